Background: an optimization exercise with open tools, aiming at small area and a short achievable clock period. Do not read the settings as production practice. RTL that was checked went through simulation tests only; none was proved equivalent to the original. Runs are listed by start time; runs that overlapped did not see each other's results, and the first one shown may already differ from the original design. Some runs may be left out. An edit can pass the tests and still lose a function that they never use. The RTL of runs 2 to 9, 13, 23 to 25, 27, 28 and 31 was laid out without a check of its function. The flow treats the clock pin as an ideal source. Dropping or thinning the clock tree relies on that and would not hold on a real chip. Power and IR drop assume default switching activity.

==> flow/design.v <==
module alu(
             clk_p_i,
             reset_n_i,
             data_a_i,
             data_b_i,
             inst_i,
             data_o
             );
      input           clk_p_i;
      input           reset_n_i;
      input   [7:0]   data_a_i;
      input   [7:0]   data_b_i;
      input   [2:0]   inst_i;
      output reg  [15:0]  data_o;
      reg     [15:0]   ALU_d2_w;
      reg     [7:0]    data_a_d1_r;
      reg     [7:0]    data_b_d1_r;
      reg     [2:0]    inst_d1_r;
      always@ (*)
      begin
          case(inst_d1_r)
            3'b000:    ALU_d2_w = {data_a_d1_r[7] ? 8'b11111111 : 8'b0, data_a_d1_r} + {data_b_d1_r[7] ? 8'b11111111 : 8'b0, data_b_d1_r};
            3'b001:    ALU_d2_w = {data_b_d1_r[7] ? 8'b11111111 : 8'b0, data_b_d1_r} - {data_a_d1_r[7] ? 8'b11111111 : 8'b0, data_a_d1_r};
            3'b010:    ALU_d2_w = {data_a_d1_r[7] ? 8'b11111111 : 8'b0, data_a_d1_r} * {data_b_d1_r[7] ? 8'b11111111 : 8'b0, data_b_d1_r};
            3'b011:    ALU_d2_w = {8'b0, data_a_d1_r & data_b_d1_r};
            3'b100:    ALU_d2_w = {8'b0, data_a_d1_r ^ data_b_d1_r};
            3'b101:    ALU_d2_w = {8'b0, data_a_d1_r[7] ? ~data_a_d1_r + 1'b1 : data_a_d1_r};
            3'b110:    ALU_d2_w = ({8'b0, data_a_d1_r} + {8'b0, data_b_d1_r}) >> 1;
            3'b111:    ALU_d2_w = (data_a_d1_r == 8'b0) ? {8'b0, data_b_d1_r} : {8'b0, data_b_d1_r} % {8'b0, data_a_d1_r};
            default:   ALU_d2_w = 0;
          endcase
      end
      always@(posedge clk_p_i or negedge reset_n_i)
      begin
          if (reset_n_i == 1'b0)
          begin
            data_a_d1_r <= 0;
            data_b_d1_r <= 0;
            inst_d1_r   <= 0;
            data_o <= 0;
          end
          else
          begin
            data_a_d1_r <= data_a_i;
            data_b_d1_r <= data_b_i;
            inst_d1_r   <= inst_i;
            data_o <= ALU_d2_w;
          end
      end
endmodule
==> flow/run.sh <==
#!/bin/bash
# synth_recipe.tcl (not shown) runs the flow's synth.tcl, then flattens the netlist and writes it again
# the make line also repeats each setting of config.mk as NAME=value (left out here)
make -C /OpenROAD-flow-scripts/flow DESIGN_CONFIG=/design/flow/config.mk WORK_HOME=/design/flow/orfs CLKGATE_MAP_FILE= SYNTH_SCRIPT=/design/flow/synth_recipe.tcl finish
==> flow/config.mk <==
export PLATFORM = sky130hd
export DESIGN_NAME = alu
export DESIGN_NICKNAME = alu
export VERILOG_FILES = /design/flow/design.v
export SDC_FILE = /design/flow/constraint.sdc
export NUM_CORES = 4
export LEC_CHECK = 0
export CAP_MARGIN = 20
export CORE_MARGIN = 2
export CORE_UTILIZATION = 40
export SLEW_MARGIN = 20
==> flow/constraint.sdc <==
create_clock -name core_clock -period 30.0 [get_ports {clk_p_i}]
set_input_delay 6.0000 -clock core_clock [delete_from_list [all_inputs] [get_ports {clk_p_i}]]
set_output_delay 6.0000 -clock core_clock [all_outputs]
set_load 0.01 [all_outputs]
==> results_dict.tcl, run 1 <==
set metrics [dict create \
    status "no timing/DRC/antenna violations" \
    portBuffers 36 \
    post-place-ws_ns -1.027 \
    slew_violations 0 \
    nets 1883 \
    max_freq_mhz 34.72 \
    final-hold-violation-count 0 \
    maxSlewHeadroom_pct 35.87 \
    synth_xor_area_share_pct 7.347 \
    overflow 0 \
    gp_congestion 0.9122 \
    cts_hold_buf 0 \
    dieHeight_um 176.5 \
    rows 63 \
    synth_top_family_by_area "adder cells" \
    fin_ws_ns 1.197 \
    synthDistinctLibCells 97 \
    path_max_fanout 11 \
    core_um2 29480 \
    fp.dieW_um 176.5 \
    drt-total-wl_mm 36.59 \
    cp.arrival_ns 29.00 \
    area_delta_synth_final_pct 18.31 \
    yosys_warnings 1 \
    drive_above_1_share_pct 16.06 \
    cts_max_path_buffers 2 \
    grt_pass1_vias 11200 \
    grt_max_degree 36 \
    clk_pin_slew_ns 0.06 \
    cts_tree "built" \
    ys.flop_type "dfrtp_1" \
    grt.total_usage_pct 23.43 \
    cts_made_buffers 5 \
    synth_cells 1495 \
    ios 37 \
    n_antenna_cell 0 \
    drt_iter0_drc 866 \
    final_min_period_over_clock_period_pct 96.01 \
    synth_compound_area_share_pct 25.86 \
    synth_area_per_cell_um2 7.962 \
    clock_sinks 35 \
    routed_via_density 5.758 \
    vias 11530 \
    die-area_um2 31160 \
    grt_pass1_wl_mm 58.80 \
    drcViolationCount 0 \
    crit_type "register to register" \
    min_period_ns 28.80 \
    skew_ns 0.008515 \
    critPathCaptureType "register" \
    synth-seq-area-share_pct 7.358 \
    ys_seq_elements 35 \
    h-tree-depth 2 \
    asyncSetResetFlopFracSynth_pct 100.0 \
    worstSetupStartpointType "register" \
    clk_latency_ns 0.30 \
    whs_ns 0.7546 \
    max_stage_delay_ns 0.61 \
    dr.pass1.iters 6 \
    hp-start "data_b_d1_r[0]" \
    synth_mux_area_share_pct 4.036 \
    required_ns 30.20 \
    synth-simple-area-share_pct 18.40 \
    setup_violations 0 \
    wl_per_cell_um 18.27 \
    crit-reg2reg-launch "data_b_d1_r[3]" \
    startpoint "data_b_d1_r[3]" \
    postRouteAntennaNets 0 \
    worstMarginPinSlew_ns 0.9609 \
    synthAdderAreaFrac_pct 31.01 \
    syn_area_um2 11900 \
    root_buffer "clkbuf_16" \
    dp_hpwl_mm 28.49 \
    hold_class "register to register" \
    drv_cap 0 \
    synth_edf_count 0 \
    fillers 2911 \
    cp_slowest_cell "or4_4" \
    initial_core_util_pct 40.38 \
    antenna_found_initial 0 \
    finish.utilization_pct 47.77 \
    path_common_cell "o21a_1" \
]
-- final timing paths --
path	end	slack (ns)	depth (start not counted)
hold reg to reg	data_o[0]	0.75	3
max in group asynchronous	data_a_d1_r[0]	23.52	1
min in group asynchronous	data_o[2]	5.84	1
setup / recovery	data_o[6]	1.20	137
setup reg to reg	data_o[6]	1.20	137
hold / removal	data_o[0]	0.75	3
-- cells by family after synthesis --
kind of cell               Yosys count
AOI/OAI and AO/OA                  445
and+or+nand+nor                    439
adders and majority gates          250
buffers and inverters              182
xor gates and xnor gates            99
muxes                               44
DFF                                 35
other                                1
-- final cells by class --
cell class,instances,area [um^2],area share (%)
inverters,142,539.3,3.829
multi-input cells,1285,10800,76.68
well taps,390,488.0,3.465
clock inverters,3,67.56,0.4797
flip-flops and latches,35,878.3,6.237
repair buffers,143,1186,8.422
clock buffers,5,125.1,0.8884
-- Yosys cell counts, types with 8 or more instances --
library cell	n	area, um^2
inv_1	135	506.7
xor2_1	40	350.3
ha_1	175	2190
mux2i_1	16	160.2
a22oi_1	8	60.06
mux2_2	25	281.5
a21o_1	46	345.3
o31ai_1	26	195.2
nand2b_1	17	106.4
and2_1	18	112.6
nor2b_1	12	75.07
a31oi_1	14	87.58
o21a_1	43	322.8
o21bai_1	12	90.09
dfrtp_1	35	875.8
xnor2_1	58	508.0
fa_1	75	1501
nand2_1	121	454.2
o221ai_1	8	70.07
nand3_1	17	85.08
nor3_1	47	235.2
clkbuf_1	31	116.4
o21ai_0	72	360.4
and3_1	10	62.56
o22ai_1	14	87.58
a21oi_1	94	470.5
o211ai_1	22	165.2
nor2_1	117	439.2
or3_1	23	143.9
-- registers in the layout, summed over array words and instances, names as in the netlist --
register,cells
data_a_d1_r,8
data_b_d1_r,8
data_o,16
inst_d1_r,3
-- cells in the final DEF (no fill, tap or decap), types with 33 or more instances in the layout --
cell type / n
dfrtp_1: 33
nor2_1: 109
o21ai_0: 67
clkdlybuf4s50_1: 35
ha_1: 167
buf_4: 103
nand2_1: 118
a21o_1: 46
o21a_1: 43
xor2_1: 40
nor3_1: 46
inv_1: 134
xnor2_1: 58
fa_1: 75
a21oi_1: 83
-- per-layer routing --
layer	routed length (um)	up-vias	GRT usage, %	share of wire (%)
li1	-	5636	-	-
met1	17090	5509	32.75	47
met2	16800	315	38.66	46
met3	1782	73	2.433	4.9
met4	923	0	5.785	2.5
met5	0	-	0	0
-- through the flow --
| step | setup TNS (ns) | cell area (um^2) | std cells |
|---|---|---|---|
| 2_1_floorplan | 0 | 11950 | 1502 |
| 3_3_place_gp | -3.486 | 12940 | 1931 |
| 3_5_place_dp | -12.65 | 12940 | 1931 |
| 4_1_cts | 0 | 13290 | 1946 |
| 5_1_grt | -4.436 | 14080 | 2003 |
| 6_report | 0 | 14080 | 2003 |
-- what timing repair did --
action / CTS / global route
cloned: 0 / 0
pin swaps: 3 / 37
buffers inserted: 7 / 57
endpoints found under the setup margin: 16 / 16
resized for setup: 22 / 75
-- worst max-delay path: cells and delay by family (launching register included) --
kind | cells | cell delay (ns)
adders and majority gates | 15 | 4.32
muxes | 6 | 1.98
and+or+nand+nor | 38 | 7.45
DFF | 1 | 0.38
AOI/OAI and AO/OA | 69 | 13.29
buffers and inverters | 9 | 1.26
Power of run 1 is left out: the tool's default activity adds up to more than one toggle a clock period on the data nets, which glitch-free logic cannot reach.
==> run 2, diff against run 1 <==
==> flow/design.v (replaced) <==
module alu(
             clk_p_i,
             reset_n_i,
             data_a_i,
             data_b_i,
             inst_i,
             data_o
             );
      input           clk_p_i;
      input           reset_n_i;
      input   [7:0]   data_a_i;
      input   [7:0]   data_b_i;
      input   [2:0]   inst_i;
      output reg  [15:0]  data_o;
      reg     [7:0]    data_a_d1_r;
      reg     [7:0]    data_b_d1_r;
      reg     [2:0]    inst_d1_r;
      wire    [7:0]    a = data_a_d1_r;
      wire    [7:0]    b = data_b_d1_r;
      wire             op_sub = (inst_d1_r == 3'b001);
      wire             op_abs = (inst_d1_r == 3'b101);
      wire             inv    = op_sub | (op_abs & a[7]);
      wire    [7:0]    x      = op_abs ? 8'b0 : b;
      wire    [7:0]    y      = a ^ {8{inv}};
      wire    [8:0]    s      = {1'b0, x} + {1'b0, y} + {8'b0, inv};
      wire             s8     = x[7] ^ y[7] ^ s[8];
      wire    [15:0]   prod;
      wire pp_0_0 = a[0] & b[0];
      wire pp_0_1 = a[0] & b[1];
      wire pp_0_2 = a[0] & b[2];
      wire pp_0_3 = a[0] & b[3];
      wire pp_0_4 = a[0] & b[4];
      wire pp_0_5 = a[0] & b[5];
      wire pp_0_6 = a[0] & b[6];
      wire pp_0_7 = ~(a[0] & b[7]);
      wire pp_1_0 = a[1] & b[0];
      wire pp_1_1 = a[1] & b[1];
      wire pp_1_2 = a[1] & b[2];
      wire pp_1_3 = a[1] & b[3];
      wire pp_1_4 = a[1] & b[4];
      wire pp_1_5 = a[1] & b[5];
      wire pp_1_6 = a[1] & b[6];
      wire pp_1_7 = ~(a[1] & b[7]);
      wire pp_2_0 = a[2] & b[0];
      wire pp_2_1 = a[2] & b[1];
      wire pp_2_2 = a[2] & b[2];
      wire pp_2_3 = a[2] & b[3];
      wire pp_2_4 = a[2] & b[4];
      wire pp_2_5 = a[2] & b[5];
      wire pp_2_6 = a[2] & b[6];
      wire pp_2_7 = ~(a[2] & b[7]);
      wire pp_3_0 = a[3] & b[0];
      wire pp_3_1 = a[3] & b[1];
      wire pp_3_2 = a[3] & b[2];
      wire pp_3_3 = a[3] & b[3];
      wire pp_3_4 = a[3] & b[4];
      wire pp_3_5 = a[3] & b[5];
      wire pp_3_6 = a[3] & b[6];
      wire pp_3_7 = ~(a[3] & b[7]);
      wire pp_4_0 = a[4] & b[0];
      wire pp_4_1 = a[4] & b[1];
      wire pp_4_2 = a[4] & b[2];
      wire pp_4_3 = a[4] & b[3];
      wire pp_4_4 = a[4] & b[4];
      wire pp_4_5 = a[4] & b[5];
      wire pp_4_6 = a[4] & b[6];
      wire pp_4_7 = ~(a[4] & b[7]);
      wire pp_5_0 = a[5] & b[0];
      wire pp_5_1 = a[5] & b[1];
      wire pp_5_2 = a[5] & b[2];
      wire pp_5_3 = a[5] & b[3];
      wire pp_5_4 = a[5] & b[4];
      wire pp_5_5 = a[5] & b[5];
      wire pp_5_6 = a[5] & b[6];
      wire pp_5_7 = ~(a[5] & b[7]);
      wire pp_6_0 = a[6] & b[0];
      wire pp_6_1 = a[6] & b[1];
      wire pp_6_2 = a[6] & b[2];
      wire pp_6_3 = a[6] & b[3];
      wire pp_6_4 = a[6] & b[4];
      wire pp_6_5 = a[6] & b[5];
      wire pp_6_6 = a[6] & b[6];
      wire pp_6_7 = ~(a[6] & b[7]);
      wire pp_7_0 = ~(a[7] & b[0]);
      wire pp_7_1 = ~(a[7] & b[1]);
      wire pp_7_2 = ~(a[7] & b[2]);
      wire pp_7_3 = ~(a[7] & b[3]);
      wire pp_7_4 = ~(a[7] & b[4]);
      wire pp_7_5 = ~(a[7] & b[5]);
      wire pp_7_6 = ~(a[7] & b[6]);
      wire pp_7_7 = a[7] & b[7];
      wire m_1, m_2; assign {m_2,m_1} = pp_0_6 + pp_1_5;
      wire m_3, m_4; assign {m_4,m_3} = pp_0_7 + pp_1_6 + pp_2_5;
      wire m_5, m_6; assign {m_6,m_5} = pp_3_4 + pp_4_3;
      wire m_7, m_8; assign {m_8,m_7} = pp_1_7 + pp_2_6 + pp_3_5;
      wire m_9, m_10; assign {m_10,m_9} = pp_4_4 + pp_5_3 + pp_6_2;
      wire m_11, m_12; assign {m_12,m_11} = pp_2_7 + pp_3_6 + pp_4_5;
      wire m_13, m_14; assign {m_14,m_13} = pp_0_4 + pp_1_3;
      wire m_15, m_16; assign {m_16,m_15} = pp_0_5 + pp_1_4 + pp_2_3;
      wire m_17, m_18; assign {m_18,m_17} = pp_3_2 + pp_4_1;
      wire m_19, m_20; assign {m_20,m_19} = m_1 + pp_2_4 + pp_3_3;
      wire m_21, m_22; assign {m_22,m_21} = pp_4_2 + pp_5_1 + pp_6_0;
      wire m_23, m_24; assign {m_24,m_23} = m_2 + m_3 + m_5;
      wire m_25, m_26; assign {m_26,m_25} = pp_5_2 + pp_6_1 + pp_7_0;
      wire m_27, m_28; assign {m_28,m_27} = m_4 + m_6 + m_7;
      wire m_29, m_30; assign {m_30,m_29} = m_9 + pp_7_1 + 1'b1;
      wire m_31, m_32; assign {m_32,m_31} = m_8 + m_10 + m_11;
      wire m_33, m_34; assign {m_34,m_33} = pp_5_4 + pp_6_3 + pp_7_2;
      wire m_35, m_36; assign {m_36,m_35} = m_12 + pp_3_7 + pp_4_6;
      wire m_37, m_38; assign {m_38,m_37} = pp_5_5 + pp_6_4 + pp_7_3;
      wire m_39, m_40; assign {m_40,m_39} = pp_4_7 + pp_5_6 + pp_6_5;
      wire m_41, m_42; assign {m_42,m_41} = pp_0_3 + pp_1_2;
      wire m_43, m_44; assign {m_44,m_43} = m_13 + pp_2_2 + pp_3_1;
      wire m_45, m_46; assign {m_46,m_45} = m_14 + m_15 + m_17;
      wire m_47, m_48; assign {m_48,m_47} = m_16 + m_18 + m_19;
      wire m_49, m_50; assign {m_50,m_49} = m_20 + m_22 + m_23;
      wire m_51, m_52; assign {m_52,m_51} = m_24 + m_26 + m_27;
      wire m_53, m_54; assign {m_54,m_53} = m_28 + m_30 + m_31;
      wire m_55, m_56; assign {m_56,m_55} = m_32 + m_34 + m_35;
      wire m_57, m_58; assign {m_58,m_57} = m_36 + m_38 + m_39;
      wire m_59, m_60; assign {m_60,m_59} = m_40 + pp_5_7 + pp_6_6;
      wire m_61, m_62; assign {m_62,m_61} = pp_0_2 + pp_1_1;
      wire m_63, m_64; assign {m_64,m_63} = m_41 + pp_2_1 + pp_3_0;
      wire m_65, m_66; assign {m_66,m_65} = m_42 + m_43 + pp_4_0;
      wire m_67, m_68; assign {m_68,m_67} = m_44 + m_45 + pp_5_0;
      wire m_69, m_70; assign {m_70,m_69} = m_46 + m_47 + m_21;
      wire m_71, m_72; assign {m_72,m_71} = m_48 + m_49 + m_25;
      wire m_73, m_74; assign {m_74,m_73} = m_50 + m_51 + m_29;
      wire m_75, m_76; assign {m_76,m_75} = m_52 + m_53 + m_33;
      wire m_77, m_78; assign {m_78,m_77} = m_54 + m_55 + m_37;
      wire m_79, m_80; assign {m_80,m_79} = m_56 + m_57 + pp_7_4;
      wire m_81, m_82; assign {m_82,m_81} = m_58 + m_59 + pp_7_5;
      wire m_83, m_84; assign {m_84,m_83} = m_60 + pp_6_7 + pp_7_6;
      wire [15:0] mra = {1'b1,m_84,m_82,m_80,m_78,m_76,m_74,m_72,m_70,m_68,m_66,m_64,m_62,m_61,pp_0_1,pp_0_0};
      wire [15:0] mrb = {1'b0,pp_7_7,m_83,m_81,m_79,m_77,m_75,m_73,m_71,m_69,m_67,m_65,m_63,pp_2_0,pp_1_0,1'b0};
      assign prod = mra + mrb;
      wire    [7:0]    rem;
      genvar k;
      generate
        for (k = 1; k <= 8; k = k + 1) begin : g_div
          wire [k-1:0] t;
          wire [k-1:0] r;
          wire [k:0]   d;
          wire         hi_zero;
          if (k == 1) begin : g_first
            assign t = b[7];
          end else begin : g_next
            assign t = {g_div[k-1].r, b[8-k]};
          end
          if (k == 8) begin : g_hz8
            assign hi_zero = 1'b1;
          end else begin : g_hz
            assign hi_zero = ~|a[7:k];
          end
          assign d = {1'b0, t} - {1'b0, a[k-1:0]};
          assign r = (hi_zero & ~d[k]) ? d[k-1:0] : t;
        end
      endgenerate
      assign rem = g_div[8].r;
      reg     [15:0]   ALU_d2_w;
      always@ (*)
      begin
          case(inst_d1_r)
            3'b000:    ALU_d2_w = {{7{s8}}, s8, s[7:0]};
            3'b001:    ALU_d2_w = {{7{s8}}, s8, s[7:0]};
            3'b010:    ALU_d2_w = prod;
            3'b011:    ALU_d2_w = {8'b0, a & b};
            3'b100:    ALU_d2_w = {8'b0, a ^ b};
            3'b101:    ALU_d2_w = {8'b0, s[7:0]};
            3'b110:    ALU_d2_w = {8'b0, s[8:1]};
            default:   ALU_d2_w = {8'b0, rem};
          endcase
      end
      always@(posedge clk_p_i)
          data_b_d1_r <= data_b_i;
      always@(posedge clk_p_i or negedge reset_n_i)
      begin
          if (reset_n_i == 1'b0)
          begin
            data_a_d1_r <= 0;
            inst_d1_r   <= 3'b011;
            data_o <= 0;
          end
          else
          begin
            data_a_d1_r <= data_a_i;
            inst_d1_r   <= inst_i;
            data_o <= ALU_d2_w;
          end
      end
endmodule
--- a/flow/config.mk
+++ b/flow/config.mk
@@ -5,6 +5,7 @@
 export SDC_FILE = /design/flow/constraint.sdc
 export NUM_CORES = 4
 export LEC_CHECK = 0
+export ABC_AREA = 1
 export CAP_MARGIN = 20
 export CORE_MARGIN = 2
 export CORE_UTILIZATION = 40
==> results_dict.tcl, run 2 <==
set metrics [dict create \
    dieHeight_um 123.3 \
    cp.arrival_ns 10.05 \
    initial_core_util_pct 41.02 \
    vias 4773 \
    cts_hold_buf 0 \
    crit-reg2reg-launch "data_a_d1_r[7]" \
    nets 941 \
    reg2reg_to "data_o[2]" \
    hold_class "register to register" \
    maxSlewHeadroom_pct 40.37 \
    largest_reg_flops 16 \
    r2r_slack_ns 20.11 \
    die-area_um2 15210 \
    crit_type "register to register" \
    dp_hpwl_mm 11.29 \
    p_comb_share_pct 61.7 \
    gp_congestion 0.8943 \
    powerDensity_nw_per_um2 51.15 \
    synth-seq-area-share_pct 14.72 \
    drv_cap 0 \
    synth_mux_area_share_pct 0 \
    overflow 0 \
    cp_slowest_cell "dfrtp_1" \
    synth.top_cell.area_share_pct 17.14 \
    rows 43 \
    drive_above_1_share_pct 7.009 \
    synth_top_family_by_area "adder cells" \
    finalPower_uw 326.8 \
    final-hold-violation-count 0 \
    setup_tns_ns 0 \
    antenna_found_initial 0 \
    portBuffers 36 \
    ios 37 \
    top_regs "data_o (16), data_a_d1_r (8), data_b_d1_r (8)" \
    critPathCaptureType "register" \
    max_freq_mhz 101.1 \
    syn_area_um2 5694 \
    clk_latency_ns 0.30 \
    grt_pass1_wl_mm 23.76 \
    fin_ws_ns 20.11 \
    drt_iter0_drc 333 \
    post-place-ws_ns 20.14 \
    synth.most_common_cell "nand2_1" \
    drcViolationCount 0 \
    final_min_period_over_clock_period_pct 32.96 \
    status "no timing/DRC/antenna violations" \
    ys_seq_elements 35 \
    dp_cells 971 \
    grt_max_degree 28 \
    synth_cells 769 \
    drt-total-wl_mm 14.24 \
    required_ns 30.16 \
    max_stage_delay_ns 0.63 \
    power.share.clock_pct 19.9 \
    layout_commonest_cell "nand2_1" \
    clock_sinks 35 \
    synth_common_cells "nand2_1, inv_1, ha_1" \
    synth_area_leaders "ha_1, fa_1, nand2_1" \
    top_register "data_o" \
    clk_pin_slew_ns 0.06 \
    n_antenna_cell 0 \
    crit_end "data_o[2]" \
    post_cts_buffers 0 \
    fillers 1437 \
    synth_area_per_cell_um2 7.405 \
    synthDistinctLibCells 55 \
    synth_xor_area_share_pct 4.614 \
    root_buffer "clkbuf_16" \
    dr.pass1.iters 4 \
    layout_common_cells "nand2_1, inv_1, ha_1" \
    worstMarginPinSlew_ns 0.8877 \
    switching_share_pct 44.87 \
    path_max_fanout 12 \
    core_um2 13880 \
    multi_input_area_um2 4174 \
    cts_tree "built" \
    reg2regPathDepth 61 \
    power.switching_uw 146.6 \
    ys.flop_type "dfrtp_1" \
    fin_cells 979 \
    grt.total_usage_pct 20.44 \
    p_seq_share_pct 18.4 \
    postRouteAntennaNets 0 \
    setup_violations 0 \
    synthAdderAreaFrac_pct 32.61 \
    slew_violations 0 \
    path_common_cell "nand2_1" \
    cts_resized 0 \
    worstSetupStartpointType "register" \
    intPower_uw 180.2 \
    startpoint "data_a_d1_r[7]" \
    routed_via_density 4.875 \
    cts_max_path_buffers 2 \
    rsz0062_at_grt "no" \
    wl_per_cell_um 14.54 \
    cts_made_buffers 5 \
    p_leak_nw 3.501 \
    synth-simple-area-share_pct 23.93 \
    seqCellArea_um2 838.3 \
    synth_top_area_cell "ha_1" \
    grt_pass1_vias 4884 \
    area_delta_synth_final_pct 12.22 \
    asyncSetResetFlopFracSynth_pct 77.14 \
    skew_ns 0.01436 \
    h-tree-depth 2 \
    vdd_ir_drop_max_uv 24.35 \
    fp.dieW_um 123.3 \
    synth_compound_area_share_pct 12.15 \
    yosys_warnings 1 \
    synth_edf_count 0 \
    min_period_ns 9.888 \
]
run 2: power by group through the flow:
stage                     Combinational (mW)  Sequential (mW)  Clock, mW
after floorplan                        0.149           0.0605          0
after global routing                   0.231           0.0610     0.0683
final                                  0.202           0.0600     0.0652
after CTS                              0.203           0.0602     0.0675
after detailed placement               0.201           0.0609          0
after global placement                 0.202           0.0610          0
run 2: stage by stage:
step	hold WS (ns)	utilization, %	cell area [um^2]
6_report	0.7492	46.03	6390
2_1_floorplan	0.6390	-	5694
3_3_place_gp	0.7315	44.78	6216
4_1_cts	0.7587	46.03	6390
3_5_place_dp	0.7559	44.78	6216
5_1_grt	0.8055	46.03	6390
run 2: worst min-delay path by stage:
stage                    from         to  slack, ns  depth (start not counted)
3_3_place_gp     inst_d1_r[1]  data_o[6]       0.73                          4
3_5_place_dp     inst_d1_r[1]  data_o[6]       0.76                          4
6_report         inst_d1_r[1]  data_o[6]       0.75                          4
4_1_cts          inst_d1_r[1]  data_o[6]       0.76                          4
2_1_floorplan  data_b_d1_r[1]  data_o[1]       0.64                          3
5_1_grt          inst_d1_r[1]  data_o[5]       0.81                          4
run 2: final cells by class:
| class | instances | area share (%) |
|---|---|---|
| inverters | 157 | 9.321 |
| clock buffers | 6 | 2.173 |
| clock inverters | 2 | 0.5483 |
| flip-flops and latches | 35 | 13.12 |
| multi-input cells | 560 | 65.32 |
| well taps | 180 | 3.525 |
| repair buffers | 39 | 5.992 |
run 2: kinds of logic (layout without fill, tap and decap cells):
logic type      after synthesis  after routing
fa+ha+maj                   122            122
simple gates                298            298
buf+inv                     174            204
flops                        35             35
xor+xnor                     30             30
compound gates              110            110
run 2: layer usage:
layer	share of wire (%)	vias to the layer above	GRT usage, %	wire [um]
met5	0	-	0	0
met4	1.9	0	6.605	275
met3	3.8	24	3.367	534
met2	47	68	34.92	6723
met1	47	2190	26.25	6705
li1	-	2491	-	-
run 2: worst max-delay path, delay by kind of cell, from the launching register on:
| kind | cells | cell delay [ns] |
|---|---|---|
| buf+inv | 7 | 0.74 |
| simple gates | 31 | 3.32 |
| fa+ha+maj | 7 | 2.55 |
| flops | 1 | 0.63 |
| compound gates | 16 | 2.50 |
==> run 3, diff against run 2 <==
==> flow/flow/run.sh (new file) <==
#!/bin/bash
# Standard layout, but synthesis without the full/half-adder cell map so that
# ABC maps the adder logic itself (smaller and faster here).
set -o pipefail
cp standard.sh standard.sh.log.txt 2>/dev/null
export ADDER_MAP_FILE=
bash standard.sh finish > flow_standard.log 2>&1
==> flow/standard.sh (new file) <==
#!/bin/bash
# synth_recipe.tcl (not shown) runs the flow's synth.tcl, then flattens the netlist and writes it again
# the make line also repeats each setting of config.mk as NAME=value (left out here)
make -C /OpenROAD-flow-scripts/flow DESIGN_CONFIG=/design/flow/config.mk WORK_HOME=/design/flow/orfs CLKGATE_MAP_FILE= SYNTH_SCRIPT=/design/flow/synth_recipe.tcl "${@:-finish}"
removed: flow/run.sh
==> results_dict.tcl, run 3 <==
set metrics [dict create \
    top_register "data_o" \
    setup_tns_ns 0 \
    p_seq_share_pct 20.8 \
    r2r_slack_ns 23.18 \
    synth_top_family_by_area "simple AND/OR/NAND/NOR gates" \
    layout_commonest_cell "nand2_1" \
    intPower_uw 149.7 \
    worstSetupStartpointType "register" \
    final-hold-violation-count 0 \
    synth_top_area_cell "nand2_1" \
    vias 6266 \
    finish.utilization_pct 44.74 \
    antenna_found_initial 0 \
    path_max_fanout 1 \
    die-area_um2 16020 \
    drive_above_1_share_pct 13.50 \
    drt_iter0_drc 477 \
    dieHeight_um 126.6 \
    clk_latency_ns 0.30 \
    max_stage_delay_ns 0.53 \
    skew_ns 0.007821 \
    hold_class "register to register" \
    drcViolationCount 0 \
    wl_met2_mm 7.527 \
    routed_via_density 5.132 \
    synth.most_common_cell "nand2_1" \
    fillers 1569 \
    finalPower_uw 282.3 \
    reg2regPathDepth 53 \
    cts_max_path_buffers 2 \
    synth.top_cell.area_share_pct 19.37 \
    worstPathCellList "clkdlybuf4s50_1" \
    post_cts_buffers 0 \
    synth_compound_area_share_pct 11.27 \
    portBuffers 36 \
    drv_cap 0 \
    fp.dieW_um 126.6 \
    m1WireLength_mm 8.452 \
    worstMarginPinSlew_ns 0.9983 \
    asyncSetResetFlopFracSynth_pct 77.14 \
    status "no timing/DRC/antenna violations" \
    dr.pass1.iters 5 \
    synth_cells 1013 \
    cts_hold_buf 0 \
    postRouteAntennaNets 0 \
    syn_area_um2 6008 \
    synthAdderAreaFrac_pct 0.4998 \
    layout_common_cells "nand2_1, nand3_1, inv_1" \
    whs_ns 0.7595 \
    nets 1057 \
    p_comb_share_pct 59.3 \
    synth-simple-area-share_pct 53.60 \
    grt.total_usage_pct 22.47 \
    core_um2 14590 \
    place_area_um2 6380 \
    power.share.clock_pct 19.8 \
    crit_family "buffers and inverters" \
    n_antenna_cell 0 \
    synth_edf_count 0 \
    cts_tree "built" \
    ios 37 \
    grt_pass1_vias 5748 \
    overflow 0 \
    postLayoutCellArea_um2 6528 \
    area_delta_synth_final_pct 8.642 \
    grt_max_degree 28 \
    min_delay_path_depth 4 \
    synth-seq-area-share_pct 13.95 \
    ys_seq_elements 35 \
    initial_core_util_pct 41.18 \
    hp-start "inst_d1_r[0]" \
    clk_pin_slew_ns 0.06 \
    synth_xor_area_share_pct 8.892 \
    gp_congestion 0.9035 \
    wl_met3_mm 1.162 \
    cts_resized 0 \
    top_regs "data_o (16), data_a_d1_r (8), data_b_d1_r (8)" \
    synth_area_leaders "nand2_1, nand3_1, dfrtp_1" \
    rsz0062_at_grt "no" \
    critPathBufInv 1 \
    synth_mux_area_share_pct 0 \
    wl_per_cell_um 14.18 \
    cts_made_buffers 5 \
    yosys_warnings 1 \
    rows 44 \
    topRoutingLayerUsed "met4" \
    slew_violations 0 \
    synthDistinctLibCells 51 \
    clock_sinks 35 \
    p_leak_nw 3.455 \
    vdd_ir_drop_max_uv 24.37 \
    drt-total-wl_mm 17.32 \
    setup_violations 0 \
    reg2reg_to "data_o[5]" \
    power.switching_uw 132.5 \
    required_ns 24.00 \
    largest_reg_flops 16 \
    synth_common_cells "nand2_1, nand3_1, inv_1" \
    max_freq_mhz 139.7 \
    root_buffer "clkbuf_16" \
    grt_pass1_wl_mm 29.26 \
    min_to "data_o[2]" \
    crit-reg2reg-launch "data_a_d1_r[1]" \
    final_min_period_over_clock_period_pct 23.86 \
    min_period_ns 7.157 \
    cp.arrival_ns 1.16 \
    dp_hpwl_mm 13.26 \
    critPathCaptureType "output pin" \
    ys.flop_type "dfrtp_1" \
    cp_slowest_cell "clkdlybuf4s50_1" \
    switching_share_pct 46.96 \
    crit_type "register to output pin" \
    synth_area_per_cell_um2 5.931 \
    h-tree-depth 2 \
    maxSlewHeadroom_pct 33.45 \
    powerDensity_nw_per_um2 43.24 \
]
-- run 3: cell count changes after synthesis, sizes merged, moves of 12 or more --
| cell | before | now |
|---|---|---|
| fa | 44 | 0 |
| nor2 | 30 | 107 |
| inv | 155 | 115 |
| clkbuf | 10 | 22 |
| nand2 | 193 | 373 |
| xor2 | 17 | 46 |
| a21oi | 45 | 25 |
| ha | 78 | 0 |
| nand3 | 44 | 148 |
-- run 3: kinds of logic after synthesis --
logic type      Yosys count
compound gates          104
buf+inv                 144
fa+ha+maj                 3
flops                    35
xor+xnor                 61
simple gates            666
-- run 3: routing by layer --
metal / up-vias / track usage (%)
met5: - / 0
met2: 189 / 35.61
li1: 3286 / -
met1: 2774 / 32.79
met3: 17 / 2.952
met4: 0 / 4.331
-- run 3: worst reg2reg max path: cells and delay by family (launching register included) --
| family | cells | cell delay, ns |
|---|---|---|
| buffers and inverters | 3 | 0.65 |
| AOI/OAI and AO/OA | 2 | 0.29 |
| DFF | 1 | 0.74 |
| and+or+nand+nor | 48 | 5.03 |
-- run 3: worst max-delay path by stage --
stage | from | end | cells after the start
finish | data_o[4] | data_o[4] | 1
global route | data_a_d1_r[1] | data_o[6] | 53
CTS | data_o[4] | data_o[4] | 1
detailed placement | data_o[4] | data_o[4] | 1
global placement | data_o[11] | data_o[11] | 1
floorplan | data_o[0] | data_o[0] | 0
-- run 3: power by group through the flow --
stage,logic (mW),registers (mW),clock network [mW]
6_report,0.168,0.0588,0.0560
5_1_grt,0.191,0.0593,0.0601
4_1_cts,0.167,0.0588,0.0583
3_5_place_dp,0.166,0.0597,0
3_3_place_gp,0.165,0.0596,0
2_1_floorplan,0.130,0.0585,0
-- run 3: stage by stage --
step | cells | worst slack, ns
finish | 1221 | 22.84
global route | 1221 | 22.40
floorplan | 1013 | 23.62
detailed placement | 1213 | 23.15
global placement | 1213 | 23.17
CTS | 1221 | 22.82
-- run 3: final cells by class --
cell class              count  area, um^2  share of cell area, %
inverters                 119       451.7                  6.920
clock buffers               7       142.6                  2.185
clock inverters             1       5.005                0.07667
well taps                 184       230.2                  3.527
flip-flops and latches     35       838.3                  12.84
multi-input cells         834        4462                  68.35
repair buffers             41       397.9                  6.095
==> run 4, diff against run 3 <==
==> flow/flow/run.sh (replaced) <==
#!/bin/bash
# Layout flow: the standard ORFS flow with three changes.
#  1. Synthesis runs ORFS's own synthesis script unchanged, but without the
#     full/half-adder cell map (ADDER_MAP_FILE empty), so that ABC maps the
#     adder logic together with the rest.
#  2. ABC uses flow/abc_area.script (a delay-targeted map with area recovery)
#     in place of ORFS's area script: a copy of ORFS's scripts folder with
#     only that file replaced is used for the synthesis step.
#  3. The port buffers that global placement inserts are buf_2 cells.
# Each step's full output goes to a log file in this folder.
set -e
HERE=$(pwd)
rm -rf "$HERE/scripts"
cp -r "$FLOW_HOME/scripts" "$HERE/scripts"
cp "$HERE/flow/abc_area.script" "$HERE/scripts/abc_area.script"
export ADDER_MAP_FILE=
bash standard.sh SCRIPTS_DIR="$HERE/scripts" synth > "$HERE/log_synth.txt" 2>&1
export BUFFER_PORTS_ARGS="-buffer_cell sky130_fd_sc_hd__buf_2"
bash standard.sh finish > "$HERE/log_finish.txt" 2>&1
==> flow/flow/abc_area.script (new file) <==
strash
dch
map -D 6000
topo
stime -c
buffer -c
upsize -c
dnsize -c
==> results_dict.tcl, run 4 <==
set metrics [dict create \
    fp.dieW_um 116.5 \
    p_leak_nw 2.738 \
    finalPower_uw 262.9 \
    min_period_ns 8.205 \
    drt-total-wl_mm 15.01 \
    synth_top_area_cell "nand2_1" \
    area_delta_synth_final_pct 9.441 \
    dr.pass1.iters 5 \
    cts_max_path_buffers 2 \
    gp_congestion 0.9147 \
    overflow 0 \
    max_freq_mhz 121.9 \
    clk_latency_ns 0.30 \
    maxSlewHeadroom_pct 44.14 \
    ys_seq_elements 35 \
    critPathCaptureType "register" \
    grt_pass1_vias 5049 \
    rows 41 \
    path_common_cell "nand2_1" \
    postRouteAntennaNets 0 \
    post_cts_buffers 0 \
    finish.utilization_pct 44.44 \
    core_um2 12470 \
    worstMarginPinSlew_ns 0.8315 \
    skew_ns 0.004610 \
    cp_slowest_cell "dfrtp_1" \
    synth-seq-area-share_pct 16.56 \
    asyncSetResetFlopFracSynth_pct 77.14 \
    drcViolationCount 0 \
    fin_ws_ns 21.80 \
    layout_commonest_cell "nand2_1" \
    hold_class "register to register" \
    h-tree-depth 2 \
    dp_cells 1049 \
    slew_violations 0 \
    status "no timing/DRC/antenna violations" \
    cp.arrival_ns 8.37 \
    fillers 1345 \
    vdd_ir_drop_max_uv 25.51 \
    synth_cells 860 \
    cts_tree "built" \
    drv_cap 0 \
    die-area_um2 13570 \
    worstSetupStartpointType "register" \
    largest_reg_flops 16 \
    grt_max_degree 28 \
    dp_hpwl_mm 11.63 \
    min_delay_path_depth 2 \
    final_min_period_over_clock_period_pct 27.35 \
    nets 905 \
    cts_made_buffers 5 \
    grt_pass1_wl_mm 24.56 \
    synth_area_per_cell_um2 5.886 \
    synth.top_cell.area_share_pct 14.24 \
    synth.most_common_cell "nand2_1" \
    ios 37 \
    crit_type "register to register" \
    portBuffers 36 \
    n_antenna_cell 0 \
    initial_core_util_pct 40.61 \
    root_buffer "clkbuf_16" \
    top_register "data_o" \
    ys.flop_type "dfrtp_1" \
    setup_violations 0 \
    final-hold-violation-count 0 \
    top_regs "data_o (16), data_a_d1_r (8), data_b_d1_r (8)" \
    grt.total_usage_pct 23.17 \
    required_ns 30.16 \
    drt_iter0_drc 389 \
    routed_via_density 5.213 \
    cts_hold_buf 0 \
    post-place-ws_ns 21.90 \
    wl_per_cell_um 14.20 \
    synthDistinctLibCells 62 \
    reg2regPathDepth 55 \
    dieHeight_um 116.5 \
    path_max_fanout 16 \
    clock_sinks 35 \
    clk_pin_slew_ns 0.06 \
    cts_resized 0 \
    layout_common_cells "nand2_1, nor2_1, inv_1" \
    synth_area_leaders "nand2_1, dfrtp_1, nor2_1" \
    powerDensity_nw_per_um2 47.44 \
    fin_cells 1057 \
    synth_common_cells "nand2_1, nor2_1, inv_1" \
    rsz0062_at_grt "no" \
    antenna_found_initial 0 \
    yosys_warnings 1 \
    drive_above_1_share_pct 11.98 \
    setup_tns_ns 0 \
    vias 5510 \
    synth_edf_count 0 \
    max_stage_delay_ns 0.80 \
    syn_area_um2 5062 \
]
==> run 4: layout make-up <==
class,instances,area [um^2],area share (%)
clock buffer,5,125.1,2.258
clock inverter,3,43.79,0.7904
inverter,112,425.4,7.678
multi-input combinational,693,3705,66.87
sequential,35,838.3,15.13
tap,172,215.2,3.884
timing repair buffer,37,187.7,3.388
==> run 4: power breakdown <==
| part | internal, mW | total [mW] | switching (mW) |
|---|---|---|---|
| clock | 0.0392 | 0.0614 | 0.0222 |
| sequential | 0.0530 | 0.0589 | 0.00586 |
| combinational | 0.0525 | 0.143 | 0.0901 |
| total | 0.145 | 0.263 | 0.118 |
==> run 4: critical path, delay by kind of cell (launching register included) <==
family / cells / cell delay [ns]
XOR/XNOR: 3 / 0.58
buffers and inverters: 6 / 0.83
flip-flops: 1 / 0.80
AO/OA/AOI/OAI: 16 / 2.55
adder cells (fa/ha/maj): 1 / 0.35
AND/OR/NAND/NOR: 29 / 2.93
==> run 4: routing by layer <==
layer	vias up	track usage (%)	wire [um]
li1	2843	-	-
met1	2487	30.49	6962
met2	148	37.09	6817
met3	32	4.982	870
met4	0	9.127	359
met5	-	0	0
==> run 4: path summary, 6_finish.rpt <==
check,start,endpoint,slack (ns)
max in group asynchronous,reset_n_i,data_o[1],23.82
worst max-delay path,data_a_d1_r[2],data_o[5],21.80
min in group asynchronous,reset_n_i,data_o[9],5.74
worst min-delay path,inst_d1_r[1],data_o[0],0.76
worst max register to register,data_a_d1_r[2],data_o[5],21.80
worst min register to register,inst_d1_r[1],data_o[0],0.76
==> run 4: through the flow <==
stage / hold WS, ns / cell area, um^2
2_1_floorplan: 0.6906 / 5062
3_3_place_gp: 0.7680 / 5371
3_5_place_dp: 0.7506 / 5371
4_1_cts: 0.7605 / 5540
5_1_grt: 0.8312 / 5540
6_report: 0.7584 / 5540
==> run 4: cell families after synthesis <==
logic type | share of synthesized area, %
compound gates | 20.66
xor+xnor | 13.79
fa+ha+maj | 1.409
buf+inv | 10.26
flops | 16.56
mux | 0.2224
simple gates | 37.10
==> run 5, diff against run 4 <==
==> flow/flow/abc_area.script (replaced) <==
strash
dch
map -B 0.9
topo
stime -c
buffer -c
upsize -c
dnsize -c
==> results_dict.tcl, run 5 <==
set metrics [dict create \
    min_period_ns 6.782 \
    cts_resized 0 \
    syn_area_um2 6008 \
    synth_area_per_cell_um2 5.931 \
    grt.total_usage_pct 22.44 \
    portBuffers 36 \
    critPathBufInv 1 \
    cts_made_buffers 5 \
    n_antenna_cell 0 \
    status "no timing/DRC/antenna violations" \
    drt-total-wl_mm 17.40 \
    antenna_found_initial 0 \
    layout_commonest_cell "nand2_1" \
    vias 6292 \
    ys.flop_type "dfrtp_1" \
    setup_violations 0 \
    slew_violations 0 \
    critPathCaptureType "output pin" \
    cp.arrival_ns 0.78 \
    hold_class "register to register" \
    crit_type "register to output pin" \
    dieHeight_um 126.6 \
    worstSetupStartpointType "register" \
    setup_tns_ns 0 \
    clock_sinks 35 \
    root_buffer "clkbuf_16" \
    largest_reg_flops 16 \
    ys_seq_elements 35 \
    initial_core_util_pct 41.18 \
    routed_via_density 5.157 \
    post_cts_buffers 0 \
    grt_max_degree 28 \
    max_freq_mhz 147.4 \
    drcViolationCount 0 \
    crit_family "flip-flops" \
    gp_congestion 0.9160 \
    powerDensity_nw_per_um2 43.43 \
    vdd_ir_drop_max_uv 20.43 \
    yosys_warnings 1 \
    place_area_um2 6192 \
    cts_hold_buf 0 \
    grt_pass1_wl_mm 28.87 \
    p_leak_nw 3.465 \
    synth_top_area_cell "nand2_1" \
    core_um2 14590 \
    finish.utilization_pct 43.46 \
    ios 37 \
    maxSlewHeadroom_pct 33.42 \
    fillers 1605 \
    fin_ws_ns 23.22 \
    synth.most_common_cell "nand2_1" \
    drv_cap 0 \
    dr.pass1.iters 5 \
    clk_latency_ns 0.30 \
    rsz0062_at_grt "no" \
    grt_pass1_vias 5733 \
    cts_tree "built" \
    required_ns 24.00 \
    seqCellArea_um2 838.3 \
    nets 1056 \
    dp_hpwl_mm 13.53 \
    final_min_period_over_clock_period_pct 22.61 \
    fp.dieW_um 126.6 \
    synthDistinctLibCells 51 \
    synth_common_cells "nand2_1, nand3_1, inv_1" \
    area_delta_synth_final_pct 5.519 \
    layout_common_cells "nand2_1, nand3_1, inv_1" \
    wl_per_cell_um 14.26 \
    synth_edf_count 0 \
    synth_area_leaders "nand2_1, nand3_1, dfrtp_1" \
    max_stage_delay_ns 0.36 \
    h-tree-depth 2 \
    path_max_fanout 1 \
    final-hold-violation-count 0 \
    cp_slowest_cell "dfrtp_1" \
    postRouteAntennaNets 0 \
    multi_input_area_um2 4462 \
    drive_above_1_share_pct 16.89 \
    drt_iter0_drc 543 \
    clk_pin_slew_ns 0.05 \
    synth_cells 1013 \
    post-place-ws_ns 23.45 \
    overflow 0 \
    top_register "data_o" \
    top_regs "data_o (16), data_a_d1_r (8), data_b_d1_r (8)" \
    synth-seq-area-share_pct 13.95 \
    asyncSetResetFlopFracSynth_pct 77.14 \
    synth.top_cell.area_share_pct 19.37 \
    die-area_um2 16020 \
    worstMarginPinSlew_ns 0.9987 \
    skew_ns 0.008170 \
    cts_max_path_buffers 2 \
    rows 44 \
    worstPathCellList "buf_2" \
    postLayoutCellArea_um2 6340 \
]
-- run 5: cell types whose count changed in the layout (fill, tap and decap cells not counted), sizes merged, moves of 6 or more --
cell / change
o21ai: -33
xor2: -9
nor3: -11
o211ai: -6
nand3b: +7
xnor2: -8
inv: +9
nor2: -49
nand3: +104
a21oi: -10
nand2: +173
-- run 5: cell families after synthesis --
family | synth area share (%)
AND/OR/NAND/NOR | 53.60
buffers and inverters | 11.79
AO/OA/AOI/OAI | 11.27
XOR/XNOR | 8.892
flip-flops | 13.95
adder cells (fa/ha/maj) | 0.4998
-- run 5: power by group --
part	total [mW]	internal [mW]	leakage, nW	switching, mW
combinational	0.162	0.0580	3.00	0.104
clock	0.0543	0.0330	0.0739	0.0213
sequential	0.0587	0.0529	0.395	0.00581
-- run 5: layout make-up --
type                       instances  share of cell area (%)
multi-input combinational        834                   70.38
sequential                        35                   13.22
inverter                         119                   7.125
tap                              184                   3.631
timing repair buffer              40                   3.316
clock buffer                       7                   2.250
clock inverter                     1                 0.07894
-- run 5: metal layers --
metal | GRT usage, % | wire [um]
met1 | 32.39 | 8563
met2 | 35.61 | 7592
met4 | 5.236 | 260
met5 | 0 | 0
met3 | 2.868 | 980
-- run 5: path summary, 6_finish.rpt --
path | depth (start not counted) | start | slack (ns) | endpoint
min in group asynchronous | 1 | reset_n_i | 5.75 | data_o[6]
max reg2reg | 49 | data_a_d1_r[1] | 23.34 | data_o[5]
min reg2reg | 4 | inst_d1_r[0] | 0.75 | data_o[2]
max in group asynchronous | 1 | reset_n_i | 23.82 | data_o[4]
max | 1 | data_o[5] | 23.22 | data_o[5]
min | 4 | inst_d1_r[0] | 0.75 | data_o[2]
-- run 5: through the flow --
| step | hold slack, ns | power (mW) | cells |
|---|---|---|---|
| 2_1_floorplan | 0.6735 | 0.1889 | 1013 |
| 3_3_place_gp | 0.7430 | 0.2195 | 1212 |
| 3_5_place_dp | 0.7408 | 0.2207 | 1212 |
| 4_1_cts | 0.7548 | 0.2767 | 1220 |
| 5_1_grt | 0.7849 | 0.3022 | 1220 |
| 6_report | 0.7516 | 0.2754 | 1220 |
==> run 6, diff against run 5 <==
--- a/flow/flow/run.sh
+++ b/flow/flow/run.sh
@@ -6,7 +6,9 @@
 #  2. ABC uses flow/abc_area.script (a delay-targeted map with area recovery)
 #     in place of ORFS's area script: a copy of ORFS's scripts folder with
 #     only that file replaced is used for the synthesis step.
-#  3. The port buffers that global placement inserts are buf_2 cells.
+#  3. Timing repair aims for 23.3 ns of setup slack (a 6.7 ns period) so
+#     that the resizer works on the critical paths even though the clock is slow.
+#  4. The port buffers that global placement inserts are buf_2 cells.
 # Each step's full output goes to a log file in this folder.
 set -e
 HERE=$(pwd)
@@ -16,4 +18,5 @@
 export ADDER_MAP_FILE=
 bash standard.sh SCRIPTS_DIR="$HERE/scripts" synth > "$HERE/log_synth.txt" 2>&1
 export BUFFER_PORTS_ARGS="-buffer_cell sky130_fd_sc_hd__buf_2"
+export SETUP_SLACK_MARGIN=${SETUP_MARGIN_OVERRIDE:-23.3}
 bash standard.sh finish > "$HERE/log_finish.txt" 2>&1
==> flow/flow/abc_area.script (replaced) <==
strash
dch
map -D 7000
topo
stime -c
buffer -c
upsize -c
dnsize -c
==> results_dict.tcl, run 6 <==
set metrics [dict create \
    top_regs "data_o (16), data_a_d1_r (8), data_b_d1_r (8)" \
    required_ns 30.17 \
    overflow 0 \
    nets 962 \
    cts_made_buffers 5 \
    asyncSetResetFlopFracSynth_pct 77.14 \
    setup_violations 0 \
    routed_via_density 5.186 \
    final-hold-violation-count 0 \
    p_comb_share_pct 61.0 \
    p_leak_nw 3.055 \
    layout_common_cells "nand2_1, nor2_1, inv_1" \
    worstMarginPinSlew_ns 0.9932 \
    skew_ns 0.009230 \
    reg2regPathDepth 58 \
    max_stage_delay_ns 0.50 \
    wl_per_cell_um 14.89 \
    setup_tns_ns 0 \
    met3_usage_pct 3.086 \
    portBuffers 36 \
    synth_top_area_cell "nand2_1" \
    grt_max_degree 28 \
    critPathCaptureType "register" \
    layout_commonest_cell "nand2_1" \
    ys.flop_type "dfrtp_1" \
    root_buffer "clkbuf_16" \
    grt_pass1_wl_mm 25.41 \
    area_delta_synth_final_pct 28.51 \
    fin_cells 1110 \
    r2r_slack_ns 22.43 \
    reg2reg_to "data_o[3]" \
    busiest_layer "met2" \
    synth_common_cells "nand2_1, nor2_1, inv_1" \
    grt.total_usage_pct 24.44 \
    drt_iter0_drc 388 \
    finalPower_uw 279.5 \
    dr.pass1.iters 5 \
    maxSlewHeadroom_pct 33.28 \
    largest_reg_flops 16 \
    min_delay_path_depth 2 \
    grt_use_met2_pct 40.16 \
    initial_core_util_pct 41.20 \
    drive_above_1_share_pct 28.03 \
    h-tree-depth 2 \
    p_seq_share_pct 20.8 \
    cts_hold_buf 0 \
    dieHeight_um 115.7 \
    crit_type "register to register" \
    cts_max_path_buffers 2 \
    synth_area_leaders "nand2_1, dfrtp_1, nor2_1" \
    synth_area_per_cell_um2 5.884 \
    cts_tree "built" \
    synth_edf_count 0 \
    intPower_uw 152.0 \
    gp_congestion 0.9493 \
    antenna_found_initial 0 \
    switching_share_pct 45.62 \
    top_register "data_o" \
    post-place-ws_ns 21.68 \
    synth_cells 848 \
    dp_hpwl_mm 11.39 \
    powerDensity_nw_per_um2 43.58 \
    power.share.clock_pct 18.3 \
    slew_violations 0 \
    grt_pass1_vias 5171 \
    clk_pin_slew_ns 0.06 \
    final_min_period_over_clock_period_pct 25.23 \
    syn_area_um2 4990 \
    path_max_fanout 8 \
    vias 5757 \
    dp_cells 1034 \
    drcViolationCount 0 \
    fin_ws_ns 22.43 \
    max_freq_mhz 132.1 \
    min_to "data_o[0]" \
    drv_cap 0 \
    fp.dieW_um 115.7 \
    power.switching_uw 127.5 \
    drt-total-wl_mm 16.53 \
    ios 37 \
    vdd_ir_drop_max_uv 29.50 \
    hp-start "inst_d1_r[1]" \
    core_um2 12110 \
    postRouteAntennaNets 0 \
    grtUsageMet1_pct 34.22 \
    clk_latency_ns 0.29 \
    cp_slowest_cell "dfrtp_4" \
    synth-seq-area-share_pct 16.80 \
    rsz0062_at_grt "yes" \
    min_period_ns 7.568 \
    rows 40 \
    n_antenna_cell 0 \
    die-area_um2 13380 \
    ys_seq_elements 35 \
    cp.arrival_ns 7.74 \
    worstSetupStartpointType "register" \
    crit-reg2reg-launch "data_a_d1_r[2]" \
    yosys_warnings 1 \
    clock_sinks 35 \
    hold_class "register to register" \
    status "no timing/DRC/antenna violations" \
    synthDistinctLibCells 60 \
    synth.top_cell.area_share_pct 13.31 \
    synth.most_common_cell "nand2_1" \
]
-- run 6: layout make-up --
type | instances | area (um^2)
repair buffers | 103 | 693.2
fillers | 1241 | 5699
repair inverters | 1 | 6.256
flip-flops and latches | 35 | 854.6
well taps | 168 | 210.2
multi-input cells | 682 | 4056
clock buffers | 7 | 132.6
inverters | 113 | 454.2
clock inverters | 1 | 5.005
-- run 6: worst max-delay path by stage --
| stage | from | endpoint | slack [ns] | cells after the start |
|---|---|---|---|---|
| finish | data_a_d1_r[2] | data_o[3] | 22.43 | 58 |
| floorplan | data_a_d1_r[3] | data_o[3] | 23.26 | 63 |
| global placement | data_a_d1_r[1] | data_o[3] | 21.92 | 54 |
| detailed placement | data_a_d1_r[1] | data_o[3] | 21.68 | 57 |
| CTS | data_a_d1_r[2] | data_o[3] | 22.57 | 59 |
| global route | data_a_d1_r[2] | data_o[3] | 21.93 | 60 |
-- run 6: timing repair --
action                                  CTS  global route
buffers inserted                         49            18
endpoints found under the setup margin   24            24
cloned                                    1             0
pin swaps                                36            53
gates resized for setup                  55            79
-- run 6: routing by layer --
metal,part of all wire (%),up-vias
met5,0,-
met4,1.8,0
met1,45,2608
li1,-,2930
met3,6.8,25
met2,46,194
-- run 6: cell families after synthesis --
group,share of synthesized area [%]
AO/OA/AOI/OAI,20.36
adder cells (fa/ha/maj),1.204
flip-flops,16.80
AND/OR/NAND/NOR,36.79
XOR/XNOR,14.69
buffers and inverters,10.16
-- run 6: worst max-delay path: cells and delay by family (launching register included) --
kind / cells / cell delay (ns)
flip-flops: 1 / 0.50
buffers and inverters: 11 / 1.06
XOR/XNOR: 3 / 0.54
AO/OA/AOI/OAI: 16 / 2.58
AND/OR/NAND/NOR: 28 / 2.76
-- run 6: power groups by stage --
stage,Combinational [mW],Sequential [mW],Clock (mW)
global placement,0.141,0.0597,0
global route,0.191,0.0587,0.0540
CTS,0.156,0.0575,0.0520
finish,0.170,0.0581,0.0510
detailed placement,0.141,0.0597,0
floorplan,0.112,0.0589,0
-- run 6: per-stage QoR --
| stage | hold WS (ns) | cell area, um^2 | util [%] |
|---|---|---|---|
| final | 0.7629 | 6412 | 52.94 |
| after global routing | 0.8129 | 6412 | 52.94 |
| after CTS | 0.7704 | 5984 | 49.41 |
| after detailed placement | 0.7644 | 5318 | 43.91 |
| after global placement | 0.7868 | 5318 | 43.91 |
| after floorplan | 0.6833 | 5005 | - |
==> run 7, diff against run 6 <==
==> flow/flow/abc_area.script (replaced) <==
strash
dch
amap
topo
stime -c
==> results_dict.tcl, run 7 <==
set metrics [dict create \
    status "no timing/DRC/antenna violations" \
    ys_seq_elements 35 \
    worstSetupStartpointType "register" \
    slew_violations 0 \
    synth_top_area_cell "dfrtp_1" \
    critPathCaptureType "register" \
    min_delay_path_depth 2 \
    drive_above_1_share_pct 31.67 \
    final_min_period_over_clock_period_pct 32.57 \
    clock_sinks 35 \
    max_stage_delay_ns 0.46 \
    crit_type "register to register" \
    vdd_ir_drop_max_uv 30.12 \
    grt_max_degree 28 \
    cp_slowest_cell "o21ai_0" \
    p_leak_nw 2.581 \
    layout_common_cells "nor2_1, nand2_1, buf_4" \
    antenna_found_initial 0 \
    root_buffer "clkbuf_8" \
    drt-total-wl_mm 18.49 \
    hp-start "data_b_d1_r[0]" \
    top_register "data_o" \
    hold_class "register to register" \
    reg2reg_to "data_o[3]" \
    grt_pass1_vias 5702 \
    wl_per_cell_um 18.12 \
    drt_iter0_drc 483 \
    ys.flop_type "dfrtp_1" \
    yosys_warnings 1 \
    p_comb_share_pct 60.9 \
    rsz0062_at_grt "yes" \
    portBuffers 36 \
    clk_latency_ns 0.32 \
    top_regs "data_o (16), data_a_d1_r (8), data_b_d1_r (8)" \
    synth.most_common_cell "nor2_1" \
    path_max_fanout 12 \
    grt.total_usage_pct 31.01 \
    synth_area_per_cell_um2 5.825 \
    min_to "data_o[0]" \
    clk_pin_slew_ns 0.10 \
    switching_share_pct 46.08 \
    cts_tree "built" \
    synthDistinctLibCells 32 \
    dp_hpwl_mm 11.47 \
    intPower_uw 143.4 \
    whs_ns 0.7561 \
    synth_cells 723 \
    overflow 0 \
    r2r_slack_ns 20.23 \
    largest_reg_flops 16 \
    synth_area_leaders "dfrtp_1, nor2_1, o21ai_0" \
    asyncSetResetFlopFracSynth_pct 77.14 \
    cts_max_path_buffers 2 \
    p_seq_share_pct 21.3 \
    die-area_um2 11370 \
    fillers 926 \
    ios 37 \
    required_ns 30.15 \
    syn_area_um2 4212 \
    core_um2 10280 \
    synth.top_cell.area_share_pct 14.85 \
    setup_violations 0 \
    drcViolationCount 0 \
    path_common_cell "buf_4" \
    max_freq_mhz 102.4 \
    synth-seq-area-share_pct 19.90 \
    dr.pass1.iters 6 \
    final-hold-violation-count 0 \
    vias 6081 \
    setup_tns_ns 0 \
    min_period_ns 9.770 \
    powerDensity_nw_per_um2 42.10 \
    reg2regPathDepth 53 \
    grt_pass1_wl_mm 27.80 \
    n_antenna_cell 0 \
    area_delta_synth_final_pct 50.03 \
    rows 37 \
    drv_cap 0 \
    synth_edf_count 0 \
    skew_ns 0.01881 \
    synth_common_cells "nor2_1, nand2_1, o21ai_0" \
    layout_commonest_cell "nor2_1" \
    worstMarginPinSlew_ns 0.7904 \
    cp.arrival_ns 9.92 \
    maxSlewHeadroom_pct 46.98 \
    nets 904 \
    power.share.clock_pct 17.8 \
    fp.dieW_um 106.6 \
    dieHeight_um 106.6 \
    routed_via_density 5.962 \
    postRouteAntennaNets 0 \
    cts_made_buffers 5 \
    power.switching_uw 122.6 \
    initial_core_util_pct 40.98 \
    gp_congestion 0.9336 \
    h-tree-depth 2 \
    cts_hold_buf 0 \
    crit-reg2reg-launch "data_a_d1_r[4]" \
]
==> run 7: cell count changes after synthesis, moves of 10 or more <==
cell and delta:
inv_1 -91, o21ai_0 +56, xor2_1 -56, nand2_1 -48, clkinv_1 +45, o21a_1 +42, nand3_1 -33, a21oi_1 +29
o22ai_1 +27, xnor2_1 -24, o21ai_1 -13, and2_0 +12, inv_2 -12, nor3_1 +10
==> run 7: cells by family (layout without fill, tap and decap cells) <==
| group | Yosys count | count (layout) | share of synthesized area (%) |
|---|---|---|---|
| buffers and inverters | 53 | 214 | 4.724 |
| and+or+nand+nor | 340 | 340 | 32.62 |
| AOI/OAI and AO/OA | 295 | 295 | 42.75 |
| DFF | 35 | 35 | 19.90 |
==> run 7: final cells by class <==
type	instances	area (um^2)	area share, %
multi-input combinational	635	3840	60.77
tap	136	170.2	2.693
timing repair buffer	153	1101	17.43
clock buffer	5	68.82	1.089
sequential	35	853.3	13.50
clock inverter	3	43.79	0.6931
inverter	53	241.5	3.822
==> run 7: repair_timing <==
item | 4_1_cts | 5_1_grt
buffers inserted | 75 | 38
pin swaps | 42 | 33
setup endpoints to repair | 24 | 24
gates resized for setup | 75 | 48
==> run 7: worst max-delay path by stage <==
stage	startpoint	end	slack, ns	depth (start not counted)
2_1_floorplan	data_a_d1_r[6]	data_o[2]	20.73	60
3_3_place_gp	data_a_d1_r[7]	data_o[2]	19.54	57
3_5_place_dp	data_a_d1_r[1]	data_o[2]	19.13	54
4_1_cts	data_a_d1_r[7]	data_o[5]	20.66	59
5_1_grt	data_a_d1_r[4]	data_o[2]	19.81	53
6_report	data_a_d1_r[4]	data_o[3]	20.23	53
==> run 7: power by group through the flow <==
stage               logic, mW  clock network, mW  registers, mW
CTS                     0.142             0.0480         0.0564
detailed placement      0.118                  0         0.0582
finish                  0.162             0.0473         0.0566
floorplan              0.0882                  0         0.0587
global route            0.178             0.0493         0.0569
global placement        0.116                  0         0.0581
==> run 7: metal layers <==
metal  share of wire [%]  vias up  GRT usage (%)
met2                  48      315          53.91
met4                 5.3        0          15.86
met1                  40     2747          36.87
li1                    -     2928              -
met3                 6.9       91          4.802
met5                   0        -              0
==> run 7: worst max-delay path: cells and delay by family, from the launching register on <==
kind                   cells  cell delay, ns
flip-flops                 1            0.43
AO/OA/AOI/OAI             25            5.59
AND/OR/NAND/NOR           16            1.89
buffers and inverters     12            1.67
==> run 7: per-stage QoR <==
stage	instances	setup slack, ns	instance area (um^2)	total power, mW	utilization [%]
2_1_floorplan	723	20.73	4442	0.1469	-
3_3_place_gp	899	19.54	4823	0.1743	46.93
3_5_place_dp	899	19.13	4823	0.1760	46.93
4_1_cts	982	20.66	5811	0.2462	56.54
5_1_grt	1020	19.81	6319	0.2845	61.48
6_report	1020	20.23	6319	0.2660	61.48
==> run 8, diff against run 7 <==
--- a/flow/design.v
+++ b/flow/design.v
@@ -135,28 +135,34 @@
       wire [15:0] mrb = {1'b0,pp_7_7,m_83,m_81,m_79,m_77,m_75,m_73,m_71,m_69,m_67,m_65,m_63,pp_2_0,pp_1_0,1'b0};
       assign prod = mra + mrb;
       wire    [7:0]    rem;
-      genvar k;
+      wire    [9:0]    a1 = {2'b0, a};
+      wire    [9:0]    a2 = {1'b0, a, 1'b0};
+      wire    [9:0]    a3 = a1 + a2;
+      genvar j;
       generate
-        for (k = 1; k <= 8; k = k + 1) begin : g_div
-          wire [k-1:0] t;
-          wire [k-1:0] r;
-          wire [k:0]   d;
-          wire         hi_zero;
-          if (k == 1) begin : g_first
-            assign t = b[7];
+        for (j = 1; j <= 4; j = j + 1) begin : g_div
+          wire [2*j-1:0] t;
+          wire [2*j-1:0] r;
+          wire [2*j:0]   d1, d2, d3;
+          wire           f1, f2, f3, ge1, ge2, ge3;
+          if (j == 1) begin : g_first
+            assign t = b[7:6];
           end else begin : g_next
-            assign t = {g_div[k-1].r, b[8-k]};
+            assign t = {g_div[j-1].r, b[9-2*j:8-2*j]};
           end
-          if (k == 8) begin : g_hz8
-            assign hi_zero = 1'b1;
-          end else begin : g_hz
-            assign hi_zero = ~|a[7:k];
-          end
-          assign d = {1'b0, t} - {1'b0, a[k-1:0]};
-          assign r = (hi_zero & ~d[k]) ? d[k-1:0] : t;
+          assign f1 = ~|a1[9:2*j];
+          assign f2 = ~|a2[9:2*j];
+          assign f3 = ~|a3[9:2*j];
+          assign d1 = {1'b0, t} - {1'b0, a1[2*j-1:0]};
+          assign d2 = {1'b0, t} - {1'b0, a2[2*j-1:0]};
+          assign d3 = {1'b0, t} - {1'b0, a3[2*j-1:0]};
+          assign ge1 = f1 & ~d1[2*j];
+          assign ge2 = f2 & ~d2[2*j];
+          assign ge3 = f3 & ~d3[2*j];
+          assign r = ge3 ? d3[2*j-1:0] : ge2 ? d2[2*j-1:0] : ge1 ? d1[2*j-1:0] : t;
         end
       endgenerate
-      assign rem = g_div[8].r;
+      assign rem = g_div[4].r;
       reg     [15:0]   ALU_d2_w;
       always@ (*)
       begin
==> flow/flow/run.sh (replaced) <==
#!/bin/bash
# Layout flow: the standard ORFS flow (standard.sh) with these changes.
#  1. Synthesis runs ORFS's own synthesis script unchanged, but without the
#     full/half-adder cell map (ADDER_MAP_FILE empty), so that ABC maps the
#     adder logic together with the rest of the logic.
#  2. ABC runs flow/abc_area.script in place of ORFS's area script: the
#     synthesis step uses a copy of ORFS's scripts folder in which only that
#     file is replaced.
#  3. The port buffers that global placement inserts are buf_2 cells.
#  4. flow/settings.sh may set further ORFS variables for the layout steps
#     (for example a setup slack margin for timing repair).
# Each step's full output goes to a log file in this folder.
set -e
HERE=$(pwd)
rm -rf "$HERE/scripts"
cp -r "$FLOW_HOME/scripts" "$HERE/scripts"
cp "$HERE/flow/abc_area.script" "$HERE/scripts/abc_area.script"
export ADDER_MAP_FILE=
bash standard.sh SCRIPTS_DIR="$HERE/scripts" synth > "$HERE/log_synth.txt" 2>&1
export BUFFER_PORTS_ARGS="-buffer_cell sky130_fd_sc_hd__buf_2"
if [[ -f "$HERE/flow/settings.sh" ]]; then source "$HERE/flow/settings.sh"; fi
bash standard.sh finish > "$HERE/log_finish.txt" 2>&1
==> flow/flow/abc_area.script (replaced) <==
strash
dch
map -B 0.9
topo
stime -c
buffer -c
upsize -c
dnsize -c
==> results_dict.tcl, run 8 <==
set metrics [dict create \
    synth_area_leaders "nand2_1, nand3_1, dfrtp_1" \
    worstPathCellList "buf_2" \
    routed_via_density 5.140 \
    path_max_fanout 1 \
    hold_class "register to register" \
    core_um2 15260 \
    slew_violations 0 \
    layout_common_cells "nand2_1, nand3_1, inv_1" \
    synth_compound_area_share_pct 13.39 \
    setup_tns_ns 0 \
    setup_violations 0 \
    top_regs "data_o (16), data_a_d1_r (8), data_b_d1_r (8)" \
    grt_max_degree 28 \
    p_leak_nw 3.694 \
    synth.most_common_cell "nand2_1" \
    n_antenna_cell 0 \
    dr.pass1.iters 7 \
    startpoint "data_o[13]" \
    critPathCaptureType "output pin" \
    synth_area_per_cell_um2 5.502 \
    fin_ws_ns 23.21 \
    worstMarginPinSlew_ns 0.9633 \
    post-place-ws_ns 23.48 \
    crit-reg2reg-launch "data_a_d1_r[2]" \
    cts_hold_buf 0 \
    clock_sinks 35 \
    p_comb_share_pct 59.8 \
    rsz0062_at_grt "no" \
    clk_latency_ns 0.30 \
    ys.flop_type "dfrtp_1" \
    top_register "data_o" \
    drv_cap 0 \
    switching_share_pct 48.71 \
    die-area_um2 16670 \
    nets 1176 \
    root_buffer "clkbuf_16" \
    p_seq_share_pct 21.2 \
    yosys_warnings 1 \
    rows 45 \
    clk_pin_slew_ns 0.06 \
    synth_xor_area_share_pct 9.792 \
    synth_edf_count 0 \
    critPathBufInv 1 \
    powerDensity_nw_per_um2 41.36 \
    min_period_ns 6.795 \
    synth_cells 1138 \
    asyncSetResetFlopFracSynth_pct 77.14 \
    h-tree-depth 2 \
    cts_resized 0 \
    grt_pass1_vias 6268 \
    synth_top_area_cell "nand2_1" \
    wl_per_cell_um 14.06 \
    cts_made_buffers 5 \
    area_delta_synth_final_pct 7.214 \
    vdd_ir_drop_max_uv 21.27 \
    drt-total-wl_mm 19.22 \
    post_cts_buffers 0 \
    gp_congestion 0.9047 \
    max_freq_mhz 147.2 \
    grt.total_usage_pct 23.68 \
    synthAdderAreaFrac_pct 0.6395 \
    worstSetupStartpointType "register" \
    crit_family "flip-flops" \
    ys_seq_elements 35 \
    dp_hpwl_mm 14.89 \
    syn_area_um2 6261 \
    power.share.clock_pct 19.1 \
    intPower_uw 142.4 \
    cp.arrival_ns 0.79 \
    layout_commonest_cell "nand2_1" \
    antenna_found_initial 0 \
    power.switching_uw 135.3 \
    status "no timing/DRC/antenna violations" \
    cp_slowest_cell "dfrtp_1" \
    cts_max_path_buffers 2 \
    synth_mux_area_share_pct 0 \
    drive_above_1_share_pct 12.72 \
    required_ns 24.00 \
    synth_common_cells "nand2_1, nand3_1, inv_1" \
    largest_reg_flops 16 \
    synth_top_family_by_area "simple AND/OR/NAND/NOR gates" \
    synth-simple-area-share_pct 51.44 \
    cts_tree "built" \
    final_min_period_over_clock_period_pct 22.65 \
    final-hold-violation-count 0 \
    crit_type "register to output pin" \
    hp-start "inst_d1_r[1]" \
    drcViolationCount 0 \
    ios 37 \
    overflow 0 \
    fp.dieW_um 129.1 \
    postRouteAntennaNets 0 \
    synth.top_cell.area_share_pct 22.42 \
    max_stage_delay_ns 0.37 \
    fillers 1685 \
    vias 7027 \
    drt_iter0_drc 657 \
    grt_pass1_wl_mm 31.23 \
    maxSlewHeadroom_pct 35.29 \
    synthDistinctLibCells 54 \
    whs_ns 0.7225 \
    skew_ns 0.008735 \
    dieHeight_um 129.1 \
    portBuffers 36 \
    initial_core_util_pct 41.03 \
    synth-seq-area-share_pct 13.39 \
]
-- run 8: cell types whose count changed after synthesis, moves of 22 or more --
cell	previous run	this run
nand2_1	129	374
nand3_1	4	130
inv_1	0	121
o21ai_0	104	29
nor2_1	158	103
clkinv_1	53	3
xor2_1	0	44
o21a_1	43	1
nand2_2	0	33
o22ai_1	33	7
xnor2_1	0	26
a21oi_1	63	41
-- run 8: per-layer routing --
layer	vias up	track usage, %	part of all wire (%)
li1	3682	-	-
met4	0	7.289	2.4
met2	214	36.75	43
met5	-	0	0
met1	3095	33.59	48
met3	36	3.881	6.5
-- run 8: final timing paths --
| path | end | depth (start not counted) | slack [ns] |
|---|---|---|---|
| setup / recovery | data_o[13] | 1 | 23.21 |
| hold / removal | data_o[0] | 4 | 0.72 |
| setup reg to reg | data_o[4] | 35 | 24.89 |
| hold reg to reg | data_o[0] | 4 | 0.72 |
| max in group asynchronous | data_a_d1_r[0] | 1 | 23.86 |
| min in group asynchronous | data_o[5] | 1 | 5.72 |
-- run 8: per-stage QoR --
stage	utilization, %	cells	total power, mW	cell area, um^2
CTS	43.99	1367	0.2781	6713
global placement	43.07	1359	0.2231	6571
detailed placement	43.07	1359	0.2242	6571
global route	43.99	1367	0.3059	6713
floorplan	-	1138	0.1904	6261
finish	43.99	1367	0.2777	6713
-- run 8: cells by family (layout without fill, tap and decap cells) --
family,after synthesis,count (layout)
adder cells (fa/ha/maj),4,4
flip-flops,35,35
AO/OA/AOI/OAI,140,140
buffers and inverters,174,192
XOR/XNOR,70,70
AND/OR/NAND/NOR,715,715
-- run 8: cell type report --
cell class                      instances  area (um^2)  area share (%)
Timing Repair Buffer                   41        217.7           3.243
Clock inverter                          2        12.51          0.1864
Multi-Input combinational cell        929         4712           70.20
Inverter                              143        539.3           8.034
Tap cell                              211        264.0           3.933
Sequential cell                        35        838.3           12.49
Clock buffer                            6        128.9           1.920
-- run 8: power groups by stage --
stage	sequential [mW]	clock, mW	combinational (mW)
2_1_floorplan	0.0581	0	0.132
3_3_place_gp	0.0595	0	0.164
3_5_place_dp	0.0594	0	0.165
4_1_cts	0.0585	0.0541	0.165
5_1_grt	0.0594	0.0558	0.191
6_report	0.0587	0.0529	0.166
==> run 9, diff against run 8 <==
==> flow/flow/abc_area.script (replaced) <==
strash
dch
map -D 5000
topo
stime -c
buffer -c
upsize -c
dnsize -c
==> results_dict.tcl, run 9 <==
set metrics [dict create \
    synth_cells 969 \
    fin_ws_ns 23.19 \
    cp_slowest_cell "dfrtp_1" \
    grt_pass1_vias 5673 \
    slew_violations 0 \
    overflow 0 \
    fillers 1577 \
    fin_cells 1167 \
    r2r_slack_ns 23.51 \
    dp_cells 1159 \
    h-tree-depth 2 \
    postLayoutCellArea_um2 6052 \
    cts_max_path_buffers 2 \
    final-hold-violation-count 0 \
    top_register "data_o" \
    cts_hold_buf 0 \
    n_antenna_cell 0 \
    asyncSetResetFlopFracSynth_pct 77.14 \
    clock_sinks 35 \
    synth-seq-area-share_pct 14.98 \
    clk_latency_ns 0.30 \
    root_buffer "clkbuf_16" \
    hp-start "inst_d1_r[1]" \
    rows 43 \
    dp_hpwl_mm 13.60 \
    post_cts_buffers 0 \
    grt_pass1_wl_mm 29.08 \
    crit-reg2reg-launch "data_a_d1_r[5]" \
    worstMarginPinSlew_ns 0.8979 \
    post-place-ws_ns 23.46 \
    core_um2 13770 \
    nets 1007 \
    setup_violations 0 \
    largest_reg_flops 16 \
    min_period_ns 6.808 \
    seqCellArea_um2 838.3 \
    clk_pin_slew_ns 0.06 \
    status "no timing/DRC/antenna violations" \
    ys_seq_elements 35 \
    synth_common_cells "nor2_1, nand2_1, inv_1" \
    dieHeight_um 122.3 \
    critPathBufInv 1 \
    reg2regPathDepth 41 \
    top_regs "data_o (16), data_a_d1_r (8), data_b_d1_r (8)" \
    reg2reg_to "data_o[4]" \
    routed_via_density 5.338 \
    min_delay_path_depth 2 \
    path_max_fanout 1 \
    antenna_found_initial 0 \
    cp.arrival_ns 0.81 \
    layout_common_cells "nor2_1, nand2_1, inv_1" \
    postRouteAntennaNets 0 \
    drive_above_1_share_pct 12.16 \
    layout_commonest_cell "nor2_1" \
    powerDensity_nw_per_um2 46.25 \
    max_stage_delay_ns 0.37 \
    synth_top_area_cell "nor2_1" \
    multi_input_area_um2 4160 \
    dr.pass1.iters 5 \
    synth_area_leaders "nor2_1, nand2_1, dfrtp_1" \
    vias 6229 \
    vdd_ir_drop_max_uv 23.72 \
    yosys_warnings 1 \
    final_min_period_over_clock_period_pct 22.69 \
    setup_tns_ns 0 \
    fp.dieW_um 122.3 \
    cts_made_buffers 5 \
    maxSlewHeadroom_pct 40.14 \
    wl_per_cell_um 15.30 \
    rsz0062_at_grt "no" \
    synth.top_cell.area_share_pct 13.62 \
    skew_ns 0.009036 \
    grt.total_usage_pct 24.89 \
    synth_edf_count 0 \
    cts_tree "built" \
    drt-total-wl_mm 17.85 \
    drv_cap 0 \
    place_area_um2 5883 \
    ys.flop_type "dfrtp_1" \
    whs_ns 0.7502 \
    critPathCaptureType "output pin" \
    worstSetupStartpointType "register" \
    synth.most_common_cell "nor2_1" \
    drcViolationCount 0 \
    crit_family "flip-flops" \
    crit_type "register to output pin" \
    synth_area_per_cell_um2 5.774 \
    max_freq_mhz 146.9 \
    worstPathCellList "buf_2" \
    synthDistinctLibCells 59 \
    drt_iter0_drc 396 \
    area_delta_synth_final_pct 8.162 \
    grt_max_degree 28 \
    cts_resized 0 \
    p_leak_nw 2.917 \
    ios 37 \
    gp_congestion 0.9507 \
    die-area_um2 14950 \
    portBuffers 36 \
    required_ns 24.00 \
    min_to "data_o[0]" \
    initial_core_util_pct 40.62 \
    syn_area_um2 5595 \
    hold_class "register to register" \
]
[run 9: kinds of logic (layout without fill, tap and decap cells)]
family | Yosys count | in the layout | synth area share (%)
buffers and inverters | 151 | 169 | 10.67
DFF | 35 | 35 | 14.98
xor gates and xnor gates | 89 | 89 | 13.93
and+or+nand+nor | 496 | 496 | 37.28
adders and majority gates | 5 | 5 | 0.8945
AOI/OAI and AO/OA | 193 | 193 | 22.25
[run 9: routing by layer]
| layer | vias to the layer above | share of wire (%) | track usage [%] |
|---|---|---|---|
| li1 | 3193 | - | - |
| met1 | 2797 | 47 | 34.06 |
| met2 | 203 | 44 | 39.97 |
| met3 | 36 | 5.8 | 3.532 |
| met4 | 0 | 3.1 | 8.693 |
| met5 | - | 0 | 0 |
[run 9: report_power, final]
group          switching [mW]  internal [mW]  total (mW)
combinational           0.100         0.0582       0.159
sequential            0.00678         0.0530      0.0598
clock                  0.0224         0.0392      0.0616
[run 9: stage by stage]
stage          util, %  total power [mW]
2_1_floorplan        -            0.1841
3_3_place_gp     42.71            0.2165
3_5_place_dp     42.71            0.2175
4_1_cts          43.94            0.2804
5_1_grt          43.94            0.3067
6_report         43.94            0.2799
[run 9: worst max-delay path by stage]
| stage | start | end | slack (ns) | cells after the start |
|---|---|---|---|---|
| 2_1_floorplan | data_o[0] | data_o[0] | 23.62 | 0 |
| 3_3_place_gp | reset_n_i | data_a_d1_r[1] | 23.48 | 1 |
| 3_5_place_dp | reset_n_i | data_a_d1_r[1] | 23.46 | 1 |
| 4_1_cts | data_o[8] | data_o[8] | 23.18 | 1 |
| 5_1_grt | data_a_d1_r[3] | data_o[4] | 22.84 | 42 |
| 6_report | data_o[8] | data_o[8] | 23.19 | 1 |
[run 9: cell type report]
| class | count | area share [%] |
|---|---|---|
| multi-input combinational | 783 | 68.74 |
| sequential | 35 | 13.85 |
| inverter | 123 | 7.670 |
| tap | 180 | 3.721 |
| timing repair buffer | 38 | 3.225 |
| clock buffer | 5 | 2.067 |
| clock inverter | 3 | 0.7236 |
[run 9: worst min-delay path, delay by kind of cell (launching register included)]
kind	cells	cell delay, ns
DFF	1	0.39
AOI/OAI and AO/OA	2	0.30
==> run 10, diff against run 9 <==
==> flow/design.v (replaced) <==
module alu(
             clk_p_i,
             reset_n_i,
             data_a_i,
             data_b_i,
             inst_i,
             data_o
             );
      input           clk_p_i;
      input           reset_n_i;
      input   [7:0]   data_a_i;
      input   [7:0]   data_b_i;
      input   [2:0]   inst_i;
      output reg  [15:0]  data_o;
      reg     [7:0]    data_a_d1_r;
      reg     [7:0]    data_b_d1_r;
      reg     [2:0]    inst_d1_r;
      wire    [7:0]    a = data_a_d1_r;
      wire    [7:0]    b = data_b_d1_r;
      wire             op_sub = (inst_d1_r == 3'b001);
      wire             op_abs = (inst_d1_r == 3'b101);
      wire             inv    = op_sub | (op_abs & a[7]);
      wire    [7:0]    x      = op_abs ? 8'b0 : b;
      wire    [7:0]    y      = a ^ {8{inv}};
      wire    [8:0]    s;
      wire    [8:0]    sc;
      assign sc[0] = inv;
      genvar q2;
      generate for (q2 = 0; q2 < 8; q2 = q2 + 1) begin : g_add
        assign {sc[q2+1], s[q2]} = x[q2] + y[q2] + sc[q2];
      end endgenerate
      assign s[8] = sc[8];
      wire             s8     = x[7] ^ y[7] ^ s[8];
      wire    [15:0]   prod;
      wire bo_0 = b[0] ^ 1'b0;
      wire bt_0 = (b[1] & ~b[0] & ~1'b0) | (~b[1] & b[0] & 1'b0);
      wire bn_0 = b[1];
      wire pp_0_0 = ((bo_0 & a[0]) | (bt_0 & 1'b0)) ^ bn_0;
      wire pp_0_1 = ((bo_0 & a[1]) | (bt_0 & a[0])) ^ bn_0;
      wire pp_0_2 = ((bo_0 & a[2]) | (bt_0 & a[1])) ^ bn_0;
      wire pp_0_3 = ((bo_0 & a[3]) | (bt_0 & a[2])) ^ bn_0;
      wire pp_0_4 = ((bo_0 & a[4]) | (bt_0 & a[3])) ^ bn_0;
      wire pp_0_5 = ((bo_0 & a[5]) | (bt_0 & a[4])) ^ bn_0;
      wire pp_0_6 = ((bo_0 & a[6]) | (bt_0 & a[5])) ^ bn_0;
      wire pp_0_7 = ((bo_0 & a[7]) | (bt_0 & a[6])) ^ bn_0;
      wire pp_0_8 = ((bo_0 & a[7]) | (bt_0 & a[7])) ^ bn_0;
      wire ps_0 = ~pp_0_8;
      wire bo_1 = b[2] ^ b[1];
      wire bt_1 = (b[3] & ~b[2] & ~b[1]) | (~b[3] & b[2] & b[1]);
      wire bn_1 = b[3];
      wire pp_1_0 = ((bo_1 & a[0]) | (bt_1 & 1'b0)) ^ bn_1;
      wire pp_1_1 = ((bo_1 & a[1]) | (bt_1 & a[0])) ^ bn_1;
      wire pp_1_2 = ((bo_1 & a[2]) | (bt_1 & a[1])) ^ bn_1;
      wire pp_1_3 = ((bo_1 & a[3]) | (bt_1 & a[2])) ^ bn_1;
      wire pp_1_4 = ((bo_1 & a[4]) | (bt_1 & a[3])) ^ bn_1;
      wire pp_1_5 = ((bo_1 & a[5]) | (bt_1 & a[4])) ^ bn_1;
      wire pp_1_6 = ((bo_1 & a[6]) | (bt_1 & a[5])) ^ bn_1;
      wire pp_1_7 = ((bo_1 & a[7]) | (bt_1 & a[6])) ^ bn_1;
      wire pp_1_8 = ((bo_1 & a[7]) | (bt_1 & a[7])) ^ bn_1;
      wire ps_1 = ~pp_1_8;
      wire bo_2 = b[4] ^ b[3];
      wire bt_2 = (b[5] & ~b[4] & ~b[3]) | (~b[5] & b[4] & b[3]);
      wire bn_2 = b[5];
      wire pp_2_0 = ((bo_2 & a[0]) | (bt_2 & 1'b0)) ^ bn_2;
      wire pp_2_1 = ((bo_2 & a[1]) | (bt_2 & a[0])) ^ bn_2;
      wire pp_2_2 = ((bo_2 & a[2]) | (bt_2 & a[1])) ^ bn_2;
      wire pp_2_3 = ((bo_2 & a[3]) | (bt_2 & a[2])) ^ bn_2;
      wire pp_2_4 = ((bo_2 & a[4]) | (bt_2 & a[3])) ^ bn_2;
      wire pp_2_5 = ((bo_2 & a[5]) | (bt_2 & a[4])) ^ bn_2;
      wire pp_2_6 = ((bo_2 & a[6]) | (bt_2 & a[5])) ^ bn_2;
      wire pp_2_7 = ((bo_2 & a[7]) | (bt_2 & a[6])) ^ bn_2;
      wire pp_2_8 = ((bo_2 & a[7]) | (bt_2 & a[7])) ^ bn_2;
      wire ps_2 = ~pp_2_8;
      wire bo_3 = b[6] ^ b[5];
      wire bt_3 = (b[7] & ~b[6] & ~b[5]) | (~b[7] & b[6] & b[5]);
      wire bn_3 = b[7];
      wire pp_3_0 = ((bo_3 & a[0]) | (bt_3 & 1'b0)) ^ bn_3;
      wire pp_3_1 = ((bo_3 & a[1]) | (bt_3 & a[0])) ^ bn_3;
      wire pp_3_2 = ((bo_3 & a[2]) | (bt_3 & a[1])) ^ bn_3;
      wire pp_3_3 = ((bo_3 & a[3]) | (bt_3 & a[2])) ^ bn_3;
      wire pp_3_4 = ((bo_3 & a[4]) | (bt_3 & a[3])) ^ bn_3;
      wire pp_3_5 = ((bo_3 & a[5]) | (bt_3 & a[4])) ^ bn_3;
      wire pp_3_6 = ((bo_3 & a[6]) | (bt_3 & a[5])) ^ bn_3;
      wire pp_3_7 = ((bo_3 & a[7]) | (bt_3 & a[6])) ^ bn_3;
      wire pp_3_8 = ((bo_3 & a[7]) | (bt_3 & a[7])) ^ bn_3;
      wire ps_3 = ~pp_3_8;
      wire m_1, m_2; assign {m_2,m_1} = pp_0_6 + pp_1_4;
      wire m_3, m_4; assign {m_4,m_3} = pp_0_7 + pp_1_5;
      wire m_5, m_6; assign {m_6,m_5} = ps_0 + pp_1_6 + pp_2_4;
      wire m_7, m_8; assign {m_8,m_7} = pp_1_7 + pp_2_5;
      wire m_9, m_10; assign {m_10,m_9} = pp_0_4 + pp_1_2;
      wire m_11, m_12; assign {m_12,m_11} = pp_0_5 + pp_1_3;
      wire m_13, m_14; assign {m_14,m_13} = m_1 + pp_2_2 + pp_3_0;
      wire m_15, m_16; assign {m_16,m_15} = m_2 + m_3 + pp_2_3;
      wire m_17, m_18; assign {m_18,m_17} = m_4 + m_5 + pp_3_2;
      wire m_19, m_20; assign {m_20,m_19} = m_6 + m_7 + pp_3_3;
      wire m_21, m_22; assign {m_22,m_21} = m_8 + ps_1 + pp_2_6;
      wire m_23, m_24; assign {m_24,m_23} = pp_2_7 + pp_3_5;
      wire m_25, m_26; assign {m_26,m_25} = pp_0_2 + pp_1_0;
      wire m_27, m_28; assign {m_28,m_27} = pp_0_3 + pp_1_1;
      wire m_29, m_30; assign {m_30,m_29} = m_9 + pp_2_0 + bn_2;
      wire m_31, m_32; assign {m_32,m_31} = m_10 + m_11 + pp_2_1;
      wire m_33, m_34; assign {m_34,m_33} = m_12 + m_13 + bn_3;
      wire m_35, m_36; assign {m_36,m_35} = m_14 + m_15 + pp_3_1;
      wire m_37, m_38; assign {m_38,m_37} = m_16 + m_17 + 1'b1;
      wire m_39, m_40; assign {m_40,m_39} = m_18 + m_19 + 1'b1;
      wire m_41, m_42; assign {m_42,m_41} = m_20 + m_21 + pp_3_4;
      wire m_43, m_44; assign {m_44,m_43} = m_22 + m_23 + 1'b1;
      wire m_45, m_46; assign {m_46,m_45} = m_24 + ps_2 + pp_3_6;
      wire m_47, m_48; assign {m_48,m_47} = pp_3_7 + 1'b1;
      wire [15:0] mra = {1'b1,m_48,m_46,m_44,m_42,m_40,m_38,m_36,m_34,m_32,m_30,m_28,m_26,m_25,pp_0_1,pp_0_0};
      wire [15:0] mrb = {1'b0,ps_3,m_47,m_45,m_43,m_41,m_39,m_37,m_35,m_33,m_31,m_29,m_27,bn_1,1'b0,bn_0};
      wire [16:0] mc; assign mc[0] = 1'b0;
      genvar q;
      generate for (q = 0; q < 16; q = q + 1) begin : g_fin
        assign {mc[q+1], prod[q]} = mra[q] + mrb[q] + mc[q];
      end endgenerate
      wire    [7:0]    rem;
      wire    [9:0]    a1 = {2'b0, a};
      wire    [9:0]    a2 = {1'b0, a, 1'b0};
      wire    [9:0]    a3 = a1 + a2;
      genvar j;
      generate
        for (j = 1; j <= 4; j = j + 1) begin : g_div
          wire [2*j-1:0] t;
          wire [2*j-1:0] r;
          wire [2*j:0]   d1, d2, d3;
          wire           f1, f2, f3, ge1, ge2, ge3;
          if (j == 1) begin : g_first
            assign t = b[7:6];
          end else begin : g_next
            assign t = {g_div[j-1].r, b[9-2*j:8-2*j]};
          end
          assign f1 = ~|a1[9:2*j];
          assign f2 = ~|a2[9:2*j];
          assign f3 = ~|a3[9:2*j];
          assign d1 = {1'b0, t} - {1'b0, a1[2*j-1:0]};
          assign d2 = {1'b0, t} - {1'b0, a2[2*j-1:0]};
          assign d3 = {1'b0, t} - {1'b0, a3[2*j-1:0]};
          assign ge1 = f1 & ~d1[2*j];
          assign ge2 = f2 & ~d2[2*j];
          assign ge3 = f3 & ~d3[2*j];
          assign r = ge3 ? d3[2*j-1:0] : ge2 ? d2[2*j-1:0] : ge1 ? d1[2*j-1:0] : t;
        end
      endgenerate
      assign rem = g_div[4].r;
      reg     [15:0]   ALU_d2_w;
      always@ (*)
      begin
          case(inst_d1_r)
            3'b000:    ALU_d2_w = {{7{s8}}, s8, s[7:0]};
            3'b001:    ALU_d2_w = {{7{s8}}, s8, s[7:0]};
            3'b010:    ALU_d2_w = prod;
            3'b011:    ALU_d2_w = {8'b0, a & b};
            3'b100:    ALU_d2_w = {8'b0, a ^ b};
            3'b101:    ALU_d2_w = {8'b0, s[7:0]};
            3'b110:    ALU_d2_w = {8'b0, s[8:1]};
            default:   ALU_d2_w = {8'b0, rem};
          endcase
      end
      always@(posedge clk_p_i)
          data_b_d1_r <= data_b_i;
      always@(posedge clk_p_i or negedge reset_n_i)
      begin
          if (reset_n_i == 1'b0)
          begin
            data_a_d1_r <= 0;
            inst_d1_r   <= 3'b011;
            data_o <= 0;
          end
          else
          begin
            data_a_d1_r <= data_a_i;
            inst_d1_r   <= inst_i;
            data_o <= ALU_d2_w;
          end
      end
endmodule
==> results_dict.tcl, run 10 <==
set metrics [dict create \
    status "no timing/DRC/antenna violations" \
    cp_slowest_cell "dfrtp_1" \
    worstSetupStartpointType "register" \
    grt_pass1_vias 5239 \
    cp.depth 39 \
    largest_reg_flops 16 \
    post-place-ws_ns 23.13 \
    cts_tree "built" \
    rsz0062_at_grt "no" \
    top_regs "data_o (16), data_a_d1_r (8), data_b_d1_r (8)" \
    ys.flop_type "dfrtp_1" \
    synth.top_cell.area_share_pct 13.85 \
    yosys_warnings 1 \
    syn_area_um2 5313 \
    p_leak_nw 2.637 \
    critPathCaptureType "register" \
    h-tree-depth 2 \
    cts_made_buffers 5 \
    dieHeight_um 119.2 \
    maxSlewHeadroom_pct 36.19 \
    hold_class "register to register" \
    ys_seq_elements 35 \
    synth_common_cells "nor2_1, nand2_1, xor2_1" \
    grt_pass1_wl_mm 26.52 \
    postRouteAntennaNets 0 \
    synth_top_area_cell "xor2_1" \
    top_register "data_o" \
    vias 5557 \
    routed_via_density 5.302 \
    portBuffers 36 \
    die-area_um2 14220 \
    core_um2 13090 \
    dp_cells 1040 \
    initial_core_util_pct 40.60 \
    grt_max_degree 28 \
    synth_cells 853 \
    cp.arrival_ns 7.18 \
    crit-reg2reg-launch "data_a_d1_r[0]" \
    dr.pass1.iters 5 \
    antenna_found_initial 0 \
    synth_edf_count 0 \
    worstMarginPinSlew_ns 0.9508 \
    fin_cells 1048 \
    setup_violations 0 \
    crit_end "data_o[6]" \
    finalPower_uw 313.6 \
    synth.most_common_cell "nor2_1" \
    synthDistinctLibCells 62 \
    startpoint "data_a_d1_r[0]" \
    skew_ns 0.01754 \
    drcViolationCount 0 \
    fillers 1386 \
    layout_commonest_cell "nor2_1" \
    critPathBufInv 5 \
    vdd_ir_drop_max_uv 20.29 \
    required_ns 30.23 \
    wl_per_cell_um 15.35 \
    layout_common_cells "nor2_1, nand2_1, xor2_1" \
    dp_hpwl_mm 12.33 \
    area_delta_synth_final_pct 8.337 \
    final-hold-violation-count 0 \
    grt.total_usage_pct 23.39 \
    n_antenna_cell 0 \
    setup_tns_ns 0 \
    drv_cap 0 \
    crit_family "compound AO/OA/AOI/OAI gates" \
    drt-total-wl_mm 16.09 \
    path_common_cell "nor2_1" \
    nets 892 \
    reg2reg_to "data_o[6]" \
    synth_area_per_cell_um2 6.228 \
    rows 42 \
    final_min_period_over_clock_period_pct 23.17 \
    drive_above_1_share_pct 15.25 \
    gp_congestion 0.9388 \
    slew_violations 0 \
    cts_resized 0 \
    cts_hold_buf 0 \
    max_stage_delay_ns 0.74 \
    clk_latency_ns 0.31 \
    postLayoutCellArea_um2 5756 \
    post_cts_buffers 0 \
    drt_iter0_drc 436 \
    path_max_fanout 18 \
    asyncSetResetFlopFracSynth_pct 77.14 \
    reg2regPathDepth 39 \
    cts_max_path_buffers 2 \
    synth-seq-area-share_pct 15.78 \
    crit_type "register to register" \
    powerDensity_nw_per_um2 54.49 \
    fin_ws_ns 23.05 \
    clk_pin_slew_ns 0.07 \
    fp.dieW_um 119.2 \
    max_freq_mhz 143.9 \
    overflow 0 \
    clock_sinks 35 \
    synth_area_leaders "xor2_1, nor2_1, dfrtp_1" \
    place_area_um2 5587 \
    r2r_slack_ns 23.05 \
    min_period_ns 6.952 \
    root_buffer "clkbuf_16" \
    ios 37 \
]
run 10: cell count changes after synthesis, moves of 6 or more:
cell and delta:
clkbuf_1 -10, inv_1 -28, maj3_1 +6, nand2_1 -55, nand3_1 -23, nor2_1 -30
o21ai_0 -18, o21ai_1 +6, o21bai_1 -6, o22ai_1 +21, xnor2_1 -12, xor2_1 +28
run 10: power breakdown:
group	switching, mW	internal (mW)
logic	0.118	0.0733
registers	0.00560	0.0535
clock network	0.0237	0.0392
total	0.148	0.166
run 10: worst min-delay path, stage by stage (launching register included):
cell and delay (ns):
dfxtp_1 0.40, a21oi_1 0.16, o221ai_1 0.13
run 10: cell families (layout without fill, tap and decap cells):
| group | Yosys count | after routing | synth area share [%] |
|---|---|---|---|
| buffers and inverters | 116 | 135 | 8.855 |
| DFF | 35 | 35 | 15.78 |
| and+or+nand+nor | 390 | 390 | 31.37 |
| adders and majority gates | 12 | 12 | 2.285 |
| AOI/OAI and AO/OA | 192 | 192 | 23.27 |
| xor gates and xnor gates | 108 | 108 | 18.44 |
run 10: metrics by stage:
stage	hold slack [ns]	util (%)
global placement	0.7402	42.69
finish	0.7474	43.99
CTS	0.7442	43.99
detailed placement	0.7282	42.69
floorplan	0.6354	-
global route	0.7891	43.99
run 10: how the worst min path moves through the flow:
stage,cells after the start,endpoint,slack [ns],startpoint
floorplan,2,data_o[0],0.64,data_b_d1_r[0]
global placement,2,data_o[0],0.74,data_b_d1_r[0]
detailed placement,2,data_o[0],0.73,data_b_d1_r[0]
CTS,2,data_o[0],0.74,data_b_d1_r[0]
global route,2,data_o[0],0.79,data_b_d1_r[0]
finish,2,data_o[0],0.75,data_b_d1_r[0]
run 10: cell type report:
class | instances | area [um^2] | area share (%)
clock buffers | 5 | 125.1 | 2.174
flip-flops and latches | 35 | 838.3 | 14.57
well taps | 176 | 220.2 | 3.826
repair buffers | 36 | 180.2 | 3.130
clock inverters | 3 | 43.79 | 0.7609
multi-input cells | 702 | 4004 | 69.57
inverters | 91 | 344.1 | 5.978
run 10: routing by layer:
metal | track usage [%] | share of wire (%) | up-vias
met3 | 4.167 | 6.1 | 24
met2 | 38.11 | 45 | 182
met4 | 8.408 | 2.5 | 0
met1 | 30.95 | 47 | 2509
li1 | - | - | 2842
met5 | 0 | 0 | -
==> run 11, diff against run 10 <==
==> flow/flow/abc_area.script (replaced) <==
strash
dch
amap
topo
stime -c
buffer -c
upsize -c
dnsize -c
--- a/flow/config.mk
+++ b/flow/config.mk
@@ -9,4 +9,5 @@
 export CAP_MARGIN = 20
 export CORE_MARGIN = 2
 export CORE_UTILIZATION = 40
+export GPL_TIMING_DRIVEN = 0
 export SLEW_MARGIN = 20
==> results_dict.tcl, run 11 <==
set metrics [dict create \
    cts_max_path_buffers 2 \
    drt-total-wl_mm 17.09 \
    hold_class "register to register" \
    synth_edf_count 0 \
    asyncSetResetFlopFracSynth_pct 77.14 \
    initial_core_util_pct 41.26 \
    path_max_fanout 10 \
    fin_cells 1007 \
    synth_area_leaders "dfrtp_1, nor2_1, a21oi_1" \
    synth_cells 795 \
    dr.pass1.iters 6 \
    cts_tree "built" \
    fp.dieW_um 115.5 \
    required_ns 30.12 \
    n_antenna_cell 0 \
    cp_slowest_cell "a32oi_1" \
    synthDistinctLibCells 67 \
    area_delta_synth_final_pct 11.34 \
    whs_ns 0.7251 \
    cts_hold_buf 0 \
    die-area_um2 13350 \
    postRouteAntennaNets 0 \
    dp_cells 999 \
    clk_latency_ns 0.30 \
    rsz0062_at_grt "no" \
    worstMarginPinSlew_ns 1.030 \
    clock_sinks 35 \
    status "no timing/DRC/antenna violations" \
    synth.most_common_cell "nor2_1" \
    p_leak_nw 2.211 \
    root_buffer "clkbuf_16" \
    finish.utilization_pct 45.93 \
    synth_common_cells "nor2_1, a21oi_1, o21ai_0" \
    final-hold-violation-count 0 \
    final_min_period_over_clock_period_pct 25.43 \
    h-tree-depth 2 \
    skew_ns 0.01607 \
    dieHeight_um 115.5 \
    gp_congestion 0.9389 \
    wl_per_cell_um 16.97 \
    max_stage_delay_ns 0.73 \
    fin_ws_ns 22.37 \
    slew_violations 0 \
    portBuffers 36 \
    min_period_ns 7.628 \
    setup_violations 0 \
    routed_via_density 5.929 \
    setup_tns_ns 0 \
    maxSlewHeadroom_pct 30.92 \
    powerDensity_nw_per_um2 48.55 \
    drive_above_1_share_pct 17.40 \
    worstSetupStartpointType "register" \
    cts_resized 0 \
    drv_cap 0 \
    nets 859 \
    rows 40 \
    min_delay_path_depth 2 \
    antenna_found_initial 0 \
    ios 37 \
    core_um2 12060 \
    overflow 0 \
    post_cts_buffers 0 \
    crit_type "register to register" \
    syn_area_um2 4976 \
    synth_top_area_cell "dfrtp_1" \
    synth_area_per_cell_um2 6.259 \
    grt_pass1_vias 5422 \
    reg2regPathDepth 36 \
    dp_hpwl_mm 13.28 \
    post-place-ws_ns 22.61 \
    grt_max_degree 28 \
    ys.flop_type "dfrtp_1" \
    critPathCaptureType "register" \
    cts_made_buffers 5 \
    top_regs "data_o (16), data_a_d1_r (8), data_b_d1_r (8)" \
    grt.total_usage_pct 26.05 \
    vdd_ir_drop_max_uv 32.16 \
    max_freq_mhz 131.1 \
    vias 5970 \
    layout_common_cells "nor2_1, a21oi_1, o21ai_0" \
    largest_reg_flops 16 \
    path_common_cell "a21oi_1" \
    grt_pass1_wl_mm 27.23 \
    synth-seq-area-share_pct 16.85 \
    drcViolationCount 0 \
    layout_commonest_cell "nor2_1" \
    fillers 1306 \
    cp.arrival_ns 7.74 \
    yosys_warnings 1 \
    drt_iter0_drc 452 \
    synth.top_cell.area_share_pct 12.57 \
    top_register "data_o" \
    clk_pin_slew_ns 0.05 \
    ys_seq_elements 35 \
]
-- run 11: report_power, final --
part	leakage [nW]	switching (mW)	internal (mW)
Clock	0.0838	0.0221	0.0392
Combinational	1.73	0.0995	0.0534
Sequential	0.396	0.00231	0.0525
Total	2.21	0.124	0.145
-- run 11: critical path, delay by kind of cell, from the launching register on --
kind	cells	cell delay (ns)
AOI/OAI and AO/OA	19	4.34
buffers and inverters	7	1.22
DFF	1	0.52
and+or+nand+nor	10	1.33
-- run 11: metal layers --
layer  track usage (%)  vias up  routed length (um)
li1                  -     3011                   -
met1             34.47     2682                7592
met2             41.60      224                7654
met4             12.13        0                 658
met3             4.184       53                1182
met5                 0        -                   0
-- run 11: final timing paths --
kind                            slack (ns)           start              to
worst max-delay path                 22.37  data_a_d1_r[7]       data_o[5]
worst min register to register        0.73  data_b_d1_r[0]       data_o[0]
max in group asynchronous            23.79       reset_n_i       data_o[5]
worst min-delay path                  0.73  data_b_d1_r[0]       data_o[0]
worst max register to register       22.37  data_a_d1_r[7]       data_o[5]
min in group asynchronous             5.74       reset_n_i  data_a_d1_r[3]
-- run 11: cell type report --
type / instances / area (um^2) / area share (%)
Timing Repair Buffer: 36 / 180.2 / 3.252
Tap cell: 168 / 210.2 / 3.794
Inverter: 77 / 289.0 / 5.217
Sequential cell: 35 / 838.3 / 15.13
Buffer: 33 / 162.7 / 2.936
Clock buffer: 5 / 125.1 / 2.258
Clock inverter: 3 / 43.79 / 0.7904
Multi-Input combinational cell: 650 / 3691 / 66.62
-- run 11: per-stage QoR --
step	power (mW)	cell area, um^2
floorplan	0.1727	4976
global placement	0.2026	5366
detailed placement	0.2059	5366
CTS	0.2681	5535
global route	0.2912	5540
finish	0.2690	5540
-- run 11: cells by family (layout without fill, tap and decap cells) --
group	Yosys count	in the layout	synth area share [%]
compound gates	377	377	49.56
xor+xnor	2	2	0.3521
buf+inv	110	154	9.077
flops	35	35	16.85
simple gates	271	271	24.16
==> run 12, diff against run 11 <==
==> flow/flow/abc_area.script (replaced) <==
strash
dch
map -D 5000
topo
stime -c
buffer -c
upsize -c
dnsize -c
==> results_dict.tcl, run 12 <==
set metrics [dict create \
    status "no timing/DRC/antenna violations" \
    post_cts_buffers 0 \
    rows 42 \
    ios 37 \
    critPathCaptureType "output pin" \
    clk_latency_ns 0.31 \
    ys.flop_type "dfrtp_1" \
    layout_commonest_cell "nor2_1" \
    asyncSetResetFlopFracSynth_pct 77.14 \
    fin_cells 1073 \
    crit_type "register to output pin" \
    drt-total-wl_mm 16.19 \
    area_delta_synth_final_pct 10.20 \
    grt_pass1_vias 5171 \
    initial_core_util_pct 40.60 \
    synth_top_area_cell "xor2_1" \
    synth_area_leaders "xor2_1, nor2_1, dfrtp_1" \
    grt_max_degree 28 \
    dr.pass1.iters 7 \
    synthDistinctLibCells 62 \
    critPathBufInv 1 \
    p_leak_nw 2.695 \
    fp.dieW_um 119.2 \
    h-tree-depth 2 \
    setup_violations 0 \
    cts_max_path_buffers 2 \
    gp_congestion 0.9313 \
    overflow 0 \
    routed_via_density 5.257 \
    synth_edf_count 0 \
    root_buffer "clkbuf_16" \
    dp_cells 1065 \
    maxSlewHeadroom_pct 40.00 \
    clock_sinks 35 \
    slew_violations 0 \
    worstPathCellList "buf_2" \
    portBuffers 36 \
    worstSetupStartpointType "register" \
    nets 917 \
    dp_hpwl_mm 12.54 \
    finalPower_uw 303.9 \
    rsz0062_at_grt "no" \
    top_register "data_o" \
    drive_above_1_share_pct 16.39 \
    worstMarginPinSlew_ns 0.8932 \
    grt.total_usage_pct 23.68 \
    synth.most_common_cell "nor2_1" \
    synth.top_cell.area_share_pct 13.85 \
    synth_area_per_cell_um2 6.228 \
    crit_family "flip-flops" \
    wl_per_cell_um 15.09 \
    powerDensity_nw_per_um2 51.92 \
    max_freq_mhz 147.1 \
    setup_tns_ns 0 \
    final_min_period_over_clock_period_pct 22.66 \
    skew_ns 0.02416 \
    drt_iter0_drc 506 \
    final-hold-violation-count 0 \
    die-area_um2 14220 \
    postLayoutCellArea_um2 5854 \
    dieHeight_um 119.2 \
    grt_pass1_wl_mm 26.54 \
    clk_pin_slew_ns 0.08 \
    vias 5641 \
    n_antenna_cell 0 \
    finish.utilization_pct 44.74 \
    syn_area_um2 5313 \
    synth-seq-area-share_pct 15.78 \
    required_ns 24.00 \
    max_stage_delay_ns 0.36 \
    cts_tree "built" \
    layout_common_cells "nor2_1, nand2_1, xor2_1" \
    hold_class "register to register" \
    cts_made_buffers 5 \
    largest_reg_flops 16 \
    ys_seq_elements 35 \
    postRouteAntennaNets 0 \
    antenna_found_initial 0 \
    cp.arrival_ns 0.80 \
    vdd_ir_drop_max_uv 20.24 \
    drv_cap 0 \
    min_period_ns 6.797 \
    drcViolationCount 0 \
    synth_common_cells "nor2_1, nand2_1, xor2_1" \
    yosys_warnings 1 \
    synth_cells 853 \
    cts_hold_buf 0 \
    cts_resized 0 \
    core_um2 13090 \
    path_max_fanout 1 \
    cp_slowest_cell "dfrtp_1" \
    top_regs "data_o (16), data_a_d1_r (8), data_b_d1_r (8)" \
    place_area_um2 5713 \
]
## run 12: area by class of cell
type,count,area (um^2)
clock inverter,2,12.51
multi-input combinational,702,4004
inverter,91,344.1
tap,176,220.2
buffer,25,126.4
clock buffer,6,128.9
fill,1399,7231
timing repair buffer,36,180.2
sequential,35,838.3
## run 12: routing by layer
| metal | track usage, % | wire, um | vias to the layer above |
|---|---|---|---|
| met1 | 32.73 | 7672 | 2519 |
| met3 | 3.017 | 957 | 33 |
| met4 | 8.110 | 443 | 0 |
| met2 | 37.97 | 7119 | 196 |
| met5 | 0 | 0 | - |
| li1 | - | - | 2893 |
## run 12: where the power goes
group	internal, mW	switching [mW]	total [mW]	leakage [nW]
clock network	0.0307	0.0226	0.0533	0.0669
registers	0.0535	0.00234	0.0558	0.397
logic	0.0749	0.120	0.195	2.23
total	0.159	0.145	0.304	2.70
## run 12: path summary, 6_finish.rpt
kind	start	end	slack, ns	cells after the start
min in group asynchronous	reset_n_i	data_o[15]	5.72	1
hold / removal	data_b_d1_r[0]	data_o[0]	0.74	2
hold reg to reg	data_b_d1_r[0]	data_o[0]	0.74	2
setup / recovery	data_o[15]	data_o[15]	23.20	1
max in group asynchronous	reset_n_i	data_a_d1_r[6]	23.82	1
setup reg to reg	data_a_d1_r[3]	data_o[6]	23.56	37
## run 12: cell families (layout without fill, tap and decap cells)
| family | Yosys count | after routing | synth area share (%) |
|---|---|---|---|
| simple gates | 390 | 390 | 31.37 |
| compound gates | 192 | 192 | 23.27 |
| buf+inv | 116 | 160 | 8.855 |
| xor+xnor | 108 | 108 | 18.44 |
| flops | 35 | 35 | 15.78 |
| fa+ha+maj | 12 | 12 | 2.285 |
## run 12: stage by stage
| stage | hold slack (ns) | setup slack (ns) |
|---|---|---|
| 4_1_cts | 0.7425 | 23.20 |
| 6_report | 0.7439 | 23.20 |
| 2_1_floorplan | 0.6354 | 23.62 |
| 3_5_place_dp | 0.7311 | 23.44 |
| 3_3_place_gp | 0.7229 | 23.45 |
| 5_1_grt | 0.7971 | 22.92 |
==> run 13, diff against run 12 <==
--- a/flow/design.v
+++ b/flow/design.v
@@ -119,7 +119,7 @@
       wire    [9:0]    a1 = {2'b0, a};
       wire    [9:0]    a2 = {1'b0, a, 1'b0};
       wire    [9:0]    a3 = a1 + a2;
-      genvar j;
+      genvar j, i;
       generate
         for (j = 1; j <= 4; j = j + 1) begin : g_div
           wire [2*j-1:0] t;
@@ -134,9 +134,27 @@
           assign f1 = ~|a1[9:2*j];
           assign f2 = ~|a2[9:2*j];
           assign f3 = ~|a3[9:2*j];
-          assign d1 = {1'b0, t} - {1'b0, a1[2*j-1:0]};
-          assign d2 = {1'b0, t} - {1'b0, a2[2*j-1:0]};
-          assign d3 = {1'b0, t} - {1'b0, a3[2*j-1:0]};
+          wire [2*j:0] bw1;
+          assign bw1[0] = 1'b0;
+          for (i = 0; i < 2*j; i = i + 1) begin : g_s1
+            assign d1[i] = t[i] ^ a1[i] ^ bw1[i];
+            assign bw1[i+1] = (~t[i] & a1[i]) | (~t[i] & bw1[i]) | (a1[i] & bw1[i]);
+          end
+          assign d1[2*j] = bw1[2*j];
+          wire [2*j:0] bw2;
+          assign bw2[0] = 1'b0;
+          for (i = 0; i < 2*j; i = i + 1) begin : g_s2
+            assign d2[i] = t[i] ^ a2[i] ^ bw2[i];
+            assign bw2[i+1] = (~t[i] & a2[i]) | (~t[i] & bw2[i]) | (a2[i] & bw2[i]);
+          end
+          assign d2[2*j] = bw2[2*j];
+          wire [2*j:0] bw3;
+          assign bw3[0] = 1'b0;
+          for (i = 0; i < 2*j; i = i + 1) begin : g_s3
+            assign d3[i] = t[i] ^ a3[i] ^ bw3[i];
+            assign bw3[i+1] = (~t[i] & a3[i]) | (~t[i] & bw3[i]) | (a3[i] & bw3[i]);
+          end
+          assign d3[2*j] = bw3[2*j];
           assign ge1 = f1 & ~d1[2*j];
           assign ge2 = f2 & ~d2[2*j];
           assign ge3 = f3 & ~d3[2*j];
==> results_dict.tcl, run 13 <==
set metrics [dict create \
    path_common_cell "o21ai_1" \
    critPathCaptureType "register" \
    antenna_found_initial 0 \
    synth-simple-area-share_pct 32.60 \
    synth_top_family_by_area "simple AND/OR/NAND/NOR gates" \
    initial_core_util_pct 40.85 \
    post_cts_buffers 0 \
    required_ns 30.17 \
    dr.pass1.iters 5 \
    whs_ns 0.7877 \
    yosys_warnings 1 \
    gp_congestion 0.9458 \
    synth.top_cell.area_share_pct 13.42 \
    synth_xor_area_share_pct 15.97 \
    drt_iter0_drc 435 \
    crit-reg2reg-launch "data_a_d1_r[3]" \
    rsz0062_at_grt "no" \
    vias 5492 \
    grt_pass1_wl_mm 25.43 \
    asyncSetResetFlopFracSynth_pct 77.14 \
    max_stage_delay_ns 0.53 \
    cts_made_buffers 5 \
    synth.most_common_cell "nand2_1" \
    nets 886 \
    maxSlewHeadroom_pct 39.48 \
    cts_tree "built" \
    p_leak_nw 2.606 \
    postLayoutCellArea_um2 5692 \
    r2r_slack_ns 23.11 \
    ios 37 \
    fin_cells 1038 \
    grt_pass1_vias 4825 \
    layout_common_cells "nand2_1, nor2_1, xor2_1" \
    fillers 1398 \
    drt-total-wl_mm 15.85 \
    min_period_ns 6.889 \
    status "no timing/DRC/antenna violations" \
    vdd_ir_drop_max_uv 31.32 \
    synth_mux_area_share_pct 0 \
    synth_top_area_cell "xor2_1" \
    drv_cap 0 \
    cp_slowest_cell "clkbuf_1" \
    worstSetupStartpointType "register" \
    synth-seq-area-share_pct 16.26 \
    fin_ws_ns 23.11 \
    final-hold-violation-count 0 \
    grt_use_met2_pct 34.54 \
    area_delta_synth_final_pct 10.41 \
    clk_latency_ns 0.30 \
    ys.flop_type "dfrtp_1" \
    overflow 0 \
    synth_common_cells "nand2_1, nor2_1, xor2_1" \
    drcViolationCount 0 \
    startpoint "data_a_d1_r[3]" \
    crit_end "data_o[3]" \
    synthDistinctLibCells 69 \
    cp.arrival_ns 7.06 \
    post-place-ws_ns 23.20 \
    setup_tns_ns 0 \
    met3_usage_pct 3.198 \
    syn_area_um2 5155 \
    skew_ns 0.005523 \
    rows 41 \
    finish.utilization_pct 45.10 \
    slew_violations 0 \
    root_buffer "clkbuf_16" \
    clk_pin_slew_ns 0.06 \
    synth_area_per_cell_um2 6.271 \
    layout_commonest_cell "nand2_1" \
    largest_reg_flops 16 \
    cts_hold_buf 0 \
    crit_type "register to register" \
    multi_input_area_um2 3891 \
    drive_above_1_share_pct 15.70 \
    top_register "data_o" \
    hp-start "data_b_d1_r[6]" \
    fp.dieW_um 117.5 \
    dp_hpwl_mm 12.50 \
    synth_area_leaders "xor2_1, nand2_1, dfrtp_1" \
    cts_max_path_buffers 2 \
    synth_edf_count 0 \
    top_regs "data_o (16), data_a_d1_r (8), data_b_d1_r (8)" \
    cts_resized 0 \
    synth_compound_area_share_pct 24.10 \
    hold_class "register to register" \
    dp_cells 1030 \
    dieHeight_um 117.5 \
    synth_cells 822 \
    place_area_um2 5550 \
    final_min_period_over_clock_period_pct 22.96 \
    worstMarginPinSlew_ns 0.9008 \
    postRouteAntennaNets 0 \
    setup_violations 0 \
    grt.total_usage_pct 23.25 \
    max_freq_mhz 145.2 \
    busiest_layer "met1" \
    clock_sinks 35 \
    grtUsageMet1_pct 34.78 \
    grt_max_degree 28 \
    powerDensity_nw_per_um2 50.84 \
    seqCellArea_um2 838.3 \
    h-tree-depth 2 \
    reg2reg_to "data_o[3]" \
    ys_seq_elements 35 \
    core_um2 12620 \
    synthAdderAreaFrac_pct 2.816 \
    routed_via_density 5.291 \
    path_max_fanout 10 \
    reg2regPathDepth 39 \
    n_antenna_cell 0 \
    wl_per_cell_um 15.27 \
    finalPower_uw 289.4 \
    die-area_um2 13810 \
    portBuffers 36 \
]
[run 13: final cells by class]
| cell class | instances | share of cell area [%] |
|---|---|---|
| Timing Repair Buffer | 36 | 3.166 |
| Clock inverter | 2 | 0.2198 |
| Sequential cell | 35 | 14.73 |
| Multi-Input combinational cell | 679 | 68.37 |
| Inverter | 81 | 5.342 |
| Tap cell | 172 | 3.781 |
| Clock buffer | 6 | 2.264 |
| Buffer | 27 | 2.132 |
[run 13: worst max-delay path, delay by kind of cell, from the launching register on]
family / cells / cell delay [ns]
adder cells (fa/ha/maj): 1 / 0.30
flip-flops: 1 / 0.33
AO/OA/AOI/OAI: 17 / 2.54
XOR/XNOR: 3 / 0.72
buffers and inverters: 5 / 1.04
AND/OR/NAND/NOR: 13 / 1.79
[run 13: kinds of logic after synthesis]
family                   after synthesis
AND/OR/NAND/NOR                      383
AO/OA/AOI/OAI                        188
buffers and inverters                108
XOR/XNOR                              94
flip-flops                            35
adder cells (fa/ha/maj)               14
[run 13: worst min path at each step]
stage / endpoint / slack, ns / cells after the start
3_3_place_gp: data_o[7] / 0.75 / 3
6_report: data_o[6] / 0.79 / 5
3_5_place_dp: data_o[7] / 0.76 / 3
2_1_floorplan: data_o[7] / 0.65 / 3
4_1_cts: data_o[6] / 0.78 / 5
5_1_grt: data_o[7] / 0.83 / 3
[run 13: per-layer routing]
metal | routed length (um) | share of wire, %
met1 | 7585 | 48
met2 | 6710 | 42
met3 | 1269 | 8.0
met4 | 288 | 1.8
met5 | 0 | 0
[run 13: where the power goes]
| group | total, mW | switching [mW] | internal, mW |
|---|---|---|---|
| combinational | 0.181 | 0.114 | 0.0661 |
| sequential | 0.0563 | 0.00264 | 0.0537 |
| clock | 0.0524 | 0.0218 | 0.0307 |
==> run 14, diff against run 13 <==
--- a/flow/design.v
+++ b/flow/design.v
@@ -119,7 +119,7 @@
       wire    [9:0]    a1 = {2'b0, a};
       wire    [9:0]    a2 = {1'b0, a, 1'b0};
       wire    [9:0]    a3 = a1 + a2;
-      genvar j, i;
+      genvar j;
       generate
         for (j = 1; j <= 4; j = j + 1) begin : g_div
           wire [2*j-1:0] t;
@@ -134,27 +134,9 @@
           assign f1 = ~|a1[9:2*j];
           assign f2 = ~|a2[9:2*j];
           assign f3 = ~|a3[9:2*j];
-          wire [2*j:0] bw1;
-          assign bw1[0] = 1'b0;
-          for (i = 0; i < 2*j; i = i + 1) begin : g_s1
-            assign d1[i] = t[i] ^ a1[i] ^ bw1[i];
-            assign bw1[i+1] = (~t[i] & a1[i]) | (~t[i] & bw1[i]) | (a1[i] & bw1[i]);
-          end
-          assign d1[2*j] = bw1[2*j];
-          wire [2*j:0] bw2;
-          assign bw2[0] = 1'b0;
-          for (i = 0; i < 2*j; i = i + 1) begin : g_s2
-            assign d2[i] = t[i] ^ a2[i] ^ bw2[i];
-            assign bw2[i+1] = (~t[i] & a2[i]) | (~t[i] & bw2[i]) | (a2[i] & bw2[i]);
-          end
-          assign d2[2*j] = bw2[2*j];
-          wire [2*j:0] bw3;
-          assign bw3[0] = 1'b0;
-          for (i = 0; i < 2*j; i = i + 1) begin : g_s3
-            assign d3[i] = t[i] ^ a3[i] ^ bw3[i];
-            assign bw3[i+1] = (~t[i] & a3[i]) | (~t[i] & bw3[i]) | (a3[i] & bw3[i]);
-          end
-          assign d3[2*j] = bw3[2*j];
+          assign d1 = {1'b0, t} - {1'b0, a1[2*j-1:0]};
+          assign d2 = {1'b0, t} - {1'b0, a2[2*j-1:0]};
+          assign d3 = {1'b0, t} - {1'b0, a3[2*j-1:0]};
           assign ge1 = f1 & ~d1[2*j];
           assign ge2 = f2 & ~d2[2*j];
           assign ge3 = f3 & ~d3[2*j];
==> flow/flow/abc_area.script (replaced) <==
strash
dch
amap
topo
stime -c
buffer -c
upsize -c
dnsize -c
==> flow/flow/settings.sh (new file) <==
export SETUP_SLACK_MARGIN=23.25
export SETUP_MOVE_SEQUENCE=sizeup,swap,buffer
==> results_dict.tcl, run 14 <==
set metrics [dict create \
    postLayoutCellArea_um2 6544 \
    dieHeight_um 115.5 \
    synth.most_common_cell "nor2_1" \
    vdd_ir_drop_max_uv 52.79 \
    ios 37 \
    min_period_ns 6.942 \
    grt.total_usage_pct 27.10 \
    die-area_um2 13350 \
    clock_sinks 35 \
    cts_hold_buf 0 \
    top_register "data_o" \
    critPathCaptureType "register" \
    cts_made_buffers 5 \
    gp_congestion 0.9389 \
    synth_cells 795 \
    slew_violations 0 \
    finalPower_uw 303.3 \
    clk_latency_ns 0.30 \
    powerDensity_nw_per_um2 46.34 \
    cts_max_path_buffers 2 \
    synth_area_per_cell_um2 6.259 \
    crit_type "register to register" \
    vias 6385 \
    wl_per_cell_um 17.30 \
    cts_tree "built" \
    grt_max_degree 28 \
    max_stage_delay_ns 0.47 \
    routed_via_density 5.967 \
    nets 922 \
    whs_ns 0.6748 \
    hold_class "register to register" \
    synth-seq-area-share_pct 16.85 \
    finish.utilization_pct 54.25 \
    drt-total-wl_mm 18.51 \
    path_common_cell "nor2_2" \
    cp_slowest_cell "a2111oi_4" \
    layout_common_cells "nor2_1, o21ai_0, a21oi_1" \
    drt_iter0_drc 450 \
    portBuffers 36 \
    max_freq_mhz 144.1 \
    final_min_period_over_clock_period_pct 23.14 \
    fin_ws_ns 23.06 \
    p_leak_nw 2.618 \
    final-hold-violation-count 0 \
    synth_edf_count 0 \
    maxSlewHeadroom_pct 40.31 \
    synth-simple-area-share_pct 24.16 \
    status "no timing/DRC/antenna violations" \
    antenna_found_initial 0 \
    h-tree-depth 2 \
    syn_area_um2 4976 \
    area_delta_synth_final_pct 31.51 \
    synth_compound_area_share_pct 49.56 \
    synth_common_cells "nor2_1, a21oi_1, o21ai_0" \
    drv_cap 0 \
    synth_xor_area_share_pct 0.3520 \
    asyncSetResetFlopFracSynth_pct 77.14 \
    worstSetupStartpointType "register" \
    rows 40 \
    clk_pin_slew_ns 0.07 \
    cp.arrival_ns 7.04 \
    synth_mux_area_share_pct 0 \
    core_um2 12060 \
    synthAdderAreaFrac_pct 0 \
    largest_reg_flops 16 \
    synth.top_cell.area_share_pct 12.57 \
    worstMarginPinSlew_ns 0.8953 \
    required_ns 30.10 \
    layout_commonest_cell "nor2_1" \
    dr.pass1.iters 7 \
    dp_hpwl_mm 13.28 \
    ys.flop_type "dfrtp_1" \
    synthDistinctLibCells 67 \
    synth_top_family_by_area "compound AO/OA/AOI/OAI gates" \
    setup_violations 0 \
    ys_seq_elements 35 \
    drive_above_1_share_pct 31.82 \
    drcViolationCount 0 \
    setup_tns_ns 0 \
    overflow 0 \
    initial_core_util_pct 41.26 \
    top_regs "data_o (16), data_a_d1_r (8), data_b_d1_r (8)" \
    rsz0062_at_grt "yes" \
    synth_top_area_cell "dfrtp_1" \
    fin_cells 1070 \
    grt_pass1_wl_mm 28.37 \
    fp.dieW_um 115.5 \
    dp_cells 999 \
    place_area_um2 5366 \
    postRouteAntennaNets 0 \
    yosys_warnings 1 \
    post-place-ws_ns 22.61 \
    skew_ns 0.01663 \
    root_buffer "clkbuf_16" \
    grt_pass1_vias 5621 \
    synth_area_leaders "dfrtp_1, nor2_1, a21oi_1" \
    path_max_fanout 10 \
    n_antenna_cell 0 \
]
-- run 14: critical path, delay by kind of cell, from the launching register on --
family	cells	cell delay [ns]
AOI/OAI and AO/OA	19	3.64
buffers and inverters	5	0.76
DFF	1	0.45
and+or+nand+nor	12	1.87
-- run 14: what timing repair did --
item | in CTS | in global routing
endpoints found under the setup margin | 24 | 28
setup buffers | 21 | 42
pin swaps | 16 | 56
resized for setup | 41 | 87
-- run 14: metal layers --
metal / vias up / GRT usage [%] / wire (um)
met5: - / 0 / 0
met4: 0 / 13.90 / 773
met3: 57 / 3.347 / 1405
met2: 267 / 43.43 / 8597
met1: 2923 / 35.84 / 7734
li1: 3138 / - / -
-- run 14: power breakdown --
group | internal, mW | leakage (nW) | switching [mW]
Sequential | 0.0525 | 0.393 | 0.00227
Clock | 0.0392 | 0.0838 | 0.0223
Combinational | 0.0737 | 2.14 | 0.113
-- run 14: worst paths after layout --
kind | start | end | slack, ns | depth (start not counted)
min in group asynchronous | reset_n_i | data_a_d1_r[3] | 5.73 | 1
worst max register to register | data_a_d1_r[0] | data_o[6] | 23.06 | 36
worst min register to register | data_b_d1_r[0] | data_o[0] | 0.67 | 2
worst max-delay path | data_a_d1_r[0] | data_o[6] | 23.06 | 36
max in group asynchronous | reset_n_i | data_a_d1_r[7] | 23.75 | 1
worst min-delay path | data_b_d1_r[0] | data_o[0] | 0.67 | 2
-- run 14: kinds of logic (layout without fill, tap and decap cells) --
group           after synthesis  in the layout
flops                        35             35
compound gates              377            377
xor+xnor                      2              2
simple gates                271            271
buf+inv                     110            217
-- run 14: layout make-up --
class,count,area [um^2]
Buffer,33,197.7
Clock buffer,5,125.1
Clock inverter,3,43.79
Fill cell,1210,5518
Inverter,77,317.8
Multi-Input combinational cell,650,4140
Sequential cell,35,844.6
Tap cell,168,210.2
Timing Repair Buffer,99,664.4
==> run 15, diff against run 14 <==
==> flow/flow/abc_area.script (replaced) <==
strash
dch
map -D 5000
topo
stime -c
buffer -c
upsize -c
dnsize -c
--- a/flow/config.mk
+++ b/flow/config.mk
@@ -8,6 +8,7 @@
 export ABC_AREA = 1
 export CAP_MARGIN = 20
 export CORE_MARGIN = 2
-export CORE_UTILIZATION = 40
+export CORE_UTILIZATION = 60
+export CTS_BUF_LIST = sky130_fd_sc_hd__clkbuf_8
 export GPL_TIMING_DRIVEN = 0
 export SLEW_MARGIN = 20
removed: flow/flow/settings.sh
==> results_dict.tcl, run 15 <==
set metrics [dict create \
    asyncSetResetFlopFracSynth_pct 77.14 \
    ys.flop_type "dfrtp_1" \
    drt_iter0_drc 462 \
    grt.total_usage_pct 33.82 \
    routed_via_density 5.942 \
    grt_pass1_vias 5535 \
    required_ns 24.00 \
    p_leak_nw 2.679 \
    power.switching_uw 145.5 \
    core_um2 8636 \
    dieHeight_um 98.10 \
    synth_area_leaders "xor2_1, nor2_1, dfrtp_1" \
    syn_area_um2 5313 \
    p_comb_share_pct 68.2 \
    final_min_period_over_clock_period_pct 22.70 \
    crit_family "flip-flops" \
    finish.utilization_pct 66.11 \
    cts_max_path_buffers 2 \
    portBuffers 36 \
    critPathCaptureType "output pin" \
    synth_common_cells "nor2_1, nand2_1, xor2_1" \
    setup_violations 0 \
    clk_latency_ns 0.30 \
    synth_cells 853 \
    max_stage_delay_ns 0.37 \
    ys_seq_elements 35 \
    vdd_ir_drop_max_uv 22.86 \
    antenna_found_initial 0 \
    setup_tns_ns 0 \
    rows 34 \
    skew_ns 0.008910 \
    synth.most_common_cell "nor2_1" \
    dr.pass1.iters 8 \
    largest_reg_flops 16 \
    rsz0062_at_grt "no" \
    cp.depth 1 \
    slew_violations 0 \
    vias 5972 \
    reg2regPathDepth 39 \
    dp_hpwl_mm 12.69 \
    die-area_um2 9623 \
    top_register "data_o" \
    post_cts_buffers 0 \
    switching_share_pct 50.26 \
    layout_common_cells "nor2_1, nand2_1, xor2_1" \
    maxSlewHeadroom_pct 35.46 \
    p_seq_share_pct 19.3 \
    drcViolationCount 0 \
    wl_per_cell_um 16.20 \
    cp.arrival_ns 0.81 \
    synth-seq-area-share_pct 15.78 \
    powerDensity_nw_per_um2 50.71 \
    power.share.clock_pct 12.5 \
    intPower_uw 144.0 \
    cp_slowest_cell "dfrtp_1" \
    min_delay_path_depth 2 \
    final-hold-violation-count 0 \
    postRouteAntennaNets 0 \
    worstSetupStartpointType "register" \
    nets 917 \
    cts_hold_buf 0 \
    yosys_warnings 1 \
    overflow 0 \
    synth_area_per_cell_um2 6.228 \
    h-tree-depth 2 \
    clk_pin_slew_ns 0.09 \
    initial_core_util_pct 61.52 \
    status "no timing/DRC/antenna violations" \
    worstPathCellList "buf_2" \
    root_buffer "clkbuf_8" \
    grt_pass1_wl_mm 26.32 \
    gp_congestion 1.002 \
    grt_max_degree 28 \
    cts_made_buffers 5 \
    fillers 841 \
    n_antenna_cell 0 \
    synth_top_area_cell "xor2_1" \
    cts_tree "built" \
    drive_above_1_share_pct 16.28 \
    whs_ns 0.7315 \
    top_regs "data_o (16), data_a_d1_r (8), data_b_d1_r (8)" \
    critPathBufInv 1 \
    synthDistinctLibCells 62 \
    drt-total-wl_mm 16.28 \
    drv_cap 0 \
    fp.dieW_um 98.10 \
    synth.top_cell.area_share_pct 13.85 \
    path_max_fanout 1 \
    min_period_ns 6.810 \
    area_delta_synth_final_pct 7.466 \
    synth_edf_count 0 \
    ios 37 \
    hold_class "register to register" \
    clock_sinks 35 \
    max_freq_mhz 146.8 \
    layout_commonest_cell "nor2_1" \
    crit_type "register to output pin" \
    cts_resized 0 \
    worstMarginPinSlew_ns 0.9607 \
]
-- run 15: cell count changes in the layout (fill, tap and decap cells not counted), sizes merged, moves of 18 or more --
cell   before  now
nor2      144  186
nand3       3   21
a21oi     109   60
o22ai      78   33
xnor2       0   21
xor2        2   87
nand2      83  143
o21ai     109   55
buf       115   55
-- run 15: layout make-up --
| cell class | instances | area (um^2) | area share [%] |
|---|---|---|---|
| Multi-Input combinational cell | 702 | 4004 | 70.13 |
| Sequential cell | 35 | 838.3 | 14.68 |
| Inverter | 91 | 344.1 | 6.027 |
| Timing Repair Buffer | 36 | 180.2 | 3.156 |
| Tap cell | 108 | 135.1 | 2.367 |
| Buffer | 25 | 126.4 | 2.213 |
| Clock buffer | 5 | 68.82 | 1.205 |
| Clock inverter | 3 | 12.51 | 0.2192 |
-- run 15: worst min-delay path: stages, from the launching register on --
cell and delay, ns:
dfxtp_1 0.39, a21oi_1 0.17, o221ai_1 0.13
-- run 15: power groups by stage --
stage	Sequential (mW)	Clock (mW)	Combinational, mW
global route	0.0566	0.0378	0.222
detailed placement	0.0569	0	0.194
floorplan	0.0595	0	0.153
CTS	0.0560	0.0361	0.195
finish	0.0560	0.0361	0.197
global placement	0.0569	0	0.188
-- run 15: final timing paths --
| check | endpoint | from | slack, ns |
|---|---|---|---|
| worst min register to register | data_o[0] | data_b_d1_r[0] | 0.73 |
| worst min-delay path | data_o[0] | data_b_d1_r[0] | 0.73 |
| worst max-delay path | data_o[1] | data_o[1] | 23.19 |
| min in group asynchronous | data_o[8] | reset_n_i | 5.73 |
| max in group asynchronous | data_o[3] | reset_n_i | 23.82 |
| worst max register to register | data_o[6] | data_a_d1_r[2] | 23.54 |
-- run 15: stage by stage --
stage	cells	total power, mW	cell area [um^2]	setup slack [ns]
6_report	1005	0.2895	5709	23.19
4_1_cts	1005	0.2872	5709	23.20
3_5_place_dp	997	0.2513	5628	23.44
5_1_grt	1005	0.3163	5709	23.00
2_1_floorplan	853	0.2127	5313	23.62
3_3_place_gp	997	0.2448	5628	23.47
-- run 15: cell families (layout without fill, tap and decap cells) --
group	after synthesis	after routing	synth area share [%]
adder cells (fa/ha/maj)	12	12	2.285
buffers and inverters	116	160	8.855
flip-flops	35	35	15.78
XOR/XNOR	108	108	18.44
AO/OA/AOI/OAI	192	192	23.27
AND/OR/NAND/NOR	390	390	31.37
-- run 15: metal layers --
metal	vias to the layer above	global-route usage [%]	wire length, um
li1	2896	-	-
met1	2706	43.00	6492
met2	303	57.32	7653
met3	67	3.579	1388
met4	0	16.13	747
met5	-	0	0
==> run 16, diff against run 15 <==
--- a/flow/config.mk
+++ b/flow/config.mk
@@ -9,6 +9,8 @@
 export CAP_MARGIN = 20
 export CORE_MARGIN = 2
 export CORE_UTILIZATION = 60
-export CTS_BUF_LIST = sky130_fd_sc_hd__clkbuf_8
+export CTS_BUF_LIST = sky130_fd_sc_hd__clkbuf_16
+export CTS_CLUSTER_DIAMETER = 500
+export CTS_CLUSTER_SIZE = 100
 export GPL_TIMING_DRIVEN = 0
 export SLEW_MARGIN = 20
==> results_dict.tcl, run 16 <==
set metrics [dict create \
    path_max_fanout 1 \
    synthDistinctLibCells 62 \
    synthAdderAreaFrac_pct 2.285 \
    cts_made_buffers 5 \
    p_seq_share_pct 18.3 \
    layout_commonest_cell "nor2_1" \
    cts_tree "built" \
    ys.flop_type "dfrtp_1" \
    synth_mux_area_share_pct 0 \
    layout_common_cells "nor2_1, nand2_1, xor2_1" \
    place_area_um2 5628 \
    syn_area_um2 5313 \
    cts_hold_buf 0 \
    dr.pass1.iters 5 \
    worstSetupStartpointType "register" \
    largest_reg_flops 16 \
    power.switching_uw 147.6 \
    status "no timing/DRC/antenna violations" \
    synth_edf_count 0 \
    slew_violations 0 \
    routed_via_density 5.925 \
    drv_cap 0 \
    maxSlewHeadroom_pct 30.27 \
    hp-start "data_b_d1_r[0]" \
    rsz0062_at_grt "no" \
    grt_pass1_wl_mm 26.36 \
    core_um2 8636 \
    synth-simple-area-share_pct 31.37 \
    hold_class "register to register" \
    synth_top_family_by_area "simple AND/OR/NAND/NOR gates" \
    postRouteAntennaNets 0 \
    cp_slowest_cell "dfrtp_1" \
    fp.dieW_um 98.10 \
    synth_top_area_cell "xor2_1" \
    r2r_slack_ns 23.52 \
    n_antenna_cell 0 \
    top_regs "data_o (16), data_a_d1_r (8), data_b_d1_r (8)" \
    post_cts_buffers 0 \
    min_delay_path_depth 2 \
    p_leak_nw 2.705 \
    cts_max_path_buffers 2 \
    wl_per_cell_um 16.32 \
    ios 37 \
    power.share.clock_pct 17.0 \
    dp_cells 997 \
    drive_above_1_share_pct 16.28 \
    powerDensity_nw_per_um2 53.08 \
    synth_compound_area_share_pct 23.27 \
    crit_type "register to output pin" \
    cts_resized 0 \
    nets 917 \
    clk_pin_slew_ns 0.06 \
    yosys_warnings 1 \
    synth.most_common_cell "nor2_1" \
    clock_sinks 35 \
    asyncSetResetFlopFracSynth_pct 77.14 \
    initial_core_util_pct 61.52 \
    fin_cells 1005 \
    max_freq_mhz 147.5 \
    setup_violations 0 \
    reg2regPathDepth 39 \
    grt_pass1_vias 5574 \
    critPathCaptureType "output pin" \
    synth_common_cells "nor2_1, nand2_1, xor2_1" \
    synth-seq-area-share_pct 15.78 \
    clk_latency_ns 0.29 \
    grt.total_usage_pct 33.98 \
    synth_area_leaders "xor2_1, nor2_1, dfrtp_1" \
    top_register "data_o" \
    min_period_ns 6.781 \
    ys_seq_elements 35 \
    reg2reg_to "data_o[6]" \
    setup_tns_ns 0 \
    switching_share_pct 48.22 \
    vdd_ir_drop_max_uv 22.86 \
    portBuffers 36 \
    finish.utilization_pct 66.76 \
    h-tree-depth 2 \
    crit-reg2reg-launch "data_a_d1_r[2]" \
    crit_family "flip-flops" \
    worstMarginPinSlew_ns 1.038 \
    vias 5955 \
    final_min_period_over_clock_period_pct 22.60 \
    die-area_um2 9623 \
    antenna_found_initial 0 \
    rows 34 \
    required_ns 24.00 \
    max_stage_delay_ns 0.36 \
    root_buffer "clkbuf_16" \
    gp_congestion 1.002 \
    drt-total-wl_mm 16.40 \
    worstPathCellList "buf_2" \
    final-hold-violation-count 0 \
    fillers 830 \
    drt_iter0_drc 407 \
    cp.arrival_ns 0.78 \
    critPathBufInv 1 \
    intPower_uw 158.5 \
    drcViolationCount 0 \
    dp_hpwl_mm 12.69 \
    overflow 0 \
    skew_ns 0.007147 \
    synth_area_per_cell_um2 6.228 \
    grt_max_degree 28 \
    postLayoutCellArea_um2 5766 \
    synth_xor_area_share_pct 18.44 \
    area_delta_synth_final_pct 8.526 \
    p_comb_share_pct 64.7 \
    min_to "data_o[0]" \
    dieHeight_um 98.10 \
    synth.top_cell.area_share_pct 13.85 \
    synth_cells 853 \
]
==> run 16: layout make-up <==
| cell class | instances | area (um^2) | share of cell area [%] |
|---|---|---|---|
| buffer | 25 | 126.4 | 2.192 |
| clock buffer | 5 | 125.1 | 2.170 |
| clock inverter | 3 | 12.51 | 0.2170 |
| inverter | 91 | 344.1 | 5.968 |
| multi-input combinational | 702 | 4004 | 69.44 |
| sequential | 35 | 838.3 | 14.54 |
| tap | 108 | 135.1 | 2.344 |
| timing repair buffer | 36 | 180.2 | 3.125 |
==> run 16: logic make-up (layout without fill, tap and decap cells) <==
kind of cell               after synthesis  count (layout)
and+or+nand+nor                        390             390
buffers and inverters                  116             160
AOI/OAI and AO/OA                      192             192
DFF                                     35              35
xor gates and xnor gates               108             108
adders and majority gates               12              12
==> run 16: metrics by stage <==
stage / setup WS, ns / hold slack (ns) / total power, mW
final: 23.22 / 0.7234 / 0.3060
after global routing: 23.01 / 0.7905 / 0.3325
after CTS: 23.22 / 0.7047 / 0.3032
after global placement: 23.47 / 0.7014 / 0.2448
after detailed placement: 23.44 / 0.7012 / 0.2513
after floorplan: 23.62 / 0.6354 / 0.2127
==> run 16: power groups by stage <==
stage	registers, mW	clock network, mW	logic (mW)
after floorplan	0.0595	0	0.153
after global placement	0.0569	0	0.188
after detailed placement	0.0569	0	0.194
after CTS	0.0561	0.0520	0.195
after global routing	0.0567	0.0538	0.222
final	0.0560	0.0520	0.198
==> run 16: worst max path at each step <==
stage                              start              to  slack, ns  cells after the start
after global routing      data_a_d1_r[2]       data_o[0]      23.01                     38
after CTS                     data_o[12]      data_o[12]      23.22                      1
after global placement         reset_n_i  data_a_d1_r[5]      23.47                      1
final                         data_o[12]      data_o[12]      23.22                      1
after floorplan                data_o[0]       data_o[0]      23.62                      0
after detailed placement       reset_n_i  data_a_d1_r[5]      23.44                      1
==> run 16: layer usage <==
layer	vias to the layer above	GRT usage, %	wire, um
li1	2903	-	-
met1	2704	42.42	6512
met2	288	57.53	7726
met3	60	4.080	1433
met4	0	17.52	727
met5	-	0	0
==> run 17, diff against run 16 <==
--- a/flow/config.mk
+++ b/flow/config.mk
@@ -9,7 +9,7 @@
 export CAP_MARGIN = 20
 export CORE_MARGIN = 2
 export CORE_UTILIZATION = 60
-export CTS_BUF_LIST = sky130_fd_sc_hd__clkbuf_16
+export CTS_BUF_LIST = sky130_fd_sc_hd__clkbuf_8
 export CTS_CLUSTER_DIAMETER = 500
 export CTS_CLUSTER_SIZE = 100
 export GPL_TIMING_DRIVEN = 0
==> results_dict.tcl, run 17 <==
set metrics [dict create \
    synth_top_family_by_area "simple AND/OR/NAND/NOR gates" \
    grt.total_usage_pct 33.82 \
    layout_common_cells "nor2_1, nand2_1, xor2_1" \
    r2r_slack_ns 23.54 \
    ys_seq_elements 35 \
    dr.pass1.iters 8 \
    min_period_ns 6.810 \
    final_min_period_over_clock_period_pct 22.70 \
    synth_common_cells "nor2_1, nand2_1, xor2_1" \
    critPathCaptureType "output pin" \
    asyncSetResetFlopFracSynth_pct 77.14 \
    drt_iter0_drc 462 \
    root_buffer "clkbuf_8" \
    p_seq_share_pct 19.3 \
    critPathBufInv 1 \
    setup_tns_ns 0 \
    clk_pin_slew_ns 0.09 \
    synthAdderAreaFrac_pct 2.285 \
    intPower_uw 144.0 \
    synth_mux_area_share_pct 0 \
    max_stage_delay_ns 0.37 \
    dieHeight_um 98.10 \
    cp_slowest_cell "dfrtp_1" \
    syn_area_um2 5313 \
    rsz0062_at_grt "no" \
    power.switching_uw 145.5 \
    path_max_fanout 1 \
    powerDensity_nw_per_um2 50.71 \
    fp.dieW_um 98.10 \
    power.share.clock_pct 12.5 \
    routed_via_density 5.942 \
    max_freq_mhz 146.8 \
    skew_ns 0.008910 \
    rows 34 \
    initial_core_util_pct 61.52 \
    layout_commonest_cell "nor2_1" \
    worstSetupStartpointType "register" \
    synth-seq-area-share_pct 15.78 \
    grtUsageMet1_pct 43.00 \
    grt_pass1_wl_mm 26.32 \
    ios 37 \
    post_cts_buffers 0 \
    crit_family "flip-flops" \
    n_antenna_cell 0 \
    yosys_warnings 1 \
    cts_max_path_buffers 2 \
    slew_violations 0 \
    core_um2 8636 \
    synth_area_per_cell_um2 6.228 \
    cts_tree "built" \
    met3_usage_pct 3.579 \
    top_register "data_o" \
    area_delta_synth_final_pct 7.466 \
    drive_above_1_share_pct 16.28 \
    worstMarginPinSlew_ns 0.9607 \
    drcViolationCount 0 \
    maxSlewHeadroom_pct 35.46 \
    synth_edf_count 0 \
    finalPower_uw 289.5 \
    overflow 0 \
    cts_resized 0 \
    ys.flop_type "dfrtp_1" \
    largest_reg_flops 16 \
    drt-total-wl_mm 16.28 \
    dp_hpwl_mm 12.69 \
    whs_ns 0.7315 \
    h-tree-depth 2 \
    synth_area_leaders "xor2_1, nor2_1, dfrtp_1" \
    crit_type "register to output pin" \
    synth_xor_area_share_pct 18.44 \
    cp.arrival_ns 0.81 \
    grt_pass1_vias 5535 \
    clk_latency_ns 0.30 \
    nets 917 \
    wl_per_cell_um 16.20 \
    synth.top_cell.area_share_pct 13.85 \
    setup_violations 0 \
    top_regs "data_o (16), data_a_d1_r (8), data_b_d1_r (8)" \
    portBuffers 36 \
    gp_congestion 1.002 \
    antenna_found_initial 0 \
    cts_hold_buf 0 \
    synth_cells 853 \
    grt_max_degree 28 \
    synth_compound_area_share_pct 23.27 \
    switching_share_pct 50.26 \
    worstPathCellList "buf_2" \
    die-area_um2 9623 \
    grt_use_met2_pct 57.32 \
    synth-simple-area-share_pct 31.37 \
    synth.most_common_cell "nor2_1" \
    status "no timing/DRC/antenna violations" \
    synth_top_area_cell "xor2_1" \
    busiest_layer "met2" \
    final-hold-violation-count 0 \
    postRouteAntennaNets 0 \
    p_comb_share_pct 68.2 \
    hold_class "register to register" \
    cts_made_buffers 5 \
    required_ns 24.00 \
    clock_sinks 35 \
    synthDistinctLibCells 62 \
    vdd_ir_drop_max_uv 22.86 \
    p_leak_nw 2.679 \
    vias 5972 \
    drv_cap 0 \
]
[run 17: stage by stage]
step	utilization, %	instances	setup slack, ns	area [um^2]
4_1_cts	66.11	1005	23.20	5709
2_1_floorplan	-	853	23.62	5313
5_1_grt	66.11	1005	23.00	5709
6_report	66.11	1005	23.19	5709
3_3_place_gp	65.17	997	23.47	5628
3_5_place_dp	65.17	997	23.44	5628
[run 17: area by class of cell]
type                            instances  area (um^2)
Multi-Input combinational cell        702         4004
Fill cell                             841         2927
Sequential cell                        35        838.3
Inverter                               91        344.1
Timing Repair Buffer                   36        180.2
Tap cell                              108        135.1
Buffer                                 25        126.4
Clock buffer                            5        68.82
Clock inverter                          3        12.51
[run 17: worst paths after layout]
kind | start | endpoint | cells after the start
worst max-delay path | data_o[1] | data_o[1] | 1
worst min-delay path | data_b_d1_r[0] | data_o[0] | 2
worst max register to register | data_a_d1_r[2] | data_o[6] | 39
worst min register to register | data_b_d1_r[0] | data_o[0] | 2
max in group asynchronous | reset_n_i | data_o[3] | 1
min in group asynchronous | reset_n_i | data_o[8] | 1
[run 17: metal layers]
metal | up-vias | part of all wire [%]
li1 | 2896 | -
met1 | 2706 | 40
met2 | 303 | 47
met3 | 67 | 8.5
met4 | 0 | 4.6
met5 | - | 0
[run 17: cell families after synthesis]
group	Yosys count
and+or+nand+nor	390
AOI/OAI and AO/OA	192
buffers and inverters	116
xor gates and xnor gates	108
DFF	35
adders and majority gates	12
[run 17: power groups by stage]
stage                     clock network [mW]  registers [mW]  logic (mW)
after global placement                     0          0.0569       0.188
final                                 0.0361          0.0560       0.197
after global routing                  0.0378          0.0566       0.222
after floorplan                            0          0.0595       0.153
after CTS                             0.0361          0.0560       0.195
after detailed placement                   0          0.0569       0.194
==> run 18, diff against run 17 <==
--- a/flow/flow/run.sh
+++ b/flow/flow/run.sh
@@ -7,7 +7,7 @@
 #     synthesis step uses a copy of ORFS's scripts folder in which only that
 #     file is replaced.
 #  3. The port buffers that global placement inserts are buf_2 cells.
-#  4. flow/settings.sh may set further ORFS variables for the layout steps
+#  5. flow/settings.sh may set further ORFS variables for the layout steps
 #     (for example a setup slack margin for timing repair).
 # Each step's full output goes to a log file in this folder.
 set -e
@@ -18,5 +18,6 @@
 export ADDER_MAP_FILE=
 bash standard.sh SCRIPTS_DIR="$HERE/scripts" synth > "$HERE/log_synth.txt" 2>&1
 export BUFFER_PORTS_ARGS="-buffer_cell sky130_fd_sc_hd__buf_2"
+export POST_CTS_TCL="$HERE/flow/clock_one_level.tcl"
 if [[ -f "$HERE/flow/settings.sh" ]]; then source "$HERE/flow/settings.sh"; fi
 bash standard.sh finish > "$HERE/log_finish.txt" 2>&1
==> flow/flow/clock_one_level.tcl (new file) <==
proc drives_something { inst } {
  foreach t [$inst getITerms] {
    if { [$t isOutputSignal] && [$t getNet] ne "NULL" } { return 1 }
  }
  return 0
}
proc out_net { inst } {
  foreach t [$inst getITerms] {
    if { [$t isOutputSignal] } { return [$t getNet] }
  }
  return "NULL"
}
set block [ord::get_db_block]
set port_net [$block findNet clk_p_i]
set port_loads [$port_net getITerms]
if { [llength $port_loads] != 1 } {
  puts "clock_one_level: the clock port drives [llength $port_loads] pins, left as it is"
  return
}
set root [[lindex $port_loads 0] getInst]
set root_out [out_net $root]
set leaves {}
set others 0
foreach it [$root_out getITerms] {
  set inst [$it getInst]
  if { $inst == $root } { continue }
  if { [string match "sky130_fd_sc_hd__clkbuf_*" [[$inst getMaster] getName]] && [drives_something $inst] } {
    lappend leaves $it
  } else {
    incr others
  }
}
if { [llength $leaves] == 0 || [llength $leaves] > 4 || $others > 0 } {
  puts "clock_one_level: [llength $leaves] leaf buffers and $others other loads on the root net, left as it is"
  return
}
# dummy loads on the leaf nets
set dummies 0
foreach it $leaves {
  set leaf_net [out_net [$it getInst]]
  foreach lt [$leaf_net getITerms] {
    set li [$lt getInst]
    if { $li == [$it getInst] } { continue }
    if { ![drives_something $li] } {
      $lt disconnect
      odb::dbInst_destroy $li
      incr dummies
    }
  }
}
# the leaf buffers go onto the clock port's net, the root buffer goes
foreach it $leaves {
  $it disconnect
  $it connect $port_net
}
foreach t [$root getITerms] { if { [$t getNet] ne "NULL" } { $t disconnect } }
odb::dbInst_destroy $root
odb::dbNet_destroy $root_out
puts "clock_one_level: clock port drives [llength $leaves] leaf buffers directly; removed the root buffer and $dummies dummy loads"
estimate_parasitics -placement
report_clock_skew
--- a/flow/config.mk
+++ b/flow/config.mk
@@ -8,9 +8,7 @@
 export ABC_AREA = 1
 export CAP_MARGIN = 20
 export CORE_MARGIN = 2
-export CORE_UTILIZATION = 60
+export CORE_UTILIZATION = 40
 export CTS_BUF_LIST = sky130_fd_sc_hd__clkbuf_8
-export CTS_CLUSTER_DIAMETER = 500
-export CTS_CLUSTER_SIZE = 100
 export GPL_TIMING_DRIVEN = 0
 export SLEW_MARGIN = 20
==> results_dict.tcl, run 18 <==
set metrics [dict create \
    ios 37 \
    critPathBufInv 1 \
    synth_cells 853 \
    synth_top_area_cell "xor2_1" \
    crit_end "data_o[15]" \
    antenna_found_initial 0 \
    crit_family "flip-flops" \
    initial_core_util_pct 40.60 \
    dr.pass1.iters 6 \
    synth.most_common_cell "nor2_1" \
    seqCellArea_um2 838.3 \
    layout_commonest_cell "nor2_1" \
    portBuffers 36 \
    maxSlewHeadroom_pct 40.78 \
    synth-seq-area-share_pct 15.78 \
    asyncSetResetFlopFracSynth_pct 77.14 \
    worstSetupStartpointType "register" \
    clock_sinks 35 \
    worstMarginPinSlew_ns 0.8815 \
    cp_slowest_cell "dfrtp_1" \
    final-hold-violation-count 0 \
    area_delta_synth_final_pct 8.573 \
    n_antenna_cell 0 \
    worstPathCellList "buf_2" \
    grt_max_degree 28 \
    yosys_warnings 1 \
    intPower_uw 140.5 \
    path_max_fanout 1 \
    drcViolationCount 0 \
    top_register "data_o" \
    p_seq_share_pct 20.1 \
    synthDistinctLibCells 62 \
    final_min_period_over_clock_period_pct 22.17 \
    status "no timing/DRC/antenna violations" \
    power.switching_uw 137.0 \
    r2r_slack_ns 23.57 \
    reg2reg_to "data_o[6]" \
    synth.top_cell.area_share_pct 13.85 \
    switching_share_pct 49.37 \
    drive_above_1_share_pct 16.13 \
    fillers 1407 \
    multi_input_area_um2 4004 \
    crit-reg2reg-launch "data_a_d1_r[3]" \
    drt-total-wl_mm 16.11 \
    crit_type "register to output pin" \
    layout_common_cells "nor2_1, nand2_1, xor2_1" \
    hold_class "register to register" \
    routed_via_density 5.236 \
    postRouteAntennaNets 0 \
    max_freq_mhz 150.3 \
    nets 916 \
    gp_congestion 0.9313 \
    synth_area_leaders "xor2_1, nor2_1, dfrtp_1" \
    synth_common_cells "nor2_1, nand2_1, xor2_1" \
    reg2regPathDepth 37 \
    cp.depth 1 \
    dieHeight_um 119.2 \
    clk_pin_slew_ns 0.10 \
    setup_violations 0 \
    clk_latency_ns 0.16 \
    postLayoutCellArea_um2 5768 \
    fp.dieW_um 119.2 \
    largest_reg_flops 16 \
    min_period_ns 6.652 \
    rows 42 \
    startpoint "data_o[15]" \
    core_um2 13090 \
    vias 5597 \
    p_leak_nw 2.657 \
    vdd_ir_drop_max_uv 18.42 \
    top_regs "data_o (16), data_a_d1_r (8), data_b_d1_r (8)" \
    ys_seq_elements 35 \
    die-area_um2 14220 \
    skew_ns 0.02874 \
    max_stage_delay_ns 0.37 \
    syn_area_um2 5313 \
    overflow 0 \
    grt_pass1_wl_mm 26.44 \
    drv_cap 0 \
    powerDensity_nw_per_um2 48.10 \
    critPathCaptureType "output pin" \
    ys.flop_type "dfrtp_1" \
    synth_area_per_cell_um2 6.228 \
    place_area_um2 5713 \
    finalPower_uw 277.5 \
    p_comb_share_pct 70.2 \
    grt.total_usage_pct 23.40 \
    required_ns 24.00 \
    synth_edf_count 0 \
    setup_tns_ns 0 \
    whs_ns 0.7606 \
    dp_hpwl_mm 12.54 \
    post-place-ws_ns 23.44 \
    cp.arrival_ns 0.65 \
    wl_per_cell_um 15.07 \
    drt_iter0_drc 442 \
    grt_pass1_vias 5145 \
    slew_violations 0 \
    fin_ws_ns 23.35 \
    power.share.clock_pct 9.6 \
    rsz0062_at_grt "no" \
]
[run 18: cell counts after synthesis]
No cell type changed its count.
[run 18: cells by family after synthesis]
| logic type | after synthesis | share of synthesized area (%) |
|---|---|---|
| AND/OR/NAND/NOR | 390 | 31.37 |
| AO/OA/AOI/OAI | 192 | 23.27 |
| buffers and inverters | 116 | 8.855 |
| XOR/XNOR | 108 | 18.44 |
| flip-flops | 35 | 15.78 |
| adder cells (fa/ha/maj) | 12 | 2.285 |
[run 18: worst min-delay path by stage]
stage,start,to,slack (ns),cells after the start
6_report,data_b_d1_r[0],data_o[0],0.76,2
5_1_grt,data_b_d1_r[0],data_o[0],0.80,2
3_5_place_dp,data_b_d1_r[0],data_o[0],0.73,2
3_3_place_gp,data_b_d1_r[0],data_o[0],0.72,2
2_1_floorplan,data_b_d1_r[0],data_o[0],0.64,2
[run 18: power by group through the flow]
stage / logic [mW] / registers, mW / clock network (mW)
global placement: 0.192 / 0.0568 / 0
floorplan: 0.153 / 0.0595 / 0
finish: 0.195 / 0.0558 / 0.0268
global route: 0.220 / 0.0565 / 0.0292
detailed placement: 0.194 / 0.0567 / 0
[run 18: routing by layer]
layer  global-route usage [%]  vias to the layer above  share of wire (%)
met5                        0                        -                  0
met3                    2.299                       29                5.3
li1                         -                     2881                  -
met1                    32.73                     2510                 48
met2                    38.04                      177                 44
met4                    6.994                        0                2.4
[run 18: layout make-up]
type | instances | area share [%]
inverters | 91 | 5.965
multi-input cells | 702 | 69.41
clock buffers | 4 | 0.9544
well taps | 176 | 3.818
repair buffers | 36 | 3.124
flip-flops and latches | 35 | 14.53
plain buffers | 25 | 2.191
[run 18: per-stage QoR]
stage | util, % | cells
2_1_floorplan | - | 853
3_5_place_dp | 43.66 | 1065
5_1_grt | 44.08 | 1069
6_report | 44.08 | 1069
3_3_place_gp | 43.66 | 1065
==> run 19, diff against run 18 <==
--- a/flow/flow/run.sh
+++ b/flow/flow/run.sh
@@ -6,7 +6,9 @@
 #  2. ABC runs flow/abc_area.script in place of ORFS's area script: the
 #     synthesis step uses a copy of ORFS's scripts folder in which only that
 #     file is replaced.
-#  3. The port buffers that global placement inserts are buf_2 cells.
+#  3. Every port gets a buffer, as in the standard flow, but from
+#     flow/buffer_ports.tcl (run before global placement): buf_1 cells on
+#     the data inputs, buf_4 on the reset input and buf_2 on the outputs.
 #  5. flow/settings.sh may set further ORFS variables for the layout steps
 #     (for example a setup slack margin for timing repair).
 # Each step's full output goes to a log file in this folder.
@@ -17,7 +19,8 @@
 cp "$HERE/flow/abc_area.script" "$HERE/scripts/abc_area.script"
 export ADDER_MAP_FILE=
 bash standard.sh SCRIPTS_DIR="$HERE/scripts" synth > "$HERE/log_synth.txt" 2>&1
-export BUFFER_PORTS_ARGS="-buffer_cell sky130_fd_sc_hd__buf_2"
+export DONT_BUFFER_PORTS=1
+export PRE_GLOBAL_PLACE_TCL="$HERE/flow/buffer_ports.tcl"
 export POST_CTS_TCL="$HERE/flow/clock_one_level.tcl"
 if [[ -f "$HERE/flow/settings.sh" ]]; then source "$HERE/flow/settings.sh"; fi
 bash standard.sh finish > "$HERE/log_finish.txt" 2>&1
==> flow/flow/buffer_ports.tcl (new file) <==
# PRE_GLOBAL_PLACE hook: buffer every input and output port, as the standard
# flow does, with buf_1 cells on the data inputs, buf_2 cells on the outputs
# and a buf_4 on the reset input, which fans out to many registers.
buffer_ports -inputs -buffer_cell sky130_fd_sc_hd__buf_1
buffer_ports -outputs -buffer_cell sky130_fd_sc_hd__buf_2
set block [ord::get_db_block]
set rnet [$block findNet reset_n_i]
foreach it [$rnet getITerms] {
  set inst [$it getInst]
  replace_cell $inst sky130_fd_sc_hd__buf_4
  puts "buffer_ports: reset buffer [$inst getName] is now [[$inst getMaster] getName]"
}
==> results_dict.tcl, run 19 <==
set metrics [dict create \
    status "aborted with a tool error" \
    lastStage "3_3_place_gp" \
    stop_error "[ERROR STA-0124] instance type 'odb__dbInst' is not an instance." \
    synth.most_common_cell "nor2_1" \
    synth_cells 853 \
    synthDistinctLibCells 62 \
    yosys_warnings 1 \
    rows 42 \
    synth.top_cell.area_share_pct 13.85 \
    dieHeight_um 119.2 \
    ios 37 \
    synth_edf_count 0 \
    synth_area_per_cell_um2 6.228 \
    syn_area_um2 5313 \
    initial_core_util_pct 40.60 \
    fp.dieW_um 119.2 \
    synth_top_area_cell "xor2_1" \
    synth-seq-area-share_pct 15.78 \
    ys.flop_type "dfrtp_1" \
    asyncSetResetFlopFracSynth_pct 77.14 \
    synth_area_leaders "xor2_1, nor2_1, dfrtp_1" \
    portBuffers 36 \
    ys_seq_elements 35 \
    synth_common_cells "nor2_1, nand2_1, xor2_1" \
]
==> run 19: cell families after synthesis <==
group           synth area share (%)
compound gates                 23.27
xor+xnor                       18.44
fa+ha+maj                      2.285
buf+inv                        8.855
flops                          15.78
simple gates                   31.37
==> run 20, diff against run 19 <==
--- a/flow/flow/run.sh
+++ b/flow/flow/run.sh
@@ -8,7 +8,7 @@
 #     file is replaced.
 #  3. Every port gets a buffer, as in the standard flow, but from
 #     flow/buffer_ports.tcl (run before global placement): buf_1 cells on
-#     the data inputs, buf_4 on the reset input and buf_2 on the outputs.
+#     the data inputs and outputs, and buf_4 on the reset input.
 #  5. flow/settings.sh may set further ORFS variables for the layout steps
 #     (for example a setup slack margin for timing repair).
 # Each step's full output goes to a log file in this folder.
==> flow/flow/buffer_ports.tcl (replaced) <==
# PRE_GLOBAL_PLACE hook: buffer every input and output port, as the standard
# flow does, with buf_1 cells on the data inputs and the outputs
# and a buf_4 on the reset input, which fans out to many registers.
buffer_ports -inputs -buffer_cell sky130_fd_sc_hd__buf_1
buffer_ports -outputs -buffer_cell sky130_fd_sc_hd__buf_1
set block [ord::get_db_block]
set rnet [$block findNet reset_n_i]
foreach it [$rnet getITerms] {
  set inst [$it getInst]
  replace_cell $inst sky130_fd_sc_hd__buf_4
  puts "buffer_ports: reset buffer [$inst getName] is now [[$inst getMaster] getName]"
}
==> results_dict.tcl, run 20 <==
set metrics [dict create \
    synthDistinctLibCells 62 \
    yosys_warnings 1 \
    synth.most_common_cell "nor2_1" \
    initial_core_util_pct 40.60 \
    dieHeight_um 119.2 \
    ios 37 \
    synth-seq-area-share_pct 15.78 \
    portBuffers 36 \
    ys_seq_elements 35 \
    synth_cells 853 \
    lastStage "3_3_place_gp" \
    synth_top_area_cell "xor2_1" \
    synth_area_per_cell_um2 6.228 \
    synth_edf_count 0 \
    syn_area_um2 5313 \
    ys.flop_type "dfrtp_1" \
    synth_common_cells "nor2_1, nand2_1, xor2_1" \
    synth_area_leaders "xor2_1, nor2_1, dfrtp_1" \
    stop_error "[ERROR STA-0124] instance type 'odb__dbInst' is not an instance." \
    rows 42 \
    synth.top_cell.area_share_pct 13.85 \
    fp.dieW_um 119.2 \
    status "aborted with a tool error" \
    asyncSetResetFlopFracSynth_pct 77.14 \
]
==> run 20: cell families after synthesis <==
group	share of synthesized area (%)
AOI/OAI and AO/OA	23.27
xor gates and xnor gates	18.44
adders and majority gates	2.285
buffers and inverters	8.855
DFF	15.78
and+or+nand+nor	31.37
==> run 21, diff against run 20 <==
--- a/flow/flow/run.sh
+++ b/flow/flow/run.sh
@@ -8,7 +8,7 @@
 #     file is replaced.
 #  3. Every port gets a buffer, as in the standard flow, but from
 #     flow/buffer_ports.tcl (run before global placement): buf_1 cells on
-#     the data inputs and outputs, and buf_4 on the reset input.
+#     the data inputs, buf_4 on the reset input and buf_2 on the outputs.
 #  5. flow/settings.sh may set further ORFS variables for the layout steps
 #     (for example a setup slack margin for timing repair).
 # Each step's full output goes to a log file in this folder.
==> flow/flow/buffer_ports.tcl (replaced) <==
# PRE_GLOBAL_PLACE hook: buffer every input and output port, as the standard
# flow does, with buf_1 cells on the data inputs, buf_2 cells on the outputs
# and a buf_4 on the reset input, which fans out to many registers.
buffer_ports -inputs -buffer_cell sky130_fd_sc_hd__buf_1
buffer_ports -outputs -buffer_cell sky130_fd_sc_hd__buf_2
set block [ord::get_db_block]
set rnet [$block findNet reset_n_i]
foreach it [$rnet getITerms] {
  set inst [$it getInst]
  replace_cell [get_cells [$inst getName]] sky130_fd_sc_hd__buf_4
  puts "buffer_ports: reset buffer [$inst getName] is now [[$inst getMaster] getName]"
}
==> results_dict.tcl, run 21 <==
set metrics [dict create \
    initial_core_util_pct 40.60 \
    crit-reg2reg-launch "data_a_d1_r[4]" \
    synthDistinctLibCells 62 \
    die-area_um2 14220 \
    synth_top_area_cell "xor2_1" \
    area_delta_synth_final_pct 8.172 \
    max_freq_mhz 150.5 \
    postRouteAntennaNets 0 \
    synth_compound_area_share_pct 23.27 \
    status "no timing/DRC/antenna violations" \
    cp_slowest_cell "dfrtp_1" \
    hp-start "data_b_d1_r[0]" \
    dieHeight_um 119.2 \
    fp.dieW_um 119.2 \
    synth-simple-area-share_pct 31.37 \
    powerDensity_nw_per_um2 48.26 \
    whs_ns 0.7453 \
    syn_area_um2 5313 \
    overflow 0 \
    clk_pin_slew_ns 0.09 \
    clock_sinks 35 \
    grt_pass1_vias 5146 \
    critPathCaptureType "output pin" \
    slew_violations 0 \
    drt-total-wl_mm 16.11 \
    reg2reg_to "data_o[6]" \
    finish.utilization_pct 43.92 \
    p_seq_share_pct 20.1 \
    worstPathCellList "buf_2" \
    cp.arrival_ns 0.64 \
    top_register "data_o" \
    ios 37 \
    min_period_ns 6.643 \
    rsz0062_at_grt "no" \
    power.switching_uw 137.1 \
    synth.top_cell.area_share_pct 13.85 \
    dr.pass1.iters 5 \
    synth_cells 853 \
    routed_via_density 5.241 \
    startpoint "data_o[6]" \
    seqCellArea_um2 838.3 \
    p_comb_share_pct 70.3 \
    crit_type "register to output pin" \
    hold_class "register to register" \
    intPower_uw 140.2 \
    synth.most_common_cell "nor2_1" \
    synth_area_per_cell_um2 6.228 \
    p_leak_nw 2.606 \
    fin_ws_ns 23.36 \
    synth_xor_area_share_pct 18.44 \
    critPathBufInv 1 \
    path_max_fanout 1 \
    post-place-ws_ns 23.52 \
    synth_top_family_by_area "simple AND/OR/NAND/NOR gates" \
    min_delay_path_depth 2 \
    clk_latency_ns 0.15 \
    portBuffers 36 \
    vias 5603 \
    core_um2 13090 \
    synth_edf_count 0 \
    worstMarginPinSlew_ns 0.9151 \
    ys.flop_type "dfrtp_1" \
    final_min_period_over_clock_period_pct 22.14 \
    switching_share_pct 49.44 \
    layout_commonest_cell "nor2_1" \
    fillers 1391 \
    asyncSetResetFlopFracSynth_pct 77.14 \
    nets 916 \
    yosys_warnings 1 \
    final-hold-violation-count 0 \
    synthAdderAreaFrac_pct 2.285 \
    reg2regPathDepth 39 \
    drv_cap 0 \
    max_stage_delay_ns 0.36 \
    grt_max_degree 28 \
    drcViolationCount 0 \
    top_regs "data_o (16), data_a_d1_r (8), data_b_d1_r (8)" \
    r2r_slack_ns 23.54 \
    dp_hpwl_mm 12.49 \
    synth_mux_area_share_pct 0 \
    rows 42 \
    setup_violations 0 \
    maxSlewHeadroom_pct 38.53 \
    crit_family "flip-flops" \
    min_to "data_o[0]" \
    setup_tns_ns 0 \
    worstSetupStartpointType "register" \
    gp_congestion 0.9213 \
    drt_iter0_drc 504 \
    power.share.clock_pct 9.6 \
    grt.total_usage_pct 23.12 \
    synth_area_leaders "xor2_1, nor2_1, dfrtp_1" \
    synth_common_cells "nor2_1, nand2_1, xor2_1" \
    largest_reg_flops 16 \
    drive_above_1_share_pct 14.00 \
    layout_common_cells "nor2_1, nand2_1, xor2_1" \
    wl_per_cell_um 15.07 \
    vdd_ir_drop_max_uv 21.91 \
    multi_input_area_um2 4004 \
    grt_pass1_wl_mm 26.09 \
    skew_ns 0.02405 \
    ys_seq_elements 35 \
    synth-seq-area-share_pct 15.78 \
    required_ns 24.00 \
    antenna_found_initial 0 \
    n_antenna_cell 0 \
]
==> run 21: power by group through the flow <==
stage | Clock [mW] | Combinational [mW] | Sequential (mW)
after floorplan | 0 | 0.153 | 0.0595
after global routing | 0.0292 | 0.219 | 0.0565
final | 0.0265 | 0.195 | 0.0558
after global placement | 0 | 0.192 | 0.0568
after detailed placement | 0 | 0.193 | 0.0567
==> run 21: through the flow <==
| stage | area (um^2) | std cells | power [mW] |
|---|---|---|---|
| floorplan | 5313 | 853 | 0.2127 |
| global placement | 5692 | 1065 | 0.2487 |
| detailed placement | 5692 | 1065 | 0.2499 |
| global route | 5747 | 1069 | 0.3049 |
| finish | 5747 | 1069 | 0.2774 |
==> run 21: how the worst max path moves through the flow <==
stage,to,slack (ns),cells past startpoint
after global routing,data_o[6],22.92,39
final,data_o[6],23.36,1
after detailed placement,data_o[7],23.52,1
after floorplan,data_o[0],23.62,0
after global placement,data_o[7],23.52,1
==> run 21: routing by layer <==
metal  track usage, %  vias to the layer above  wire [um]
met5                0                        -          0
met4            8.854                        0        568
met3            3.161                       34       1038
met2            37.82                      175       7053
met1            30.83                     2498       7445
li1                 -                     2896          -
==> run 21: logic make-up (layout without fill, tap and decap cells) <==
| kind of cell | after synthesis | count (layout) |
|---|---|---|
| XOR/XNOR | 108 | 108 |
| buffers and inverters | 116 | 156 |
| adder cells (fa/ha/maj) | 12 | 12 |
| AO/OA/AOI/OAI | 192 | 192 |
| AND/OR/NAND/NOR | 390 | 390 |
| flip-flops | 35 | 35 |
==> run 21: final cells by class <==
cell class / count / share of cell area [%]
buffer: 25 / 2.199
clock buffer: 4 / 0.9580
inverter: 91 / 5.987
multi-input combinational: 702 / 69.67
sequential: 35 / 14.59
tap: 176 / 3.832
timing repair buffer: 36 / 2.765
==> run 22, diff against run 21 <==
--- a/flow/flow/run.sh
+++ b/flow/flow/run.sh
@@ -8,7 +8,7 @@
 #     file is replaced.
 #  3. Every port gets a buffer, as in the standard flow, but from
 #     flow/buffer_ports.tcl (run before global placement): buf_1 cells on
-#     the data inputs, buf_4 on the reset input and buf_2 on the outputs.
+#     the data inputs and outputs, and buf_4 on the reset input.
 #  5. flow/settings.sh may set further ORFS variables for the layout steps
 #     (for example a setup slack margin for timing repair).
 # Each step's full output goes to a log file in this folder.
==> flow/flow/buffer_ports.tcl (replaced) <==
# PRE_GLOBAL_PLACE hook: buffer every input and output port, as the standard
# flow does, with buf_1 cells on the data inputs and the outputs
# and a buf_4 on the reset input, which fans out to many registers.
buffer_ports -inputs -buffer_cell sky130_fd_sc_hd__buf_1
buffer_ports -outputs -buffer_cell sky130_fd_sc_hd__buf_1
set block [ord::get_db_block]
set rnet [$block findNet reset_n_i]
foreach it [$rnet getITerms] {
  set inst [$it getInst]
  replace_cell [get_cells [$inst getName]] sky130_fd_sc_hd__buf_4
  puts "buffer_ports: reset buffer [$inst getName] is now [[$inst getMaster] getName]"
}
==> results_dict.tcl, run 22 <==
set metrics [dict create \
    max_freq_mhz 150.6 \
    wl_per_cell_um 15.04 \
    yosys_warnings 1 \
    die-area_um2 14220 \
    p_comb_share_pct 70.1 \
    fp.dieW_um 119.2 \
    vias 5598 \
    final-hold-violation-count 0 \
    post-place-ws_ns 23.54 \
    critPathCaptureType "output pin" \
    worstSetupStartpointType "register" \
    clk_latency_ns 0.15 \
    n_antenna_cell 0 \
    whs_ns 0.7509 \
    skew_ns 0.02808 \
    synth_cells 853 \
    powerDensity_nw_per_um2 48.18 \
    asyncSetResetFlopFracSynth_pct 77.14 \
    grt_pass1_wl_mm 26.12 \
    initial_core_util_pct 40.60 \
    crit_type "register to output pin" \
    power.switching_uw 137.0 \
    layout_common_cells "nor2_1, nand2_1, xor2_1" \
    layout_commonest_cell "nor2_1" \
    setup_violations 0 \
    postLayoutCellArea_um2 5727 \
    max_stage_delay_ns 0.37 \
    dr.pass1.iters 5 \
    rows 42 \
    grtUsageMet1_pct 31.14 \
    synth.top_cell.area_share_pct 13.85 \
    drv_cap 0 \
    drt-total-wl_mm 16.08 \
    synth_edf_count 0 \
    grt_pass1_vias 5098 \
    p_leak_nw 2.550 \
    final_min_period_over_clock_period_pct 22.14 \
    setup_tns_ns 0 \
    crit_family "flip-flops" \
    gp_congestion 0.9236 \
    top_register "data_o" \
    worstPathCellList "buf_1" \
    synth_common_cells "nor2_1, nand2_1, xor2_1" \
    portBuffers 36 \
    ys.flop_type "dfrtp_1" \
    p_seq_share_pct 20.3 \
    ys_seq_elements 35 \
    power.share.clock_pct 9.7 \
    met3_usage_pct 2.634 \
    synth_top_area_cell "xor2_1" \
    fin_ws_ns 23.36 \
    routed_via_density 5.237 \
    grt.total_usage_pct 22.92 \
    hold_class "register to register" \
    synth_area_per_cell_um2 6.228 \
    status "no timing/DRC/antenna violations" \
    clk_pin_slew_ns 0.10 \
    r2r_slack_ns 23.61 \
    maxSlewHeadroom_pct 34.49 \
    slew_violations 0 \
    synth_area_leaders "xor2_1, nor2_1, dfrtp_1" \
    grt_use_met2_pct 38.43 \
    worstMarginPinSlew_ns 0.9752 \
    dieHeight_um 119.2 \
    intPower_uw 138.9 \
    nets 916 \
    cp.arrival_ns 0.64 \
    syn_area_um2 5313 \
    path_max_fanout 1 \
    synth.most_common_cell "nor2_1" \
    drive_above_1_share_pct 12.21 \
    clock_sinks 35 \
    core_um2 13090 \
    switching_share_pct 49.67 \
    ios 37 \
    antenna_found_initial 0 \
    min_period_ns 6.642 \
    drcViolationCount 0 \
    synthDistinctLibCells 62 \
    postRouteAntennaNets 0 \
    dp_hpwl_mm 12.51 \
    critPathBufInv 1 \
    synth-seq-area-share_pct 15.78 \
    vdd_ir_drop_max_uv 21.13 \
    grt_max_degree 28 \
    drt_iter0_drc 426 \
    place_area_um2 5672 \
    largest_reg_flops 16 \
    overflow 0 \
    rsz0062_at_grt "no" \
    finalPower_uw 275.9 \
    cp_slowest_cell "dfrtp_1" \
    required_ns 24.00 \
    busiest_layer "met2" \
    top_regs "data_o (16), data_a_d1_r (8), data_b_d1_r (8)" \
    area_delta_synth_final_pct 7.796 \
]
==> run 22: cell counts after synthesis <==
No cell type changed its count.
==> run 22: final timing paths <==
check / start / endpoint / cells after the start
max in group asynchronous: reset_n_i / inst_d1_r[0] / 1
hold / removal: data_b_d1_r[0] / data_o[0] / 2
min in group asynchronous: reset_n_i / data_o[6] / 1
setup reg to reg: data_a_d1_r[4] / data_o[6] / 39
setup / recovery: data_o[6] / data_o[6] / 1
hold reg to reg: data_b_d1_r[0] / data_o[0] / 2
==> run 22: cell type report <==
cell class              instances  area [um^2]
well taps                     176        220.2
flip-flops and latches         35        838.3
fillers                      1453         7358
clock buffers                   4        55.05
multi-input cells             702         4004
repair buffers                 36        138.9
plain buffers                  25        126.4
inverters                      91        344.1
==> run 22: tightest hold or removal path: stages (launching register included) <==
cell	delay, ns
dfxtp_1	0.41
a21oi_1	0.17
o221ai_1	0.13
==> run 22: routing by layer <==
metal | routed length (um) | up-vias
li1 | - | 2888
met1 | 7530 | 2509
met2 | 7268 | 175
met3 | 975 | 26
met4 | 307 | 0
met5 | 0 | -
==> run 22: power groups by stage <==
stage	Sequential, mW	Combinational (mW)	Clock (mW)
floorplan	0.0595	0.153	0
global placement	0.0569	0.190	0
detailed placement	0.0569	0.191	0
global route	0.0566	0.217	0.0293
finish	0.0559	0.193	0.0267
==> run 22: cells by family (layout without fill, tap and decap cells) <==
logic type | after synthesis | count (layout) | share of synthesized area (%)
AOI/OAI and AO/OA | 192 | 192 | 23.27
xor gates and xnor gates | 108 | 108 | 18.44
buffers and inverters | 116 | 156 | 8.855
DFF | 35 | 35 | 15.78
and+or+nand+nor | 390 | 390 | 31.37
adders and majority gates | 12 | 12 | 2.285
==> run 22: through the flow <==
step                utilization (%)  cells
floorplan                         -    853
global placement              43.34   1065
detailed placement            43.34   1065
global route                  43.77   1069
finish                        43.77   1069
==> run 23, diff against run 22 <==
--- a/flow/design.v
+++ b/flow/design.v
@@ -20,17 +20,20 @@
       wire             op_sub = (inst_d1_r == 3'b001);
       wire             op_abs = (inst_d1_r == 3'b101);
       wire             inv    = op_sub | (op_abs & a[7]);
-      wire    [7:0]    x      = op_abs ? 8'b0 : b;
+      wire    [7:0]    x      = b & {8{~op_abs}};
       wire    [7:0]    y      = a ^ {8{inv}};
+      wire    [7:0]    p      = x ^ y;       
+      wire    [7:0]    g      = x & y;       
       wire    [8:0]    s;
       wire    [8:0]    sc;
       assign sc[0] = inv;
       genvar q2;
       generate for (q2 = 0; q2 < 8; q2 = q2 + 1) begin : g_add
-        assign {sc[q2+1], s[q2]} = x[q2] + y[q2] + sc[q2];
+        assign s[q2]    = p[q2] ^ sc[q2];
+        assign sc[q2+1] = g[q2] | (p[q2] & sc[q2]);
       end endgenerate
       assign s[8] = sc[8];
-      wire             s8     = x[7] ^ y[7] ^ s[8];
+      wire             s8     = p[7] ^ sc[8];
       wire    [15:0]   prod;
       wire bo_0 = b[0] ^ 1'b0;
       wire bt_0 = (b[1] & ~b[0] & ~1'b0) | (~b[1] & b[0] & 1'b0);
@@ -151,8 +154,8 @@
             3'b000:    ALU_d2_w = {{7{s8}}, s8, s[7:0]};
             3'b001:    ALU_d2_w = {{7{s8}}, s8, s[7:0]};
             3'b010:    ALU_d2_w = prod;
-            3'b011:    ALU_d2_w = {8'b0, a & b};
-            3'b100:    ALU_d2_w = {8'b0, a ^ b};
+            3'b011:    ALU_d2_w = {8'b0, g};
+            3'b100:    ALU_d2_w = {8'b0, p};
             3'b101:    ALU_d2_w = {8'b0, s[7:0]};
             3'b110:    ALU_d2_w = {8'b0, s[8:1]};
             default:   ALU_d2_w = {8'b0, rem};
==> results_dict.tcl, run 23 <==
set metrics [dict create \
    drt_iter0_drc 395 \
    rsz0062_at_grt "no" \
    synth_cells 880 \
    initial_core_util_pct 40.60 \
    ios 37 \
    max_freq_mhz 144.7 \
    area_delta_synth_final_pct 7.764 \
    worstSetupStartpointType "register" \
    path_common_cell "nand2_1" \
    synth_area_per_cell_um2 6.061 \
    clock_sinks 35 \
    ys_seq_elements 35 \
    required_ns 29.98 \
    status "no timing/DRC/antenna violations" \
    postRouteAntennaNets 0 \
    fin_cells 1096 \
    min_to "data_o[4]" \
    final_min_period_over_clock_period_pct 23.04 \
    nets 943 \
    drcViolationCount 0 \
    min_period_ns 6.911 \
    reg2reg_to "data_o[5]" \
    worstMarginPinSlew_ns 1.008 \
    top_register "data_o" \
    final-hold-violation-count 0 \
    dieHeight_um 119.5 \
    vias 5766 \
    synthAdderAreaFrac_pct 0.7741 \
    whs_ns 0.7984 \
    cp.arrival_ns 6.89 \
    min_delay_path_depth 3 \
    wl_per_cell_um 14.43 \
    dp_cells 1092 \
    grt.total_usage_pct 22.76 \
    setup_tns_ns 0 \
    maxSlewHeadroom_pct 32.29 \
    die-area_um2 14270 \
    crit-reg2reg-launch "data_a_d1_r[7]" \
    fp.dieW_um 119.5 \
    grt_max_degree 28 \
    routed_via_density 5.261 \
    hp-start "inst_d1_r[2]" \
    skew_ns 0.007965 \
    synth-simple-area-share_pct 34.37 \
    synth_top_family_by_area "simple AND/OR/NAND/NOR gates" \
    synthDistinctLibCells 61 \
    grt_pass1_wl_mm 26.29 \
    synth-seq-area-share_pct 15.72 \
    rows 42 \
    asyncSetResetFlopFracSynth_pct 77.14 \
    grt_pass1_vias 5273 \
    clk_latency_ns 0.13 \
    yosys_warnings 1 \
    largest_reg_flops 16 \
    synth_common_cells "nor2_1, nand2_1, inv_1" \
    critPathCaptureType "register" \
    vdd_ir_drop_max_uv 17.47 \
    top_regs "data_o (16), data_a_d1_r (8), data_b_d1_r (8)" \
    synth_compound_area_share_pct 23.25 \
    synth.most_common_cell "nor2_1" \
    hold_class "register to register" \
    antenna_found_initial 0 \
    setup_violations 0 \
    drive_above_1_share_pct 9.239 \
    reg2regPathDepth 40 \
    layout_commonest_cell "nor2_1" \
    overflow 0 \
    path_max_fanout 10 \
    synth_area_leaders "xor2_1, nor2_1, dfrtp_1" \
    finalPower_uw 266.1 \
    syn_area_um2 5334 \
    crit_type "register to register" \
    gp_congestion 0.9288 \
    n_antenna_cell 0 \
    dr.pass1.iters 5 \
    r2r_slack_ns 23.09 \
    max_stage_delay_ns 0.53 \
    drt-total-wl_mm 15.81 \
    clk_pin_slew_ns 0.06 \
    synth_xor_area_share_pct 16.91 \
    slew_violations 0 \
    p_leak_nw 2.598 \
    ys.flop_type "dfrtp_1" \
    portBuffers 36 \
    post-place-ws_ns 23.33 \
    drv_cap 0 \
    core_um2 13140 \
    fin_ws_ns 23.09 \
    powerDensity_nw_per_um2 46.30 \
    synth_edf_count 0 \
    dp_hpwl_mm 12.80 \
    layout_common_cells "nor2_1, nand2_1, inv_1" \
    synth_mux_area_share_pct 0 \
    synth.top_cell.area_share_pct 12.48 \
    cp_slowest_cell "nor4_1" \
    synth_top_area_cell "xor2_1" \
]
[run 23: cell families (layout without fill, tap and decap cells)]
| kind of cell | after synthesis | count (layout) |
|---|---|---|
| compound gates | 193 | 193 |
| fa+ha+maj | 4 | 4 |
| flops | 35 | 35 |
| buf+inv | 124 | 164 |
| simple gates | 424 | 424 |
| xor+xnor | 100 | 100 |
[run 23: where the power goes]
| part | total [mW] | switching (mW) | internal [mW] |
|---|---|---|---|
| Clock | 0.0247 | 0.0126 | 0.0121 |
| Combinational | 0.185 | 0.116 | 0.0695 |
| Sequential | 0.0563 | 0.00288 | 0.0534 |
| Total | 0.266 | 0.131 | 0.135 |
[run 23: how the worst max path moves through the flow]
stage / end / startpoint / depth (start not counted) / slack (ns)
after floorplan: data_o[0] / data_o[0] / 0 / 23.62
after global placement: data_o[6] / data_a_d1_r[7] / 35 / 23.28
after detailed placement: data_o[6] / data_a_d1_r[7] / 40 / 23.33
after global routing: data_o[5] / data_a_d1_r[7] / 35 / 22.32
final: data_o[5] / data_a_d1_r[7] / 40 / 23.09
[run 23: cell type report]
type                            count  area (um^2)
Tap cell                          176        220.2
Buffer                             23        98.84
Clock buffer                        4        55.05
Fill cell                        1459         7390
Inverter                          101        380.4
Sequential cell                    35        838.3
Multi-Input combinational cell    721         4016
Timing Repair Buffer               36        138.9
[run 23: critical path: cells and delay by family (launching register included)]
kind / cells / cell delay [ns]
compound gates: 13 / 2.35
xor+xnor: 2 / 0.37
buf+inv: 5 / 0.83
flops: 1 / 0.35
simple gates: 20 / 2.83
[run 23: metrics by stage]
stage	area, um^2	utilization (%)
after floorplan	5334	-
after global placement	5693	43.33
after detailed placement	5693	43.33
after global routing	5748	43.75
final	5748	43.75
[run 23: routing by layer]
layer / share of wire (%) / GRT usage [%]
met4: 2.5 / 6.618
met5: 0 / 0
met3: 4.4 / 2.011
met1: 46 / 29.64
met2: 47 / 39.93
==> run 24, diff against run 23 <==
==> flow/design.v: back to that of run 13 <==
==> results_dict.tcl, run 24 <==
set metrics [dict create \
    status "no timing/DRC/antenna violations" \
    synth_area_leaders "xor2_1, nand2_1, dfrtp_1" \
    p_leak_nw 2.462 \
    fp.dieW_um 117.5 \
    final-hold-violation-count 0 \
    switching_share_pct 49.98 \
    rows 41 \
    n_antenna_cell 0 \
    area_delta_synth_final_pct 7.937 \
    dp_hpwl_mm 12.43 \
    drv_cap 0 \
    die-area_um2 13810 \
    powerDensity_nw_per_um2 46.77 \
    whs_ns 0.7815 \
    routed_via_density 5.293 \
    gp_congestion 0.9461 \
    drcViolationCount 0 \
    min_to "data_o[6]" \
    largest_reg_flops 16 \
    overflow 0 \
    worstMarginPinSlew_ns 0.9125 \
    clock_sinks 35 \
    vias 5473 \
    reg2reg_to "data_o[6]" \
    final_min_period_over_clock_period_pct 22.75 \
    wl_per_cell_um 15.21 \
    setup_violations 0 \
    setup_tns_ns 0 \
    layout_common_cells "nand2_1, nor2_1, xor2_1" \
    synth_common_cells "nand2_1, nor2_1, xor2_1" \
    power.switching_uw 130.0 \
    grt_pass1_wl_mm 25.66 \
    synthDistinctLibCells 69 \
    topRoutingLayerUsed "met4" \
    top_regs "data_o (16), data_a_d1_r (8), data_b_d1_r (8)" \
    crit-reg2reg-launch "data_a_d1_r[3]" \
    max_freq_mhz 146.5 \
    r2r_slack_ns 23.17 \
    postRouteAntennaNets 0 \
    synth_top_area_cell "xor2_1" \
    top_register "data_o" \
    finalPower_uw 260.2 \
    skew_ns 0.01620 \
    antenna_found_initial 0 \
    synth.top_cell.area_share_pct 13.42 \
    drt_iter0_drc 388 \
    ys.flop_type "dfrtp_1" \
    clk_latency_ns 0.14 \
    synth_edf_count 0 \
    synth_cells 822 \
    dr.pass1.iters 5 \
    p_comb_share_pct 68.9 \
    clk_pin_slew_ns 0.07 \
    critPathBufInv 6 \
    finish.utilization_pct 44.09 \
    drive_above_1_share_pct 11.37 \
    hold_class "register to register" \
    hp-start "data_b_d1_r[6]" \
    syn_area_um2 5155 \
    ys_seq_elements 35 \
    synth-seq-area-share_pct 16.26 \
    p_seq_share_pct 21.7 \
    crit_family "compound AO/OA/AOI/OAI gates" \
    min_period_ns 6.825 \
    grt.total_usage_pct 23.05 \
    postLayoutCellArea_um2 5564 \
    cp_slowest_cell "clkbuf_1" \
    intPower_uw 130.2 \
    synth_area_per_cell_um2 6.271 \
    required_ns 30.00 \
    m1WireLength_mm 7.746 \
    ios 37 \
    yosys_warnings 1 \
    place_area_um2 5509 \
    asyncSetResetFlopFracSynth_pct 77.14 \
    nets 885 \
    power.share.clock_pct 9.4 \
    maxSlewHeadroom_pct 38.70 \
    grt_max_degree 28 \
    wl_met3_mm 1.023 \
    path_common_cell "nand2_1" \
    reg2regPathDepth 40 \
    initial_core_util_pct 40.85 \
    critPathCaptureType "register" \
    path_max_fanout 10 \
    drt-total-wl_mm 15.73 \
    worstSetupStartpointType "register" \
    grt_pass1_vias 4950 \
    max_stage_delay_ns 0.57 \
    cp.arrival_ns 6.83 \
    min_delay_path_depth 5 \
    rsz0062_at_grt "no" \
    slew_violations 0 \
    synth.most_common_cell "nand2_1" \
    portBuffers 36 \
    wl_met2_mm 6.671 \
    layout_commonest_cell "nand2_1" \
    vdd_ir_drop_max_uv 31.38 \
    dieHeight_um 117.5 \
    crit_type "register to register" \
    core_um2 12620 \
]
## run 24: worst max path at each step
stage	startpoint	endpoint	slack (ns)	cells past startpoint
after floorplan	data_o[0]	data_o[0]	23.62	0
after global placement	data_a_d1_r[3]	data_o[6]	23.33	40
after detailed placement	data_a_d1_r[3]	data_o[3]	23.28	41
after global routing	data_a_d1_r[3]	data_o[3]	22.45	41
final	data_a_d1_r[3]	data_o[6]	23.17	40
## run 24: per-layer routing
| metal | vias to the layer above | GRT usage (%) |
|---|---|---|
| met5 | - | 0 |
| met4 | 0 | 5.723 |
| met3 | 26 | 3.343 |
| met2 | 173 | 35.09 |
| met1 | 2457 | 34.12 |
| li1 | 2817 | - |
## run 24: layout make-up
cell class | instances | area (um^2)
multi-input cells | 679 | 3891
repair buffers | 36 | 138.9
flip-flops and latches | 35 | 838.3
clock buffers | 4 | 55.05
plain buffers | 27 | 121.4
fillers | 1412 | 7056
well taps | 172 | 215.2
inverters | 81 | 304.0
## run 24: kinds of logic after synthesis
group	Yosys count	synth area share, %
AOI/OAI and AO/OA	188	24.10
xor gates and xnor gates	94	15.97
adders and majority gates	14	2.816
buffers and inverters	108	8.252
DFF	35	16.26
and+or+nand+nor	383	32.60
## run 24: per-stage QoR
stage	worst slack [ns]	cells
finish	23.17	1034
global route	22.45	1034
detailed placement	23.28	1030
global placement	23.33	1030
floorplan	23.62	822
## run 24: tightest hold or removal path: stages, from the launching register on
cell and delay [ns]:
dfxtp_1 0.39, nand2_1 0.12, nand3_1 0.07, o21ai_0 0.07, a21oi_1 0.04, o2111ai_1 0.06
## run 24: power by group through the flow
stage,clock [mW],sequential (mW),combinational (mW)
floorplan,0,0.0599,0.139
global placement,0,0.0572,0.176
detailed placement,0,0.0573,0.177
finish,0.0246,0.0564,0.179
global route,0.0285,0.0571,0.201
==> run 25, diff against run 24 <==
--- a/flow/design.v
+++ b/flow/design.v
@@ -116,10 +116,18 @@
         assign {mc[q+1], prod[q]} = mra[q] + mrb[q] + mc[q];
       end endgenerate
       wire    [7:0]    rem;
+      wire    [9:0]    a3;
+      wire    [8:0]    a3c;
+      assign a3[0]  = a[0];
+      assign a3c[1] = 1'b0;
+      genvar q3;
+      generate for (q3 = 1; q3 < 8; q3 = q3 + 1) begin : g_a3
+        assign {a3c[q3+1], a3[q3]} = a[q3] + a[q3-1] + a3c[q3];
+      end endgenerate
+      assign {a3[9], a3[8]} = a[7] + a3c[8];
       wire    [9:0]    a1 = {2'b0, a};
       wire    [9:0]    a2 = {1'b0, a, 1'b0};
-      wire    [9:0]    a3 = a1 + a2;
-      genvar j, i;
+      genvar j;
       generate
         for (j = 1; j <= 4; j = j + 1) begin : g_div
           wire [2*j-1:0] t;
@@ -131,30 +139,12 @@
           end else begin : g_next
             assign t = {g_div[j-1].r, b[9-2*j:8-2*j]};
           end
-          assign f1 = ~|a1[9:2*j];
-          assign f2 = ~|a2[9:2*j];
-          assign f3 = ~|a3[9:2*j];
-          wire [2*j:0] bw1;
-          assign bw1[0] = 1'b0;
-          for (i = 0; i < 2*j; i = i + 1) begin : g_s1
-            assign d1[i] = t[i] ^ a1[i] ^ bw1[i];
-            assign bw1[i+1] = (~t[i] & a1[i]) | (~t[i] & bw1[i]) | (a1[i] & bw1[i]);
-          end
-          assign d1[2*j] = bw1[2*j];
-          wire [2*j:0] bw2;
-          assign bw2[0] = 1'b0;
-          for (i = 0; i < 2*j; i = i + 1) begin : g_s2
-            assign d2[i] = t[i] ^ a2[i] ^ bw2[i];
-            assign bw2[i+1] = (~t[i] & a2[i]) | (~t[i] & bw2[i]) | (a2[i] & bw2[i]);
-          end
-          assign d2[2*j] = bw2[2*j];
-          wire [2*j:0] bw3;
-          assign bw3[0] = 1'b0;
-          for (i = 0; i < 2*j; i = i + 1) begin : g_s3
-            assign d3[i] = t[i] ^ a3[i] ^ bw3[i];
-            assign bw3[i+1] = (~t[i] & a3[i]) | (~t[i] & bw3[i]) | (a3[i] & bw3[i]);
-          end
-          assign d3[2*j] = bw3[2*j];
+          assign f1 = ({2'b0, a}       < (10'd1 << (2*j)));
+          assign f2 = ({1'b0, a, 1'b0} < (10'd1 << (2*j)));
+          assign f3 = ({2'b0, a} < ((10'd1 << (2*j)) + 10'd2) / 10'd3);
+          assign d1 = {1'b0, t} - {1'b0, a1[2*j-1:0]};
+          assign d2 = {1'b0, t} - {1'b0, a2[2*j-1:0]};
+          assign d3 = {1'b0, t} - {1'b0, a3[2*j-1:0]};
           assign ge1 = f1 & ~d1[2*j];
           assign ge2 = f2 & ~d2[2*j];
           assign ge3 = f3 & ~d3[2*j];
==> results_dict.tcl, run 25 <==
set metrics [dict create \
    dp_cells 1060 \
    gp_congestion 0.9540 \
    p_leak_nw 2.608 \
    powerDensity_nw_per_um2 49.01 \
    reg2regPathDepth 44 \
    synth.top_cell.area_share_pct 12.84 \
    layout_common_cells "nand2_1, nor2_1, xor2_1" \
    worstSetupStartpointType "register" \
    path_max_fanout 1 \
    layout_commonest_cell "nand2_1" \
    top_register "data_o" \
    intPower_uw 144.6 \
    setup_violations 0 \
    synth_edf_count 0 \
    ys_seq_elements 35 \
    top_regs "data_o (16), data_a_d1_r (8), data_b_d1_r (8)" \
    routed_via_density 5.210 \
    area_delta_synth_final_pct 7.592 \
    drt_iter0_drc 426 \
    drt-total-wl_mm 15.84 \
    r2r_slack_ns 23.53 \
    post-place-ws_ns 23.52 \
    postRouteAntennaNets 0 \
    vias 5543 \
    syn_area_um2 5455 \
    setup_tns_ns 0 \
    critPathBufInv 1 \
    p_comb_share_pct 72.0 \
    final_min_period_over_clock_period_pct 22.12 \
    finalPower_uw 287.7 \
    ys.flop_type "dfrtp_1" \
    skew_ns 0.01540 \
    clk_pin_slew_ns 0.07 \
    fp.dieW_um 120.8 \
    die-area_um2 14590 \
    whs_ns 0.6920 \
    crit_type "register to output pin" \
    max_stage_delay_ns 0.38 \
    fin_ws_ns 23.36 \
    switching_share_pct 49.75 \
    synth-seq-area-share_pct 15.37 \
    portBuffers 36 \
    cp.depth 1 \
    grt_max_degree 28 \
    synthDistinctLibCells 72 \
    crit_family "flip-flops" \
    wl_per_cell_um 14.89 \
    synth.most_common_cell "nand2_1" \
    vdd_ir_drop_max_uv 25.69 \
    final-hold-violation-count 0 \
    dieHeight_um 120.8 \
    synth_cells 848 \
    clock_sinks 35 \
    fillers 1442 \
    hold_class "register to register" \
    maxSlewHeadroom_pct 41.41 \
    drive_above_1_share_pct 12.16 \
    rows 42 \
    cp.arrival_ns 0.64 \
    nets 911 \
    reg2reg_to "data_o[0]" \
    rsz0062_at_grt "no" \
    clk_latency_ns 0.14 \
    fin_cells 1064 \
    drcViolationCount 0 \
    crit-reg2reg-launch "data_a_d1_r[6]" \
    required_ns 24.00 \
    overflow 0 \
    cp_slowest_cell "dfrtp_1" \
    worstPathCellList "buf_1" \
    synth_common_cells "nand2_1, nor2_1, xor2_1" \
    status "no timing/DRC/antenna violations" \
    finish.utilization_pct 44.15 \
    grt_pass1_wl_mm 26.42 \
    drv_cap 0 \
    hp-start "data_b_d1_r[0]" \
    synth_area_leaders "xor2_1, dfrtp_1, nand2_1" \
    core_um2 13300 \
    min_to "data_o[0]" \
    n_antenna_cell 0 \
    synth_top_area_cell "xor2_1" \
    dr.pass1.iters 5 \
    worstMarginPinSlew_ns 0.8730 \
    ios 37 \
    p_seq_share_pct 19.7 \
    dp_hpwl_mm 12.59 \
    min_delay_path_depth 2 \
    grt.total_usage_pct 22.88 \
    largest_reg_flops 16 \
    antenna_found_initial 0 \
    synth_area_per_cell_um2 6.433 \
    place_area_um2 5814 \
    max_freq_mhz 150.7 \
    slew_violations 0 \
    min_period_ns 6.636 \
    yosys_warnings 1 \
    critPathCaptureType "output pin" \
    postLayoutCellArea_um2 5869 \
    initial_core_util_pct 41.03 \
    grt_pass1_vias 5208 \
    asyncSetResetFlopFracSynth_pct 77.14 \
    power.switching_uw 143.1 \
    power.share.clock_pct 8.3 \
]
-- run 25: cell count changes in the layout (fill, tap and decap cells not counted), sizes merged, moves of 6 or more --
cell	change
buf	+8
clkbuf	-7
nor2	+6
xnor2	+10
xor2	+6
-- run 25: per-layer routing --
layer / up-vias / GRT usage (%) / routed length (um)
li1: 2880 / - / -
met1: 2479 / 32.12 / 7515
met2: 151 / 36.48 / 6834
met3: 33 / 2.123 / 978
met4: 0 / 8.212 / 516
met5: - / 0 / 0
-- run 25: how the worst max path moves through the flow --
| stage | startpoint | endpoint | slack, ns |
|---|---|---|---|
| finish | data_o[3] | data_o[3] | 23.36 |
| global route | data_a_d1_r[6] | data_o[0] | 22.88 |
| detailed placement | data_o[3] | data_o[3] | 23.52 |
| global placement | data_o[6] | data_o[6] | 23.52 |
| floorplan | data_o[0] | data_o[0] | 23.62 |
-- run 25: area by class of cell --
cell class                      instances  area [um^2]  share of cell area [%]
Tap cell                              176        220.2                   3.752
Sequential cell                        35        838.3                   14.28
Multi-Input combinational cell        698         4078                   69.47
Timing Repair Buffer                   36        138.9                   2.366
Inverter                               87        335.3                   5.713
Clock buffer                            4        55.05                  0.9380
Buffer                                 28        203.9                   3.475
-- run 25: power by group through the flow --
stage,clock network (mW),logic [mW],registers (mW)
floorplan,0,0.167,0.0600
global placement,0,0.205,0.0575
detailed placement,0,0.206,0.0576
global route,0.0273,0.234,0.0573
finish,0.0238,0.207,0.0567
-- run 25: cells by family (layout without fill, tap and decap cells) --
group / count (synthesis) / after routing / share of synthesized area [%]
AO/OA/AOI/OAI: 194 / 194 / 23.56
XOR/XNOR: 110 / 110 / 18.56
adder cells (fa/ha/maj): 13 / 13 / 2.385
buffers and inverters: 115 / 155 / 9.885
flip-flops: 35 / 35 / 15.37
AND/OR/NAND/NOR: 381 / 381 / 30.25
==> run 26, diff against run 25 <==
--- a/flow/design.v
+++ b/flow/design.v
@@ -116,17 +116,9 @@
         assign {mc[q+1], prod[q]} = mra[q] + mrb[q] + mc[q];
       end endgenerate
       wire    [7:0]    rem;
-      wire    [9:0]    a3;
-      wire    [8:0]    a3c;
-      assign a3[0]  = a[0];
-      assign a3c[1] = 1'b0;
-      genvar q3;
-      generate for (q3 = 1; q3 < 8; q3 = q3 + 1) begin : g_a3
-        assign {a3c[q3+1], a3[q3]} = a[q3] + a[q3-1] + a3c[q3];
-      end endgenerate
-      assign {a3[9], a3[8]} = a[7] + a3c[8];
       wire    [9:0]    a1 = {2'b0, a};
       wire    [9:0]    a2 = {1'b0, a, 1'b0};
+      wire    [9:0]    a3 = a1 + a2;
       genvar j;
       generate
         for (j = 1; j <= 4; j = j + 1) begin : g_div
@@ -139,9 +131,9 @@
           end else begin : g_next
             assign t = {g_div[j-1].r, b[9-2*j:8-2*j]};
           end
-          assign f1 = ({2'b0, a}       < (10'd1 << (2*j)));
-          assign f2 = ({1'b0, a, 1'b0} < (10'd1 << (2*j)));
-          assign f3 = ({2'b0, a} < ((10'd1 << (2*j)) + 10'd2) / 10'd3);
+          assign f1 = ~|a1[9:2*j];
+          assign f2 = ~|a2[9:2*j];
+          assign f3 = ~|a3[9:2*j];
           assign d1 = {1'b0, t} - {1'b0, a1[2*j-1:0]};
           assign d2 = {1'b0, t} - {1'b0, a2[2*j-1:0]};
           assign d3 = {1'b0, t} - {1'b0, a3[2*j-1:0]};
==> flow/flow/abc_area.script (replaced) <==
strash
dch
map -D 5200
topo
stime -c
buffer -c
upsize -c
dnsize -c
==> results_dict.tcl, run 26 <==
set metrics [dict create \
    status "no timing/DRC/antenna violations" \
    met3_usage_pct 3.255 \
    ys_seq_elements 35 \
    reg2regPathDepth 39 \
    synth.top_cell.area_share_pct 13.60 \
    overflow 0 \
    max_freq_mhz 150.9 \
    multi_input_area_um2 4029 \
    top_regs "data_o (16), data_a_d1_r (8), data_b_d1_r (8)" \
    vdd_ir_drop_max_uv 21.26 \
    finish.utilization_pct 43.96 \
    hp-start "data_b_d1_r[0]" \
    grtUsageMet1_pct 30.93 \
    grt_use_met2_pct 37.57 \
    synthDistinctLibCells 70 \
    skew_ns 0.007739 \
    core_um2 13240 \
    min_period_ns 6.626 \
    dr.pass1.iters 7 \
    layout_common_cells "nor2_1, nand2_1, xor2_1" \
    setup_tns_ns 0 \
    rsz0062_at_grt "no" \
    gp_congestion 0.9033 \
    wl_per_cell_um 15.04 \
    rows 42 \
    clock_sinks 35 \
    yosys_warnings 1 \
    crit_type "register to register" \
    min_to "data_o[0]" \
    p_leak_nw 2.602 \
    busiest_layer "met2" \
    initial_core_util_pct 40.84 \
    synth_top_area_cell "xor2_1" \
    final_min_period_over_clock_period_pct 22.09 \
    die-area_um2 14460 \
    ys.flop_type "dfrtp_1" \
    drive_above_1_share_pct 12.63 \
    fin_ws_ns 23.37 \
    dp_hpwl_mm 12.51 \
    synth_cells 855 \
    top_register "data_o" \
    grt.total_usage_pct 22.82 \
    finalPower_uw 275.6 \
    required_ns 29.98 \
    place_area_um2 5767 \
    max_stage_delay_ns 0.63 \
    n_antenna_cell 0 \
    layout_commonest_cell "nor2_1" \
    setup_violations 0 \
    r2r_slack_ns 23.37 \
    drcViolationCount 0 \
    critPathCaptureType "register" \
    worstSetupStartpointType "register" \
    grt_pass1_wl_mm 26.12 \
    path_max_fanout 10 \
    dp_cells 1067 \
    powerDensity_nw_per_um2 47.34 \
    fp.dieW_um 120.3 \
    slew_violations 0 \
    fillers 1448 \
    grt_max_degree 28 \
    largest_reg_flops 16 \
    antenna_found_initial 0 \
    cp_slowest_cell "o21ai_0" \
    synth_common_cells "nor2_1, nand2_1, xor2_1" \
    seqCellArea_um2 838.3 \
    hold_class "register to register" \
    nets 918 \
    grt_pass1_vias 5147 \
    startpoint "data_a_d1_r[1]" \
    drt-total-wl_mm 16.11 \
    min_delay_path_depth 2 \
    dieHeight_um 120.3 \
    vias 5602 \
    drt_iter0_drc 458 \
    asyncSetResetFlopFracSynth_pct 77.14 \
    synth-seq-area-share_pct 15.50 \
    clk_pin_slew_ns 0.07 \
    portBuffers 36 \
    synth.most_common_cell "nor2_1" \
    crit_family "compound AO/OA/AOI/OAI gates" \
    ios 37 \
    critPathBufInv 8 \
    drv_cap 0 \
    area_delta_synth_final_pct 7.658 \
    maxSlewHeadroom_pct 40.74 \
    postLayoutCellArea_um2 5822 \
    synth_area_leaders "xor2_1, nor2_1, dfrtp_1" \
    crit-reg2reg-launch "data_a_d1_r[1]" \
    routed_via_density 5.231 \
    fin_cells 1071 \
    postRouteAntennaNets 0 \
    synth_edf_count 0 \
    cp.arrival_ns 6.61 \
    post-place-ws_ns 23.52 \
    final-hold-violation-count 0 \
    worstMarginPinSlew_ns 0.8821 \
    reg2reg_to "data_o[6]" \
    synth_area_per_cell_um2 6.325 \
    syn_area_um2 5408 \
    clk_latency_ns 0.13 \
    whs_ns 0.7209 \
]
run 26: changes by cell type after synthesis, sizes merged, moves of 12 or more:
cell	previous run	this run
nand2	171	144
o21ai	68	56
nor2	143	190
inv	79	91
run 26: routing by layer:
layer | up-vias | share of wire (%)
met5 | - | 0
met4 | 0 | 2.7
met3 | 32 | 6.9
met2 | 183 | 44
met1 | 2479 | 47
li1 | 2908 | -
run 26: kinds of logic after synthesis:
| family | count (synthesis) | synth area share, % |
|---|---|---|
| xor+xnor | 106 | 17.65 |
| buf+inv | 117 | 9.995 |
| fa+ha+maj | 13 | 2.453 |
| simple gates | 400 | 32.16 |
| flops | 35 | 15.50 |
| compound gates | 184 | 22.24 |
run 26: how the worst max path moves through the flow:
stage / end / slack [ns] / depth (start not counted)
after floorplan: data_o[0] / 23.62 / 0
after global routing: data_o[6] / 22.77 / 39
final: data_o[6] / 23.37 / 39
after detailed placement: data_o[6] / 23.52 / 39
after global placement: data_o[7] / 23.54 / 1
run 26: worst reg2reg max path: cells and delay by family, from the launching register on:
kind / cells / cell delay, ns
xor gates and xnor gates: 2 / 0.36
AOI/OAI and AO/OA: 14 / 2.39
adders and majority gates: 1 / 0.19
buffers and inverters: 8 / 0.97
and+or+nand+nor: 14 / 2.21
DFF: 1 / 0.37
run 26: where the power goes:
group          total, mW  switching [mW]  internal (mW)
combinational      0.195           0.123         0.0724
sequential        0.0559         0.00248         0.0535
clock             0.0245          0.0124         0.0121
run 26: area by class of cell:
| class | count | area share (%) |
|---|---|---|
| inverter | 94 | 6.254 |
| buffer | 23 | 3.030 |
| multi-input combinational | 703 | 69.20 |
| sequential | 35 | 14.40 |
| clock buffer | 4 | 0.9456 |
| tap | 176 | 3.783 |
| timing repair buffer | 36 | 2.386 |
==> run 27, diff against run 26 <==
--- a/flow/design.v
+++ b/flow/design.v
@@ -110,11 +110,12 @@
       wire m_47, m_48; assign {m_48,m_47} = pp_3_7 + 1'b1;
       wire [15:0] mra = {1'b1,m_48,m_46,m_44,m_42,m_40,m_38,m_36,m_34,m_32,m_30,m_28,m_26,m_25,pp_0_1,pp_0_0};
       wire [15:0] mrb = {1'b0,ps_3,m_47,m_45,m_43,m_41,m_39,m_37,m_35,m_33,m_31,m_29,m_27,bn_1,1'b0,bn_0};
-      wire [16:0] mc; assign mc[0] = 1'b0;
+      wire [8:0] mc; assign mc[0] = 1'b0;
       genvar q;
-      generate for (q = 0; q < 16; q = q + 1) begin : g_fin
+      generate for (q = 0; q < 8; q = q + 1) begin : g_fin
         assign {mc[q+1], prod[q]} = mra[q] + mrb[q] + mc[q];
       end endgenerate
+      assign prod[15:8] = mra[15:8] + mrb[15:8] + {7'b0, mc[8]};
       wire    [7:0]    rem;
       wire    [9:0]    a1 = {2'b0, a};
       wire    [9:0]    a2 = {1'b0, a, 1'b0};
==> flow/flow/abc_area.script (replaced) <==
strash
dch
map -D 5000
topo
stime -c
buffer -c
upsize -c
dnsize -c
==> results_dict.tcl, run 27 <==
set metrics [dict create \
    path_max_fanout 9 \
    fp.dieW_um 119.2 \
    postRouteAntennaNets 0 \
    vias 5730 \
    path_common_cell "nor2_1" \
    startpoint "data_a_d1_r[4]" \
    r2r_slack_ns 22.94 \
    synth_common_cells "nor2_1, nand2_1, xor2_1" \
    postLayoutCellArea_um2 5725 \
    initial_core_util_pct 40.59 \
    skew_ns 0.02361 \
    dieHeight_um 119.2 \
    dp_cells 1082 \
    setup_tns_ns 0 \
    cp_slowest_cell "dfrtp_1" \
    powerDensity_nw_per_um2 46.18 \
    wl_per_cell_um 15.12 \
    maxSlewHeadroom_pct 41.53 \
    synth_cells 870 \
    final-hold-violation-count 0 \
    yosys_warnings 1 \
    area_delta_synth_final_pct 7.797 \
    rsz0062_at_grt "no" \
    intPower_uw 132.0 \
    switching_share_pct 50.08 \
    layout_common_cells "nor2_1, nand2_1, xor2_1" \
    grt_use_met2_pct 38.69 \
    dr.pass1.iters 6 \
    grtUsageMet1_pct 31.87 \
    rows 42 \
    multi_input_area_um2 3986 \
    synth-seq-area-share_pct 15.78 \
    die-area_um2 14220 \
    p_seq_share_pct 21.4 \
    grt_pass1_wl_mm 26.89 \
    overflow 0 \
    drive_above_1_share_pct 10.00 \
    hp-start "data_b_d1_r[0]" \
    clk_latency_ns 0.15 \
    crit_type "register to register" \
    largest_reg_flops 16 \
    min_delay_path_depth 2 \
    fin_cells 1086 \
    top_register "data_o" \
    status "no timing/DRC/antenna violations" \
    antenna_found_initial 0 \
    finish.utilization_pct 43.76 \
    seqCellArea_um2 838.3 \
    nets 933 \
    dp_hpwl_mm 13.05 \
    ys_seq_elements 35 \
    reg2reg_to "data_o[6]" \
    busiest_layer "met2" \
    power.share.clock_pct 9.6 \
    setup_violations 0 \
    p_comb_share_pct 69.0 \
    fillers 1444 \
    core_um2 13090 \
    hold_class "register to register" \
    clk_pin_slew_ns 0.09 \
    n_antenna_cell 0 \
    max_freq_mhz 141.7 \
    synthDistinctLibCells 60 \
    critPathCaptureType "register" \
    finalPower_uw 264.4 \
    top_regs "data_o (16), data_a_d1_r (8), data_b_d1_r (8)" \
    final_min_period_over_clock_period_pct 23.53 \
    met3_usage_pct 3.736 \
    p_leak_nw 2.630 \
    grt.total_usage_pct 23.66 \
    crit-reg2reg-launch "data_a_d1_r[4]" \
    cp.arrival_ns 7.05 \
    reg2regPathDepth 36 \
    grt_pass1_vias 5304 \
    routed_via_density 5.276 \
    asyncSetResetFlopFracSynth_pct 77.14 \
    synth.top_cell.area_share_pct 13.19 \
    drt_iter0_drc 461 \
    layout_commonest_cell "nor2_1" \
    grt_max_degree 28 \
    vdd_ir_drop_max_uv 16.77 \
    place_area_um2 5670 \
    ys.flop_type "dfrtp_1" \
    synth_edf_count 0 \
    drcViolationCount 0 \
    slew_violations 0 \
    synth_area_per_cell_um2 6.105 \
    clock_sinks 35 \
    synth.most_common_cell "nor2_1" \
    synth_area_leaders "xor2_1, nor2_1, dfrtp_1" \
    worstMarginPinSlew_ns 0.8703 \
    worstSetupStartpointType "register" \
    ios 37 \
    portBuffers 36 \
    synth_top_area_cell "xor2_1" \
    min_period_ns 7.059 \
    min_to "data_o[0]" \
    drt-total-wl_mm 16.42 \
    max_stage_delay_ns 0.66 \
    gp_congestion 0.9838 \
    power.switching_uw 132.4 \
    drv_cap 0 \
    required_ns 29.99 \
    syn_area_um2 5311 \
]
[run 27: cell count changes after synthesis, sizes merged, moves of 3 or more]
cell     before  now
a2111oi       0    3
xnor2        21   26
xor2         85   82
inv          91   94
maj3         13    9
a221oi        5    1
o211ai       11    7
nand2       144  155
clkinv        3    6
nor2        190  194
[run 27: worst max-delay path: cells and delay by family (launching register included)]
kind	cells	cell delay, ns
AND/OR/NAND/NOR	17	2.60
AO/OA/AOI/OAI	12	2.24
buffers and inverters	5	0.86
flip-flops	1	0.66
XOR/XNOR	2	0.53
[run 27: power groups by stage]
stage                     registers (mW)  logic (mW)  clock network, mW
final                             0.0567       0.182             0.0254
after global placement            0.0576       0.179                  0
after detailed placement          0.0576       0.181                  0
after floorplan                   0.0602       0.142                  0
after global routing              0.0575       0.207             0.0273
[run 27: final cells by class]
cell class	count	share of cell area, %
multi-input combinational	713	69.62
sequential	35	14.64
inverter	100	6.600
tap	176	3.846
timing repair buffer	36	2.426
buffer	22	1.901
clock buffer	4	0.9615
[run 27: kinds of logic (layout without fill, tap and decap cells)]
kind of cell / after synthesis / count (layout) / synth area share, %
buffers and inverters: 122 / 162 / 9.164
adders and majority gates: 9 / 9 / 1.743
AOI/OAI and AO/OA: 182 / 182 / 21.60
DFF: 35 / 35 / 15.78
xor gates and xnor gates: 108 / 108 / 18.09
and+or+nand+nor: 414 / 414 / 33.62
[run 27: worst max-delay path by stage]
stage,to,depth (start not counted)
floorplan,data_o[0],0
global placement,data_o[6],36
detailed placement,data_o[6],36
global route,data_o[6],36
finish,data_o[6],36
[run 27: per-layer routing]
layer | routed length, um | up-vias | part of all wire, %
met3 | 1137 | 26 | 6.9
met5 | 0 | - | 0
li1 | - | 2917 | -
met1 | 7371 | 2576 | 45
met2 | 7491 | 211 | 46
met4 | 417 | 0 | 2.5
[run 27: per-stage QoR]
step / worst slack (ns) / hold slack [ns]
2_1_floorplan: 23.62 / 0.5238
3_3_place_gp: 23.16 / 0.5608
3_5_place_dp: 23.23 / 0.5734
5_1_grt: 22.42 / 0.6676
6_report: 22.94 / 0.5972
==> run 28, diff against run 27 <==
--- a/flow/design.v
+++ b/flow/design.v
@@ -110,12 +110,7 @@
       wire m_47, m_48; assign {m_48,m_47} = pp_3_7 + 1'b1;
       wire [15:0] mra = {1'b1,m_48,m_46,m_44,m_42,m_40,m_38,m_36,m_34,m_32,m_30,m_28,m_26,m_25,pp_0_1,pp_0_0};
       wire [15:0] mrb = {1'b0,ps_3,m_47,m_45,m_43,m_41,m_39,m_37,m_35,m_33,m_31,m_29,m_27,bn_1,1'b0,bn_0};
-      wire [8:0] mc; assign mc[0] = 1'b0;
-      genvar q;
-      generate for (q = 0; q < 8; q = q + 1) begin : g_fin
-        assign {mc[q+1], prod[q]} = mra[q] + mrb[q] + mc[q];
-      end endgenerate
-      assign prod[15:8] = mra[15:8] + mrb[15:8] + {7'b0, mc[8]};
+      assign prod = mra + mrb;
       wire    [7:0]    rem;
       wire    [9:0]    a1 = {2'b0, a};
       wire    [9:0]    a2 = {1'b0, a, 1'b0};
==> results_dict.tcl, run 28 <==
set metrics [dict create \
    status "no timing/DRC/antenna violations" \
    path_max_fanout 1 \
    dr.pass1.iters 6 \
    synthDistinctLibCells 60 \
    fp.dieW_um 121.0 \
    dp_hpwl_mm 13.24 \
    grt.total_usage_pct 23.37 \
    syn_area_um2 5475 \
    vdd_ir_drop_max_uv 24.79 \
    powerDensity_nw_per_um2 44.31 \
    ys.flop_type "dfrtp_1" \
    grt_pass1_vias 5335 \
    worstSetupStartpointType "register" \
    area_delta_synth_final_pct 7.655 \
    finish.utilization_pct 44.33 \
    synth_edf_count 0 \
    cp_slowest_cell "dfrtp_1" \
    ios 37 \
    asyncSetResetFlopFracSynth_pct 77.14 \
    top_regs "data_o (16), data_a_d1_r (8), data_b_d1_r (8)" \
    ys_seq_elements 35 \
    drcViolationCount 0 \
    drv_cap 0 \
    p_leak_nw 2.759 \
    wl_per_cell_um 14.84 \
    vias 6008 \
    max_freq_mhz 150.9 \
    critPathBufInv 1 \
    max_stage_delay_ns 0.37 \
    portBuffers 36 \
    final_min_period_over_clock_period_pct 22.09 \
    die-area_um2 14640 \
    final-hold-violation-count 0 \
    cp.arrival_ns 0.63 \
    fin_cells 1133 \
    nets 980 \
    grt_pass1_wl_mm 26.97 \
    r2r_slack_ns 23.96 \
    layout_commonest_cell "nor2_1" \
    clk_latency_ns 0.14 \
    met3_usage_pct 2.491 \
    setup_tns_ns 0 \
    maxSlewHeadroom_pct 35.74 \
    crit_family "flip-flops" \
    setup_violations 0 \
    initial_core_util_pct 41.18 \
    fin_ws_ns 23.37 \
    yosys_warnings 1 \
    skew_ns 0.01403 \
    layout_common_cells "nor2_1, nand2_1, inv_1" \
    min_delay_path_depth 4 \
    dp_cells 1129 \
    routed_via_density 5.303 \
    grt_use_met2_pct 36.06 \
    synth_cells 917 \
    crit_type "register to output pin" \
    synth-seq-area-share_pct 15.31 \
    n_antenna_cell 0 \
    drt-total-wl_mm 16.82 \
    clk_pin_slew_ns 0.08 \
    rsz0062_at_grt "no" \
    busiest_layer "met2" \
    rows 42 \
    hold_class "register to register" \
    core_um2 13300 \
    top_register "data_o" \
    postRouteAntennaNets 0 \
    required_ns 24.00 \
    synth_top_area_cell "nor2_1" \
    reg2regPathDepth 33 \
    synth_area_leaders "nor2_1, dfrtp_1, xor2_1" \
    synth.top_cell.area_share_pct 14.40 \
    post-place-ws_ns 23.53 \
    clock_sinks 35 \
    synth_common_cells "nor2_1, nand2_1, inv_1" \
    drive_above_1_share_pct 11.70 \
    antenna_found_initial 0 \
    gp_congestion 0.8932 \
    grtUsageMet1_pct 34.15 \
    min_period_ns 6.628 \
    slew_violations 0 \
    largest_reg_flops 16 \
    overflow 0 \
    worstMarginPinSlew_ns 0.9638 \
    reg2reg_to "data_o[6]" \
    hp-start "data_b_d1_r[0]" \
    crit-reg2reg-launch "data_a_d1_r[3]" \
    synth.most_common_cell "nor2_1" \
    critPathCaptureType "output pin" \
    dieHeight_um 121.0 \
    synth_area_per_cell_um2 5.971 \
    min_to "data_o[0]" \
    worstPathCellList "buf_1" \
    whs_ns 0.7125 \
    drt_iter0_drc 527 \
    grt_max_degree 28 \
]
==> run 28: per-stage QoR <==
stage	power, mW	instance area, um^2
floorplan	0.1993	5475
global placement	0.2337	5834
detailed placement	0.2350	5834
global route	0.2898	5894
finish	0.2612	5894
==> run 28: kinds of logic (layout without fill, tap and decap cells) <==
family / count (synthesis) / after routing / synth area share [%]
adders and majority gates: 11 / 11 / 2.011
DFF: 35 / 35 / 15.31
buffers and inverters: 137 / 177 / 10.12
AOI/OAI and AO/OA: 192 / 192 / 22.53
xor gates and xnor gates: 93 / 93 / 15.29
and+or+nand+nor: 449 / 449 / 34.74
==> run 28: per-layer routing <==
metal	routed length, um	vias to the layer above
li1	-	3057
met1	8017	2677
met2	7275	243
met3	1175	31
met4	350	0
met5	0	-
==> run 28: layout make-up <==
class	count	area, um^2
multi-input combinational	745	4088
clock buffer	4	55.05
timing repair buffer	36	138.9
sequential	35	838.3
buffer	24	127.6
inverter	113	426.7
fill	1457	7401
tap	176	220.2
==> run 28: report_power, final <==
group | leakage (nW) | switching [mW] | total, mW | internal, mW
combinational | 2.33 | 0.116 | 0.179 | 0.0632
clock | 0.0288 | 0.0136 | 0.0257 | 0.0121
sequential | 0.397 | 0.00270 | 0.0560 | 0.0533
==> run 28: worst max-delay path by stage <==
stage | depth (start not counted) | end | startpoint
detailed placement | 1 | data_o[11] | data_o[11]
finish | 1 | data_o[11] | data_o[11]
global route | 1 | data_o[11] | data_o[11]
floorplan | 0 | data_o[0] | data_o[0]
global placement | 1 | data_o[8] | data_o[8]
==> run 29, diff against run 28 <==
--- a/flow/design.v
+++ b/flow/design.v
@@ -110,7 +110,11 @@
       wire m_47, m_48; assign {m_48,m_47} = pp_3_7 + 1'b1;
       wire [15:0] mra = {1'b1,m_48,m_46,m_44,m_42,m_40,m_38,m_36,m_34,m_32,m_30,m_28,m_26,m_25,pp_0_1,pp_0_0};
       wire [15:0] mrb = {1'b0,ps_3,m_47,m_45,m_43,m_41,m_39,m_37,m_35,m_33,m_31,m_29,m_27,bn_1,1'b0,bn_0};
-      assign prod = mra + mrb;
+      wire [16:0] mc; assign mc[0] = 1'b0;
+      genvar q;
+      generate for (q = 0; q < 16; q = q + 1) begin : g_fin
+        assign {mc[q+1], prod[q]} = mra[q] + mrb[q] + mc[q];
+      end endgenerate
       wire    [7:0]    rem;
       wire    [9:0]    a1 = {2'b0, a};
       wire    [9:0]    a2 = {1'b0, a, 1'b0};
--- a/flow/config.mk
+++ b/flow/config.mk
@@ -8,7 +8,7 @@
 export ABC_AREA = 1
 export CAP_MARGIN = 20
 export CORE_MARGIN = 2
-export CORE_UTILIZATION = 40
+export CORE_UTILIZATION = 60
 export CTS_BUF_LIST = sky130_fd_sc_hd__clkbuf_8
 export GPL_TIMING_DRIVEN = 0
 export SLEW_MARGIN = 20
==> results_dict.tcl, run 29 <==
set metrics [dict create \
    clk_pin_slew_ns 0.08 \
    vdd_ir_drop_max_uv 21.87 \
    vias 5843 \
    maxSlewHeadroom_pct 34.77 \
    worstMarginPinSlew_ns 0.9710 \
    ios 37 \
    drt_iter0_drc 473 \
    grt.total_usage_pct 33.31 \
    dr.pass1.iters 5 \
    wl_per_cell_um 15.97 \
    rsz0062_at_grt "no" \
    postLayoutCellArea_um2 5642 \
    asyncSetResetFlopFracSynth_pct 77.14 \
    crit_type "register to output pin" \
    worstPathCellList "buf_1" \
    critPathBufInv 1 \
    n_antenna_cell 0 \
    critPathCaptureType "output pin" \
    nets 916 \
    hold_class "register to register" \
    grt_max_degree 28 \
    setup_tns_ns 0 \
    synthDistinctLibCells 62 \
    cp.arrival_ns 0.63 \
    portBuffers 36 \
    postRouteAntennaNets 0 \
    min_period_ns 6.634 \
    fin_ws_ns 23.37 \
    synth_area_leaders "xor2_1, nor2_1, dfrtp_1" \
    ys_seq_elements 35 \
    clock_sinks 35 \
    core_um2 8636 \
    synth_common_cells "nor2_1, nand2_1, xor2_1" \
    initial_core_util_pct 61.52 \
    synth_area_per_cell_um2 6.228 \
    ys.flop_type "dfrtp_1" \
    fillers 825 \
    area_delta_synth_final_pct 6.194 \
    synth_top_area_cell "xor2_1" \
    drt-total-wl_mm 15.98 \
    grt_pass1_vias 5344 \
    cp_slowest_cell "dfrtp_1" \
    drive_above_1_share_pct 12.21 \
    synth_cells 853 \
    dp_hpwl_mm 12.46 \
    max_freq_mhz 150.7 \
    rows 34 \
    layout_common_cells "nor2_1, nand2_1, xor2_1" \
    status "no timing/DRC/antenna violations" \
    post-place-ws_ns 23.53 \
    final_min_period_over_clock_period_pct 22.11 \
    max_stage_delay_ns 0.37 \
    seqCellArea_um2 838.3 \
    synth.top_cell.area_share_pct 13.85 \
    layout_commonest_cell "nor2_1" \
    yosys_warnings 1 \
    dieHeight_um 98.10 \
    crit_family "flip-flops" \
    die-area_um2 9623 \
    drv_cap 0 \
    multi_input_area_um2 4004 \
    largest_reg_flops 16 \
    drcViolationCount 0 \
    skew_ns 0.007570 \
    synth_edf_count 0 \
    antenna_found_initial 0 \
    fp.dieW_um 98.10 \
    synth.most_common_cell "nor2_1" \
    clk_latency_ns 0.14 \
    overflow 0 \
    worstSetupStartpointType "register" \
    required_ns 24.00 \
    gp_congestion 0.9846 \
    top_register "data_o" \
    slew_violations 0 \
    synth-seq-area-share_pct 15.78 \
    top_regs "data_o (16), data_a_d1_r (8), data_b_d1_r (8)" \
    path_max_fanout 1 \
    powerDensity_nw_per_um2 49.12 \
    fin_cells 1001 \
    place_area_um2 5587 \
    routed_via_density 5.837 \
    p_leak_nw 2.550 \
    syn_area_um2 5313 \
    grt_pass1_wl_mm 25.94 \
    setup_violations 0 \
    dp_cells 997 \
    final-hold-violation-count 0 \
]
## run 29: cell count changes after synthesis, sizes merged, moves of 3 or more
| cell | delta |
|---|---|
| clkbuf | -3 |
| nor3 | -6 |
| nand3 | +5 |
| o311ai | -3 |
| nor2 | -38 |
| o21ai | -4 |
| inv | -20 |
| buf | +4 |
| nand2 | -25 |
| xor2 | +14 |
| a31oi | -4 |
## run 29: cell families (layout without fill, tap and decap cells)
kind of cell | after synthesis | in the layout | share of synthesized area [%]
and+or+nand+nor | 390 | 390 | 31.37
AOI/OAI and AO/OA | 192 | 192 | 23.27
buffers and inverters | 116 | 156 | 8.855
xor gates and xnor gates | 108 | 108 | 18.44
DFF | 35 | 35 | 15.78
adders and majority gates | 12 | 12 | 2.285
## run 29: layout make-up
cell class | instances | share of cell area, %
Inverter | 91 | 6.099
Timing Repair Buffer | 36 | 2.462
Sequential cell | 35 | 14.86
Tap cell | 108 | 2.395
Clock buffer | 4 | 0.9758
Buffer | 25 | 2.240
Multi-Input combinational cell | 702 | 70.97
## run 29: path summary, 6_finish.rpt
kind / startpoint / endpoint / slack [ns] / cells past startpoint
worst max-delay path: data_o[12] / data_o[12] / 23.37 / 1
worst min-delay path: data_b_d1_r[0] / data_o[0] / 0.74 / 2
worst max register to register: data_a_d1_r[7] / data_o[6] / 23.58 / 40
worst min register to register: data_b_d1_r[0] / data_o[0] / 0.74 / 2
max in group asynchronous: reset_n_i / inst_d1_r[0] / 23.90 / 1
min in group asynchronous: reset_n_i / data_o[11] / 5.77 / 1
## run 29: layer usage
metal / wire (um) / GRT usage (%)
met5: 0 / 0
met4: 507 / 13.35
met3: 1270 / 4.223
met2: 7394 / 55.74
met1: 6809 / 43.60
## run 29: power by group
| part | switching (mW) | total [mW] | internal [mW] |
|---|---|---|---|
| logic | 0.120 | 0.193 | 0.0733 |
| registers | 0.00265 | 0.0560 | 0.0534 |
| clock network | 0.0157 | 0.0280 | 0.0122 |
## run 29: metrics by stage
stage | hold WS (ns) | utilization [%] | power [mW]
after floorplan | 0.6354 | - | 0.2127
after global placement | 0.6896 | 64.69 | 0.2427
after detailed placement | 0.7184 | 64.69 | 0.2473
after global routing | 0.7936 | 65.33 | 0.3034
final | 0.7369 | 65.33 | 0.2771
==> run 30, diff against run 29 <==
--- a/flow/config.mk
+++ b/flow/config.mk
@@ -8,7 +8,7 @@
 export ABC_AREA = 1
 export CAP_MARGIN = 20
 export CORE_MARGIN = 2
-export CORE_UTILIZATION = 60
+export CORE_UTILIZATION = 70
 export CTS_BUF_LIST = sky130_fd_sc_hd__clkbuf_8
 export GPL_TIMING_DRIVEN = 0
 export SLEW_MARGIN = 20
==> results_dict.tcl, run 30 <==
set metrics [dict create \
    status "no timing/DRC/antenna violations" \
    top_register "data_o" \
    synth_common_cells "nor2_1, nand2_1, xor2_1" \
    setup_tns_ns 0 \
    area_delta_synth_final_pct 5.982 \
    synth_edf_count 0 \
    worstSetupStartpointType "register" \
    final_min_period_over_clock_period_pct 22.11 \
    synth-seq-area-share_pct 15.78 \
    clk_pin_slew_ns 0.08 \
    yosys_warnings 1 \
    required_ns 24.00 \
    dr.pass1.iters 6 \
    fin_ws_ns 23.37 \
    startpoint "data_o[3]" \
    crit_family "flip-flops" \
    synth_area_per_cell_um2 6.228 \
    grt.total_usage_pct 38.04 \
    grt_pass1_vias 5775 \
    routed_via_density 6.123 \
    grt_pass1_wl_mm 25.90 \
    largest_reg_flops 16 \
    antenna_found_initial 0 \
    synthDistinctLibCells 62 \
    drt_iter0_drc 656 \
    nets 916 \
    dieHeight_um 91.12 \
    setup_violations 0 \
    grt_use_met2_pct 65.62 \
    layout_common_cells "nor2_1, nand2_1, xor2_1" \
    path_max_fanout 1 \
    maxSlewHeadroom_pct 31.70 \
    hp-start "data_b_d1_r[0]" \
    drcViolationCount 0 \
    dp_hpwl_mm 12.47 \
    worstPathCellList "buf_1" \
    hold_class "register to register" \
    vias 6074 \
    p_leak_nw 2.550 \
    power.share.clock_pct 9.6 \
    dp_cells 988 \
    max_freq_mhz 150.8 \
    grt_max_degree 28 \
    asyncSetResetFlopFracSynth_pct 77.14 \
    critPathCaptureType "output pin" \
    critPathBufInv 1 \
    core_um2 7292 \
    worstMarginPinSlew_ns 1.017 \
    fp.dieW_um 91.12 \
    max_stage_delay_ns 0.37 \
    clock_sinks 35 \
    grtUsageMet1_pct 45.93 \
    min_period_ns 6.633 \
    initial_core_util_pct 72.86 \
    ys.flop_type "dfrtp_1" \
    skew_ns 0.01249 \
    synth_area_leaders "xor2_1, nor2_1, dfrtp_1" \
    gp_congestion 1.021 \
    slew_violations 0 \
    ios 37 \
    rsz0062_at_grt "no" \
    syn_area_um2 5313 \
    power.switching_uw 141.2 \
    portBuffers 36 \
    overflow 0 \
    drt-total-wl_mm 15.94 \
    vdd_ir_drop_max_uv 27.10 \
    postRouteAntennaNets 0 \
    crit-reg2reg-launch "data_a_d1_r[7]" \
    post-place-ws_ns 23.53 \
    switching_share_pct 50.41 \
    cp.arrival_ns 0.63 \
    crit_type "register to output pin" \
    cp_slowest_cell "dfrtp_1" \
    rows 31 \
    fin_cells 992 \
    drv_cap 0 \
    synth.most_common_cell "nor2_1" \
    p_comb_share_pct 70.3 \
    synth_top_area_cell "xor2_1" \
    p_seq_share_pct 20.1 \
    wl_per_cell_um 16.06 \
    ys_seq_elements 35 \
    final-hold-violation-count 0 \
    top_regs "data_o (16), data_a_d1_r (8), data_b_d1_r (8)" \
    synth_cells 853 \
    met3_usage_pct 5.394 \
    n_antenna_cell 0 \
    die-area_um2 8302 \
    powerDensity_nw_per_um2 49.73 \
    synth.top_cell.area_share_pct 13.85 \
    busiest_layer "met2" \
    intPower_uw 138.8 \
    clk_latency_ns 0.14 \
    drive_above_1_share_pct 12.21 \
    layout_commonest_cell "nor2_1" \
]
-- run 30: cell counts after synthesis --
Identical to the previous run, type by type.
-- run 30: power by group through the flow --
stage          logic [mW]  clock network (mW)  registers [mW]
5_1_grt             0.218              0.0281          0.0567
3_3_place_gp        0.184                   0          0.0569
2_1_floorplan       0.153                   0          0.0595
6_report            0.197              0.0269          0.0561
3_5_place_dp        0.192                   0          0.0571
-- run 30: layout make-up --
cell class	instances	area (um^2)
multi-input combinational	702	4004
tap	99	123.9
buffer	25	126.4
sequential	35	838.3
clock buffer	4	55.05
timing repair buffer	36	138.9
fill	609	1662
inverter	91	344.1
-- run 30: through the flow --
stage          hold WS, ns  instance area [um^2]  power [mW]  util (%)
3_5_place_dp        0.6982                  5575      0.2494     76.46
5_1_grt             0.7502                  5630      0.3032     77.21
2_1_floorplan       0.6354                  5313      0.2127         -
6_report            0.7151                  5630      0.2800     77.21
3_3_place_gp        0.6956                  5575      0.2409     76.46
-- run 30: per-layer routing --
layer	part of all wire [%]	wire length, um
met1	38	6038
met5	0	0
met4	5.5	881
met3	10	1669
met2	46	7346
-- run 30: kinds of logic (layout without fill, tap and decap cells) --
group	after synthesis	after routing	synth area share (%)
and+or+nand+nor	390	390	31.37
AOI/OAI and AO/OA	192	192	23.27
buffers and inverters	116	156	8.855
xor gates and xnor gates	108	108	18.44
DFF	35	35	15.78
adders and majority gates	12	12	2.285
-- run 30: path summary, 6_finish.rpt --
path	end	slack [ns]	cells past startpoint
worst min register to register	data_o[0]	0.72	2
min in group asynchronous	data_o[12]	5.77	1
worst min-delay path	data_o[0]	0.72	2
max in group asynchronous	inst_d1_r[1]	23.91	1
worst max-delay path	data_o[3]	23.37	1
worst max register to register	data_o[6]	23.44	41
==> run 31, diff against run 30 <==
--- a/flow/design.v
+++ b/flow/design.v
@@ -17,8 +17,9 @@
       reg     [2:0]    inst_d1_r;
       wire    [7:0]    a = data_a_d1_r;
       wire    [7:0]    b = data_b_d1_r;
-      wire             op_sub = (inst_d1_r == 3'b001);
-      wire             op_abs = (inst_d1_r == 3'b101);
+      wire    [2:0]    inst = inst_d1_r ^ 3'b011;
+      wire             op_sub = (inst == 3'b001);
+      wire             op_abs = (inst == 3'b101);
       wire             inv    = op_sub | (op_abs & a[7]);
       wire    [7:0]    x      = op_abs ? 8'b0 : b;
       wire    [7:0]    y      = a ^ {8{inv}};
@@ -147,7 +148,7 @@
       reg     [15:0]   ALU_d2_w;
       always@ (*)
       begin
-          case(inst_d1_r)
+          case(inst)
             3'b000:    ALU_d2_w = {{7{s8}}, s8, s[7:0]};
             3'b001:    ALU_d2_w = {{7{s8}}, s8, s[7:0]};
             3'b010:    ALU_d2_w = prod;
@@ -165,13 +166,13 @@
           if (reset_n_i == 1'b0)
           begin
             data_a_d1_r <= 0;
-            inst_d1_r   <= 3'b011;
+            inst_d1_r   <= 3'b000;
             data_o <= 0;
           end
           else
           begin
             data_a_d1_r <= data_a_i;
-            inst_d1_r   <= inst_i;
+            inst_d1_r   <= inst_i ^ 3'b011;
             data_o <= ALU_d2_w;
           end
       end
--- a/flow/config.mk
+++ b/flow/config.mk
@@ -8,7 +8,7 @@
 export ABC_AREA = 1
 export CAP_MARGIN = 20
 export CORE_MARGIN = 2
-export CORE_UTILIZATION = 70
+export CORE_UTILIZATION = 40
 export CTS_BUF_LIST = sky130_fd_sc_hd__clkbuf_8
 export GPL_TIMING_DRIVEN = 0
 export SLEW_MARGIN = 20
==> results_dict.tcl, run 31 <==
set metrics [dict create \
    ys.flop_type "dfrtp_1" \
    synth.most_common_cell "nor2_1" \
    top_regs "data_o (16), data_a_d1_r (8), data_b_d1_r (8)" \
    clock_sinks 35 \
    worstMarginPinSlew_ns 0.9781 \
    min_period_ns 6.745 \
    worstSetupStartpointType "register" \
    dr.pass1.iters 5 \
    setup_tns_ns 0 \
    min_delay_path_depth 3 \
    p_leak_nw 2.589 \
    drcViolationCount 0 \
    critPathBufInv 8 \
    synthDistinctLibCells 62 \
    synth-seq-area-share_pct 15.66 \
    grt_max_degree 28 \
    synth.top_cell.area_share_pct 13.29 \
    synth_area_leaders "xor2_1, nor2_1, dfrtp_1" \
    area_delta_synth_final_pct 7.757 \
    gp_congestion 0.9202 \
    drt_iter0_drc 471 \
    drt-total-wl_mm 16.87 \
    clk_pin_slew_ns 0.07 \
    cp.depth 39 \
    postRouteAntennaNets 0 \
    routed_via_density 5.420 \
    final_min_period_over_clock_period_pct 22.48 \
    crit_family "compound AO/OA/AOI/OAI gates" \
    synth_area_per_cell_um2 6.130 \
    n_antenna_cell 0 \
    dieHeight_um 119.5 \
    antenna_found_initial 0 \
    powerDensity_nw_per_um2 47.67 \
    final-hold-violation-count 0 \
    reg2regPathDepth 39 \
    dp_hpwl_mm 13.25 \
    synth_cells 871 \
    top_register "data_o" \
    portBuffers 36 \
    path_max_fanout 10 \
    max_freq_mhz 148.3 \
    place_area_um2 5698 \
    drive_above_1_share_pct 9.769 \
    status "no timing/DRC/antenna violations" \
    skew_ns 0.01626 \
    synth_edf_count 0 \
    synth_top_area_cell "xor2_1" \
    overflow 0 \
    nets 934 \
    wl_per_cell_um 15.52 \
    critPathCaptureType "register" \
    core_um2 13140 \
    layout_commonest_cell "nor2_1" \
    rsz0062_at_grt "no" \
    crit_type "register to register" \
    die-area_um2 14290 \
    startpoint "data_a_d1_r[0]" \
    r2r_slack_ns 23.26 \
    yosys_warnings 1 \
    slew_violations 0 \
    ios 37 \
    syn_area_um2 5339 \
    ys_seq_elements 35 \
    grt.total_usage_pct 24.19 \
    crit_end "data_o[6]" \
    drv_cap 0 \
    fp.dieW_um 119.5 \
    maxSlewHeadroom_pct 34.29 \
    required_ns 29.98 \
    grt_pass1_vias 5630 \
    synth_common_cells "nor2_1, nand2_1, xor2_1" \
    clk_latency_ns 0.14 \
    finish.utilization_pct 43.79 \
    grt_pass1_wl_mm 27.98 \
    asyncSetResetFlopFracSynth_pct 77.14 \
    vias 5892 \
    hold_class "register to register" \
    vdd_ir_drop_max_uv 18.37 \
    layout_common_cells "nor2_1, nand2_1, xor2_1" \
    setup_violations 0 \
    initial_core_util_pct 40.64 \
    postLayoutCellArea_um2 5753 \
    reg2reg_to "data_o[6]" \
    max_stage_delay_ns 0.55 \
    cp_slowest_cell "dfrtp_1" \
    rows 42 \
    cp.arrival_ns 6.73 \
    crit-reg2reg-launch "data_a_d1_r[0]" \
    largest_reg_flops 16 \
]
run 31: kinds of logic after synthesis:
kind of cell             count (synthesis)  share of synthesized area, %
XOR/XNOR                                99                         16.52
buffers and inverters                  117                         8.390
AND/OR/NAND/NOR                        409                         32.88
flip-flops                              35                         15.65
adder cells (fa/ha/maj)                 12                         2.273
AO/OA/AOI/OAI                          199                         24.28
run 31: how the worst min path moves through the flow:
stage                      endpoint  slack [ns]      startpoint
final                     data_o[0]        0.70  data_b_d1_r[0]
after detailed placement  data_o[0]        0.68  data_b_d1_r[0]
after global routing      data_o[0]        0.75  data_b_d1_r[0]
after global placement    data_o[0]        0.69  data_b_d1_r[0]
after floorplan           data_o[0]        0.62  data_b_d1_r[0]
run 31: layout make-up:
| class | count | area (um^2) |
|---|---|---|
| well taps | 176 | 220.2 |
| clock buffers | 4 | 55.05 |
| multi-input cells | 719 | 4055 |
| inverters | 94 | 352.8 |
| flip-flops and latches | 35 | 835.8 |
| repair buffers | 36 | 138.9 |
| plain buffers | 23 | 95.09 |
| fillers | 1456 | 7385 |
run 31: worst reg2reg max path, delay by kind of cell (launching register included):
family / cells / cell delay (ns)
compound gates: 17 / 2.92
buf+inv: 8 / 0.99
flops: 1 / 0.55
simple gates: 14 / 2.14
run 31: metal layers:
metal	part of all wire [%]	vias up	track usage, %
li1	-	2975	-
met1	45	2682	32.30
met2	46	203	41.25
met3	5.8	32	1.711
met4	2.8	0	8.309
met5	0	-	0
run 31: through the flow:
step | total power, mW | hold slack (ns) | cells | setup WS (ns)
3_3_place_gp | 0.2475 | 0.6919 | 1083 | 23.43
2_1_floorplan | 0.2113 | 0.6177 | 871 | 23.62
5_1_grt | 0.3037 | 0.7467 | 1087 | 22.42
6_report | 0.2743 | 0.6974 | 1087 | 23.26
3_5_place_dp | 0.2487 | 0.6849 | 1083 | 23.38
run 31: power breakdown:
| part | internal [mW] | switching (mW) |
|---|---|---|
| Combinational | 0.0717 | 0.120 |
| Sequential | 0.0535 | 0.00352 |
| Clock | 0.0121 | 0.0133 |

[port drivers added, routing unchanged]
No port has a modelled driver above. Below, the same layouts with a new extraction and two added sets of constraints.
Step 1 sets driving cells, clkbuf_16 on the clock port and buf_2 on the other inputs (assumed; they add their load-dependent delay and slew).
Step 2, shift: input delay + t, output delay - t, t = (earliest + latest rising clock arrival at the registers) / 2. This alone moves slack from input paths to output paths.
a / b / c = ideal ports / drivers / drivers and shift; a / b = the first two.
run	shift t [ns]	setup slack, ns	slew at the worst register clock pin (ns)
run 1	0.337	1.197 / 1.197 / 1.197	0.06 / 0.06
run 2	0.339	20.112 / 20.112 / 20.112	0.07 / 0.07
run 3	0.338	22.843 / 22.799 / 23.137	0.06 / 0.06
run 4	0.338	21.795 / 21.795 / 21.795	0.06 / 0.06
run 5	0.334	23.218 / 23.175 / 23.344	0.06 / 0.06
run 6	0.327	22.432 / 22.432 / 22.432	0.06 / 0.06
run 7	0.350	20.230 / 20.230 / 20.230	0.10 / 0.10
run 8	0.336	23.205 / 23.163 / 23.498	0.06 / 0.06
run 9	0.335	23.192 / 23.152 / 23.486	0.06 / 0.06
run 10	0.344	23.048 / 23.048 / 23.048	0.07 / 0.07
run 11	0.329	22.372 / 22.372 / 22.372	0.07 / 0.07
run 12	0.334	23.203 / 23.164 / 23.498	0.08 / 0.08
run 13	0.340	23.111 / 23.111 / 23.111	0.06 / 0.06
run 14	0.331	23.058 / 23.058 / 23.058	0.07 / 0.07
run 15	0.329	23.190 / 23.157 / 23.485	0.09 / 0.09
run 16	0.320	23.219 / 23.182 / 23.482	0.06 / 0.06
run 17	0.329	23.190 / 23.157 / 23.485	0.09 / 0.09
run 18	0.209	23.348 / 23.281 / 23.489	0.10 / 0.10
run 21	0.206	23.357 / 23.289 / 23.495	0.09 / 0.09
run 22	0.203	23.358 / 23.295 / 23.497	0.10 / 0.10
run 23	0.191	23.089 / 23.089 / 23.089	0.07 / 0.07
run 24	0.197	23.175 / 23.175 / 23.175	0.07 / 0.07
run 25	0.204	23.364 / 23.288 / 23.492	0.07 / 0.07
run 26	0.200	23.374 / 23.308 / 23.374	0.07 / 0.07
run 27	0.200	22.941 / 22.941 / 22.941	0.09 / 0.09
run 28	0.199	23.372 / 23.306 / 23.505	0.08 / 0.08
run 29	0.198	23.366 / 23.308 / 23.506	0.08 / 0.08
run 30	0.191	23.367 / 23.309 / 23.438	0.08 / 0.08
run 31	0.198	23.255 / 23.255 / 23.255	0.08 / 0.08
After both steps setup and hold are still met in every run listed. Setup slack includes reset recovery checks.
